What follows belongs to an exercise in optimizing a design on an open flow for small area, a short achievable clock period and few clock cycles; a production flow would make more cautious choices.
Function was checked by simulation only, so behaviour that the tests miss may differ from the original.
The runs stand in the order in which they began. Some may have run side by side, so a run need not build on the results above it, and the first need not be the original design.
Not every run is shown, and edits may drop behaviour that the tests do not exercise.
Power and IR drop assume default switching activity.

==> flow/design.v <==
module register #(parameter WORD_LEN=32)(
    clk, 
    rst, 
    ld, 
    in, 
    out
    );
    input clk, rst, ld;
    input [WORD_LEN - 1: 0] in;
    output reg [WORD_LEN - 1: 0] out;
    always @(posedge clk or posedge rst) begin
        if (rst)
            out <= 0;
        else if (ld)
            out <= in;
    end
endmodule
module incrementer #(parameter WORD_LEN=32)(
    in, 
    out
    );
    input [WORD_LEN - 1:0] in;
    output [WORD_LEN - 1:0] out;
    assign out = in + 4;
endmodule
module mux2to1 #(parameter WORD_LEN=32) (
    a, 
    b, 
    sel_a, 
    sel_b, 
    out
    );
    input [WORD_LEN - 1:0] a, b;
    input sel_a, sel_b;
    output reg [WORD_LEN - 1:0] out;
    always @(a or b or sel_a or sel_b)
    begin
        out = 0;
        if (sel_a)
            out = a;
        else if (sel_b)
            out = b; 
    end
endmodule
module mux_3_to_1 
    #(parameter WIDTH=32)
(
    in1,
    in2,
    in3,
    sel,
    out
);
    input [WIDTH - 1 : 0] in1;
    input [WIDTH - 1 : 0] in2;
    input [WIDTH - 1 : 0] in3;
    input [1:0] sel;
    output reg [WIDTH - 1 : 0] out;
    always @(*) begin
        out = {WIDTH{1'b0}};
        if (sel == 2'b00)
            out = in1;
        else if (sel == 2'b01)
            out = in2;
        else if (sel == 2'b10)
            out = in3;
    end
endmodule
module IF_Stage(
    clk, 
    rst, 
    freeze, 
    branch_taken,
    branch_addr,
    instruction,
    PC,
    imem_addr,
    imem_rdata
);
    input clk, rst, freeze, branch_taken;
    input [32 - 1:0] branch_addr;
    output [32 - 1:0] instruction;
    output [32 - 1 : 0] PC;
    output [32 - 1 : 0] imem_addr;
    input [32 - 1 : 0] imem_rdata;
    wire [32 - 1 : 0] read_data;
    wire[32 - 1 : 0] pc_in, pc_reg_out, pc_inc_out;
    register #(.WORD_LEN(32)) pc_reg(
        .clk(clk), 
        .rst(rst),
        .ld(~freeze), 
        .in(pc_in), 
        .out(pc_reg_out)
    );
    incrementer #(.WORD_LEN(32)) pc_inc(
        .in(pc_reg_out), 
        .out(pc_inc_out)
    );
    mux2to1 #(.WORD_LEN(32)) pc_mux(
        .a(pc_inc_out), 
        .b(branch_addr), 
        .sel_a(~branch_taken), 
        .sel_b(branch_taken), 
        .out(pc_in)
    );
    assign imem_addr = pc_reg_out;
    assign read_data = imem_rdata;
    assign instruction = read_data;
    assign PC = pc_inc_out;
endmodule
module IF_Stage_Reg (
	input clk, rst, freeze, flush,
	input[32 - 1:0] PC_in, instruction_in,
	output reg[32 - 1:0] PC, instruction
);
	always @(posedge clk, posedge rst) begin
		if (rst)
		begin
			PC <= 32'b0;
			instruction <= 32'b0;
		end
		else begin
			if (freeze) begin
			  	PC <= PC;
				instruction <= instruction;
			end
			else if (flush)
			begin
			  	PC <= 32'b0;
				instruction <= 32'b0;
			end
			else
			begin
			  	PC <= PC_in;
				instruction <= instruction_in;
			end
		end
	end
endmodule
module ControlUnit(
		mode, opcode, s,
		exe_cmd, mem_read, mem_write,
		wb_enable, branch_taken, status_write_enable
		);
	input[2 - 1 : 0] mode;
	input[4 - 1 : 0] opcode;
	input s;
	output reg[4 - 1 : 0] exe_cmd;
	output reg mem_read, mem_write, wb_enable,
			branch_taken, status_write_enable;
	always @(mode, opcode, s) begin
		exe_cmd = 0; mem_read = 0;
		mem_write = 0; wb_enable = 0;
		branch_taken = 0;
		status_write_enable = 0;
		case (mode)
			2'b00 : begin
				case (opcode) 
					4'b1101 : begin
						wb_enable = 1'b1;
						status_write_enable = s;
						exe_cmd = 4'b1101;
					end
					4'b1111 : begin
						wb_enable = 1'b1;
						status_write_enable = s;
						exe_cmd = 4'b1111;
					end
					4'b0100 : begin
						wb_enable = 1'b1;
						status_write_enable = s;
						exe_cmd = 4'b0100;
					end
					4'b0101 : begin
						wb_enable = 1'b1;
						status_write_enable = s;
						exe_cmd = 4'b0101;
					end
					4'b0010 : begin
						wb_enable = 1'b1;
						status_write_enable = s;
						exe_cmd = 4'b0010;
					end		
					4'b0110 : begin
						wb_enable = 1'b1;
						status_write_enable = s;
						exe_cmd = 4'b0110;
					end
					4'b0000 : begin
						wb_enable = 1'b1;
						status_write_enable = s;
						exe_cmd = 4'b0000;
					end
					4'b1100 : begin
						wb_enable = 1'b1;
						status_write_enable = s;
						exe_cmd = 4'b1100;
					end
					4'b0001 : begin
						wb_enable = 1'b1;
						status_write_enable = s;
						exe_cmd = 4'b0001;
					end
					4'b1010 : begin
						wb_enable = 1'b0;
						status_write_enable = 1'b1;
						exe_cmd = 4'b1010;
					end
					4'b1000: begin
						wb_enable = 1'b0;
						status_write_enable = 1'b1;
						exe_cmd = 4'b1000;
					end
				endcase
			end
			2'b01 : begin
				case (s) 
					1'b1: begin
						wb_enable = 1'b1;
						status_write_enable = 1'b1;
						exe_cmd = 4'b0100;
						mem_read = 1'b1;
					end
					1'b0: begin
						wb_enable = 1'b0;
						status_write_enable = 1'b0;
						exe_cmd = 4'b0100;
						mem_write = 1'b1;
					end
				endcase
			end
			2'b10 : begin
				branch_taken = 1'b1;
			end
		endcase
	end
endmodule
module Condition_Check (
    cond,
    stat_reg,
    cond_state
);
    input [4 - 1:0] cond;
    input [4 - 1:0] stat_reg;
    output cond_state;
    wire z, c, n, v;
    assign {z, c, n, v} = stat_reg;
    reg cond_state_reg;
    always @(cond, z, c, n, v) begin
        cond_state_reg = 1'b0;
        case(cond)
            4'b0000 : begin
                cond_state_reg = z;
            end
            4'b0001 : begin
                cond_state_reg = ~z;
            end
            4'b0010 : begin
                cond_state_reg = c;
            end
            4'b0011 : begin
                cond_state_reg = ~c;
            end
            4'b0100 : begin
                cond_state_reg = n;
            end
            4'b0101 : begin
                cond_state_reg = ~n;
            end
            4'b0110 : begin
                cond_state_reg = v;
            end
            4'b0111 : begin
                cond_state_reg = ~v;
            end
            4'b1000 : begin
                cond_state_reg = c & ~z;
            end
            4'b1001 : begin
                cond_state_reg = ~c | z;
            end
            4'b1010 : begin
                cond_state_reg = (n & v) | (~n & ~v);
            end
            4'b1011 : begin
                cond_state_reg = (n & ~v) | (~n & v);
            end
            4'b1100 : begin
                cond_state_reg = ~z & ((n & v) | (~n & ~v));
            end
            4'b1101 : begin
                cond_state_reg = z | (n & ~v) | (~n & ~v);
            end
            4'b1110 : begin
                cond_state_reg = 1'b1;
            end
        endcase
    end
    assign cond_state = cond_state_reg;
endmodule
module RegisterFile (
	clk, 
    rst, 
    src1, 
    src2, 
    dest_wb, 
	result_wb,  
    wb_enable,
	reg1, 
    reg2
);
    input clk, rst;
    input [4 - 1 : 0] src1, src2, dest_wb;
	input[32 - 1:0] result_wb;
    input wb_enable;
	output [32 - 1:0] reg1, reg2;
    reg[32 - 1:0] data[0:16 - 1];
    always @(negedge clk, posedge rst) begin
		if (rst) begin
            data[0] <= 32'd0;
            data[1] <= 32'd1;
            data[2] <= 32'd2;
            data[3] <= 32'd3;
            data[4] <= 32'd4;
            data[5] <= 32'd5;
            data[6] <= 32'd6;
            data[7] <= 32'd7;
            data[8] <= 32'd8;
            data[9] <= 32'd9;
            data[10] <= 32'd10;
            data[11] <= 32'd11;
            data[12] <= 32'd12;
            data[13] <= 32'd13;
            data[14] <= 32'd14;
            data[15] <= 32'd15;
        end
        else if (wb_enable) data[dest_wb] <= result_wb;
	end
    assign reg1 = data[src1];
    assign reg2 = data[src2];
endmodule 
module ID_Stage(
	clk,
	rst,
	PC_in,
	instruction_in,
	hazard,
	status_register_in,	
	wb_dest,
	wb_value,
	wb_enable_WB,
	PC,
	mem_read_out, 
	mem_write_out, 
	wb_enable_out,
	execute_command_out,
	branch_taken_out, 
	status_write_enable_out,
	reg_file_out1, 
	reg_file_out2,
	two_src,
	src1_out, 
	src2_out,
	immediate_out,
	signed_immediate,
	shift_operand,
	dest_reg_out  
);
	input clk;
	input rst;
	input[32 - 1: 0] PC_in;
	input[32 - 1:0] instruction_in;
	input hazard;
	input [3:0] status_register_in;
	input [4 - 1 : 0] wb_dest;
	input [32 - 1 : 0] wb_value;
	input wb_enable_WB;
	output[32 - 1: 0] PC;
	output mem_read_out, mem_write_out, wb_enable_out;
	output [4 - 1:0] execute_command_out;
	output branch_taken_out, status_write_enable_out;
	output [32 - 1:0] reg_file_out1, reg_file_out2;
	output two_src;
	output [4 - 1 : 0] src1_out, src2_out;
	output immediate_out;
	output [23:0] signed_immediate;
	output [12 - 1:0] shift_operand;
	output [4 - 1:0] dest_reg_out;  
	assign PC = PC_in;
	assign src1_out = instruction_in[19:16];
	wire two_src_mem_write_en;
	wire control_unit_mux_enable;
	wire mem_write;
	assign two_src_mem_write_en = mem_write;
	assign two_src = (~instruction_in[25]) | (two_src_mem_write_en);
	wire mem_read, wb_enable, branch_taken, status_write_enable;
	wire [4 - 1:0] execute_command;
	ControlUnit control_unit(
		.mode(instruction_in[27:26]),
		.opcode(instruction_in[24:21]), 
		.s(instruction_in[20]),
		.exe_cmd(execute_command), 
		.mem_read(mem_read), 
		.mem_write(mem_write),
		.wb_enable(wb_enable), 
		.branch_taken(branch_taken),
		.status_write_enable(status_write_enable)
	);
	wire cond_state;
	assign control_unit_mux_enable = ~cond_state | hazard;
	assign mem_read_out = control_unit_mux_enable == 1'b0 ? mem_read : 1'b0;
	assign mem_write_out = control_unit_mux_enable == 1'b0 ? mem_write : 1'b0;
	assign wb_enable_out = control_unit_mux_enable == 1'b0 ? wb_enable : 1'b0;
	assign branch_taken_out = control_unit_mux_enable == 1'b0 ? branch_taken : 1'b0;
	assign status_write_enable_out = control_unit_mux_enable == 1'b0 ? status_write_enable : 1'b0;
	assign execute_command_out = control_unit_mux_enable == 1'b0 ? execute_command : 4'b0;
	wire[4 - 1:0] reg_file_src1, reg_file_src2;
	assign reg_file_src1 = instruction_in[19:16];
	assign reg_file_src2 = mem_write ? instruction_in[15:12] : instruction_in[3:0];
	assign src2_out = reg_file_src2; 
	RegisterFile register_file(
		.clk(clk), 
		.rst(rst),
    	.src1(reg_file_src1), 
		.src2(reg_file_src2),
		.dest_wb(wb_dest),
		.result_wb(wb_value),
    	.wb_enable(wb_enable_WB),
		.reg1(reg_file_out1), .reg2(reg_file_out2)
	);
	Condition_Check condition_check(
		.cond(instruction_in[31:28]),
		.stat_reg(status_register_in),
		.cond_state(cond_state)
    );
	assign shift_operand = instruction_in[11:0];
	assign signed_immediate = instruction_in[23:0];
	assign dest_reg_out = instruction_in[15:12];
	assign immediate_out = instruction_in[25];
endmodule
module ID_Stage_Reg(
	clk, 
	rst, 
	flush, 
	pc_in, 
	mem_read_in, 
	mem_write_in, 
	wb_enable_in,
	branch_taken_in, 
	status_write_enable_in, 
	execute_command_in, 
	val_rn_in, 
	val_rm_in,
	immediate_in, 
	signed_immediate_in, 
	shift_operand_in, 
	dest_reg_in,
	status_register_in, 
	pc_out, 
	mem_read_out, 
	mem_write_out, 
	wb_enable_out,
	branch_taken_out, 
	status_write_enable_out, 
	execute_command_out, 
	val_rn_out,
	val_rm_out,
	immediate_out, 
	signed_immediate_out, 
	shift_operand_out, 
	dest_reg_out,
	status_register_out,
	src1_in,
	src2_in,
	src1_out,
	src2_out,
	freeze
);
	input clk, rst, flush;
	input[32 - 1: 0] pc_in;
	input mem_read_in, mem_write_in, wb_enable_in;
	input branch_taken_in, status_write_enable_in;
	input [4 - 1:0] execute_command_in;
	input [32 - 1:0] val_rn_in, val_rm_in;
	input immediate_in;
	input [23:0] signed_immediate_in;
	input [12 - 1:0] shift_operand_in;
	input [4 - 1:0] dest_reg_in;
	input [3:0] status_register_in;
	input freeze;
	output reg[32 - 1: 0] pc_out;
	output reg mem_read_out, mem_write_out, wb_enable_out;
	output reg branch_taken_out, status_write_enable_out;
	output reg [4 - 1:0] execute_command_out;
	output reg [32 - 1:0] val_rn_out, val_rm_out;
	output reg immediate_out;
	output reg [23:0] signed_immediate_out;
	output reg [12 - 1:0] shift_operand_out;
	output reg [4 - 1:0] dest_reg_out;
	output reg [3:0] status_register_out;	
	input [4 - 1 : 0] src1_in, src2_in;
	output reg [4 - 1 : 0] src1_out, src2_out;
	always @(posedge clk, posedge rst) 
        if (rst) begin
			pc_out <= 32'b0;
			{mem_read_out, mem_write_out, wb_enable_out} <= {3'b0};
			{branch_taken_out, status_write_enable_out} <= {2'b0};
			execute_command_out <= 4'b0;
			{val_rn_out, val_rm_out} <= {32'b0, 32'b0};
			immediate_out <= 1'b0;
			signed_immediate_out <= 24'b0;
			shift_operand_out <= 12'b0;
			dest_reg_out <= 4'b0;
			status_register_out <= 4'b0;
		end
        else
		begin
			if (freeze)
			begin
			end
			else
			if (flush)
			begin
				pc_out <= 32'b0;
				{mem_read_out, mem_write_out, wb_enable_out} <= {3'b0};
				{branch_taken_out, status_write_enable_out} <= {2'b0};
				execute_command_out <= 4'b0;
				{val_rn_out, val_rm_out} <= {32'b0, 32'b0};
				immediate_out <= 1'b0;
				signed_immediate_out <= 24'b0;
				shift_operand_out <= 12'b0;
				dest_reg_out <= 4'b0;
				status_register_out <= 4'b0;
				src1_out <= 4'b0;
				src2_out <= 4'b0;
			end
			else
			begin
			  	pc_out <= pc_in;
				{mem_read_out, mem_write_out, wb_enable_out} <= {mem_read_in, mem_write_in, wb_enable_in};
				{branch_taken_out, status_write_enable_out} <= {branch_taken_in, status_write_enable_in};
				execute_command_out <= execute_command_in;
				{val_rn_out, val_rm_out} <= {val_rn_in, val_rm_in};
				immediate_out <= immediate_in;
				signed_immediate_out <= signed_immediate_in;
				shift_operand_out <= shift_operand_in;
				dest_reg_out <= dest_reg_in;
				status_register_out <= status_register_in;
            	src1_out <= src1_in;
				src2_out <= src2_in;
			end
		end
endmodule
module HazardDetector (
    input [4 - 1:0] src1, src2,
    input [4 - 1:0] exe_wb_dest,
    input [4 - 1:0]mem_wb_dest,
    input two_src, 
    input exe_wb_enable,
    input mem_wb_enable,
    input hazard_ignore,
    input EXE_mem_read_en,
    output reg hazard
);  
    always @(*)
    begin
        hazard = 1'b0;
        if (~hazard_ignore) begin
            if ((src1 == exe_wb_dest) && (exe_wb_enable == 1'b1))
                hazard = 1'b1;
            else
            if ((src1 == mem_wb_dest) && (mem_wb_enable == 1'b1))
                hazard = 1'b1;
            else
            if ((src2 == exe_wb_dest) && (exe_wb_enable == 1'b1) && (two_src == 1'b1))
                hazard = 1'b1;            
            else
            if ((src2 == mem_wb_dest) && (mem_wb_enable == 1'b1) && (two_src == 1'b1))
                hazard = 1'b1;    
            else
                hazard = 1'b0;
        end
        if (hazard_ignore) begin
            if ((src1 == exe_wb_dest) && EXE_mem_read_en)
                hazard = 1'b1;
            else
            if ((src2 == exe_wb_dest) && (two_src == 1'b1) && EXE_mem_read_en)
                hazard = 1'b1;
            else
                hazard = 1'b0;
        end
    end
endmodule
module val2gen(
		input [32 - 1:0] val_rm,
        input [11:0] shift_operand,
        input immediate, is_mem_command,
        output reg [32 - 1:0] val2_out
		);
    reg [2 * (32) - 1 : 0] tmp;
    integer i;
    always @(val_rm, shift_operand, immediate, is_mem_command) begin
        val2_out = 32'b0;
        tmp = 0;
        if (is_mem_command == 1'b0) begin
            if (immediate == 1'b1) begin
                val2_out = {24'b0 ,shift_operand[7 : 0]};
                tmp = {val2_out, val2_out} >> (({{2'b0},shift_operand[11 : 8]}) << 1);
                val2_out = tmp[32 - 1 : 0];
            end 
            else 
            if(immediate == 1'b0 && shift_operand[4] == 0) begin
                case(shift_operand[6:5])
                    2'b00 : begin
                        val2_out = val_rm << shift_operand[11 : 7];
                    end
                    2'b01 : begin
                        val2_out = val_rm >> shift_operand[11 : 7];
                    end
                    2'b10 : begin
                        val2_out = val_rm >>> shift_operand[11 : 7];
                    end
                    2'b11 : begin
                        tmp = {val_rm, val_rm} >> (shift_operand[11 : 7]);
                        val2_out = tmp[32 - 1 : 0];
                    end
                endcase
            end
        end 
        else  
        begin
            val2_out = { {20{shift_operand[11]}} , shift_operand[11 : 0]}; 
        end
    end
endmodule 
module ALU (
    alu_in1, 
    alu_in2,
    alu_command,
    status_register,
    alu_out,
    alu_status_register_out
    );
    input [32 - 1:0] alu_in1, alu_in2;
    input [4 - 1:0] alu_command;
    input [3:0] status_register;
    output reg [32 - 1:0] alu_out;
    output [3:0] alu_status_register_out;
    wire cin;
    assign cin = status_register[1];
    wire z, n; 
    assign z = (alu_out == 32'b0) ? 1'b1 : 1'b0;
    assign n = (alu_out[32 - 1]); 
    reg v, cout; 
    assign alu_status_register_out = {z, cout, n, v};
    always @(*) begin
        cout = 1'b0;
        v = 1'b0;
        case (alu_command)
            4'b1101:
                alu_out = alu_in2;
            4'b1111:
                alu_out = ~alu_in2; 
            4'b0100:
                begin
                    {cout, alu_out} = alu_in1 + alu_in2;
                    v = ((alu_in1[32 - 1] == alu_in2[32 - 1])
                            & (alu_out[32 - 1] != alu_in1[32 - 1]));
                end
            4'b0101:
                begin
                    {cout, alu_out} = alu_in1 + alu_in2 + cin;
                    v = ((alu_in1[32 - 1] == alu_in2[32 - 1]) 
                        & (alu_out[32 - 1] != alu_in1[32 - 1]));
                end
            4'b0010:
                begin
                    {cout, alu_out} = alu_in1 - alu_in2;
                    v = ((alu_in1[32 - 1] == ~alu_in2[32 - 1])
                        & (alu_out[32 - 1] != alu_in1[32 - 1]));
                end
            4'b0110:
                begin
                    {cout, alu_out} = alu_in1 - alu_in2 - 1 + cin;
                    v = ((alu_in1[32 - 1] == alu_in2[32 - 1])
                        & (alu_out[32 - 1] != alu_in1[32 - 1]));
                end
            4'b0000:
                alu_out	 = 	alu_in1 & alu_in2;
            4'b1100:
                alu_out	 = 	alu_in1 | alu_in2;
            4'b0001:
                alu_out	 = 	alu_in1 ^ alu_in2;
            4'b1010:
                begin
                    {cout, alu_out} = {alu_in1[31], {alu_in1}} - {alu_in2[31], {alu_in2}};
                        v = ((alu_in1[32 - 1] == ~alu_in2[32 - 1])
                            & (alu_out[32 - 1] != alu_in1[32 - 1]));
                end
            4'b1000:
                alu_out	 = 	alu_in1 & alu_in2;
            4'b0100:
                alu_out	 = 	alu_in1 + alu_in2;
            4'b0100:
                alu_out	 = 	alu_in1 + alu_in2;
            default:
                alu_out = 32'b0;
        endcase
    end    
endmodule
module EXE_Stage(
	clk, 
	rst,
	pc_in, 
	wb_enable_in, 
	mem_read_in, 
	mem_write_in, 
	status_register_write_enable, 
	branch_taken_in, 
	execute_command_in,
	immediate_in, 
	signed_immediate_24_in, 
	shift_operand_in, 
	val_rn_in, 
	val_rm_in, 
	status_register_in,
	pc_out,
	status_bits, 
	alu_res,
	branch_address,
	alu_res_in_MEM,
	wb_value_WB,
	alu_mux_src_1_sel,
	alu_mux_src_2_sel,
	val_rm_mux_out
);
	input clk, rst;
	input [32 - 1: 0] pc_in;
	input wb_enable_in, mem_read_in, mem_write_in, status_register_write_enable, branch_taken_in;
	input [4 - 1 : 0] execute_command_in;
	input immediate_in;
	input [23:0] signed_immediate_24_in;
	input [12 - 1 : 0] shift_operand_in;
	input [32 - 1: 0] val_rn_in, val_rm_in;
	input [3:0] status_register_in; 
	input [32 - 1 : 0] alu_res_in_MEM;
	input [32 - 1 : 0] wb_value_WB;
	input [1:0] alu_mux_src_1_sel;
	input [1:0] alu_mux_src_2_sel;
	output [32 - 1: 0] pc_out;
	output [3:0] status_bits;
	output [32 - 1 : 0] alu_res;
	output [32 - 1 : 0] branch_address;
	output [32 - 1 : 0] val_rm_mux_out;
	assign pc_out = pc_in;
	wire [32 - 1 : 0] alu_out;
	wire [32 - 1 : 0] val2out;
	wire [32 - 1 : 0] alu_mux_rn_out;
	wire [32 - 1 : 0] alu_mux_rm_out;
	ALU alu(
    	.alu_in1(alu_mux_rn_out), 
		.alu_in2(val2out),
    	.alu_command(execute_command_in),
    	.status_register(status_register_in),
    	.alu_out(alu_out),
    	.alu_status_register_out(status_bits)
    );
	assign alu_res = alu_out;
	wire is_mem_command;
	assign is_mem_command = mem_read_in | mem_write_in;
	mux_3_to_1 #(32) alu_mux_src_1(
		.in1(val_rn_in),
		.in2(alu_res_in_MEM),
		.in3(wb_value_WB),
		.sel(alu_mux_src_1_sel),
		.out(alu_mux_rn_out)
	);
	mux_3_to_1 #(32) alu_mux_src_2(
		.in1(val_rm_in),
		.in2(alu_res_in_MEM),
		.in3(wb_value_WB),
		.sel(alu_mux_src_2_sel),
		.out(alu_mux_rm_out)
	);
	assign val_rm_mux_out = alu_mux_rm_out;
	val2gen v2g(
		.val_rm(alu_mux_rm_out),
        .shift_operand(shift_operand_in),
        .immediate(immediate_in), 
		.is_mem_command(is_mem_command),
        .val2_out(val2out)
		);
	wire [32 - 1 : 0] adder_out;
	wire [32 - 1 : 0] sign_immediate_extended = { {8{signed_immediate_24_in[23]}}, signed_immediate_24_in}; 
	assign adder_out = pc_in + (sign_immediate_extended << 2);	
	assign branch_address = adder_out;
endmodule 
module EXE_Stage_Reg(
	clk,
	rst,
	pc_in,
	wb_enable_in,
	mem_read_in,
	mem_write_in,
	alu_res_in,
	val_rm_in,
	dest_in,
	pc_out,
	wb_enable_out,
	mem_read_out,
	mem_write_out,
	alu_res_out,
	val_rm_out,
	dest_out,
	freeze
);
	input clk, rst;
	input [32 - 1 : 0] pc_in;
	input wb_enable_in, mem_read_in, mem_write_in;
	input [32 - 1 : 0] alu_res_in, val_rm_in;
	input [4 - 1 : 0] dest_in;
	input freeze;
	output reg[32 - 1 : 0] pc_out;
	output reg wb_enable_out, mem_read_out, mem_write_out;
	output reg [32 - 1 : 0] alu_res_out, val_rm_out;
	output reg [4 - 1 : 0] dest_out;
	always @(posedge clk, posedge rst) 
        if (rst)
		begin
            pc_out <= 32'b0;
			{wb_enable_out, mem_read_out, mem_write_out} <= {3'b0};
			{alu_res_out, val_rm_out} <= {32'b0, 32'b0};
			dest_out <= 4'b0;
		end
        else
		begin
			if (freeze)
			begin
			end
			else
			begin
				pc_out <= pc_in;
				{wb_enable_out, mem_read_out, mem_write_out} <= {wb_enable_in, mem_read_in, mem_write_in};
				{alu_res_out, val_rm_out} <= {alu_res_in, val_rm_in};
				dest_out <= dest_in;
			end
		end
endmodule
module StatusRegister(
    clk,
    rst,
    ld,
    in,
    out
);
    input clk;
    input rst;
    input ld;
    input [3:0] in;
    output reg [3:0] out;
    always@(negedge clk, posedge rst) 
	begin
		if (rst) 
            out <= 0;
		else 
        if (ld) 
            out <= in;
	end
endmodule
module cache(
    clk,
    rst,
    address,
    write_data,
    cache_read_en,
    cache_write_en,
    invalidate,
    read_data,
    hit
);
    input clk, rst;
    input [16 : 0] address;
    input [63 : 0] write_data;
    input cache_read_en, cache_write_en, invalidate;
    output [32 - 1 : 0] read_data;
    output hit;
    wire [12 - 1 : 0] tag;
    wire col;
    wire [$clog2(16) - 1 : 0] row;
    assign {tag, row, col} = address;
    reg [32 - 1 : 0] data_0_0 [0 : 16 - 1];
    reg [32 - 1 : 0] data_0_1 [0 : 16 - 1];
    reg [32 - 1 : 0] data_1_0 [0 : 16 - 1];
    reg [32 - 1 : 0] data_1_1 [0 : 16 - 1];
    reg [12 - 1 : 0] tag_0 [0 : 16 - 1];
    reg [12 - 1 : 0] tag_1 [0 : 16 - 1];
    reg [16 - 1 : 0] valid_0;
    reg [16 - 1 : 0] valid_1;
    reg [16 - 1 : 0] lru;
    wire set_0_hit, set_1_hit;
    assign set_0_hit = (tag_0[row] == tag) & valid_0[row];
    assign set_1_hit = (tag_1[row] == tag) & valid_1[row];
    wire [32 - 1 : 0] data_0_out = col ? data_0_1[row] : data_0_0[row];
    wire [32 - 1 : 0] data_1_out = col ? data_1_1[row] : data_1_0[row];
    mux2to1 #(.WORD_LEN(32)) read_data_mux(
        .a(data_0_out),
        .b(data_1_out),
        .sel_a(set_0_hit),
        .sel_b(set_1_hit),
        .out(read_data)
    );
    assign hit = set_0_hit | set_1_hit;
    always @(posedge clk, posedge rst) begin
        if (rst) begin
            valid_0 <= {16{1'b0}};
            valid_1 <= {16{1'b0}};
            lru <= {16{1'b0}};
        end
        else begin
            if (cache_read_en & hit)
                lru[row] <= set_0_hit ? 1'b0: 1'b1;
            if (invalidate & hit) begin
                if (set_0_hit) begin
                    valid_0[row] <= 1'b0;
                    lru[row] <= 1'b1;
                end
                else if (set_1_hit) begin
                    valid_1[row] <= 1'b0;
                    lru[row] <= 1'b0;
                end
            end
            if (cache_write_en) begin
                if (~lru[row])
                    valid_1[row] <= 1'b1;
                else
                    valid_0[row] <= 1'b1;
            end
        end
    end
    always @(posedge clk) begin
        if (cache_write_en) begin
            if (~lru[row]) begin
                data_1_1[row] <= write_data[63 : 32];
                data_1_0[row] <= write_data[31 : 0];
                tag_1[row] <= tag;
            end
            else begin
                data_0_1[row] <= write_data[63 : 32];
                data_0_0[row] <= write_data[31 : 0];
                tag_0[row] <= tag;
            end
        end
    end
endmodule
module cache_controller(
    clk, 
    rst, 
    addr, 
    write_data,
    mem_read_enable, 
    mem_write_enable,
    sram_ready,
    read_data,
    sram_read_data,
    sram_addr,
    sram_write_data,
    sram_write_en,
    sram_read_en,
    ready
);
    input clk, rst;
    input [32 - 1 : 0] addr;
    input [32 - 1 : 0] write_data;
    input mem_read_enable, mem_write_enable;
    input [2 * 32 - 1 : 0] sram_read_data;
    input sram_ready;
    output reg [32 - 1 : 0] sram_addr;
    output reg [32 - 1 : 0] sram_write_data;
    output reg [32 - 1 : 0] read_data;
    output ready;
    output sram_write_en, sram_read_en;
    wire [16 : 0] cache_addr;
    assign cache_addr = addr[17 : 2];
    wire [32 - 1 : 0] cache_read_data;
    wire cache_write_en, cache_read_en, cache_invalidate;
    wire cache_hit;
    cache cache(
        .clk(clk),
        .rst(rst),
        .address(cache_addr),
        .write_data(sram_read_data),
        .cache_read_en(cache_read_en),
        .cache_write_en(cache_write_en),
        .invalidate(cache_invalidate),
        .read_data(cache_read_data),
        .hit(cache_hit)
    );
    reg [2 : 0] ps, ns;
    parameter   IDLE = 3'b000, 
                MISS = 3'b001, 
                WRITE = 3'b010;
    assign sram_write_en = (ps == WRITE);
    assign sram_read_en = (ps == MISS);
    assign ready = (ns == IDLE);
    assign cache_read_en = (ps == IDLE);
    assign cache_write_en = (ps == MISS && sram_ready);
    assign cache_invalidate = (ps == IDLE && ns == WRITE);
    always @(posedge clk, posedge rst) begin
        if (rst)
            ps <= IDLE;
        else
            ps <= ns;
    end
    always @(*)
    begin
        case (ps)
            IDLE: begin
            if (mem_read_enable && ~cache_hit)
                ns = MISS;
            else if (mem_write_enable)
                ns = WRITE;
            else
                ns = IDLE; 
            end
            MISS: begin
                if (sram_ready)
                    ns = IDLE;
                else
                    ns = MISS;
            end
            WRITE: begin
                if (sram_ready)
                    ns = IDLE;
                else
                    ns = WRITE;
            end
            default: ns = IDLE;
        endcase
    end
    always @(*) begin
        read_data = 32'b0;
        if (ps == IDLE && cache_hit)
            read_data = cache_read_data;
        else 
        if (ps == MISS && sram_ready) begin
            read_data = addr[2] ? sram_read_data[63:32] : sram_read_data[31:0];
        end
    end
    always @(*)
    begin
        sram_write_data = 32'b0;
        if (ps == WRITE)
            sram_write_data = write_data;
    end
    always @(*)
    begin
        sram_addr = 32'b0;
        if (ps == MISS || ps == WRITE)
            sram_addr = addr;
    end
endmodule
module MEM_Stage(
	clk,
	rst,
	pc_in,
	mem_write_in,
	mem_read_in,
	alu_res_in,
	val_rm_in,
	data_mem_out,
	pc_out,
	alu_res_out_MEM,
	freeze_MEM,
	dmem_addr,
	dmem_wdata,
	dmem_we,
	dmem_re,
	dmem_rdata,
	dmem_ready
);
	input clk;
	input rst;
	input [32 - 1 : 0] pc_in;
	input mem_write_in;
	input mem_read_in;
	input [32 - 1 : 0] alu_res_in;
	input [32 - 1 : 0] val_rm_in;
	output [32 - 1 : 0] data_mem_out;
	output [32 - 1 : 0] pc_out;
	output freeze_MEM;
	output [32 - 1 : 0] dmem_addr;
	output [32 - 1 : 0] dmem_wdata;
	output dmem_we, dmem_re;
	input [2 * 32 - 1 : 0] dmem_rdata;
	input dmem_ready;
	assign pc_out = pc_in;
	output [32 - 1 : 0] alu_res_out_MEM;
	assign alu_res_out_MEM = alu_res_in;
	wire [32 - 1 : 0] sram_addr;
    wire [32 - 1 : 0] sram_write_data;
    wire sram_write_en;
    wire sram_read_en;
    wire [2 * 32 - 1 : 0] sram_read_data; 
    wire sram_ready;
    assign dmem_addr = sram_addr;
    assign dmem_wdata = sram_write_data;
    assign dmem_we = sram_write_en;
    assign dmem_re = sram_read_en;
    assign sram_read_data = dmem_rdata;
    assign sram_ready = dmem_ready;
	wire cache_ready;
    cache_controller cache_ctrl(
        .clk(clk),
        .rst(rst),
        .addr(alu_res_in), 
        .write_data(val_rm_in),
        .mem_read_enable(mem_read_in), 
        .mem_write_enable(mem_write_in),
        .read_data(data_mem_out),
        .ready(cache_ready),
        .sram_addr(sram_addr),
        .sram_write_data(sram_write_data),
        .sram_write_en(sram_write_en),
        .sram_read_en(sram_read_en),
        .sram_read_data(sram_read_data), 
        .sram_ready(sram_ready)
    );
	assign freeze_MEM = ~cache_ready;
endmodule 
module MEM_Stage_Reg(
	clk,
	rst,
	pc_in,
	wb_enable_in,
	mem_read_in,
	alu_res_in,
	data_mem_in,
	dest_reg_in,
	wb_enable_out,
	mem_read_out,
	alu_res_out,
	data_mem_out,
	dest_reg_out,
	pc_out,
	freeze
);
	input clk;
	input rst;
	input [32 - 1 : 0] pc_in;
	input wb_enable_in;
	input mem_read_in;
	input [32 - 1 : 0] alu_res_in;
	input [32 - 1 : 0] data_mem_in;
	input [4 - 1 : 0] dest_reg_in;
	input freeze;
	output reg wb_enable_out;
	output reg mem_read_out;
	output reg [32 - 1 : 0] alu_res_out;
	output reg [32 - 1 : 0] data_mem_out;
	output reg [4 - 1 : 0] dest_reg_out;
	output reg [32 - 1 : 0] pc_out;
	always @(posedge clk, posedge rst) 
        if (rst)
		begin
			wb_enable_out <= 1'b0;
			mem_read_out <= 1'b0;
			alu_res_out <= 32'b0;
			data_mem_out <= 32'b0;
			dest_reg_out <= 4'b0;
			pc_out <= 32'b0;
		end
        else
		begin
			if (freeze)
			begin
			end
			else
			begin
				wb_enable_out <= wb_enable_in;
				mem_read_out <= mem_read_in;
				alu_res_out <= alu_res_in;
				data_mem_out <= data_mem_in;
				dest_reg_out <= dest_reg_in;
				pc_out <= pc_in;
			end
		end
endmodule
module WB_Stage(
	clk,
	rst,
	pc_in,
	mem_read,
	alu_res_in,
	data_mem_in,
	wb_value,
	pc_out
);
	input clk;
	input rst;
	input [32 - 1 : 0] pc_in;
	input mem_read;
	input [32 - 1 : 0] alu_res_in;
	input [32 - 1 : 0] data_mem_in;
	output [32 - 1 : 0] wb_value;
	output [32 - 1 : 0] pc_out;
	assign pc_out = pc_in;
	mux2to1  #(.WORD_LEN(32)) wb_stage_mux(
		.a(data_mem_in), .sel_a(mem_read),
		.b(alu_res_in), .sel_b(~mem_read),
		.out(wb_value)
	);
endmodule 
module Forwarding 
(
    en_forwarding,
	WB_wb_en, 
    MEM_wb_en,
    MEM_dst, 
    WB_dst, 
    src1_in, 
    src2_in,
    sel_src1, 
    sel_src2,
    ignore_hazard
);
    input en_forwarding;
	input WB_wb_en, MEM_wb_en;
    input [4 - 1:0] MEM_dst, WB_dst, src1_in, src2_in;
    output reg [1:0] sel_src1, sel_src2;
    output reg ignore_hazard;
	always@(*) begin
		sel_src1 = 2'b0;
		sel_src2 = 2'b0;
        ignore_hazard = 1'b0;
        if (en_forwarding && WB_wb_en) begin
            if (WB_dst == src1_in) begin
                sel_src1 = 2'b10;  
                ignore_hazard = 1'b1;
            end
            if (WB_dst == src2_in) begin
                sel_src2 = 2'b10;  
                ignore_hazard = 1'b1;
            end
        end
        if (en_forwarding && MEM_wb_en) begin
            if (MEM_dst == src1_in) begin
                sel_src1 = 2'b01;
                ignore_hazard = 1'b1;
            end
            if (MEM_dst == src2_in) begin
                sel_src2 = 2'b01;
                ignore_hazard = 1'b1;
            end
        end
	end
endmodule
module ARM(
	input clk,
	input rst,
	output [32 - 1 : 0] imem_addr,
	input [32 - 1 : 0] imem_rdata,
	output [32 - 1 : 0] dmem_addr,
	output [32 - 1 : 0] dmem_wdata,
	output dmem_we,
	output dmem_re,
	input [2 * 32 - 1 : 0] dmem_rdata,
	input dmem_ready,
	output wb_en,
	output [4 - 1 : 0] wb_dest,
	output [32 - 1 : 0] wb_value
);
	wire frwrd_mode;
	assign frwrd_mode = 1'b1;
	wire freeze, branch_taken, flush;
	wire[32 - 1:0] 	PC_IF, PC_IF_Reg,
								PC_ID, PC_ID_Reg,
								PC_EXE, PC_EXE_Reg,
								PC_MEM, PC_MEM_Reg,
								PC_WB;
	wire [3:0] actual_status_register_out; 
	wire[32 - 1:0] 	Instruction_IF, Instruction_IF_Reg;
	wire hazard;
	assign freeze = hazard;
	wire branch_taken_ID_Reg;
	assign flush = branch_taken_ID_Reg;
	wire branch_taken_EXE;
	assign branch_taken_EXE = branch_taken_ID_Reg;
	wire [32 - 1 : 0] branch_address_EXE;
	wire freeze_MEM;  
	IF_Stage IF_Stage(
		.clk(clk), 
		.rst(rst),
		.freeze(freeze | freeze_MEM), 
		.branch_taken(branch_taken_EXE),
		.branch_addr(branch_address_EXE),
		.PC(PC_IF),
		.instruction(Instruction_IF),
		.imem_addr(imem_addr),
		.imem_rdata(imem_rdata)
	);
	IF_Stage_Reg IF_Stage_Reg(
		.clk(clk), 
		.rst(rst),
		.freeze(freeze | freeze_MEM), 
		.flush(flush),
		.PC_in(PC_IF), 
		.instruction_in(Instruction_IF),
        .PC(PC_IF_Reg), 
		.instruction(Instruction_IF_Reg)
	);
	wire mem_read_ID, mem_read_ID_Reg;
	wire mem_write_ID, mem_write_ID_Reg;
	wire wb_enable_ID, wb_enable_ID_Reg;
	wire [4 - 1:0] execute_command_ID, execute_command_ID_Reg;
	wire branch_taken_ID; 
	wire status_write_enable_ID, status_write_enable_ID_Reg;
	wire [32 - 1:0] reg_file_1_ID, reg_file_1_ID_Reg;
	wire [32 - 1:0] reg_file_2_ID, reg_file_2_ID_Reg;
	wire immediate_ID, immediate_ID_Reg;
	wire [23:0] signed_immediate_ID, signed_immediate_ID_Reg;
	wire [12 - 1:0] shift_operand_ID, shift_operand_ID_Reg;
	wire [4 - 1:0] dest_reg_ID, dest_reg_ID_Reg;
	wire [3:0] status_register_ID_Reg, status_register_ID;
	wire two_src_ID;
	wire [4 - 1 : 0] src1_ID, src2_ID;
	wire [4 - 1 : 0] dest_reg_EXE_Reg;
	wire wb_enable_MEM_Reg;
	wire [32 - 1 : 0] wb_value_WB;
	wire [4 - 1 : 0] dest_reg_MEM_Reg;
	ID_Stage ID_Stage(
		.clk(clk), 
		.rst(rst), 
		.PC_in(PC_IF_Reg), 
		.hazard(hazard),
		.instruction_in(Instruction_IF_Reg), 
		.PC(PC_ID), 
		.status_register_in(actual_status_register_out),
		.wb_dest(dest_reg_MEM_Reg),
		.wb_value(wb_value_WB),
		.wb_enable_WB(wb_enable_MEM_Reg),
		.mem_read_out(mem_read_ID), 
		.mem_write_out(mem_write_ID), 
		.wb_enable_out(wb_enable_ID),
		.execute_command_out(execute_command_ID),
		.branch_taken_out(branch_taken_ID), 
		.status_write_enable_out(status_write_enable_ID),
		.reg_file_out1(reg_file_1_ID), 
		.reg_file_out2(reg_file_2_ID), 
		.two_src(two_src_ID),
		.src1_out(src1_ID),
		.src2_out(src2_ID),
		.immediate_out(immediate_ID),
		.signed_immediate(signed_immediate_ID), 
		.shift_operand(shift_operand_ID),
		.dest_reg_out(dest_reg_ID)
	);
	wire wb_enable_EXE_Reg;
	wire ignore_hazard_FWD;
	HazardDetector HazardDetector(
		.src1(src1_ID), 
		.src2(src2_ID),
		.exe_wb_dest(dest_reg_ID_Reg), 
		.mem_wb_dest(dest_reg_EXE_Reg),  
		.two_src(two_src_ID), 
		.exe_wb_enable(wb_enable_ID_Reg),  
		.mem_wb_enable(wb_enable_EXE_Reg),  
		.EXE_mem_read_en(mem_read_ID_Reg),
		.hazard(hazard),
		.hazard_ignore(frwrd_mode)
	);
	assign status_register_ID = actual_status_register_out;
	wire [4 - 1 : 0] src1_ID_Reg, src2_ID_Reg;
	ID_Stage_Reg ID_Stage_Reg(
		.clk(clk), 
		.rst(rst), 
		.flush(flush), 
		.pc_in(PC_ID), 
		.mem_read_in(mem_read_ID),
		.mem_write_in(mem_write_ID), 
		.wb_enable_in(wb_enable_ID),
		.branch_taken_in(branch_taken_ID), 
		.status_write_enable_in(status_write_enable_ID), 
		.execute_command_in(execute_command_ID), 
		.val_rn_in(reg_file_1_ID), 
		.val_rm_in(reg_file_2_ID),
		.immediate_in(immediate_ID), 
		.signed_immediate_in(signed_immediate_ID),
		.shift_operand_in(shift_operand_ID), 
		.dest_reg_in(dest_reg_ID),
		.status_register_in(status_register_ID), 
		.pc_out(PC_ID_Reg), 
		.mem_read_out(mem_read_ID_Reg),
		.mem_write_out(mem_write_ID_Reg), 
		.wb_enable_out(wb_enable_ID_Reg),
		.branch_taken_out(branch_taken_ID_Reg), 
		.status_write_enable_out(status_write_enable_ID_Reg), 
		.execute_command_out(execute_command_ID_Reg), 
		.val_rn_out(reg_file_1_ID_Reg), 
		.val_rm_out(reg_file_2_ID_Reg),
		.immediate_out(immediate_ID_Reg), 
		.signed_immediate_out(signed_immediate_ID_Reg),
		.shift_operand_out(shift_operand_ID_Reg), 
		.dest_reg_out(dest_reg_ID_Reg),
		.status_register_out(status_register_ID_Reg),
		.freeze(freeze_MEM),
		.src1_in(src1_ID),
		.src2_in(src2_ID),
		.src1_out(src1_ID_Reg),
		.src2_out(src2_ID_Reg)
	);
	wire [32 - 1 : 0] alu_res_EXE;
	wire [3:0] alu_status_bits;
	wire [32 - 1 : 0] val_rm_mux_out_EXE;
	wire [32 - 1 : 0] alu_res_out_MEM;
	wire [1 : 0] sel_src1_FWD, sel_src2_FWD;
	EXE_Stage EXE_Stage(
		.clk(clk), 
		.rst(rst),
		.pc_in(PC_ID_Reg), 
		.wb_enable_in(wb_enable_ID_Reg), 
		.mem_read_in(mem_read_ID_Reg), 
		.mem_write_in(mem_write_ID_Reg), 
		.status_register_write_enable(status_write_enable_ID_Reg), 
		.branch_taken_in(branch_taken_ID_Reg), 
		.execute_command_in(execute_command_ID_Reg),
		.immediate_in(immediate_ID_Reg), 
		.signed_immediate_24_in(signed_immediate_ID_Reg), 
		.shift_operand_in(shift_operand_ID_Reg), 
		.val_rn_in(reg_file_1_ID_Reg), 
		.val_rm_in(reg_file_2_ID_Reg), 
		.status_register_in(status_register_ID_Reg),
		.pc_out(PC_EXE),
		.status_bits(alu_status_bits), 
		.alu_res(alu_res_EXE),
		.branch_address(branch_address_EXE),
		.alu_res_in_MEM(alu_res_out_MEM),  
		.wb_value_WB(wb_value_WB),
		.alu_mux_src_1_sel(sel_src1_FWD),  
		.alu_mux_src_2_sel(sel_src2_FWD),  
		.val_rm_mux_out(val_rm_mux_out_EXE)
	);
	wire mem_read_EXE_Reg;
	wire mem_write_EXE_Reg;
	wire [32 - 1 : 0] alu_res_EXE_Reg;
	wire [32 - 1 : 0] val_rm_EXE_Reg;
	EXE_Stage_Reg EXE_Stage_Reg(
		.clk(clk),
		.rst(rst),
		.pc_in(PC_EXE),
		.wb_enable_in(wb_enable_ID_Reg),
		.mem_read_in(mem_read_ID_Reg),
		.mem_write_in(mem_write_ID_Reg),
		.alu_res_in(alu_res_EXE),
		.val_rm_in(val_rm_mux_out_EXE),
		.dest_in(dest_reg_ID_Reg),
		.freeze(freeze_MEM),
		.pc_out(PC_EXE_Reg),
		.wb_enable_out(wb_enable_EXE_Reg),
		.mem_read_out(mem_read_EXE_Reg),
		.mem_write_out(mem_write_EXE_Reg),
		.alu_res_out(alu_res_EXE_Reg),
		.val_rm_out(val_rm_EXE_Reg),
		.dest_out(dest_reg_EXE_Reg)
	);
	StatusRegister StatusRegister(
		.clk(clk),
		.rst(rst),
		.ld(status_write_enable_ID_Reg),
		.in(alu_status_bits),
		.out(actual_status_register_out)
	);
	wire [32 - 1 : 0] data_mem_MEM;
	MEM_Stage MEM_Stage(
		.clk(clk),
		.rst(rst),
		.pc_in(PC_EXE_Reg),
		.mem_write_in(mem_write_EXE_Reg),
		.mem_read_in(mem_read_EXE_Reg),
		.alu_res_in(alu_res_EXE_Reg),
		.val_rm_in(val_rm_EXE_Reg),
		.data_mem_out(data_mem_MEM),
		.pc_out(PC_MEM),
		.alu_res_out_MEM(alu_res_out_MEM),
		.freeze_MEM(freeze_MEM),
		.dmem_addr(dmem_addr),
		.dmem_wdata(dmem_wdata),
		.dmem_we(dmem_we),
		.dmem_re(dmem_re),
		.dmem_rdata(dmem_rdata),
		.dmem_ready(dmem_ready)
	);
	wire mem_read_MEM_Reg;
	wire [32 - 1 : 0] alu_res_MEM_Reg;
	wire [32 - 1 : 0] data_mem_MEM_Reg;
	MEM_Stage_Reg MEM_Stage_Reg(
		.clk(clk),
		.rst(rst),
		.pc_in(PC_MEM),
		.wb_enable_in(wb_enable_EXE_Reg),
		.mem_read_in(mem_read_EXE_Reg),
		.alu_res_in(alu_res_EXE_Reg),
		.data_mem_in(data_mem_MEM),
		.dest_reg_in(dest_reg_EXE_Reg),
		.freeze(freeze_MEM),
		.wb_enable_out(wb_enable_MEM_Reg),
		.mem_read_out(mem_read_MEM_Reg),
		.alu_res_out(alu_res_MEM_Reg),
		.data_mem_out(data_mem_MEM_Reg),
		.dest_reg_out(dest_reg_MEM_Reg),
		.pc_out(PC_MEM_Reg)
	);
	WB_Stage WB_Stage(
		.clk(clk),
		.rst(rst),
		.pc_in(PC_MEM_Reg),
		.mem_read(mem_read_MEM_Reg),
		.alu_res_in(alu_res_MEM_Reg),
		.data_mem_in(data_mem_MEM_Reg),
		.wb_value(wb_value_WB),
		.pc_out(PC_WB)
	);
	Forwarding Forwarding ( 
		.en_forwarding(frwrd_mode),
		.WB_wb_en(wb_enable_MEM_Reg), 
		.MEM_wb_en(wb_enable_EXE_Reg),
		.MEM_dst(dest_reg_EXE_Reg), 
		.WB_dst(dest_reg_MEM_Reg), 
		.src1_in(src1_ID_Reg), 
		.src2_in(src2_ID_Reg),
		.sel_src1(sel_src1_FWD), 
		.sel_src2(sel_src2_FWD),
		.ignore_hazard(ignore_hazard_FWD)
	);
	assign wb_en = wb_enable_MEM_Reg;
	assign wb_dest = dest_reg_MEM_Reg;
	assign wb_value = wb_value_WB;
endmodule 
==> flow/run.sh <==
#!/bin/bash
# synth_recipe.tcl (not shown) runs the flow's synth.tcl, then flattens the netlist and writes it again
# the make line also repeats each setting of config.mk as NAME=value (left out here)
make -C /OpenROAD-flow-scripts/flow DESIGN_CONFIG=/design/flow/config.mk WORK_HOME=/design/flow/orfs CLKGATE_MAP_FILE= SYNTH_SCRIPT=/design/flow/synth_recipe.tcl finish
==> flow/config.mk <==
export PLATFORM = sky130hd
export DESIGN_NAME = ARM
export DESIGN_NICKNAME = ARM
export VERILOG_FILES = /design/flow/design.v
export SDC_FILE = /design/flow/constraint.sdc
export NUM_CORES = 4
export LEC_CHECK = 0
export CAP_MARGIN = 20
export CORE_MARGIN = 2
export CORE_UTILIZATION = 40
export SETUP_SLACK_MARGIN = 0.5
export SLEW_MARGIN = 20
==> flow/constraint.sdc <==
create_clock -name core_clock -period 18.0 [get_ports {clk}]
set_input_delay 3.6000 -clock core_clock [delete_from_list [all_inputs] [get_ports {clk}]]
set_output_delay 3.6000 -clock core_clock [all_outputs]
set_load 0.01 [all_outputs]
==> results of run 1 <==
## where the power goes
group,leakage (nW),internal [mW],switching [mW]
sequential,33.9,9.26,0.924
combinational,23.3,6.50,10.7
clock,5.71,4.15,3.07
total,62.9,19.9,14.7
## cell families (layout without fill, tap and decap cells)
logic type / after synthesis / in the layout / synth area share, %
other cells: 0 / 20 / 0
compound gates: 2638 / 2638 / 11.3
buf+inv: 980 / 1954 / 2.47
flops: 3342 / 3342 / 62.5
fa+ha+maj: 159 / 159 / 1.31
xor+xnor: 188 / 188 / 1.07
mux: 1021 / 1021 / 13.4
simple gates: 2691 / 2693 / 7.95
## cells in the mapped netlist (41+ instances only)
master	n	area share, %
a211oi_1	41	0.20
a21oi_1	745	2.4
a221oi_1	101	0.58
a22o_1	91	0.52
a22oi_1	355	1.7
a31oi_1	58	0.24
and2_1	92	0.38
buf_1	102	0.25
buf_2	41	0.13
clkbuf_1	650	1.6
dfrtn_1	484	7.9
dfrtp_1	418	6.8
edfxtp_1	2408	47
ha_1	156	1.3
inv_1	175	0.43
mux2_2	51	0.37
mux2i_1	149	0.97
mux4_2	821	12
nand2_1	933	2.3
nand2b_1	82	0.33
nand3_1	194	0.63
nand3b_1	62	0.30
nand4_1	101	0.41
nor2_1	860	2.1
nor3_1	138	0.45
nor4_1	54	0.22
o211ai_1	48	0.24
o21a_1	45	0.22
o21ai_0	558	1.8
o22ai_1	60	0.25
o311ai_0	59	0.34
o31ai_1	87	0.43
o41ai_1	68	0.39
xnor2_1	134	0.77
xor2_1	54	0.31
## area by class of cell
cell class | instances | area, um^2
inverter | 178 | 672
tap | 5038 | 6300
timing repair buffer | 1099 | 9320
antenna | 20 | 50.0
sequential | 3342 | 95800
fill | 33300 | 203000
clock buffer | 464 | 9770
multi-input combinational | 6699 | 55200
clock inverter | 213 | 1640
## state kept, by name, summed over array words and instances (netlist names), 176 cells and up
name and cells:
MEM_Stage.cache_ctrl.cache.data_1_0 512, ID_Stage.register_file.data 512, MEM_Stage.cache_ctrl.cache.tag_1 176, MEM_Stage.cache_ctrl.cache.data_0_1 512
MEM_Stage.cache_ctrl.cache.tag_0 176, MEM_Stage.cache_ctrl.cache.data_1_1 512, MEM_Stage.cache_ctrl.cache.data_0_0 512
## path summary, 6_finish.rpt
check,from,to,slack (ns),cells past startpoint
worst min-delay path,ID_Stage.register_file.data[0][30],ID_Stage.register_file.data[0][30],0.45,2
max in group asynchronous,rst,ID_Stage.register_file.data[13][11],4.40,3
worst max register to register,ID_Stage_Reg.signed_immediate_out[7],StatusRegister.out[3],0.63,29
min in group asynchronous,rst,ID_Stage_Reg.signed_immediate_out[1],3.27,2
worst min register to register,ID_Stage.register_file.data[0][30],ID_Stage.register_file.data[0][30],0.45,2
worst max-delay path,ID_Stage_Reg.signed_immediate_out[7],StatusRegister.out[3],0.63,29
## placed cells by master, fill, tap and decap left out, drive strengths merged, types with 225 or more instances in the layout
master,n
clkdlybuf4s50,225
clkbuf,468
mux4,821
a22oi,355
nor2,861
a21oi,746
dfrtn,484
nand2,933
dfrtp,418
buf,870
edfxtp,2408
o21ai,562
## worst max-delay path, delay by kind of cell, from the launching register on
| family | cells | cell delay (ns) |
|---|---|---|
| AND/OR/NAND/NOR | 8 | 2.51 |
| XOR/XNOR | 1 | 0.17 |
| AO/OA/AOI/OAI | 12 | 3.04 |
| adder cells (fa/ha/maj) | 1 | 0.48 |
| flip-flops | 1 | 0.64 |
| buffers and inverters | 7 | 1.42 |
## stage by stage
step	hold WS [ns]	power, mW	setup TNS (ns)
3_5_place_dp	0.455	26.7	-0.128
6_report	0.454	34.6	0
4_1_cts	0.456	34.0	0
3_3_place_gp	0.445	26.6	-0.309
2_1_floorplan	0.432	19.1	-3546.01
5_1_grt	0.477	35.9	0
## per-layer routing
metal	part of all wire (%)	GRT usage, %	vias up
li1	-	-	44400
met1	39	39.6	55300
met2	45	44.9	6349
met3	9.6	5.64	1532
met4	7.0	16.9	32
met5	0.035	0	-
## what timing repair did
item                       CTS  global route
setup buffers                5            25
gates resized for setup     28           165
cloned                       2             5
setup endpoints to repair    4             4
pin swaps                    5            37
==> summary.txt, run 1 <==
Run status
  • Outcome: timing/DRC/antenna clean

Worst setup path
  • Most used cell, CP: buf_4
  • Crit path DAT: 9.25 ns
  • Startpoint Class: register
  • Critical path endpoint category: register
  • Worst path max stage delay: 0.64 ns
  • WP data required: 9.88 ns
  • Kind of critical path: register to register
  • CP max-delay cell: dfrtp_2
  • Critical Path Fanout Max: 21

Detailed routing
  • Wire per inst: 34.2 um
  • DRC: 0
  • Vias post-DR: 108,000
  • Routed WL: 584,000 um
  • Vias per cell: 6.31
  • First-pass iteration count of the detailed router: 7
  • Initial DRC count: 14,700
  • DRT antenna net count: 0

Placed design
  • Number of port buffers: 233
  • DP Worst Slack: -0.128 ns
  • Cell Area, Placed: 166,000 um^2
  • Routability cong.: 1.05
  • Post-DP HPWL: 361,000 um
  • Dpl cells: 16,300

Clocking
  • Worst skew pair latency: 0.92 ns
  • Hold_buf cts: 0
  • Cts bufs inserted: 354
  • Clk pin slew, worst setup/hold paths: 0.05 ns
  • Max Root-Sink Buffers: 4
  • Sink Count: 3,342
  • CTS H-tree depth: 5
  • Root Driver: clkbuf_16
  • CTS tree: yes

Floorplan
  • Die Height: 623 um
  • Die ar.: 388,000 um^2
  • Top Ports: 234
  • Core region area: 382,000 um^2
  • Die X: 623 um
  • FP Rows: 227
  • Starting Density: 40.1%

Finish
  • Fin area: 179,000 um^2
  • Post-route insts no fill: 17,100
  • Share of post-route cells with drive strength above 1: 21.9%
  • Layout area overhead: 16.7%
  • Post-layout utilization of the core: 46.8%
  • NumNets Final: 12,000

Global routing
  • Initial antenna violation count: 47
  • Tot GR Track Use: 29.5%
  • GRT Residual Overflow: 0
  • Vias in the first global route: 105,000
  • Largest net degree at the start of global routing: 174
  • First-pass GRT wire length: 816,000 um

Timing
  • Setup WS post-layout: 0.635 ns
  • Rel. slew slack: 19.8%
  • Clock Skews: 0.0661 ns
  • Worst-margin pin slew: 1.19 ns
  • RSZ-0062 raised after global routing: false
  • Setup violators final: 0
  • Slew Limit Fails: 0
  • Final hold violation count: 0

Pwr
  • VDD IR-drop max: 194 uV
  • Leakage: 62.9 nW
  • Power Density: 194 nW/um^2

Synthesis
  • Sequential cell area fraction in the yosys report: 62.5%
  • Post-synth EDFFs: 2,408
  • Ys Warns: 18
  • Post-synth ARST share: 27.9%
  • Post-synth top flop: edfxtp_1
  • Mapped Cells: 11,000
  • Mapped Area: 153,000 um^2
  • Synth unique cells: 108
  • Flops & latches, synth: 3,342
  • Syn Area/Cell: 13.9 um^2

Job
  • Max-Cap Viols: 0

Min path
  • HP Class: register to register
Testbench counts, summed over its fixed seeds: cycles 153,172.
==> inputs of run 2 (changes only) <==
==> flow/design.v (replaced) <==
module ARM(
	input clk,
	input rst,
	output [31:0] imem_addr,
	input  [31:0] imem_rdata,
	output [31:0] dmem_addr,
	output [31:0] dmem_wdata,
	output dmem_we,
	output dmem_re,
	input  [63:0] dmem_rdata,
	input  dmem_ready,
	output reg wb_en,
	output reg [3:0] wb_dest,
	output reg [31:0] wb_value
);
	reg [31:0] pc;
	reg [31:0] ir;
	reg ir_v;
	wire stall;
	wire br_taken;
	wire [31:0] br_target = pc + {{6{ir[23]}}, ir[23:0], 2'b00};
	assign imem_addr = pc;
	always @(posedge clk or posedge rst)
		if (rst) begin
			pc <= 32'd0;
			ir_v <= 1'b0;
		end else if (!stall) begin
			pc <= br_taken ? br_target : pc + 32'd4;
			ir_v <= ~br_taken;
		end
	always @(posedge clk)
		if (!stall) ir <= imem_rdata;
	wire [3:0] cond = ir[31:28];
	wire [1:0] mode = ir[27:26];
	wire       imm  = ir[25];
	wire [3:0] opc  = ir[24:21];
	wire       s    = ir[20];
	wire [3:0] rn   = ir[19:16];
	wire [3:0] rd   = ir[15:12];
	wire is_dp  = (mode == 2'b00);
	wire is_mem = (mode == 2'b01);
	wire is_br  = (mode == 2'b10);
	wire is_ldr = is_mem & s;
	wire is_str = is_mem & ~s;
	wire op_and = (opc == 4'b0000);
	wire op_eor = (opc == 4'b0001);
	wire op_sub = (opc == 4'b0010);
	wire op_add = (opc == 4'b0100);
	wire op_adc = (opc == 4'b0101);
	wire op_sbc = (opc == 4'b0110);
	wire op_tst = (opc == 4'b1000);
	wire op_cmp = (opc == 4'b1010);
	wire op_orr = (opc == 4'b1100);
	wire op_mov = (opc == 4'b1101);
	wire op_mvn = (opc == 4'b1111);
	wire op_valid = op_and | op_eor | op_sub | op_add | op_adc | op_sbc |
	                op_tst | op_cmp | op_orr | op_mov | op_mvn;
	reg [3:0] flags;
	wire fz = flags[3], fc = flags[2], fn = flags[1], fv = flags[0];
	reg cpass;
	always @(*) begin
		case (cond)
			4'h0: cpass = fz;
			4'h1: cpass = ~fz;
			4'h2: cpass = fc;
			4'h3: cpass = ~fc;
			4'h4: cpass = fn;
			4'h5: cpass = ~fn;
			4'h6: cpass = fv;
			4'h7: cpass = ~fv;
			4'h8: cpass = fc & ~fz;
			4'h9: cpass = ~fc | fz;
			4'hA: cpass = ~(fn ^ fv);
			4'hB: cpass = fn ^ fv;
			4'hC: cpass = ~fz & ~(fn ^ fv);
			4'hD: cpass = fz | ~fv;
			4'hE: cpass = 1'b1;
			default: cpass = 1'b0;
		endcase
	end
	wire ok = ir_v & cpass;
	reg [31:0] rf [0:15];
	reg [15:0] rw;
	wire [3:0] ra2 = is_mem ? rd : ir[3:0];
	wire [31:0] a   = rw[rn]  ? rf[rn]  : {28'd0, rn};
	wire [31:0] rmv = rw[ra2] ? rf[ra2] : {28'd0, ra2};
	wire        rf_we;
	wire [31:0] rf_wd;
	always @(posedge clk)
		if (rf_we) rf[rd] <= rf_wd;
	always @(posedge clk or posedge rst)
		if (rst) rw <= 16'd0;
		else if (rf_we) rw[rd] <= 1'b1;
	wire [4:0] sh_n = imm ? {ir[11:8], 1'b0} : ir[11:7];
	wire sh_lsl = ~imm & (ir[6:5] == 2'b00);
	wire sh_lsr = ~imm & (ir[6] ^ ir[5]);
	wire [4:0] rot_n = sh_lsl ? (5'd0 - sh_n) : sh_n;
	wire [31:0] rot_in = imm ? {24'd0, ir[7:0]} : rmv;
	wire [31:0] r0 = rot_n[0] ? {rot_in[0], rot_in[31:1]} : rot_in;
	wire [31:0] r1 = rot_n[1] ? {r0[1:0], r0[31:2]} : r0;
	wire [31:0] r2 = rot_n[2] ? {r1[3:0], r1[31:4]} : r1;
	wire [31:0] r3 = rot_n[3] ? {r2[7:0], r2[31:8]} : r2;
	wire [31:0] r4 = rot_n[4] ? {r3[15:0], r3[31:16]} : r3;
	wire [31:0] sh_mask = sh_lsl ? (32'hFFFFFFFF << sh_n) :
	                      sh_lsr ? (32'hFFFFFFFF >> sh_n) : 32'hFFFFFFFF;
	wire [31:0] b = is_mem ? {{20{ir[11]}}, ir[11:0]} :
	                (~imm & ir[4]) ? 32'd0 : (r4 & sh_mask);
	wire arith = is_mem | (is_dp & (op_add | op_adc | op_sub | op_sbc | op_cmp));
	wire inv   = is_dp & (op_sub | op_sbc | op_cmp);
	wire cin   = is_dp & ((op_adc | op_sbc) ? fn : (op_sub | op_cmp));
	wire [31:0] bx = inv ? ~b : b;
	wire [32:0] sum = {1'b0, a} + {1'b0, bx} + {32'd0, cin};
	wire a32 = is_dp & op_cmp & a[31];
	wire b32 = inv & ~(op_cmp & b[31]);
	wire cout_ar = a32 ^ b32 ^ sum[32];
	wire v_ar = ((a[31] ~^ bx[31]) ^ (is_dp & op_sbc)) & (sum[31] ^ a[31]);
	reg [31:0] logic_res;
	always @(*) begin
		case (opc[3:2])
			2'b00:   logic_res = op_eor ? (a ^ b) : (a & b);    
			2'b10:   logic_res = a & b;                         
			default: logic_res = opc[1] ? ~b : (opc[0] ? b : (a | b));  
		endcase
	end
	wire [31:0] res = arith ? sum[31:0] : logic_res;
	wire [3:0] new_flags = {(res == 32'd0), arith & cout_ar, res[31], arith & v_ar};
	reg busy, m_we, ld_wait;
	reg [31:0] m_addr, m_wdata;
	wire bus_free = ~busy | dmem_ready;
	wire do_ldr = ok & is_ldr;
	wire do_str = ok & is_str;
	wire ld_done = ld_wait & dmem_ready;
	wire issue = ((do_str | (do_ldr & ~ld_wait)) & bus_free);
	assign stall = (do_str & ~bus_free) | (do_ldr & ~ld_done);
	always @(posedge clk or posedge rst)
		if (rst) begin
			busy <= 1'b0;
			ld_wait <= 1'b0;
		end else begin
			if (issue) busy <= 1'b1;
			else if (dmem_ready) busy <= 1'b0;
			if (do_ldr & ~ld_wait & bus_free) ld_wait <= 1'b1;
			else if (dmem_ready) ld_wait <= 1'b0;
		end
	always @(posedge clk)
		if (issue) begin
			m_we <= is_str;
			m_addr <= sum[31:0];
			m_wdata <= rmv;
		end
	assign dmem_addr = m_addr;
	assign dmem_wdata = m_wdata;
	assign dmem_we = busy & m_we;
	assign dmem_re = busy & ~m_we;
	wire [31:0] ld_word = m_addr[2] ? dmem_rdata[63:32] : dmem_rdata[31:0];
	wire dp_we = ok & is_dp & op_valid & ~op_cmp & ~op_tst;
	assign rf_we = dp_we | (do_ldr & ld_done);
	assign rf_wd = is_mem ? ld_word : res;
	wire flags_we = ~stall & ok & ((is_dp & op_valid & (s | op_cmp | op_tst)) | is_ldr);
	always @(posedge clk or posedge rst)
		if (rst) flags <= 4'd0;
		else if (flags_we) flags <= new_flags;
	assign br_taken = ok & is_br;
	always @(posedge clk or posedge rst)
		if (rst) wb_en <= 1'b0;
		else wb_en <= rf_we;
	always @(posedge clk) begin
		wb_dest <= rd;
		wb_value <= rf_wd;
	end
endmodule
==> summary.txt, run 2 <==
Worst setup path
  • Crit path DAT: 12.59 ns
  • Worst path max stage delay: 0.87 ns
  • Kind of critical path: register to register
  • Critical path endpoint category: register
  • CP max-delay cell: buf_4
  • WP data required: 18.38 ns
  • Critical Path Fanout Max: 76
  • Startpoint Class: register

Clocking
  • Max Root-Sink Buffers: 3
  • Clk pin slew, worst setup/hold paths: 0.06 ns
  • Cts bufs inserted: 79
  • Cts repair resizes: 0
  • Hold_buf cts: 0
  • CTS H-tree depth: 3
  • CTS tree: yes
  • Worst skew pair latency: 0.69 ns
  • Post-CTS setup buffer count: 0
  • Sink Count: 703
  • Root Driver: clkbuf_16

Pwr
  • Power Density: 125 nW/um^2
  • Leakage: 17.7 nW
  • VDD IR-drop max: 67.8 uV
  • Post-layout power: 6.04 mW

Synthesis
  • Post-synth top cells: edfxtp_1, nand2_1, nor2_1, a21oi_1, mux2i_1
  • Post-synth ARST share: 7.68%
  • Sequential cell area fraction in the yosys report: 49.0%
  • Mapped Cells: 3,719
  • Most common cell in the netlist: edfxtp_1
  • Ys Warns: 1
  • Post-synth EDFFs: 609
  • Area leader, netlist: edfxtp_1
  • Synth unique cells: 113
  • Mapped Area: 41,700 um^2
  • Syn Area/Cell: 11.2 um^2
  • Post-synth top flop: edfxtp_1
  • Synth area leaders: edfxtp_1, mux4_2, nand2_1, mux2i_1, ha_1
  • Flops & latches, synth: 703
  • Top cell type's share of synthesized area: 43.8%

Floorplan
  • Die X: 327 um
  • Die Height: 327 um
  • FP Rows: 118
  • Top Ports: 234
  • Starting Density: 40.3%
  • Core region area: 103,000 um^2
  • Die ar.: 107,000 um^2

Global routing
  • Tot GR Track Use: 28.5%
  • First-pass GRT wire length: 223,000 um
  • Initial antenna violation count: 9
  • Largest net degree at the start of global routing: 77
  • GRT Residual Overflow: 0
  • Vias in the first global route: 31,300

Timing
  • Tcrit/Tclk final: 67.9%
  • Min Tclk post-route: 12.21 ns
  • Fmax: 0.0819 GHz
  • Rel. slew slack: 15.1%
  • Setup WS post-layout: 5.79 ns
  • Clock Skews: 0.0439 ns
  • RSZ-0062 raised after global routing: false
  • Setup TNS: 0 ns
  • Setup violators final: 0
  • Worst-margin pin slew: 1.26 ns
  • Final hold violation count: 0
  • Slew Limit Fails: 0

Detailed routing
  • DRT antenna net count: 0
  • Vias per cell: 6.30
  • Initial DRC count: 4,616
  • Routed WL: 156,000 um
  • Wire per inst: 29.3 um
  • Vias post-DR: 33,500
  • DRC: 0
  • First-pass iteration count of the detailed router: 6

Finish
  • Commonest non-fill, non-tap cell in the layout: edfxtp_1
  • Diode count: 0
  • Post-route insts no fill: 5,320
  • Max reg flops: 512
  • Largest Register: rf
  • NumNets Final: 4,112
  • Share of post-route cells with drive strength above 1: 12.7%
  • Commonest non-fill, non-tap cells in the layout: edfxtp_1, nand2_1, clkdlybuf4s50_1, nor2_1, a21oi_1
  • Layout area overhead: 15.4%

Run status
  • Outcome: timing/DRC/antenna clean

Job
  • Max-Cap Viols: 0

Placed design
  • Dpl cells: 5,175
  • Post-DP HPWL: 103,000 um
  • DP Worst Slack: 6.22 ns
  • Number of port buffers: 231
  • Routability cong.: 1.02

Min path
  • HP Class: register to register
## run 2: cells by family (layout without fill, tap and decap cells)
family / count (synthesis) / count (layout) / share of synthesized area (%)
simple gates: 1202 / 1202 / 13.2
compound gates: 855 / 855 / 14.3
flops: 703 / 703 / 49.0
mux: 365 / 365 / 13.4
buf+inv: 361 / 581 / 3.95
fa+ha+maj: 137 / 137 / 4.16
xor+xnor: 95 / 95 / 1.99
other cells: 1 / 2 / 0.00899
## run 2: final timing paths
check,cells after the start,to,start,slack (ns)
worst max-delay path,32,rf[11][30],ir[0],5.79
worst min-delay path,1,pc[31],pc[31],0.47
worst max register to register,32,rf[11][30],ir[0],5.79
worst min register to register,1,pc[31],pc[31],0.47
max in group asynchronous,3,ld_wait,rst,13.99
min in group asynchronous,3,rw[6],rst,3.47
## run 2: final cells by class
type | instances | area [um^2]
well taps | 1380 | 1730
flip-flops and latches | 703 | 20500
fillers | 9420 | 55300
clock buffers | 103 | 2140
multi-input cells | 2656 | 19900
inverters | 105 | 394
repair buffers | 331 | 3060
clock inverters | 42 | 551
## run 2: where the power goes
group	total (mW)	switching, mW	internal [mW]
Sequential	2.14	0.107	2.03
Combinational	2.21	1.42	0.787
Clock	1.69	0.699	0.989
## run 2: critical path, delay by kind of cell, from the launching register on
kind	cells	cell delay (ns)
AOI/OAI and AO/OA	20	6.14
buffers and inverters	4	2.64
adders and majority gates	2	0.95
muxes	2	0.80
DFF	1	0.57
xor gates and xnor gates	2	0.33
and+or+nand+nor	2	0.30
## run 2: routing by layer
layer / global-route usage, % / share of wire, % / wire length [um]
met1: 40.2 / 41 / 64500
met4: 12.6 / 4.7 / 7280
met3: 5.10 / 9.8 / 15200
met5: 0 / 0.016 / 25
met2: 43.1 / 44 / 69100
## run 2: per-stage QoR
step | utilization (%) | area, um^2 | hold WS, ns
floorplan | - | 41700 | 0.346
global placement | 43.9 | 45500 | 0.459
detailed placement | 43.9 | 45500 | 0.464
CTS | 46.5 | 48200 | 0.471
global route | 46.5 | 48200 | 0.496
finish | 46.5 | 48200 | 0.468
Testbench counts for the RTL of run 2, summed over its fixed seeds: cycles 143,618.
==> inputs of run 3 (changes only) <==
--- a/flow/design.v
+++ b/flow/design.v
@@ -17,8 +17,16 @@
 	reg [31:0] ir;
 	reg ir_v;
+	reg [4:0] rot_n;
+	reg sh_lsl, sh_lsr;
 	wire stall;
-	wire br_taken;
-	wire [31:0] br_target = pc + {{6{ir[23]}}, ir[23:0], 2'b00};
+	wire mispredict;
+	wire [31:0] pc_inc = pc + 32'd4;
+	wire pred_if = (imem_rdata[27:26] == 2'b10) & (imem_rdata[31:28] != 4'hF);
+	wire [31:0] pred_target = pc_inc + {{6{imem_rdata[23]}}, imem_rdata[23:0], 2'b00};
+	wire [31:0] recover = pc - {{6{ir[23]}}, ir[23:0], 2'b00};
 	assign imem_addr = pc;
+	wire [4:0] sh_n_if = imem_rdata[25] ? {imem_rdata[11:8], 1'b0} : imem_rdata[11:7];
+	wire lsl_if = ~imem_rdata[25] & (imem_rdata[6:5] == 2'b00);
+	wire lsr_if = ~imem_rdata[25] & (imem_rdata[6] ^ imem_rdata[5]);
 	always @(posedge clk or posedge rst)
 		if (rst) begin
@@ -26,9 +34,14 @@
 			ir_v <= 1'b0;
 		end else if (!stall) begin
-			pc <= br_taken ? br_target : pc + 32'd4;
-			ir_v <= ~br_taken;
+			pc <= mispredict ? recover : (pred_if ? pred_target : pc_inc);
+			ir_v <= ~mispredict;
 		end
 	always @(posedge clk)
-		if (!stall) ir <= imem_rdata;
+		if (!stall) begin
+			ir <= imem_rdata;
+			rot_n <= lsl_if ? (5'd0 - sh_n_if) : sh_n_if;
+			sh_lsl <= lsl_if;
+			sh_lsr <= lsr_if;
+		end
 	wire [3:0] cond = ir[31:28];
 	wire [1:0] mode = ir[27:26];
@@ -82,7 +95,4 @@
 	reg [31:0] rf [0:15];
 	reg [15:0] rw;
-	wire [3:0] ra2 = is_mem ? rd : ir[3:0];
-	wire [31:0] a   = rw[rn]  ? rf[rn]  : {28'd0, rn};
-	wire [31:0] rmv = rw[ra2] ? rf[ra2] : {28'd0, ra2};
 	wire        rf_we;
 	wire [31:0] rf_wd;
@@ -92,8 +102,15 @@
 		if (rst) rw <= 16'd0;
 		else if (rf_we) rw[rd] <= 1'b1;
-	wire [4:0] sh_n = imm ? {ir[11:8], 1'b0} : ir[11:7];
-	wire sh_lsl = ~imm & (ir[6:5] == 2'b00);
-	wire sh_lsr = ~imm & (ir[6] ^ ir[5]);
-	wire [4:0] rot_n = sh_lsl ? (5'd0 - sh_n) : sh_n;
+	wire [3:0] fi_rn  = imem_rdata[19:16];
+	wire [3:0] fi_ra2 = (imem_rdata[27:26] == 2'b01) ? imem_rdata[15:12] : imem_rdata[3:0];
+	wire [31:0] fi_a = (rf_we & (rd == fi_rn))  ? rf_wd : rw[fi_rn]  ? rf[fi_rn]  : {28'd0, fi_rn};
+	wire [31:0] fi_m = (rf_we & (rd == fi_ra2)) ? rf_wd : rw[fi_ra2] ? rf[fi_ra2] : {28'd0, fi_ra2};
+	reg [31:0] a, rmv;
+	always @(posedge clk)
+		if (!stall) begin
+			a <= fi_a;
+			rmv <= fi_m;
+		end
+	wire [4:0] sh_n = ir[11:7];
 	wire [31:0] rot_in = imm ? {24'd0, ir[7:0]} : rmv;
 	wire [31:0] r0 = rot_n[0] ? {rot_in[0], rot_in[31:1]} : rot_in;
@@ -125,33 +142,27 @@
 	wire [31:0] res = arith ? sum[31:0] : logic_res;
 	wire [3:0] new_flags = {(res == 32'd0), arith & cout_ar, res[31], arith & v_ar};
-	reg busy, m_we, ld_wait;
+	reg busy, m_we;
 	reg [31:0] m_addr, m_wdata;
-	wire bus_free = ~busy | dmem_ready;
+	wire [31:0] addr_c = a + {{20{ir[11]}}, ir[11:0]};
 	wire do_ldr = ok & is_ldr;
 	wire do_str = ok & is_str;
-	wire ld_done = ld_wait & dmem_ready;
-	wire issue = ((do_str | (do_ldr & ~ld_wait)) & bus_free);
-	assign stall = (do_str & ~bus_free) | (do_ldr & ~ld_done);
+	wire ld_done = dmem_ready & ~(busy & m_we);
+	assign stall = (do_str & busy) | (do_ldr & ~ld_done);
 	always @(posedge clk or posedge rst)
-		if (rst) begin
-			busy <= 1'b0;
-			ld_wait <= 1'b0;
-		end else begin
-			if (issue) busy <= 1'b1;
-			else if (dmem_ready) busy <= 1'b0;
-			if (do_ldr & ~ld_wait & bus_free) ld_wait <= 1'b1;
-			else if (dmem_ready) ld_wait <= 1'b0;
-		end
+		if (rst) busy <= 1'b0;
+		else if (busy) begin
+			if (dmem_ready) busy <= 1'b0;
+		end else if ((do_ldr | do_str) & ~dmem_ready) busy <= 1'b1;
 	always @(posedge clk)
-		if (issue) begin
+		if (~busy) begin
 			m_we <= is_str;
-			m_addr <= sum[31:0];
+			m_addr <= addr_c;
 			m_wdata <= rmv;
 		end
-	assign dmem_addr = m_addr;
-	assign dmem_wdata = m_wdata;
-	assign dmem_we = busy & m_we;
-	assign dmem_re = busy & ~m_we;
-	wire [31:0] ld_word = m_addr[2] ? dmem_rdata[63:32] : dmem_rdata[31:0];
+	assign dmem_addr = busy ? m_addr : addr_c;
+	assign dmem_wdata = busy ? m_wdata : rmv;
+	assign dmem_we = busy ? m_we : do_str;
+	assign dmem_re = busy ? ~m_we : do_ldr;
+	wire [31:0] ld_word = dmem_addr[2] ? dmem_rdata[63:32] : dmem_rdata[31:0];
 	wire dp_we = ok & is_dp & op_valid & ~op_cmp & ~op_tst;
 	assign rf_we = dp_we | (do_ldr & ld_done);
@@ -161,5 +172,5 @@
 		if (rst) flags <= 4'd0;
 		else if (flags_we) flags <= new_flags;
-	assign br_taken = ok & is_br;
+	assign mispredict = ir_v & is_br & (cond != 4'hF) & ~cpass;
 	always @(posedge clk or posedge rst)
 		if (rst) wb_en <= 1'b0;
==> summary.txt, run 3 <==
Finish
  • Filler Cell Count: 10,300
  • Commonest non-fill, non-tap cell in the layout: edfxtp_1
  • Layout area overhead: 15.1%
  • Largest Register: rf
  • Max reg flops: 512
  • Post-route insts no fill: 5,525
  • Share of post-route cells with drive strength above 1: 17.6%
  • NumNets Final: 4,220
  • Commonest non-fill, non-tap cells in the layout: edfxtp_1, mux4_2, nand2_1, clkdlybuf4s50_1, o21ai_0
  • Fin area: 53,600 um^2

Detailed routing
  • Metal1 wirelength: 63,000 um
  • Initial DRC count: 4,471
  • Routed WL: 159,000 um
  • DR WL met2: 71,700 um
  • Wire per inst: 28.8 um
  • Top Layer Used: met5
  • Vias post-DR: 34,400
  • DRC: 0
  • Met3 routed WL: 16,400 um
  • DRT antenna net count: 0
  • First-pass iteration count of the detailed router: 6
  • Vias per cell: 6.22

Worst setup path
  • Startpoint Class: register
  • RR Endpoint: flags[3]
  • Crit path DAT: 5.35 ns
  • R2R depth: 24
  • FF-to-FF setup slack: 9.71 ns
  • Critical Path Fanout Max: 10
  • Critical path endpoint category: primary output
  • WP data required: 14.40 ns
  • Reg2reg start: rot_n[0]
  • Kind of critical path: register to primary output

Synthesis
  • Area share of xor/xnor cells in the synthesized design: 3.18%
  • Syn Area/Cell: 12.4 um^2
  • Synth Area in Simple Gates: 8.39%
  • Post-Synth Adder-Cell Area: 5.37%
  • Mapped Area: 46,600 um^2
  • Post-synthesis mux area share: 21.2%
  • Post-synth top flop: edfxtp_1
  • Post-synth EDFFs: 616
  • Post-synth top cells: edfxtp_1, mux4_2, nand2_1, o21ai_0, nor2_1
  • Synth unique cells: 86
  • Most common cell in the netlist: edfxtp_1
  • Complex-gate fraction of the synthesized area: 11.7%
  • Ys Warns: 1
  • Top cell type's share of synthesized area: 39.7%
  • Flops & latches, synth: 769
  • Post-synth ARST share: 6.89%
  • Area leader, netlist: edfxtp_1
  • Sequential cell area fraction in the yosys report: 46.8%
  • Mapped Cells: 3,760
  • Largest family of logic cells by synthesized area: multiplexers
  • Synth area leaders: edfxtp_1, mux4_2, ha_1, dfxtp_1, dfrtp_1

Timing
  • Fmax: 0.112 GHz
  • Slew Limit Fails: 0
  • Setup violators final: 0
  • Setup TNS: 0 ns
  • Worst-margin pin slew: 1.20 ns
  • Clock Skews: 0.0354 ns
  • Final hold violation count: 0
  • Rel. slew slack: 19.2%
  • RSZ-0062 raised after global routing: false
  • Min Tclk post-route: 8.95 ns
  • Tcrit/Tclk final: 49.7%

Pwr
  • Power Density: 126 nW/um^2
  • Leakage: 19.4 nW
  • Post-layout power: 6.75 mW
  • VDD IR-drop max: 76.5 uV

Floorplan
  • Top Ports: 234
  • Starting Density: 40.2%
  • Die Height: 345 um
  • Die ar.: 119,000 um^2
  • Die X: 345 um
  • FP Rows: 125
  • Core region area: 116,000 um^2

Clocking
  • Max Root-Sink Buffers: 3
  • Sink Count: 769
  • Root Driver: clkbuf_16
  • Cts repair resizes: 0
  • Hold_buf cts: 0
  • Clk pin slew, worst setup/hold paths: 0.06 ns
  • CTS tree: yes
  • Cts bufs inserted: 86
  • CTS H-tree depth: 3
  • Worst skew pair latency: 0.69 ns
  • Post-CTS setup buffer count: 0

Global routing
  • First-pass GRT wire length: 231,000 um
  • Vias in the first global route: 33,200
  • GRT Residual Overflow: 0
  • Tot GR Track Use: 26.2%
  • Largest net degree at the start of global routing: 135
  • Initial antenna violation count: 15

Min path
  • Hold depth: 1
  • End of the worst hold path: m_wdata[18]
  • Hold Crit Start: m_wdata[18]
  • HP Class: register to register

Placed design
  • Cell Area, Placed: 50,700 um^2
  • Post-DP HPWL: 106,000 um
  • Routability cong.: 0.975
  • Number of port buffers: 231
  • Dpl cells: 5,359

Run status
  • Outcome: timing/DRC/antenna clean

Job
  • Max-Cap Viols: 0
## run 3: where the power goes
group	internal (mW)	switching [mW]	total, mW
sequential	2.22	0.289	2.51
clock	1.03	0.767	1.79
combinational	1.04	1.41	2.44
total	4.29	2.46	6.75
## run 3: final cells by class
class	instances	area [um^2]	share of cell area, %
Sequential cell	769	21800	40.7
Multi-Input combinational cell	2585	23400	43.7
Tap cell	1524	1910	3.55
Clock inverter	51	569	1.06
Antenna cell	3	7.51	0.0140
Inverter	176	666	1.24
Clock buffer	111	2320	4.32
Timing Repair Buffer	306	2910	5.42
## run 3: logic make-up (layout without fill, tap and decap cells)
logic type	count (synthesis)	after routing
other	1	5
AND/OR/NAND/NOR	847	847
AO/OA/AOI/OAI	842	842
buffers and inverters	407	644
adder cells (fa/ha/maj)	197	197
flip-flops	769	769
multiplexers	528	528
XOR/XNOR	169	169
## run 3: worst max-delay path, stage by stage, from the launching register on
cell,delay (ns)
edfxtp_1,0.57
ha_1,0.36
a21oi_1,0.29
o22ai_1,0.21
a41oi_1,0.42
a21oi_1,0.17
o31a_1,0.31
o21ai_0,0.24
o21ai_0,0.20
o311ai_0,0.35
a21oi_1,0.17
a31oi_1,0.34
nor2_1,0.10
a311oi_1,0.35
clkdlybuf4s50_1,0.61
## run 3: how the worst max path moves through the flow
stage          slack (ns)            end       start  cells after the start
2_1_floorplan       10.33           a[0]  dmem_ready                      5
3_3_place_gp         9.74  dmem_addr[31]       ir[1]                     14
3_5_place_dp         9.69  dmem_addr[31]       ir[1]                     14
4_1_cts              8.95  dmem_addr[31]       ir[1]                     14
5_1_grt              8.70  dmem_addr[31]       ir[1]                     14
6_report             9.05  dmem_addr[31]       ir[1]                     14
## run 3: metrics by stage
stage,hold slack (ns),setup WS [ns],util [%]
floorplan,0.389,10.33,-
global placement,0.455,9.74,43.8
detailed placement,0.459,9.69,43.8
CTS,0.473,8.95,46.3
global route,0.485,8.70,46.3
finish,0.468,9.05,46.3
## run 3: per-layer routing
layer	track usage (%)	up-vias
met5	0	-
met4	12.1	8
met3	6.09	350
met2	40.4	1923
met1	35.0	17100
li1	-	15000
Testbench counts for the RTL of run 3, summed over its fixed seeds: cycles 125,312.
==> inputs of run 4 (changes only) <==
--- a/flow/design.v
+++ b/flow/design.v
@@ -104,6 +104,20 @@
 	wire [3:0] fi_rn  = imem_rdata[19:16];
 	wire [3:0] fi_ra2 = (imem_rdata[27:26] == 2'b01) ? imem_rdata[15:12] : imem_rdata[3:0];
-	wire [31:0] fi_a = (rf_we & (rd == fi_rn))  ? rf_wd : rw[fi_rn]  ? rf[fi_rn]  : {28'd0, fi_rn};
-	wire [31:0] fi_m = (rf_we & (rd == fi_ra2)) ? rf_wd : rw[fi_ra2] ? rf[fi_ra2] : {28'd0, fi_ra2};
+	wire [15:0] oh_a = 16'd1 << fi_rn;
+	wire [15:0] oh_m = 16'd1 << fi_ra2;
+	reg [31:0] rd_a, rd_m;
+	integer i;
+	always @(*) begin
+		rd_a = 32'd0;
+		rd_m = 32'd0;
+		for (i = 0; i < 16; i = i + 1) begin
+			rd_a = rd_a | ({32{oh_a[i]}} & rf[i]);
+			rd_m = rd_m | ({32{oh_m[i]}} & rf[i]);
+		end
+	end
+	wire wr_a = |(oh_a & rw);
+	wire wr_m = |(oh_m & rw);
+	wire [31:0] fi_a = (rf_we & (rd == fi_rn))  ? rf_wd : wr_a ? rd_a : {28'd0, fi_rn};
+	wire [31:0] fi_m = (rf_we & (rd == fi_ra2)) ? rf_wd : wr_m ? rd_m : {28'd0, fi_ra2};
 	reg [31:0] a, rmv;
 	always @(posedge clk)
==> flow/flow/run.sh (new file) <==
#!/bin/bash
set -euo pipefail
bash standard.sh finish SETUP_SLACK_MARGIN=12 > standard_flow.log 2>&1
==> flow/standard.sh (new file) <==
#!/bin/bash
# synth_recipe.tcl (not shown) runs the flow's synth.tcl, then flattens the netlist and writes it again
# the make line also repeats each setting of config.mk as NAME=value (left out here)
make -C /OpenROAD-flow-scripts/flow DESIGN_CONFIG=/design/flow/config.mk WORK_HOME=/design/flow/orfs CLKGATE_MAP_FILE= SYNTH_SCRIPT=/design/flow/synth_recipe.tcl "${@:-finish}"
removed: flow/run.sh
==> summary.txt, run 4 <==
Worst setup path
  • CP max-delay cell: edfxtp_1
  • WP data required: 14.40 ns
  • Critical path endpoint category: primary output
  • Critical Path Fanout Max: 3
  • Worst path max stage delay: 0.56 ns
  • FF-to-FF setup slack: 11.94 ns
  • Startpoint Class: register
  • Most used cell, CP: o21ai_2
  • Crit path DAT: 3.95 ns
  • Critical path's top delay family: compound AO/OA/AOI/OAI gates
  • Crit path buf inv count: 1
  • Kind of critical path: register to primary output
  • Cell chain of the critical path: ha_4 -> a211oi_4 -> o21ai_2 -> a32o_2 -> a2111oi_4 -> o21ai_2 -> a31oi_2 -> a21oi_2 -> a311oi_2 -> o21ba_2 -> nor2_2 -> a211oi_2 -> buf_2

Clocking
  • Clk pin slew, worst setup/hold paths: 0.06 ns
  • CTS H-tree depth: 3
  • Root Driver: clkbuf_16
  • Sink Count: 769
  • CTS tree: yes
  • Hold_buf cts: 0
  • Worst skew pair latency: 0.71 ns
  • Max Root-Sink Buffers: 3
  • Cts bufs inserted: 84

Pwr
  • Leakage: 21.3 nW
  • Power Density: 121 nW/um^2
  • Post-layout power: 6.93 mW
  • VDD IR-drop max: 82.2 uV

Finish
  • Commonest non-fill, non-tap cells in the layout: edfxtp_1, nand2_1, a21oi_1, buf_4, nor2_1
  • Largest Register: rf
  • Post-layout utilization of the core: 50.2%
  • Commonest non-fill, non-tap cell in the layout: edfxtp_1
  • Layout area overhead: 24.4%
  • NumNets Final: 5,136
  • Max reg flops: 512
  • Share of post-route cells with drive strength above 1: 20.2%

Timing
  • Clock Skews: 0.0580 ns
  • Worst-margin pin slew: 1.16 ns
  • Slew Limit Fails: 0
  • Final hold violation count: 0
  • Fmax: 0.132 GHz
  • Rel. slew slack: 22.3%
  • Setup WS post-layout: 10.45 ns
  • Final hold slack: 0.446 ns
  • Tcrit/Tclk final: 42.0%
  • Min Tclk post-route: 7.55 ns
  • Setup TNS: 0 ns
  • RSZ-0062 raised after global routing: true
  • Setup violators final: 0

Synthesis
  • Post-synth top cells: edfxtp_1, nand2_1, a21oi_1, nor2_1, clkbuf_1
  • Syn Area/Cell: 10.4 um^2
  • Mapped Cells: 4,450
  • Synth area leaders: edfxtp_1, ha_1, dfxtp_1, nand2_1, a21oi_1
  • Flops & latches, synth: 769
  • Mapped Area: 46,100 um^2
  • Most common cell in the netlist: edfxtp_1
  • Post-synth ARST share: 6.89%
  • Sequential cell area fraction in the yosys report: 47.4%
  • Post-synth EDFFs: 616
  • Post-synth top flop: edfxtp_1
  • Ys Warns: 1
  • Top cell type's share of synthesized area: 40.1%
  • Area leader, netlist: edfxtp_1
  • Synth unique cells: 103

Placed design
  • Routability cong.: 1.02
  • DP Worst Slack: 9.33 ns
  • Number of port buffers: 231
  • Post-DP HPWL: 128,000 um

Global routing
  • Vias in the first global route: 39,700
  • Largest net degree at the start of global routing: 75
  • Initial antenna violation count: 15
  • GRT Residual Overflow: 0
  • Tot GR Track Use: 33.9%
  • First-pass GRT wire length: 289,000 um

Floorplan
  • Die ar.: 118,000 um^2
  • FP Rows: 124
  • Core region area: 114,000 um^2
  • Top Ports: 234
  • Die Height: 343 um
  • Die X: 343 um
  • Starting Density: 40.3%

Detailed routing
  • First-pass iteration count of the detailed router: 9
  • Initial DRC count: 6,949
  • Routed WL: 207,000 um
  • Vias per cell: 6.67
  • DRT antenna net count: 0
  • Wire per inst: 32.3 um
  • DRC: 0
  • Vias post-DR: 42,800

Min path
  • HP Class: register to register

Job
  • Max-Cap Viols: 0

Run status
  • Outcome: timing/DRC/antenna clean
-- run 4: final timing paths --
kind / start / to / depth (start not counted)
worst max-delay path: a[1] / dmem_addr[31] / 13
worst min-delay path: m_addr[19] / m_addr[19] / 2
worst max register to register: rmv[28] / rf[5][31] / 22
worst min register to register: m_addr[19] / m_addr[19] / 2
max in group asynchronous: rst / busy / 3
min in group asynchronous: rst / rw[2] / 3
-- run 4: timing repair --
item / in CTS / in global routing
endpoints found under the setup margin: 766 / 512
buffers inserted: 138 / 78
cloned: 10 / 6
gates resized for setup: 460 / 182
pin swaps: 94 / 78
-- run 4: where the power goes --
part           switching, mW  internal (mW)  leakage (nW)
combinational           1.59           1.16          12.6
clock                  0.770           1.01          1.38
sequential             0.231           2.17          7.29
total                   2.59           4.34          21.3
-- run 4: layout make-up --
type                            count  area (um^2)
Antenna cell                        3         7.51
Clock buffer                      112         2340
Clock inverter                     43          505
Fill cell                       10200        57000
Inverter                          159          643
Multi-Input combinational cell   3249        24600
Sequential cell                   769        21800
Tap cell                         1512         1890
Timing Repair Buffer              572         5550
Timing Repair inverter              5         35.0
-- run 4: per-layer routing --
layer  vias to the layer above  part of all wire (%)  GRT usage (%)
met5                         -                 0.025              0
met4                         8                   6.5           18.0
met3                       783                    13           9.20
met2                      3363                    43           51.4
met1                     20700                    37           44.1
li1                      18000                     -              -
-- run 4: kinds of logic (layout without fill, tap and decap cells) --
family          count (synthesis)  in the layout  synth area share, %
other cells                     1              5              0.00814
xor+xnor                      172            172                 3.27
simple gates                 1178           1178                 11.8
buf+inv                       435            891                 3.83
fa+ha+maj                     197            197                 5.43
mux                           200            202                 5.73
flops                         769            769                 47.4
compound gates               1498           1498                 22.6
-- run 4: worst min-delay path, delay by kind of cell (launching register included) --
kind	cells	cell delay (ns)
compound gates	1	0.05
flops	1	0.31
simple gates	1	0.06
-- run 4: metrics by stage --
| stage | cell area, um^2 | instances |
|---|---|---|
| after floorplan | 46500 | 4451 |
| after global placement | 50800 | 6034 |
| after detailed placement | 50800 | 6034 |
| after CTS | 55900 | 6337 |
| after global routing | 57400 | 6422 |
| final | 57400 | 6424 |
Testbench counts for the RTL of run 4, summed over its fixed seeds: cycles 125,312.
==> inputs of run 5 (changes only) <==
--- a/flow/design.v
+++ b/flow/design.v
@@ -161,11 +161,18 @@
 	wire do_ldr = ok & is_ldr;
 	wire do_str = ok & is_str;
+	reg lb_v;
+	reg [7:0]  lb_tag;
+	reg [63:0] lb_d;
+	wire hit = lb_v & (lb_tag == addr_c[10:3]);
+	wire [31:0] hit_word = addr_c[2] ? lb_d[63:32] : lb_d[31:0];
+	wire ld_bus = do_ldr & ~hit;
 	wire ld_done = dmem_ready & ~(busy & m_we);
-	assign stall = (do_str & busy) | (do_ldr & ~ld_done);
+	wire ld_fill = ld_bus & ld_done;
+	assign stall = (do_str & busy) | (ld_bus & ~ld_done);
 	always @(posedge clk or posedge rst)
 		if (rst) busy <= 1'b0;
 		else if (busy) begin
 			if (dmem_ready) busy <= 1'b0;
-		end else if ((do_ldr | do_str) & ~dmem_ready) busy <= 1'b1;
+		end else if ((ld_bus | do_str) & ~dmem_ready) busy <= 1'b1;
 	always @(posedge clk)
 		if (~busy) begin
@@ -174,11 +181,20 @@
 			m_wdata <= rmv;
 		end
+	always @(posedge clk or posedge rst)
+		if (rst) lb_v <= 1'b0;
+		else if (do_str & ~busy & hit) lb_v <= 1'b0;
+		else if (ld_fill) lb_v <= 1'b1;
+	always @(posedge clk)
+		if (ld_fill) begin
+			lb_tag <= addr_c[10:3];
+			lb_d <= dmem_rdata;
+		end
 	assign dmem_addr = busy ? m_addr : addr_c;
 	assign dmem_wdata = busy ? m_wdata : rmv;
 	assign dmem_we = busy ? m_we : do_str;
-	assign dmem_re = busy ? ~m_we : do_ldr;
-	wire [31:0] ld_word = dmem_addr[2] ? dmem_rdata[63:32] : dmem_rdata[31:0];
+	assign dmem_re = busy ? ~m_we : ld_bus;
+	wire [31:0] ld_word = hit ? hit_word : (dmem_addr[2] ? dmem_rdata[63:32] : dmem_rdata[31:0]);
 	wire dp_we = ok & is_dp & op_valid & ~op_cmp & ~op_tst;
-	assign rf_we = dp_we | (do_ldr & ld_done);
+	assign rf_we = dp_we | (do_ldr & (hit | ld_done));
 	assign rf_wd = is_mem ? ld_word : res;
 	wire flags_we = ~stall & ok & ((is_dp & op_valid & (s | op_cmp | op_tst)) | is_ldr);
==> summary.txt, run 5 <==
Floorplan
  • Starting Density: 40.3%
  • Die ar.: 122,000 um^2
  • Die X: 349 um
  • FP Rows: 126
  • Top Ports: 234
  • Core region area: 118,000 um^2
  • Die Height: 349 um

Detailed routing
  • DRC: 0
  • Initial DRC count: 6,644
  • Vias per cell: 6.65
  • Wire per inst: 32.0 um
  • Routed WL: 202,000 um
  • First-pass iteration count of the detailed router: 7
  • Vias post-DR: 41,900
  • DRT antenna net count: 0

Worst setup path
  • Worst path max stage delay: 0.55 ns
  • WP data required: 14.40 ns
  • Crit path DAT: 4.23 ns
  • Startpoint Class: register
  • Most used cell, CP: o211ai_1
  • Critical path endpoint category: primary output
  • Critical Path Fanout Max: 4
  • CP max-delay cell: edfxtp_1
  • Kind of critical path: register to primary output
  • Cell chain of the critical path: buf_6 -> inv_8 -> fa_2 -> nor2b_2 -> o31a_1 -> o211ai_1 -> a21oi_2 -> o311a_1 -> o21ai_2 -> o211ai_1 -> a31oi_1 -> a21oi_2 -> nand2_1 -> o211ai_1 -> mux2i_1 -> nand3_1 -> buf_2

Clocking
  • CTS H-tree depth: 3
  • Sink Count: 842
  • Root Driver: clkbuf_16
  • Max Root-Sink Buffers: 3
  • Hold_buf cts: 0
  • Cts bufs inserted: 89
  • Clk pin slew, worst setup/hold paths: 0.06 ns
  • CTS tree: yes
  • Worst skew pair latency: 0.71 ns

Finish
  • Layout area overhead: 25.3%
  • Commonest non-fill, non-tap cells in the layout: edfxtp_1, nand2_1, buf_4, a22oi_1, a21oi_1
  • Regs by FF count: rf: 512 flops, lb_d: 64 flops
  • NumNets Final: 4,989
  • Largest Register: rf
  • Commonest non-fill, non-tap cell in the layout: edfxtp_1
  • Max reg flops: 512
  • Post-layout utilization of the core: 50.5%
  • Share of post-route cells with drive strength above 1: 21.6%
  • Post-route insts no fill: 6,308

Placed design
  • Routability cong.: 1.01
  • Dpl cells: 5,889
  • Number of port buffers: 231
  • Post-DP HPWL: 119,000 um

Timing
  • Fmax: 0.128 GHz
  • Min Tclk post-route: 7.83 ns
  • Final hold violation count: 0
  • Slew Limit Fails: 0
  • Setup violators final: 0
  • RSZ-0062 raised after global routing: true
  • Worst-margin pin slew: 1.23 ns
  • Setup TNS: 0 ns
  • Tcrit/Tclk final: 43.5%
  • Clock Skews: 0.0573 ns
  • Rel. slew slack: 17.2%

Global routing
  • Largest net degree at the start of global routing: 72
  • Vias in the first global route: 39,200
  • GRT Residual Overflow: 0
  • Tot GR Track Use: 31.2%
  • Initial antenna violation count: 7
  • First-pass GRT wire length: 277,000 um

Min path
  • HP Class: register to register

Pwr
  • Int Pwr: 4.93 mW
  • Clock share of power: 25.3%
  • Sw frac: 36.5%
  • Leakage: 21.7 nW
  • Reg power frac: 34.6%
  • Sw Pwr: 2.83 mW
  • VDD IR-drop max: 75.2 uV
  • Power Density: 130 nW/um^2
  • Logic pwr share: 40.1%

Synthesis
  • Mapped Cells: 4,276
  • Post-synth EDFFs: 688
  • Syn Area/Cell: 11.1 um^2
  • Mapped Area: 47,600 um^2
  • Post-synth top cells: edfxtp_1, nand2_1, a21oi_1, nor2_1, a22oi_1
  • Synth unique cells: 97
  • Flops & latches, synth: 842
  • Most common cell in the netlist: edfxtp_1
  • Synth area leaders: edfxtp_1, ha_1, dfxtp_1, a22oi_1, a221oi_1
  • Post-synth top flop: edfxtp_1
  • Post-synth ARST share: 6.41%
  • Area leader, netlist: edfxtp_1
  • Sequential cell area fraction in the yosys report: 50.4%
  • Top cell type's share of synthesized area: 43.4%
  • Ys Warns: 1

Run status
  • Outcome: timing/DRC/antenna clean

Job
  • Max-Cap Viols: 0
==> run 5: changes by cell type after synthesis, moves of 44 or more <==
cell      before  now
a21oi_1      344  275
a22oi_1      167  240
edfxtp_1     616  688
o21ai_0      214  165
a22o_1       110  154
nand2_1      509  302
==> run 5: what timing repair did <==
action,CTS,global route
hold endpoints to repair,0,0
pin swaps,78,117
setup endpoints to repair,1007,556
gates resized for setup,450,228
buffers inserted,135,88
cloned,12,14
==> run 5: metrics by stage <==
stage / total power [mW] / area, um^2 / hold slack [ns] / worst slack [ns]
detailed placement: 5.27 / 52300 / 0.434 / 9.95
finish: 7.76 / 59700 / 0.445 / 10.17
global route: 8.05 / 59700 / 0.468 / 9.95
floorplan: 4.24 / 48000 / 0.346 / 11.33
CTS: 7.49 / 57900 / 0.449 / 10.20
global placement: 5.25 / 52300 / 0.432 / 9.96
==> run 5: metal layers <==
metal  part of all wire [%]  track usage [%]  up-vias
met1                     37             39.7    20300
met3                     13             9.06      778
met4                    6.2             16.6        8
met2                     44             47.8     3295
li1                       -                -    17600
met5                  0.034            0.240        -
==> run 5: cells by family (layout without fill, tap and decap cells) <==
kind of cell               Yosys count  after routing  synth area share [%]
adders and majority gates          197            197                  5.25
DFF                                842            842                  50.4
AOI/OAI and AO/OA                 1448           1448                  21.6
muxes                              213            213                  6.11
and+or+nand+nor                    960            960                  9.43
buffers and inverters              422            913                  3.54
other                                1              6               0.00787
xor gates and xnor gates           193            193                  3.64
==> run 5: path summary, 6_finish.rpt <==
check                      startpoint            end  slack, ns  cells past startpoint
hold / removal             m_addr[29]     m_addr[29]       0.44                      2
min in group asynchronous         rst          rw[6]       3.48                      3
setup / recovery                 a[1]  dmem_addr[30]      10.17                     17
setup reg to reg              rmv[23]        rmv[30]      11.77                     24
max in group asynchronous         rst           busy      13.80                      3
hold reg to reg            m_addr[29]     m_addr[29]       0.44                      2
==> run 5: power groups by stage <==
stage	registers, mW	clock network (mW)	logic [mW]
detailed placement	2.72	0	2.55
global placement	2.72	0	2.53
CTS	2.67	1.98	2.84
global route	2.69	2.05	3.31
floorplan	2.60	0	1.64
finish	2.68	1.97	3.11
==> run 5: worst max-delay path: cells and delay by family (launching register included) <==
family	cells	cell delay (ns)
flip-flops	1	0.55
buffers and inverters	3	0.35
multiplexers	1	0.21
adder cells (fa/ha/maj)	1	0.41
AND/OR/NAND/NOR	3	0.33
AO/OA/AOI/OAI	9	1.67
==> run 5: layout make-up <==
| cell class | count | area (um^2) |
|---|---|---|
| clock buffers | 114 | 2410 |
| flip-flops and latches | 842 | 24000 |
| clock inverters | 52 | 726 |
| well taps | 1536 | 1920 |
| repair buffers | 576 | 5780 |
| repair inverters | 9 | 70.1 |
| multi-input cells | 3013 | 24000 |
| diodes | 4 | 10.0 |
| inverters | 162 | 678 |
| fillers | 10400 | 58400 |
Testbench counts for the RTL of run 5, summed over its fixed seeds: cycles 114,659.
==> inputs of run 6 (changes only) <==
--- a/flow/design.v
+++ b/flow/design.v
@@ -167,14 +167,22 @@
 	wire [31:0] hit_word = addr_c[2] ? lb_d[63:32] : lb_d[31:0];
 	wire ld_bus = do_ldr & ~hit;
-	wire ld_done = dmem_ready & ~(busy & m_we);
-	wire ld_fill = ld_bus & ld_done;
-	assign stall = (do_str & busy) | (ld_bus & ~ld_done);
-	always @(posedge clk or posedge rst)
-		if (rst) busy <= 1'b0;
-		else if (busy) begin
-			if (dmem_ready) busy <= 1'b0;
-		end else if ((ld_bus | do_str) & ~dmem_ready) busy <= 1'b1;
-	always @(posedge clk)
-		if (~busy) begin
+	reg ld_wait;
+	wire bus_free = ~busy | dmem_ready;
+	wire ld_done = ld_wait & dmem_ready;
+	wire ld_fill = ld_done;
+	wire issue = (do_str | (ld_bus & ~ld_wait)) & bus_free;
+	assign stall = (do_str & ~bus_free) | (ld_bus & ~ld_done);
+	always @(posedge clk or posedge rst)
+		if (rst) begin
+			busy <= 1'b0;
+			ld_wait <= 1'b0;
+		end else begin
+			if (issue) busy <= 1'b1;
+			else if (dmem_ready) busy <= 1'b0;
+			if (ld_bus & ~ld_wait & bus_free) ld_wait <= 1'b1;
+			else if (dmem_ready) ld_wait <= 1'b0;
+		end
+	always @(posedge clk)
+		if (issue) begin
 			m_we <= is_str;
 			m_addr <= addr_c;
@@ -183,5 +191,5 @@
 	always @(posedge clk or posedge rst)
 		if (rst) lb_v <= 1'b0;
-		else if (do_str & ~busy & hit) lb_v <= 1'b0;
+		else if (do_str & bus_free & hit) lb_v <= 1'b0;
 		else if (ld_fill) lb_v <= 1'b1;
 	always @(posedge clk)
@@ -190,9 +198,9 @@
 			lb_d <= dmem_rdata;
 		end
-	assign dmem_addr = busy ? m_addr : addr_c;
-	assign dmem_wdata = busy ? m_wdata : rmv;
-	assign dmem_we = busy ? m_we : do_str;
-	assign dmem_re = busy ? ~m_we : ld_bus;
-	wire [31:0] ld_word = hit ? hit_word : (dmem_addr[2] ? dmem_rdata[63:32] : dmem_rdata[31:0]);
+	assign dmem_addr = m_addr;
+	assign dmem_wdata = m_wdata;
+	assign dmem_we = busy & m_we;
+	assign dmem_re = busy & ~m_we;
+	wire [31:0] ld_word = hit ? hit_word : (m_addr[2] ? dmem_rdata[63:32] : dmem_rdata[31:0]);
 	wire dp_we = ok & is_dp & op_valid & ~op_cmp & ~op_tst;
 	assign rf_we = dp_we | (do_ldr & (hit | ld_done));
==> summary.txt, run 6 <==
Detailed routing
  • First-pass iteration count of the detailed router: 10
  • Initial DRC count: 6,983
  • Vias post-DR: 43,900
  • DRT antenna net count: 0
  • Routed WL: 210,000 um
  • Wire per inst: 31.8 um
  • Vias per cell: 6.65
  • DRC: 0

Timing
  • Setup violators final: 0
  • Setup WS post-layout: 11.70 ns
  • Setup TNS: 0 ns
  • Slew Limit Fails: 0
  • RSZ-0062 raised after global routing: true
  • Tcrit/Tclk final: 35.0%
  • Final hold slack: 0.494 ns
  • Final hold violation count: 0
  • Worst-margin pin slew: 1.05 ns
  • Clock Skews: 0.0648 ns
  • Fmax: 0.159 GHz
  • Min Tclk post-route: 6.30 ns
  • Rel. slew slack: 30.1%

Synthesis
  • Post-synth EDFFs: 752
  • Sequential cell area fraction in the yosys report: 50.5%
  • Syn Area/Cell: 10.8 um^2
  • Mapped Cells: 4,523
  • Synth area leaders: edfxtp_1, ha_1, a21oi_1, nand2_1, a22oi_1
  • Top cell type's share of synthesized area: 46.2%
  • Mapped Area: 48,900 um^2
  • Synth unique cells: 100
  • Post-synth top flop: edfxtp_1
  • Most common cell in the netlist: edfxtp_1
  • Area leader, netlist: edfxtp_1
  • Flops & latches, synth: 843
  • Post-synth top cells: edfxtp_1, nand2_1, a21oi_1, clkbuf_1, o21ai_0
  • Post-synth ARST share: 6.52%
  • Ys Warns: 1

Placed design
  • Post-DP HPWL: 125,000 um
  • Routability cong.: 1.02
  • Cell Area, Placed: 53,300 um^2
  • DP Worst Slack: 8.85 ns
  • Number of port buffers: 231

Worst setup path
  • RR Endpoint: flags[3]
  • Cell chain of the critical path: buf_12 -> ha_4 -> fa_2 -> a211oi_2 -> o211ai_1 -> nand2_2 -> o311a_4 -> o31ai_4 -> nand4_1 -> a31oi_4 -> o41a_1 -> a221o_1 -> a21bo_2 -> xnor2_2 -> a32oi_1
  • CP max-delay cell: o41a_1
  • Kind of critical path: primary input to register
  • Critical path's top delay family: compound AO/OA/AOI/OAI gates
  • Worst path max stage delay: 0.48 ns
  • Critical Path Fanout Max: 3
  • Worst setup startpoint: imem_rdata[0]
  • Crit path DAT: 6.83 ns
  • Reg2reg start: rmv[8]
  • FF-to-FF setup slack: 11.75 ns
  • Worst path depth: 15
  • WP data required: 18.53 ns
  • Critical path endpoint category: register
  • Startpoint Class: primary input
  • Setup crit end: pc[30]
  • R2R depth: 20
  • Crit path buf inv count: 1

Finish
  • Regs by FF count: rf: 512 flops, lb_d: 64 flops
  • Share of post-route cells with drive strength above 1: 17.4%
  • Layout area overhead: 23.2%
  • NumNets Final: 5,184
  • Max reg flops: 512
  • Commonest non-fill, non-tap cells in the layout: edfxtp_1, nand2_1, a21oi_1, buf_4, clkdlybuf4s50_1
  • Fin area: 60,300 um^2
  • Commonest non-fill, non-tap cell in the layout: edfxtp_1
  • Largest Register: rf

Clocking
  • Worst skew pair latency: 0.73 ns
  • Root Driver: clkbuf_16
  • Sink Count: 843
  • CTS H-tree depth: 3
  • Cts bufs inserted: 92
  • Hold_buf cts: 0
  • Clk pin slew, worst setup/hold paths: 0.06 ns
  • CTS tree: yes
  • Max Root-Sink Buffers: 3

Floorplan
  • Top Ports: 234
  • Die ar.: 125,000 um^2
  • Core region area: 122,000 um^2
  • Die Height: 354 um
  • Die X: 354 um
  • Starting Density: 40.2%
  • FP Rows: 128

Global routing
  • Tot GR Track Use: 32.1%
  • GRT Residual Overflow: 0
  • Largest net degree at the start of global routing: 82
  • Vias in the first global route: 41,200
  • Initial antenna violation count: 17
  • First-pass GRT wire length: 294,000 um

Job
  • Max-Cap Viols: 0

Pwr
  • Clock share of power: 25.8%
  • Sw frac: 37.4%
  • Reg power frac: 34.7%
  • Logic pwr share: 39.5%
  • Leakage: 22.0 nW
  • Int Pwr: 4.86 mW
  • VDD IR-drop max: 79.4 uV
  • Power Density: 129 nW/um^2
  • Sw Pwr: 2.90 mW

Run status
  • Outcome: timing/DRC/antenna clean

Min path
  • HP Class: register to register
  • Hold Crit Start: ld_wait
-- run 6: area by class of cell --
| cell class | instances | area, um^2 |
|---|---|---|
| fillers | 10700 | 61300 |
| flip-flops and latches | 843 | 24700 |
| multi-input cells | 3223 | 24100 |
| repair buffers | 548 | 5540 |
| clock buffers | 107 | 2400 |
| well taps | 1625 | 2030 |
| clock inverters | 63 | 792 |
| inverters | 177 | 689 |
| diodes | 13 | 32.5 |
| repair inverters | 3 | 20.0 |
-- run 6: repair_timing --
action	4_1_cts	5_1_grt
cloned	21	5
setup endpoints to repair	718	416
gates resized for setup	309	154
setup buffers	127	60
pin swaps	65	37
-- run 6: cells by family after synthesis --
family                     after synthesis  share of synthesized area (%)
AOI/OAI and AO/OA                     1541                           21.7
other                                    1                        0.00767
muxes                                  189                           4.98
adders and majority gates              197                           5.12
and+or+nand+nor                       1107                           10.7
xor gates and xnor gates               184                           3.35
buffers and inverters                  461                           3.72
DFF                                    843                           50.5
-- run 6: worst min-delay path by stage --
| stage | to | cells after the start |
|---|---|---|
| after floorplan | wb_dest[2] | 0 |
| after global placement | ld_wait | 1 |
| after detailed placement | ld_wait | 1 |
| after CTS | ld_wait | 1 |
| after global routing | rw[11] | 1 |
| final | ld_wait | 1 |
-- run 6: routing by layer --
layer | global-route usage [%] | up-vias | part of all wire [%]
li1 | - | 18300 | -
met1 | 40.7 | 21100 | 36
met2 | 47.9 | 3477 | 43
met3 | 9.83 | 962 | 13
met4 | 20.1 | 14 | 7.5
met5 | 0.566 | - | 0.098
-- run 6: power groups by stage --
stage               logic, mW  clock network (mW)  registers, mW
finish                   3.07                2.00           2.70
floorplan                1.63                   0           2.65
CTS                      2.84                2.02           2.69
detailed placement       2.51                   0           2.76
global placement         2.49                   0           2.76
global route             3.26                2.10           2.70
-- run 6: stage by stage --
| stage | cells | util [%] | power [mW] |
|---|---|---|---|
| after global placement | 6206 | 43.8 | 5.25 |
| after detailed placement | 6206 | 43.8 | 5.27 |
| after global routing | 6592 | 49.5 | 8.06 |
| after CTS | 6524 | 48.7 | 7.54 |
| final | 6602 | 49.6 | 7.76 |
| after floorplan | 4524 | - | 4.28 |
Testbench counts for the RTL of run 6, summed over its fixed seeds: cycles 121,395.
==> inputs of run 7 (changes only) <==
--- a/flow/design.v
+++ b/flow/design.v
@@ -155,5 +155,9 @@
 	end
 	wire [31:0] res = arith ? sum[31:0] : logic_res;
-	wire [3:0] new_flags = {(res == 32'd0), arith & cout_ar, res[31], arith & v_ar};
+	wire [31:0] zp = a ^ bx;
+	wire [31:0] zt = {a[30:0] | bx[30:0], cin};
+	wire z_sum = &(zp ~^ zt);
+	wire z_logic = (logic_res == 32'd0);
+	wire [3:0] new_flags = {arith ? z_sum : z_logic, arith & cout_ar, res[31], arith & v_ar};
 	reg busy, m_we;
 	reg [31:0] m_addr, m_wdata;
@@ -161,9 +165,20 @@
 	wire do_ldr = ok & is_ldr;
 	wire do_str = ok & is_str;
-	reg lb_v;
-	reg [7:0]  lb_tag;
-	reg [63:0] lb_d;
-	wire hit = lb_v & (lb_tag == addr_c[10:3]);
-	wire [31:0] hit_word = addr_c[2] ? lb_d[63:32] : lb_d[31:0];
+	localparam LB = 2;
+	reg [LB-1:0] lb_v;
+	reg [8:0]  lb_tag [0:LB-1];
+	reg [31:0] lb_d   [0:LB-1];
+	reg lb_ptr;
+	reg [LB-1:0] lb_hit;
+	reg [31:0] hit_word;
+	integer j;
+	always @(*) begin
+		hit_word = 32'd0;
+		for (j = 0; j < LB; j = j + 1) begin
+			lb_hit[j] = lb_v[j] & (lb_tag[j] == addr_c[10:2]);
+			hit_word = hit_word | ({32{lb_hit[j]}} & lb_d[j]);
+		end
+	end
+	wire hit = |lb_hit;
 	wire ld_bus = do_ldr & ~hit;
 	reg ld_wait;
@@ -190,11 +205,19 @@
 		end
 	always @(posedge clk or posedge rst)
-		if (rst) lb_v <= 1'b0;
-		else if (do_str & bus_free & hit) lb_v <= 1'b0;
-		else if (ld_fill) lb_v <= 1'b1;
-	always @(posedge clk)
-		if (ld_fill) begin
-			lb_tag <= addr_c[10:3];
-			lb_d <= dmem_rdata;
+		if (rst) begin
+			lb_v <= {LB{1'b0}};
+			lb_ptr <= 1'b0;
+		end else if (do_str & bus_free) begin
+			lb_v <= lb_v & ~lb_hit;
+		end else if (ld_fill) begin
+			lb_v[lb_ptr] <= 1'b1;
+			lb_ptr <= ~lb_ptr;
+		end
+	always @(posedge clk)
+		for (j = 0; j < LB; j = j + 1) begin
+			if (ld_fill & (lb_ptr == j)) begin
+				lb_tag[j] <= addr_c[10:2];
+				lb_d[j] <= m_addr[2] ? dmem_rdata[63:32] : dmem_rdata[31:0];
+			end
 		end
 	assign dmem_addr = m_addr;
==> summary.txt, run 7 <==
Synthesis
  • Area leader, netlist: edfxtp_1
  • Mapped Area: 49,800 um^2
  • Most common cell in the netlist: edfxtp_1
  • Post-synth top cells: edfxtp_1, nand2_1, a21oi_1, nor2_1, clkbuf_1
  • Synth unique cells: 103
  • Post-synth top flop: edfxtp_1
  • Top cell type's share of synthesized area: 45.9%
  • Flops & latches, synth: 855
  • Sequential cell area fraction in the yosys report: 50.2%
  • Synth area leaders: edfxtp_1, ha_1, a21oi_1, a22oi_1, dfrtp_1
  • Post-synth ARST share: 6.67%
  • Ys Warns: 3
  • Post-synth EDFFs: 762
  • Syn Area/Cell: 11.0 um^2
  • Mapped Cells: 4,542

Timing
  • Final hold slack: 0.470 ns
  • Tcrit/Tclk final: 33.4%
  • Fmax: 0.167 GHz
  • Clock Skews: 0.0424 ns
  • Worst-margin pin slew: 1.23 ns
  • Slew Limit Fails: 0
  • Setup TNS: 0 ns
  • Rel. slew slack: 18.0%
  • Final hold violation count: 0
  • RSZ-0062 raised after global routing: true
  • Min Tclk post-route: 6.00 ns
  • Setup violators final: 0

Worst setup path
  • R2R depth: 20
  • Critical path endpoint category: register
  • Crit path buf inv count: 1
  • CP max-delay cell: buf_2
  • Kind of critical path: primary input to register
  • Critical path's top delay family: compound AO/OA/AOI/OAI gates
  • Startpoint Class: primary input
  • WP data required: 18.60 ns
  • Cell chain of the critical path: buf_2 -> ha_1 -> o21ai_0 -> nor2_2 -> o221ai_2 -> o21ai_2 -> o31ai_4 -> o211a_1 -> a21oi_2 -> a41oi_2 -> mux2i_1 -> o41a_1 -> o22a_1
  • Worst path depth: 13
  • Critical Path Fanout Max: 6
  • Worst path max stage delay: 0.40 ns
  • Crit path DAT: 6.60 ns

Finish
  • Filler Cell Count: 11,100
  • Largest Register: rf
  • Layout area overhead: 20.6%
  • NumNets Final: 5,179
  • Fin area: 60,100 um^2
  • Max reg flops: 512
  • Commonest non-fill, non-tap cells in the layout: edfxtp_1, nand2_1, a21oi_1, nor2_1, a22oi_1
  • Post-layout utilization of the core: 48.6%
  • Regs by FF count: rf: 512 flops, lb_d: 64 flops
  • Share of post-route cells with drive strength above 1: 15.5%
  • Commonest non-fill, non-tap cell in the layout: edfxtp_1

Floorplan
  • Starting Density: 40.3%
  • Core region area: 124,000 um^2
  • Top Ports: 234
  • Die X: 357 um
  • FP Rows: 129
  • Die ar.: 127,000 um^2
  • Die Height: 357 um

Clocking
  • CTS H-tree depth: 3
  • Sink Count: 855
  • Cts bufs inserted: 93
  • Hold_buf cts: 0
  • CTS tree: yes
  • Max Root-Sink Buffers: 3
  • Clk pin slew, worst setup/hold paths: 0.06 ns
  • Worst skew pair latency: 0.74 ns
  • Root Driver: clkbuf_16

Min path
  • Hold depth: 1
  • HP Class: register to register

Pwr
  • Power Density: 133 nW/um^2
  • VDD IR-drop max: 94.5 uV
  • Post-layout power: 8.01 mW
  • Leakage: 21.9 nW

Placed design
  • Routability cong.: 0.982
  • Cell Area, Placed: 54,200 um^2
  • Number of port buffers: 231
  • Post-DP HPWL: 129,000 um

Detailed routing
  • Routed WL: 211,000 um
  • Met3 routed WL: 26,800 um
  • Vias post-DR: 43,200
  • Vias per cell: 6.57
  • DRT antenna net count: 0
  • First-pass iteration count of the detailed router: 9
  • DRC: 0
  • Initial DRC count: 7,006
  • Wire per inst: 32.1 um
  • DR WL met2: 90,600 um
  • Top Layer Used: met5
  • Metal1 wirelength: 78,500 um

Global routing
  • Largest net degree at the start of global routing: 161
  • GRT Residual Overflow: 0
  • Vias in the first global route: 40,400
  • Tot GR Track Use: 32.1%
  • Initial antenna violation count: 15
  • First-pass GRT wire length: 296,000 um

Run status
  • Outcome: timing/DRC/antenna clean

Job
  • Max-Cap Viols: 0
==> run 7: cell types whose count changed in the layout (fill, tap and decap cells not counted), sizes merged, moves of 26 or more <==
| cell | previous run | this run |
|---|---|---|
| inv | 173 | 199 |
| buf | 304 | 244 |
| o211ai | 68 | 32 |
| o21ai | 222 | 194 |
| ha | 192 | 224 |
| nor2 | 212 | 252 |
| nand2 | 427 | 369 |
| and2 | 62 | 25 |
==> run 7: timing repair <==
item | in CTS | in global routing
setup buffers | 103 | 34
gates cloned | 20 | 0
endpoints found under the setup margin | 1021 | 396
resized for setup | 207 | 99
pin swaps | 26 | 29
==> run 7: layout make-up <==
class | count | area (um^2) | share of cell area, %
tap | 1637 | 2050 | 3.41
antenna | 4 | 10.0 | 0.0167
sequential | 855 | 25000 | 41.7
multi-input combinational | 3207 | 24000 | 39.9
inverter | 205 | 820 | 1.36
clock buffer | 112 | 2460 | 4.09
clock inverter | 61 | 662 | 1.10
timing repair buffer | 487 | 5050 | 8.41
timing repair inverter | 2 | 12.5 | 0.0208
==> run 7: kinds of logic after synthesis <==
family,Yosys count,share of synthesized area [%]
other cells,1,0.00753
fa+ha+maj,229,5.83
mux,184,4.83
buf+inv,486,3.92
compound gates,1503,21.0
flops,855,50.2
simple gates,1062,10.0
xor+xnor,222,4.21
==> run 7: metrics by stage <==
stage / std cells / worst slack, ns
global placement: 6236 / 9.36
CTS: 6532 / 11.94
global route: 6567 / 11.88
floorplan: 4543 / 11.80
detailed placement: 6236 / 9.32
finish: 6570 / 12.00
==> run 7: path summary, 6_finish.rpt <==
kind / startpoint / endpoint / slack, ns
setup / recovery: imem_rdata[3] / pc[28] / 12.00
hold / removal: pc[31] / pc[31] / 0.47
setup reg to reg: rmv[11] / rmv[31] / 12.03
hold reg to reg: pc[31] / pc[31] / 0.47
max in group asynchronous: rst / flags[2] / 13.85
min in group asynchronous: rst / wb_en / 3.42
==> run 7: power breakdown <==
part | leakage, nW | internal, mW | total, mW | switching (mW)
clock network | 1.52 | 1.13 | 1.96 | 0.839
logic | 12.3 | 1.30 | 3.25 | 1.95
registers | 8.13 | 2.53 | 2.80 | 0.270
total | 21.9 | 4.95 | 8.01 | 3.06
==> run 7: worst reg2reg max path, stage by stage (launching register included) <==
cell,delay (ns)
edfxtp_1,0.60
mux2i_1,0.26
mux4_2,0.55
o22a_1,0.29
a21oi_1,0.48
a211oi_2,0.22
xor2_1,0.38
inv_1,0.08
ha_1,0.44
o21ai_0,0.20
o21ai_1,0.27
a31oi_4,0.16
o21ai_4,0.23
a21oi_4,0.10
buf_4,0.16
o31ai_4,0.33
o211ai_1,0.15
o221ai_1,0.14
a21oi_2,0.10
buf_4,0.26
mux2_2,0.33
==> run 7: routing by layer <==
| metal | global-route usage, % | up-vias |
|---|---|---|
| li1 | - | 18200 |
| met4 | 19.1 | 14 |
| met3 | 10.0 | 820 |
| met2 | 48.0 | 3214 |
| met5 | 0 | - |
| met1 | 41.0 | 20900 |
Testbench counts for the RTL of run 7, summed over its fixed seeds: cycles 112,813.
==> inputs of run 8 (changes only) <==
==> flow/flow/run.sh (replaced) <==
#!/bin/bash
set -euo pipefail
bash standard.sh finish SETUP_SLACK_MARGIN=12 CORE_UTILIZATION=55 PLACE_DENSITY=0.7 > standard_flow.log 2>&1
==> summary.txt, run 8 <==
Timing
  • RSZ-0062 raised after global routing: true
  • Setup violators final: 0
  • Fmax: 0.167 GHz
  • Tcrit/Tclk final: 33.3%
  • Slew Limit Fails: 0
  • Clock Skews: 0.0480 ns
  • Worst-margin pin slew: 1.11 ns
  • Final hold slack: 0.478 ns
  • Rel. slew slack: 25.9%
  • Setup TNS: 0 ns
  • Min Tclk post-route: 5.99 ns
  • Final hold violation count: 0

Clocking
  • Worst skew pair latency: 0.72 ns
  • Sink Count: 855
  • Hold_buf cts: 0
  • Clk pin slew, worst setup/hold paths: 0.07 ns
  • Root Driver: clkbuf_16
  • CTS H-tree depth: 3
  • Cts bufs inserted: 89
  • Max Root-Sink Buffers: 3
  • CTS tree: yes

Run status
  • Outcome: timing/DRC/antenna clean

Global routing
  • First-pass GRT wire length: 279,000 um
  • Vias in the first global route: 40,500
  • Largest net degree at the start of global routing: 82
  • GRT Residual Overflow: 0
  • Tot GR Track Use: 41.0%
  • Initial antenna violation count: 10

Synthesis
  • Post-synth EDFFs: 762
  • Flops & latches, synth: 855
  • Mapped Area: 49,800 um^2
  • Top cell type's share of synthesized area: 45.9%
  • Synth unique cells: 103
  • Most common cell in the netlist: edfxtp_1
  • Syn Area/Cell: 11.0 um^2
  • Post-synth top cells: edfxtp_1, nand2_1, a21oi_1, nor2_1, clkbuf_1
  • Mapped Cells: 4,542
  • Sequential cell area fraction in the yosys report: 50.2%
  • Synth area leaders: edfxtp_1, ha_1, a21oi_1, a22oi_1, dfrtp_1
  • Post-synth ARST share: 6.67%
  • Ys Warns: 3
  • Area leader, netlist: edfxtp_1
  • Post-synth top flop: edfxtp_1

Placed design
  • Dpl cells: 5,772
  • Routability cong.: 1.01
  • Number of port buffers: 231
  • Post-DP HPWL: 122,000 um

Worst setup path
  • Critical path endpoint category: register
  • Worst path max stage delay: 0.81 ns
  • Crit path buf inv count: 2
  • Critical path's top delay family: compound AO/OA/AOI/OAI gates
  • Cell chain of the critical path: mux4_2 -> nand2_1 -> mux4_2 -> a211o_1 -> a21boi_4 -> xor2_2 -> inv_1 -> ha_1 -> a211oi_2 -> o21a_1 -> o21ai_1 -> a31oi_2 -> o21ai_4 -> a21oi_4 -> o21ai_1 -> a311o_1 -> a21oi_2 -> a31oi_2 -> buf_6 -> mux2_1
  • Critical Path Fanout Max: 19
  • Crit path DAT: 6.43 ns
  • WP data required: 18.44 ns
  • CP max-delay cell: edfxtp_1
  • Startpoint Class: register
  • Kind of critical path: register to register

Finish
  • Regs by FF count: rf: 512 flops, lb_d: 64 flops
  • Share of post-route cells with drive strength above 1: 14.6%
  • Post-layout utilization of the core: 65.6%
  • Commonest non-fill, non-tap cell in the layout: edfxtp_1
  • Commonest non-fill, non-tap cells in the layout: edfxtp_1, nand2_1, a21oi_1, nor2_1, ha_1
  • Layout area overhead: 18.3%
  • Largest Register: rf
  • NumNets Final: 5,142
  • Post-route insts no fill: 6,074
  • Max reg flops: 512

Job
  • Max-Cap Viols: 0

Detailed routing
  • DRT antenna net count: 0
  • Wire per inst: 32.5 um
  • First-pass iteration count of the detailed router: 7
  • DRC: 0
  • Vias per cell: 7.15
  • Initial DRC count: 7,735
  • Vias post-DR: 43,500
  • Routed WL: 198,000 um

Floorplan
  • Die ar.: 93,000 um^2
  • Top Ports: 234
  • Die X: 305 um
  • FP Rows: 110
  • Die Height: 305 um
  • Starting Density: 55.4%
  • Core region area: 89,900 um^2

Pwr
  • Power Density: 135 nW/um^2
  • Leakage: 21.7 nW
  • Post-layout power: 7.94 mW
  • VDD IR-drop max: 149 uV

Min path
  • HP Class: register to register
run 8: final cells by class:
| type | instances | area [um^2] |
|---|---|---|
| inverters | 205 | 810 |
| repair inverters | 1 | 5.00 |
| diodes | 8 | 20.0 |
| clock inverters | 49 | 709 |
| repair buffers | 455 | 4530 |
| clock buffers | 118 | 2430 |
| fillers | 6857 | 30900 |
| flip-flops and latches | 855 | 25000 |
| multi-input cells | 3207 | 23900 |
| well taps | 1176 | 1470 |
run 8: cell families after synthesis:
logic type,share of synthesized area (%)
adder cells (fa/ha/maj),5.83
multiplexers,4.83
buffers and inverters,3.92
XOR/XNOR,4.21
other,0.00753
flip-flops,50.2
AND/OR/NAND/NOR,10.0
AO/OA/AOI/OAI,21.0
run 8: worst register-to-register path, cell delays in order, from the launching register on:
cell and delay, ns:
edfxtp_1 0.81, mux4_2 0.42, nand2_1 0.15, mux4_2 0.49
a211o_1 0.38, a21boi_4 0.18, xor2_2 0.20, inv_1 0.09
ha_1 0.34, a211oi_2 0.30, o21a_1 0.21, o21ai_1 0.10
a31oi_2 0.29, o21ai_4 0.12, a21oi_4 0.25, o21ai_1 0.14
a311o_1 0.39, a21oi_2 0.25, a31oi_2 0.08, buf_6 0.22
mux2_1 0.33
run 8: metal layers:
metal / up-vias / global-route usage [%] / routed length, um
met3: 911 / 12.9 / 28100
li1: 18100 / - / -
met1: 20800 / 52.9 / 70700
met5: - / 0 / 41
met4: 6 / 24.9 / 14000
met2: 3635 / 60.4 / 84700
run 8: final timing paths:
check                      slack [ns]  depth (start not counted)  startpoint  endpoint
max in group asynchronous       13.88                          3         rst   lb_v[0]
min in group asynchronous        3.45                          3         rst     wb_en
setup reg to reg                12.01                         20     rmv[26]   rmv[29]
hold reg to reg                  0.48                          1      pc[31]    pc[31]
setup / recovery                12.01                         20     rmv[26]   rmv[29]
hold / removal                   0.48                          1      pc[31]    pc[31]
run 8: report_power, final:
part	switching, mW	internal (mW)	leakage [nW]	total [mW]
Sequential	0.294	2.53	8.13	2.82
Combinational	1.88	1.26	12.1	3.14
Clock	0.840	1.14	1.50	1.98
Total	3.02	4.92	21.7	7.94
run 8: what timing repair did:
action | CTS | global route
setup buffers | 52 | 63
hold endpoints to repair | 0 | 0
pin swaps | 20 | 24
resized for setup | 164 | 125
setup endpoints to repair | 979 | 919
cloned | 8 | 4
run 8: metrics by stage:
| step | worst slack [ns] | instance area (um^2) |
|---|---|---|
| after global placement | 9.88 | 53600 |
| after CTS | 11.90 | 57900 |
| after floorplan | 11.80 | 49900 |
| final | 12.01 | 58900 |
| after detailed placement | 9.84 | 53600 |
| after global routing | 11.92 | 58900 |
==> inputs of run 9 (changes only) <==
==> flow/flow/run.sh (replaced) <==
#!/bin/bash
set -euo pipefail
bash standard.sh finish SETUP_SLACK_MARGIN=12 CORE_UTILIZATION=55 PLACE_DENSITY=0.7 \
  "BUFFER_PORTS_ARGS=-buffer_cell sky130_fd_sc_hd__buf_1" CTS_CLUSTER_SIZE=30 \
  > standard_flow.log 2>&1
==> summary.txt, run 9 <==
Synthesis
  • Syn Area/Cell: 11.0 um^2
  • Area leader, netlist: edfxtp_1
  • Top cell type's share of synthesized area: 45.9%
  • Mapped Cells: 4,542
  • Ys Warns: 3
  • Post-synth top flop: edfxtp_1
  • Synth unique cells: 103
  • Most common cell in the netlist: edfxtp_1
  • Mapped Area: 49,800 um^2
  • Flops & latches, synth: 855
  • Post-synth top cells: edfxtp_1, nand2_1, a21oi_1, nor2_1, clkbuf_1
  • Post-synth EDFFs: 762
  • Sequential cell area fraction in the yosys report: 50.2%
  • Post-synth ARST share: 6.67%
  • Synth area leaders: edfxtp_1, ha_1, a21oi_1, a22oi_1, dfrtp_1

Timing
  • Fmax: 0.163 GHz
  • RSZ-0062 raised after global routing: true
  • Clock Skews: 0.0534 ns
  • Setup violators final: 0
  • Rel. slew slack: 23.9%
  • Final hold violation count: 0
  • Min Tclk post-route: 6.12 ns
  • Setup WS post-layout: 11.88 ns
  • Setup TNS: 0 ns
  • Worst-margin pin slew: 1.14 ns
  • Slew Limit Fails: 0
  • Tcrit/Tclk final: 34.0%

Placed design
  • Cell Area, Placed: 52,100 um^2
  • Post-DP HPWL: 122,000 um
  • Routability cong.: 1.01
  • DP Worst Slack: 10.07 ns
  • Number of port buffers: 231

Detailed routing
  • First-pass iteration count of the detailed router: 10
  • DRT antenna net count: 0
  • Vias post-DR: 43,500
  • DR WL met2: 83,700 um
  • Met3 routed WL: 29,000 um
  • Initial DRC count: 7,800
  • Metal1 wirelength: 70,000 um
  • Routed WL: 199,000 um
  • DRC: 0
  • Wire per inst: 32.8 um
  • Top Layer Used: met5
  • Vias per cell: 7.18

Pwr
  • VDD IR-drop max: 99.5 uV
  • Post-layout power: 7.79 mW
  • Leakage: 21.0 nW
  • Power Density: 136 nW/um^2

Run status
  • Outcome: timing/DRC/antenna clean

Floorplan
  • Die Height: 305 um
  • FP Rows: 110
  • Starting Density: 55.4%
  • Top Ports: 234
  • Die X: 305 um
  • Core region area: 89,900 um^2
  • Die ar.: 93,000 um^2

Global routing
  • Largest net degree at the start of global routing: 65
  • Vias in the first global route: 40,500
  • First-pass GRT wire length: 277,000 um
  • Initial antenna violation count: 8
  • Tot GR Track Use: 40.5%
  • GRT Residual Overflow: 0

Worst setup path
  • Startpoint Class: primary input
  • Critical path endpoint category: register
  • WP data required: 18.50 ns
  • Critical Path Fanout Max: 33
  • Crit path DAT: 6.62 ns
  • Kind of critical path: primary input to register

Finish
  • Share of post-route cells with drive strength above 1: 14.4%
  • Largest Register: rf
  • Layout area overhead: 15.1%
  • Commonest non-fill, non-tap cell in the layout: edfxtp_1
  • Commonest non-fill, non-tap cells in the layout: edfxtp_1, nand2_1, a21oi_1, nor2_1, buf_1
  • Max reg flops: 512
  • Regs by FF count: rf: 512 flops, lb_d: 64 flops
  • Filler Cell Count: 7,082
  • NumNets Final: 5,133
  • Fin area: 57,400 um^2

Clocking
  • Max Root-Sink Buffers: 3
  • Root Driver: clkbuf_16
  • CTS H-tree depth: 3
  • Clk pin slew, worst setup/hold paths: 0.06 ns
  • Cts bufs inserted: 91
  • Worst skew pair latency: 0.72 ns
  • Sink Count: 855
  • CTS tree: yes
  • Hold_buf cts: 0

Min path
  • HP Class: register to register

Job
  • Max-Cap Viols: 0
## run 9: cell counts after synthesis
Identical to the previous run, type by type.
## run 9: repair_timing
item                       in CTS  in global routing
setup endpoints to repair     949                365
setup buffers                  35                 66
pin swaps                      12                 29
gates resized for setup       119                106
gates cloned                    3                 13
## run 9: cell families after synthesis
group	Yosys count	share of synthesized area, %
mux	184	4.83
simple gates	1062	10.0
compound gates	1503	21.0
fa+ha+maj	229	5.83
xor+xnor	222	4.21
flops	855	50.2
other cells	1	0.00753
buf+inv	486	3.92
## run 9: layout make-up
class	count	area, um^2	share of cell area, %
repair inverters	2	12.5	0.0218
clock inverters	62	697	1.21
diodes	9	22.5	0.0393
inverters	205	811	1.41
repair buffers	446	3080	5.37
multi-input cells	3204	23800	41.5
clock buffers	109	2430	4.24
flip-flops and latches	855	25000	43.6
well taps	1176	1470	2.56
## run 9: final timing paths
| kind | startpoint | end | slack (ns) | depth (start not counted) |
|---|---|---|---|---|
| max reg2reg | rmv[8] | rmv[29] | 12.02 | 19 |
| max | imem_rdata[19] | a[4] | 11.88 | 12 |
| min in group asynchronous | rst | rw[4] | 3.14 | 3 |
| max in group asynchronous | rst | lb_ptr | 14.18 | 3 |
| min | pc[31] | pc[31] | 0.48 | 1 |
| min reg2reg | pc[31] | pc[31] | 0.48 | 1 |
## run 9: critical path, stage by stage
cell and delay [ns]:
buf_2 0.29, nand2_1 0.29, nor3_2 0.25, buf_6 0.48, a22o_1 0.21, a221oi_1 0.05
nand3_1 0.16, nor2_4 0.05, buf_6 0.23, a31oi_1 0.62, nor2_1 0.12, a21oi_1 0.21
## run 9: per-stage QoR
stage	hold WS, ns	cells	utilization, %
after floorplan	0.346	4543	-
after global placement	0.467	5771	58.0
after detailed placement	0.474	5771	58.0
after CTS	0.487	5980	62.4
after global routing	0.508	6059	63.8
final	0.481	6068	63.8
## run 9: metal layers
metal / global-route usage [%] / vias up
met2: 59.6 / 3733
met3: 11.9 / 1050
met5: 0.879 / -
met1: 52.4 / 20700
met4: 25.8 / 10
li1: - / 18100
## run 9: power breakdown
part | internal, mW | total, mW | switching [mW]
Sequential | 2.53 | 2.82 | 0.292
Clock | 1.10 | 1.95 | 0.849
Combinational | 1.13 | 3.02 | 1.89
==> inputs of run 10 (changes only) <==
==> flow/flow/run.sh (replaced) <==
#!/bin/bash
set -euo pipefail
bash standard.sh finish SETUP_SLACK_MARGIN=12 CORE_UTILIZATION=55 PLACE_DENSITY=0.7 \
  "BUFFER_PORTS_ARGS=-buffer_cell sky130_fd_sc_hd__buf_1" SLEW_MARGIN=10 CAP_MARGIN=10 \
  > standard_flow.log 2>&1
==> summary.txt, run 10 <==
Run status
  • Outcome: timing/DRC/antenna clean

Synthesis
  • Top cell type's share of synthesized area: 45.9%
  • Ys Warns: 3
  • Area leader, netlist: edfxtp_1
  • Post-synth top cells: edfxtp_1, nand2_1, a21oi_1, nor2_1, clkbuf_1
  • Synth unique cells: 103
  • Flops & latches, synth: 855
  • Mapped Cells: 4,542
  • Mapped Area: 49,800 um^2
  • Post-synth ARST share: 6.67%
  • Synth area leaders: edfxtp_1, ha_1, a21oi_1, a22oi_1, dfrtp_1
  • Post-synth top flop: edfxtp_1
  • Sequential cell area fraction in the yosys report: 50.2%
  • Most common cell in the netlist: edfxtp_1
  • Syn Area/Cell: 11.0 um^2
  • Post-synth EDFFs: 762

Finish
  • NumNets Final: 5,133
  • Commonest non-fill, non-tap cells in the layout: edfxtp_1, nand2_1, a21oi_1, nor2_1, buf_1
  • Register area: 25,000 um^2
  • Filler Cell Count: 7,082
  • Regs by FF count: rf: 512 flops, lb_d: 64 flops
  • Fin area: 57,400 um^2
  • Commonest non-fill, non-tap cell in the layout: edfxtp_1
  • Multi-input gate area: 23,800 um^2
  • Layout area overhead: 15.1%
  • Max reg flops: 512
  • Largest Register: rf
  • Share of post-route cells with drive strength above 1: 14.4%

Timing
  • Final hold violation count: 0
  • Setup TNS: 0 ns
  • Slew Limit Fails: 0
  • Setup violators final: 0
  • Fmax: 0.163 GHz
  • Rel. slew slack: 23.9%
  • Min Tclk post-route: 6.12 ns
  • Worst-margin pin slew: 1.14 ns
  • RSZ-0062 raised after global routing: true
  • Tcrit/Tclk final: 34.0%
  • Clock Skews: 0.0534 ns

Job
  • Max-Cap Viols: 0

Detailed routing
  • DRC: 0
  • Wire per inst: 32.8 um
  • Routed WL: 199,000 um
  • Vias post-DR: 43,500
  • Vias per cell: 7.18
  • Initial DRC count: 7,800
  • DRT antenna net count: 0
  • First-pass iteration count of the detailed router: 10

Worst setup path
  • WP data required: 18.50 ns
  • Crit path DAT: 6.62 ns
  • Critical path endpoint category: register
  • Startpoint Class: primary input
  • Critical Path Fanout Max: 33
  • CP max-delay cell: a31oi_1
  • Kind of critical path: primary input to register
  • Cell chain of the critical path: buf_2 -> nand2_1 -> nor3_2 -> buf_6 -> a22o_1 -> a221oi_1 -> nand3_1 -> nor2_4 -> buf_6 -> a31oi_1 -> nor2_1 -> a21oi_1
  • Most used cell, CP: buf_6
  • FF-to-FF setup slack: 12.02 ns
  • Crit path buf inv count: 3
  • Critical path's top delay family: compound AO/OA/AOI/OAI gates
  • Worst path max stage delay: 0.62 ns

Placed design
  • Cell Area, Placed: 52,100 um^2
  • Post-DP HPWL: 122,000 um
  • Routability cong.: 1.01
  • Number of port buffers: 231

Global routing
  • GRT Residual Overflow: 0
  • Vias in the first global route: 40,500
  • Tot GR Track Use: 40.5%
  • Initial antenna violation count: 8
  • First-pass GRT wire length: 277,000 um
  • Largest net degree at the start of global routing: 65

Pwr
  • Leakage: 21.0 nW
  • VDD IR-drop max: 99.5 uV
  • Power Density: 136 nW/um^2

Clocking
  • Max Root-Sink Buffers: 3
  • Sink Count: 855
  • Worst skew pair latency: 0.72 ns
  • CTS H-tree depth: 3
  • Clk pin slew, worst setup/hold paths: 0.06 ns
  • CTS tree: yes
  • Cts bufs inserted: 91
  • Root Driver: clkbuf_16

Floorplan
  • Die X: 305 um
  • Die ar.: 93,000 um^2
  • FP Rows: 110
  • Core region area: 89,900 um^2
  • Top Ports: 234
  • Die Height: 305 um
  • Starting Density: 55.4%

Min path
  • HP Class: register to register
## run 10: cell counts in the layout (fill, tap and decap cells not counted)
Identical to the previous run, type by type.
## run 10: cell families (layout without fill, tap and decap cells)
family | Yosys count | after routing | share of synthesized area, %
buf+inv | 486 | 824 | 3.92
mux | 184 | 184 | 4.83
xor+xnor | 222 | 222 | 4.21
fa+ha+maj | 229 | 229 | 5.83
simple gates | 1062 | 1064 | 10.0
other cells | 1 | 11 | 0.00753
compound gates | 1503 | 1503 | 21.0
flops | 855 | 855 | 50.2
## run 10: per-layer routing
| metal | vias to the layer above | global-route usage, % | share of wire, % |
|---|---|---|---|
| met5 | - | 0.879 | 0.083 |
| met4 | 10 | 25.8 | 8.2 |
| met3 | 1050 | 11.9 | 15 |
| met2 | 3733 | 59.6 | 42 |
| met1 | 20700 | 52.4 | 35 |
| li1 | 18100 | - | - |
## run 10: final cells by class
cell class,instances,share of cell area [%]
antenna,9,0.0393
clock buffer,109,4.24
clock inverter,62,1.21
inverter,205,1.41
multi-input combinational,3204,41.5
sequential,855,43.6
tap,1176,2.56
timing repair buffer,446,5.37
timing repair inverter,2,0.0218
## run 10: timing repair
action,in CTS,in global routing
endpoints found under the hold margin,0,0
pin swaps,12,29
gates cloned,3,13
endpoints found under the setup margin,949,365
resized for setup,119,106
hold buffers,0,0
setup buffers,35,66
## run 10: path summary, 6_finish.rpt
check	from	end	cells past startpoint
worst min register to register	pc[31]	pc[31]	1
worst min-delay path	pc[31]	pc[31]	1
worst max-delay path	imem_rdata[19]	a[4]	12
min in group asynchronous	rst	rw[4]	3
max in group asynchronous	rst	lb_ptr	3
worst max register to register	rmv[8]	rmv[29]	19
## run 10: power by group
group / leakage, nW / switching (mW) / internal, mW / total (mW)
combinational: 11.3 / 1.89 / 1.13 / 3.02
clock: 1.51 / 0.849 / 1.10 / 1.95
sequential: 8.13 / 0.292 / 2.53 / 2.82
## run 10: metrics by stage
| step | hold WS [ns] | std cells | power, mW | setup slack, ns | util [%] |
|---|---|---|---|---|---|
| final | 0.481 | 6068 | 7.79 | 11.88 | 63.8 |
| after CTS | 0.487 | 5980 | 7.56 | 12.00 | 62.4 |
| after global placement | 0.467 | 5771 | 5.50 | 10.16 | 58.0 |
| after global routing | 0.508 | 6059 | 8.07 | 11.89 | 63.8 |
| after detailed placement | 0.474 | 5771 | 5.53 | 10.07 | 58.0 |
| after floorplan | 0.346 | 4543 | 4.57 | 11.80 | - |
==> inputs of run 11 (changes only) <==
==> flow/flow/run.sh (replaced) <==
#!/bin/bash
set -euo pipefail
bash standard.sh finish SETUP_SLACK_MARGIN=12 CORE_UTILIZATION=65 PLACE_DENSITY=0.78 \
  "BUFFER_PORTS_ARGS=-buffer_cell sky130_fd_sc_hd__buf_1" \
  > standard_flow.log 2>&1
==> summary.txt, run 11 <==
Floorplan
  • Die Height: 281 um
  • Die X: 281 um
  • Starting Density: 65.6%
  • Die ar.: 78,900 um^2
  • FP Rows: 101
  • Core region area: 75,900 um^2
  • Top Ports: 234

Clocking
  • Sink Count: 855
  • Worst skew pair latency: 0.69 ns
  • CTS H-tree depth: 3
  • Clk pin slew, worst setup/hold paths: 0.06 ns
  • Max Root-Sink Buffers: 3
  • CTS tree: yes
  • Cts bufs inserted: 87
  • Root Driver: clkbuf_16

Global routing
  • Tot GR Track Use: 46.8%
  • Largest net degree at the start of global routing: 161
  • Vias in the first global route: 41,200
  • First-pass GRT wire length: 269,000 um
  • GRT Residual Overflow: 0
  • Initial antenna violation count: 11

Min path
  • HP Class: register to register

Worst setup path
  • Reg2reg start: rot_n[0]
  • Cell chain of the critical path: clkbuf_2 -> nand2b_1 -> nor2_4 -> buf_4 -> a22oi_1 -> nand3_1 -> nor2_2 -> buf_6 -> a31oi_1 -> nor2_1 -> a21oi_1
  • Setup crit end: a[12]
  • Crit path DAT: 6.60 ns
  • Startpoint Class: primary input
  • RR Endpoint: a[31]
  • R2R depth: 23
  • Crit path buf inv count: 3
  • Kind of critical path: primary input to register
  • FF-to-FF setup slack: 12.02 ns
  • Critical path's top delay family: buffers and inverters
  • Critical path endpoint category: register
  • WP data required: 18.51 ns
  • CP max-delay cell: a31oi_1
  • Worst path depth: 11
  • Worst path max stage delay: 0.63 ns
  • Critical Path Fanout Max: 33
  • Worst setup startpoint: imem_rdata[17]

Timing
  • Fmax: 0.164 GHz
  • Final hold violation count: 0
  • Setup TNS: 0 ns
  • Tcrit/Tclk final: 33.9%
  • RSZ-0062 raised after global routing: true
  • Setup WS post-layout: 11.90 ns
  • Worst-margin pin slew: 1.37 ns
  • Clock Skews: 0.0368 ns
  • Min Tclk post-route: 6.10 ns
  • Setup violators final: 0
  • Slew Limit Fails: 0
  • Rel. slew slack: 8.57%

Synthesis
  • Post-Synth Adder-Cell Area: 5.83%
  • Area share of xor/xnor cells in the synthesized design: 4.21%
  • Sequential cell area fraction in the yosys report: 50.2%
  • Flops & latches, synth: 855
  • Area leader, netlist: edfxtp_1
  • Mapped Area: 49,800 um^2
  • Post-synth EDFFs: 762
  • Complex-gate fraction of the synthesized area: 21.0%
  • Synth Area in Simple Gates: 10.0%
  • Top cell type's share of synthesized area: 45.9%
  • Post-synth top cells: edfxtp_1, nand2_1, a21oi_1, nor2_1, clkbuf_1
  • Post-synthesis mux area share: 4.83%
  • Largest family of logic cells by synthesized area: compound AO/OA/AOI/OAI gates
  • Synth unique cells: 103
  • Ys Warns: 3
  • Post-synth top flop: edfxtp_1
  • Syn Area/Cell: 11.0 um^2
  • Synth area leaders: edfxtp_1, ha_1, a21oi_1, a22oi_1, dfrtp_1
  • Most common cell in the netlist: edfxtp_1
  • Mapped Cells: 4,542
  • Post-synth ARST share: 6.67%

Job
  • Max-Cap Viols: 0

Finish
  • Register area: 25,000 um^2
  • Largest Register: rf
  • Multi-input gate area: 23,700 um^2
  • Regs by FF count: rf: 512 flops, lb_d: 64 flops
  • Max reg flops: 512
  • Filler Cell Count: 5,109
  • Commonest non-fill, non-tap cells in the layout: edfxtp_1, nand2_1, a21oi_1, nor2_1, buf_1
  • NumNets Final: 5,109
  • Layout area overhead: 14.0%
  • Commonest non-fill, non-tap cell in the layout: edfxtp_1
  • Share of post-route cells with drive strength above 1: 13.8%

Pwr
  • VDD IR-drop max: 126 uV
  • Leakage: 20.8 nW
  • Power Density: 136 nW/um^2

Run status
  • Outcome: timing/DRC/antenna clean

Detailed routing
  • Wire per inst: 32.1 um
  • Initial DRC count: 8,642
  • DRC: 0
  • First-pass iteration count of the detailed router: 9
  • DRT antenna net count: 0
  • Routed WL: 190,000 um
  • Vias per cell: 7.45
  • Vias post-DR: 43,900

Placed design
  • Routability cong.: 1.04
  • Post-DP HPWL: 117,000 um
  • Number of port buffers: 231
  • DP Worst Slack: 10.15 ns
-- run 11: metal layers --
layer  vias up  routed length (um)  track usage (%)
met2      4052               80000             68.9
met1     20600               63300             58.1
met4        14               16800             31.8
met5         -                 192            0.750
met3      1223               29200             16.4
li1      18100                   -                -
-- run 11: timing repair --
action,4_1_cts,5_1_grt
hold buffers,0,0
pin swaps,16,27
setup endpoints to repair,918,857
gates cloned,4,5
buffers inserted,48,45
gates resized for setup,115,96
endpoints found under the hold margin,0,0
-- run 11: cell families after synthesis --
group,Yosys count
AOI/OAI and AO/OA,1503
xor gates and xnor gates,222
adders and majority gates,229
buffers and inverters,486
DFF,855
muxes,184
other,1
and+or+nand+nor,1062
-- run 11: where the power goes --
group | internal (mW) | switching, mW | total, mW
sequential | 2.53 | 0.295 | 2.82
combinational | 1.11 | 1.85 | 2.96
clock | 1.14 | 0.824 | 1.97
total | 4.78 | 2.97 | 7.75
-- run 11: worst register-to-register path, stage by stage (launching register included) --
cell and delay, ns:
edfxtp_1 0.40, buf_4 0.15, buf_12 0.16, mux4_2 0.57, and2_1 0.21, mux4_2 0.50
nor3b_1 0.18, a211oi_2 0.21, buf_4 0.16, xor2_1 0.19, inv_1 0.07, ha_2 0.38
o21ai_0 0.12, o21a_1 0.23, o21ai_1 0.18, a31oi_2 0.16, o21ai_2 0.30, a21oi_4 0.13
o31ai_4 0.33, buf_4 0.17, o221ai_2 0.15, a21oi_1 0.29, buf_4 0.32, a21o_1 0.24
-- run 11: worst min path at each step --
stage | end | depth (start not counted) | slack [ns] | startpoint
floorplan | wb_dest[3] | 0 | 0.35 | ir[15]
detailed placement | pc[31] | 1 | 0.47 | pc[31]
global placement | pc[31] | 1 | 0.46 | pc[31]
CTS | pc[31] | 1 | 0.48 | pc[31]
global route | pc[31] | 1 | 0.51 | pc[31]
finish | pc[31] | 1 | 0.47 | pc[31]
-- run 11: layout make-up --
type	count	share of cell area, %
clock buffers	111	4.08
clock inverters	51	1.42
multi-input cells	3204	41.8
well taps	1030	2.27
repair buffers	426	4.86
inverters	205	1.43
flip-flops and latches	855	44.1
repair inverters	2	0.0220
diodes	14	0.0617
-- run 11: metrics by stage --
| stage | power [mW] | instance area, um^2 | utilization, % | hold slack [ns] | cells |
|---|---|---|---|---|---|
| 2_1_floorplan | 4.57 | 49900 | - | 0.346 | 4543 |
| 3_3_place_gp | 5.43 | 51900 | 68.4 | 0.461 | 5620 |
| 3_5_place_dp | 5.48 | 51900 | 68.4 | 0.467 | 5620 |
| 4_1_cts | 7.50 | 55900 | 73.7 | 0.480 | 5834 |
| 5_1_grt | 8.00 | 56800 | 74.8 | 0.508 | 5884 |
| 6_report | 7.75 | 56800 | 74.8 | 0.468 | 5898 |
==> inputs of run 12 (changes only) <==
==> flow/flow/run.sh (replaced) <==
#!/bin/bash
set -euo pipefail
bash standard.sh finish SETUP_SLACK_MARGIN=12 CORE_UTILIZATION=70 PLACE_DENSITY=0.82 \
  "BUFFER_PORTS_ARGS=-buffer_cell sky130_fd_sc_hd__buf_1" \
  > standard_flow.log 2>&1
==> summary.txt, run 12 <==
Synthesis
  • Post-synth top cells: edfxtp_1, nand2_1, a21oi_1, nor2_1, clkbuf_1
  • Mapped Area: 49,800 um^2
  • Sequential cell area fraction in the yosys report: 50.2%
  • Synth unique cells: 103
  • Top cell type's share of synthesized area: 45.9%
  • Most common cell in the netlist: edfxtp_1
  • Synth area leaders: edfxtp_1, ha_1, a21oi_1, a22oi_1, dfrtp_1
  • Post-synth ARST share: 6.67%
  • Post-synth top flop: edfxtp_1
  • Mapped Cells: 4,542
  • Syn Area/Cell: 11.0 um^2
  • Flops & latches, synth: 855
  • Post-synth EDFFs: 762
  • Ys Warns: 3
  • Area leader, netlist: edfxtp_1

Detailed routing
  • Routed WL: 194,000 um
  • Vias per cell: 7.83
  • Initial DRC count: 9,653
  • DRT antenna net count: 0
  • DRC: 0
  • First-pass iteration count of the detailed router: 11
  • Wire per inst: 33.4 um
  • Vias post-DR: 45,400

Timing
  • Slew Limit Fails: 0
  • Setup violators final: 0
  • RSZ-0062 raised after global routing: true
  • Final hold slack: 0.493 ns
  • Rel. slew slack: 17.4%
  • Fmax: 0.159 GHz
  • Tcrit/Tclk final: 34.9%
  • Min Tclk post-route: 6.29 ns
  • Clock Skews: 0.0467 ns
  • Setup TNS: 0 ns
  • Final hold violation count: 0
  • Worst-margin pin slew: 1.24 ns
  • Setup WS post-layout: 11.71 ns

Floorplan
  • Die Height: 271 um
  • Starting Density: 70.9%
  • FP Rows: 97
  • Die ar.: 73,300 um^2
  • Die X: 271 um
  • Top Ports: 234
  • Core region area: 70,300 um^2

Run status
  • Outcome: timing/DRC/antenna clean

Worst setup path
  • Critical path's top delay family: compound AO/OA/AOI/OAI gates
  • Crit path DAT: 6.60 ns
  • WP data required: 18.31 ns
  • Crit path buf inv count: 3
  • Cell chain of the critical path: ha_1 -> inv_1 -> fa_1 -> nand2b_1 -> a21o_1 -> a32oi_2 -> a21oi_1 -> xnor3_1 -> nor2b_1 -> a22oi_2 -> buf_4 -> a211oi_4 -> o21a_4 -> and3_4 -> buf_4
  • Critical path endpoint category: register
  • Critical Path Fanout Max: 31
  • Startpoint Class: register
  • Most used cell, CP: buf_4
  • Worst path max stage delay: 0.83 ns
  • CP max-delay cell: a211oi_4
  • Kind of critical path: register to register

Global routing
  • Tot GR Track Use: 50.7%
  • Initial antenna violation count: 14
  • Vias in the first global route: 42,000
  • GRT Residual Overflow: 0
  • Largest net degree at the start of global routing: 91
  • First-pass GRT wire length: 274,000 um

Finish
  • Max reg flops: 512
  • Commonest non-fill, non-tap cell in the layout: edfxtp_1
  • Layout area overhead: 13.6%
  • NumNets Final: 5,113
  • Largest Register: rf
  • Commonest non-fill, non-tap cells in the layout: edfxtp_1, nand2_1, a21oi_1, nor2_1, buf_1
  • Regs by FF count: rf: 512 flops, lb_d: 64 flops
  • Fin area: 56,600 um^2
  • Share of post-route cells with drive strength above 1: 14.1%

Pwr
  • Leakage: 20.7 nW
  • Sw Pwr: 3.01 mW
  • Clock share of power: 23.7%
  • VDD IR-drop max: 150 uV
  • Power Density: 136 nW/um^2
  • Int Pwr: 4.68 mW
  • Logic pwr share: 39.7%
  • Reg power frac: 36.7%
  • Sw frac: 39.1%

Clocking
  • Worst skew pair latency: 0.68 ns
  • Clk pin slew, worst setup/hold paths: 0.06 ns
  • Sink Count: 855
  • Root Driver: clkbuf_16
  • Hold_buf cts: 0
  • Max Root-Sink Buffers: 3
  • CTS tree: yes
  • Cts bufs inserted: 85
  • CTS H-tree depth: 3

Placed design
  • Number of port buffers: 231
  • Post-DP HPWL: 119,000 um
  • Cell Area, Placed: 51,800 um^2
  • Routability cong.: 1.05
  • DP Worst Slack: 10.32 ns

Job
  • Max-Cap Viols: 0

Min path
  • HP Class: register to register
==> run 12: cell counts after synthesis <==
Identical to the previous run, type by type.
==> run 12: timing repair <==
item / 4_1_cts / 5_1_grt
cloned: 3 / 8
gates resized for setup: 107 / 136
pin swaps: 11 / 34
buffers inserted: 50 / 46
endpoints found under the setup margin: 943 / 887
hold endpoints to repair: 0 / 0
==> run 12: area by class of cell <==
type,instances,area (um^2)
Timing Repair Buffer,431,2800
Clock inverter,43,484
Sequential cell,855,25000
Multi-Input combinational cell,3205,23900
Fill cell,4092,13700
Timing Repair inverter,2,12.5
Inverter,205,805
Tap cell,940,1180
Antenna cell,6,15.0
Clock buffer,115,2360
==> run 12: worst paths after layout <==
kind,startpoint,to,slack [ns],depth (start not counted)
max reg2reg,ir[0],rf[5][28],11.71,15
min in group asynchronous,rst,pc[19],3.18,3
min reg2reg,pc[31],pc[31],0.49,1
max in group asynchronous,rst,lb_ptr,14.10,3
min,pc[31],pc[31],0.49,1
max,ir[0],rf[5][28],11.71,15
==> run 12: power groups by stage <==
stage | logic, mW | clock network (mW) | registers, mW
after floorplan | 1.84 | 0 | 2.73
after global placement | 2.58 | 0 | 2.84
after detailed placement | 2.63 | 0 | 2.85
after CTS | 2.77 | 1.80 | 2.79
after global routing | 3.22 | 1.88 | 2.81
final | 3.05 | 1.82 | 2.82
==> run 12: per-layer routing <==
layer	up-vias	wire length, um	GRT usage [%]	share of wire (%)
met1	21100	60900	62.2	31
met5	-	230	0.395	0.12
met3	1538	33400	19.8	17
met4	22	19600	37.5	10
met2	4798	79800	72.5	41
li1	18000	-	-	-
==> run 12: cell families after synthesis <==
logic type	count (synthesis)	share of synthesized area, %
AND/OR/NAND/NOR	1062	10.0
XOR/XNOR	222	4.21
flip-flops	855	50.2
multiplexers	184	4.83
AO/OA/AOI/OAI	1503	21.0
buffers and inverters	486	3.92
other	1	0.00753
adder cells (fa/ha/maj)	229	5.83
==> run 12: stage by stage <==
stage	instances	utilization [%]	power [mW]
CTS	5742	79.1	7.36
detailed placement	5531	73.7	5.48
global placement	5531	73.7	5.43
floorplan	4543	-	4.57
finish	5802	80.6	7.69
global route	5798	80.6	7.91
==> inputs of run 13 (changes only) <==
==> flow/flow/run.sh (replaced) <==
#!/bin/bash
set -euo pipefail
bash standard.sh finish SETUP_SLACK_MARGIN=11.75 CORE_UTILIZATION=65 PLACE_DENSITY=0.78 \
  "BUFFER_PORTS_ARGS=-buffer_cell sky130_fd_sc_hd__buf_1" \
  > standard_flow.log 2>&1
==> summary.txt, run 13 <==
Run status
  • Outcome: timing/DRC/antenna clean

Clocking
  • CTS H-tree depth: 3
  • Cts bufs inserted: 86
  • Sink Count: 855
  • Max Root-Sink Buffers: 3
  • Worst skew pair latency: 0.71 ns
  • CTS tree: yes
  • Clk pin slew, worst setup/hold paths: 0.07 ns
  • Root Driver: clkbuf_16

Worst setup path
  • Reg2reg start: rmv[13]
  • RR Endpoint: rmv[29]
  • Critical path endpoint category: register
  • WP data required: 18.42 ns
  • Startpoint Class: primary input
  • Crit path DAT: 6.65 ns
  • FF-to-FF setup slack: 11.78 ns
  • Critical Path Fanout Max: 26
  • Kind of critical path: primary input to register
  • R2R depth: 20
  • Worst setup startpoint: imem_rdata[27]

Placed design
  • Dpl cells: 5,620
  • Post-DP HPWL: 118,000 um
  • Routability cong.: 1.05
  • DP Worst Slack: 10.19 ns
  • Number of port buffers: 231

Finish
  • Share of post-route cells with drive strength above 1: 11.9%
  • Filler Cell Count: 5,266
  • Commonest non-fill, non-tap cell in the layout: edfxtp_1
  • Layout area overhead: 12.0%
  • Regs by FF count: rf: 512 flops, lb_d: 64 flops
  • Post-route insts no fill: 5,825
  • Commonest non-fill, non-tap cells in the layout: edfxtp_1, nand2_1, a21oi_1, nor2_1, buf_1
  • Max reg flops: 512
  • NumNets Final: 5,047
  • Largest Register: rf

Synthesis
  • Post-synth ARST share: 6.67%
  • Most common cell in the netlist: edfxtp_1
  • Synth unique cells: 103
  • Synth area leaders: edfxtp_1, ha_1, a21oi_1, a22oi_1, dfrtp_1
  • Flops & latches, synth: 855
  • Area leader, netlist: edfxtp_1
  • Top cell type's share of synthesized area: 45.9%
  • Post-synth top flop: edfxtp_1
  • Ys Warns: 3
  • Post-synth EDFFs: 762
  • Syn Area/Cell: 11.0 um^2
  • Post-synth top cells: edfxtp_1, nand2_1, a21oi_1, nor2_1, clkbuf_1
  • Mapped Cells: 4,542
  • Mapped Area: 49,800 um^2
  • Sequential cell area fraction in the yosys report: 50.2%

Floorplan
  • Top Ports: 234
  • Die ar.: 78,900 um^2
  • Core region area: 75,900 um^2
  • Die X: 281 um
  • Die Height: 281 um
  • Starting Density: 65.6%
  • FP Rows: 101

Detailed routing
  • Wire per inst: 31.9 um
  • DRC: 0
  • Vias per cell: 7.39
  • Vias post-DR: 43,100
  • Routed WL: 186,000 um
  • First-pass iteration count of the detailed router: 10
  • Initial DRC count: 8,075
  • DRT antenna net count: 0

Pwr
  • Sw Pwr: 2.92 mW
  • Power Density: 136 nW/um^2
  • Clock share of power: 25.2%
  • VDD IR-drop max: 104 uV
  • Int Pwr: 4.67 mW
  • Reg power frac: 37.3%
  • Logic pwr share: 37.5%
  • Leakage: 20.3 nW
  • Sw frac: 38.4%

Timing
  • RSZ-0062 raised after global routing: true
  • Final hold violation count: 0
  • Worst-margin pin slew: 1.06 ns
  • Fmax: 0.161 GHz
  • Tcrit/Tclk final: 34.6%
  • Setup WS post-layout: 11.78 ns
  • Min Tclk post-route: 6.22 ns
  • Clock Skews: 0.0747 ns
  • Setup TNS: 0 ns
  • Rel. slew slack: 29.0%
  • Slew Limit Fails: 0
  • Setup violators final: 0

Global routing
  • Met3 Use GR: 16.5%
  • Initial antenna violation count: 8
  • First-pass GRT wire length: 266,000 um
  • Largest net degree at the start of global routing: 65
  • Met1 GRT Util: 57.6%
  • GR Util met2: 67.9%
  • Vias in the first global route: 40,100
  • Layer with the highest usage: met2
  • Tot GR Track Use: 46.2%
  • GRT Residual Overflow: 0

Min path
  • Hold Crit Start: pc[31]
  • HP Class: register to register
  • Hold depth: 1
  • End of the worst hold path: pc[31]

Job
  • Max-Cap Viols: 0
## run 13: cell counts after synthesis
Identical to the previous run, type by type.
## run 13: cell type report
class / count / area, um^2 / share of cell area (%)
Clock buffer: 118 / 2420 / 4.34
Timing Repair Buffer: 366 / 2040 / 3.66
Sequential cell: 855 / 25000 / 44.9
Clock inverter: 43 / 639 / 1.15
Timing Repair inverter: 1 / 5.00 / 0.00897
Antenna cell: 3 / 7.51 / 0.0135
Multi-Input combinational cell: 3204 / 23600 / 42.2
Tap cell: 1030 / 1290 / 2.31
Inverter: 205 / 801 / 1.44
## run 13: routing by layer
metal / routed length [um] / vias up
li1: - / 17900
met1: 62200 / 20100
met2: 78400 / 3870
met3: 28800 / 1150
met4: 16500 / 8
met5: 60 / -
## run 13: power by group through the flow
stage | Clock, mW | Sequential (mW) | Combinational (mW)
after floorplan | 0 | 2.73 | 1.84
after global placement | 0 | 2.85 | 2.59
after detailed placement | 0 | 2.85 | 2.63
after CTS | 1.91 | 2.81 | 2.70
after global routing | 1.99 | 2.83 | 3.04
final | 1.91 | 2.83 | 2.85
## run 13: how the worst max path moves through the flow
stage	to	slack [ns]
4_1_cts	rmv[25]	11.74
2_1_floorplan	pc[28]	11.78
3_3_place_gp	rmv[3]	10.28
3_5_place_dp	rmv[1]	10.19
5_1_grt	rmv[29]	11.63
6_report	rmv[3]	11.78
## run 13: cells by family after synthesis
kind of cell	Yosys count	share of synthesized area, %
AO/OA/AOI/OAI	1503	21.0
AND/OR/NAND/NOR	1062	10.0
flip-flops	855	50.2
buffers and inverters	486	3.92
adder cells (fa/ha/maj)	229	5.83
XOR/XNOR	222	4.21
multiplexers	184	4.83
other	1	0.00753
## run 13: timing repair
item,4_1_cts,5_1_grt
setup buffers,18,20
hold buffers,0,0
gates resized for setup,62,72
pin swaps,5,9
hold endpoints to repair,0,0
setup endpoints to repair,405,361
cloned,2,1
## run 13: worst max-delay path: stages
cell and delay (ns):
buf_1 0.19, nand2b_4 0.30, mux2i_4 0.38, nand2b_2 0.43
nor2_2 0.06, clkbuf_8 0.28, a22oi_1 0.26, nand2_1 0.07
a2111oi_0 0.64, o2111ai_1 0.20, o21ai_0 0.11, mux2i_1 0.09
## run 13: stage by stage
stage               utilization, %  hold WS (ns)  total power [mW]  area (um^2)
finish                        73.5         0.481              7.59        55800
global route                  73.4         0.499              7.85        55800
CTS                           72.9         0.479              7.42        55300
detailed placement            68.3         0.466              5.48        51900
global placement              68.3         0.461              5.44        51900
floorplan                        -         0.346              4.57        49900
==> inputs of run 14 (changes only) <==
==> flow/flow/run.sh (replaced) <==
#!/bin/bash
set -euo pipefail
bash standard.sh finish SETUP_SLACK_MARGIN=12 CORE_UTILIZATION=60 PLACE_DENSITY=0.74 \
  "BUFFER_PORTS_ARGS=-buffer_cell sky130_fd_sc_hd__buf_1" \
  > standard_flow.log 2>&1
==> summary.txt, run 14 <==
Timing
  • Slew Limit Fails: 0
  • Final hold violation count: 0
  • Fmax: 0.165 GHz
  • Setup violators final: 0
  • RSZ-0062 raised after global routing: true
  • Setup TNS: 0 ns
  • Worst-margin pin slew: 1.11 ns
  • Rel. slew slack: 25.9%
  • Min Tclk post-route: 6.07 ns
  • Clock Skews: 0.0526 ns
  • Tcrit/Tclk final: 33.7%
  • Final hold slack: 0.476 ns
  • Setup WS post-layout: 11.93 ns

Finish
  • Regs by FF count: rf: 512 flops, lb_d: 64 flops
  • NumNets Final: 5,108
  • Commonest non-fill, non-tap cells in the layout: edfxtp_1, nand2_1, a21oi_1, nor2_1, ha_1
  • Max reg flops: 512
  • Layout area overhead: 13.6%
  • Fin area: 56,600 um^2
  • Largest Register: rf
  • Post-layout utilization of the core: 68.9%
  • Share of post-route cells with drive strength above 1: 13.5%
  • Post-route insts no fill: 5,931
  • Commonest non-fill, non-tap cell in the layout: edfxtp_1

Global routing
  • Initial antenna violation count: 7
  • Tot GR Track Use: 44.5%
  • GRT Residual Overflow: 0
  • Largest net degree at the start of global routing: 66
  • Vias in the first global route: 40,800
  • First-pass GRT wire length: 277,000 um

Pwr
  • VDD IR-drop max: 118 uV
  • Sw Pwr: 2.97 mW
  • Post-layout power: 7.68 mW
  • Leakage: 20.7 nW
  • Sw frac: 38.7%
  • Clock share of power: 24.8%
  • Logic pwr share: 38.5%
  • Reg power frac: 36.7%
  • Int Pwr: 4.71 mW
  • Power Density: 136 nW/um^2

Synthesis
  • Top cell type's share of synthesized area: 45.9%
  • Sequential cell area fraction in the yosys report: 50.2%
  • Mapped Area: 49,800 um^2
  • Syn Area/Cell: 11.0 um^2
  • Post-synth top cells: edfxtp_1, nand2_1, a21oi_1, nor2_1, clkbuf_1
  • Synth area leaders: edfxtp_1, ha_1, a21oi_1, a22oi_1, dfrtp_1
  • Mapped Cells: 4,542
  • Most common cell in the netlist: edfxtp_1
  • Post-synth EDFFs: 762
  • Flops & latches, synth: 855
  • Synth unique cells: 103
  • Ys Warns: 3
  • Post-synth ARST share: 6.67%
  • Area leader, netlist: edfxtp_1
  • Post-synth top flop: edfxtp_1

Placed design
  • Post-DP HPWL: 122,000 um
  • Number of port buffers: 231
  • Routability cong.: 1.02
  • Cell Area, Placed: 52,000 um^2
  • DP Worst Slack: 10.16 ns
  • Dpl cells: 5,662

Clocking
  • Clk pin slew, worst setup/hold paths: 0.06 ns
  • CTS tree: yes
  • CTS H-tree depth: 3
  • Cts bufs inserted: 87
  • Worst skew pair latency: 0.71 ns
  • Hold_buf cts: 0
  • Max Root-Sink Buffers: 3
  • Root Driver: clkbuf_16
  • Sink Count: 855

Floorplan
  • FP Rows: 105
  • Die Height: 292 um
  • Starting Density: 60.7%
  • Die ar.: 85,400 um^2
  • Core region area: 82,100 um^2
  • Die X: 292 um
  • Top Ports: 234

Min path
  • HP Class: register to register

Detailed routing
  • Wire per inst: 32.8 um
  • Routed WL: 195,000 um
  • First-pass iteration count of the detailed router: 10
  • Vias per cell: 7.33
  • Vias post-DR: 43,500
  • DRT antenna net count: 0
  • Initial DRC count: 7,719
  • DRC: 0

Worst setup path
  • Critical path endpoint category: register
  • Critical Path Fanout Max: 32
  • WP data required: 18.54 ns
  • Crit path DAT: 6.61 ns
  • Startpoint Class: primary input
  • Kind of critical path: primary input to register

Run status
  • Outcome: timing/DRC/antenna clean

Job
  • Max-Cap Viols: 0
[run 14: timing repair]
item,CTS,global route
setup endpoints to repair,948,821
hold endpoints to repair,0,0
buffers inserted,55,35
resized for setup,108,84
gates cloned,5,4
pin swaps,13,22
[run 14: power by group through the flow]
stage	sequential [mW]	clock [mW]	combinational (mW)
after CTS	2.80	1.91	2.79
after global placement	2.86	0	2.61
after floorplan	2.73	0	1.84
after global routing	2.81	1.98	3.16
final	2.82	1.91	2.96
after detailed placement	2.86	0	2.65
[run 14: routing by layer]
metal	global-route usage, %	share of wire (%)	up-vias
met5	0.340	0.014	-
met4	29.3	8.7	4
met3	14.9	15	1100
met2	64.9	42	3816
met1	56.6	35	20500
li1	-	-	18000
[run 14: kinds of logic after synthesis]
| group | after synthesis | share of synthesized area, % |
|---|---|---|
| xor+xnor | 222 | 4.21 |
| buf+inv | 486 | 3.92 |
| mux | 184 | 4.83 |
| compound gates | 1503 | 21.0 |
| other cells | 1 | 0.00753 |
| fa+ha+maj | 229 | 5.83 |
| flops | 855 | 50.2 |
| simple gates | 1062 | 10.0 |
[run 14: worst max-delay path, stage by stage]
cell and delay [ns]:
buf_2 0.27, nand2_1 0.30, nor3_2 0.28, buf_4 0.48
a22o_1 0.22, a221oi_1 0.05, nand3_1 0.15, nor2_2 0.06
clkbuf_8 0.31, a31oi_1 0.57, nor2_1 0.13, a21oi_1 0.16
[run 14: path summary, 6_finish.rpt]
path                           startpoint          to  slack (ns)  depth (start not counted)
setup / recovery           imem_rdata[19]        a[5]       11.93                         12
hold / removal                     pc[31]      pc[31]        0.48                          1
setup reg to reg                   rmv[4]  rf[11][22]       11.97                         22
hold reg to reg                    pc[31]      pc[31]        0.48                          1
max in group asynchronous             rst        busy       14.17                          3
min in group asynchronous             rst      rw[12]        3.17                          3
[run 14: cell type report]
| type | instances | area (um^2) |
|---|---|---|
| antenna | 6 | 15.0 |
| tap | 1070 | 1340 |
| fill | 6138 | 25500 |
| multi-input combinational | 3206 | 23800 |
| sequential | 855 | 25000 |
| clock buffer | 114 | 2340 |
| timing repair inverter | 1 | 5.00 |
| inverter | 205 | 798 |
| clock inverter | 50 | 661 |
| timing repair buffer | 424 | 2640 |
==> inputs of run 15 (changes only) <==
==> flow/flow/run.sh (replaced) <==
#!/bin/bash
set -euo pipefail
bash standard.sh finish SETUP_SLACK_MARGIN=12.25 CORE_UTILIZATION=65 PLACE_DENSITY=0.78 \
  "BUFFER_PORTS_ARGS=-buffer_cell sky130_fd_sc_hd__buf_1" \
  > standard_flow.log 2>&1
==> summary.txt, run 15 <==
Detailed routing
  • Vias post-DR: 45,900
  • Metal1 wirelength: 65,800 um
  • Routed WL: 204,000 um
  • Initial DRC count: 9,521
  • DRC: 0
  • Top Layer Used: met5
  • First-pass iteration count of the detailed router: 12
  • Wire per inst: 33.9 um
  • Vias per cell: 7.64
  • DRT antenna net count: 0
  • Met3 routed WL: 33,000 um
  • DR WL met2: 85,800 um

Timing
  • Final hold violation count: 0
  • Min Tclk post-route: 6.01 ns
  • Setup violators final: 0
  • Worst-margin pin slew: 1.23 ns
  • Slew Limit Fails: 0
  • Setup WS post-layout: 11.99 ns
  • Clock Skews: 0.0544 ns
  • Rel. slew slack: 17.7%
  • Fmax: 0.166 GHz
  • RSZ-0062 raised after global routing: true
  • Setup TNS: 0 ns
  • Tcrit/Tclk final: 33.4%

Finish
  • Max reg flops: 512
  • NumNets Final: 5,228
  • Commonest non-fill, non-tap cell in the layout: edfxtp_1
  • Post-layout utilization of the core: 77.7%
  • Fin area: 59,000 um^2
  • Layout area overhead: 18.4%
  • Commonest non-fill, non-tap cells in the layout: edfxtp_1, nand2_1, a21oi_1, nor2_1, buf_4
  • Regs by FF count: rf: 512 flops, lb_d: 64 flops
  • Filler Cell Count: 4,825
  • Register area: 25,000 um^2
  • Multi-input gate area: 24,600 um^2
  • Share of post-route cells with drive strength above 1: 17.9%
  • Largest Register: rf

Pwr
  • Sw frac: 38.8%
  • Int Pwr: 4.92 mW
  • Clock share of power: 24.8%
  • Leakage: 21.7 nW
  • Logic pwr share: 40.1%
  • Post-layout power: 8.04 mW
  • Power Density: 136 nW/um^2
  • Sw Pwr: 3.12 mW
  • VDD IR-drop max: 98.3 uV
  • Reg power frac: 35.1%

Global routing
  • Vias in the first global route: 41,800
  • First-pass GRT wire length: 281,000 um
  • Initial antenna violation count: 16
  • GRT Residual Overflow: 0
  • Largest net degree at the start of global routing: 79
  • Tot GR Track Use: 49.3%

Synthesis
  • Synth unique cells: 103
  • Flops & latches, synth: 855
  • Ys Warns: 3
  • Syn Area/Cell: 11.0 um^2
  • Post-synth EDFFs: 762
  • Mapped Area: 49,800 um^2
  • Most common cell in the netlist: edfxtp_1
  • Post-synth ARST share: 6.67%
  • Area leader, netlist: edfxtp_1
  • Top cell type's share of synthesized area: 45.9%
  • Post-synth top cells: edfxtp_1, nand2_1, a21oi_1, nor2_1, clkbuf_1
  • Mapped Cells: 4,542
  • Post-synth top flop: edfxtp_1
  • Sequential cell area fraction in the yosys report: 50.2%
  • Synth area leaders: edfxtp_1, ha_1, a21oi_1, a22oi_1, dfrtp_1

Clocking
  • CTS H-tree depth: 3
  • Clk pin slew, worst setup/hold paths: 0.06 ns
  • Root Driver: clkbuf_16
  • Max Root-Sink Buffers: 3
  • CTS tree: yes
  • Cts bufs inserted: 87
  • Sink Count: 855
  • Hold_buf cts: 0
  • Worst skew pair latency: 0.71 ns

Min path
  • HP Class: register to register

Placed design
  • Routability cong.: 1.03
  • Cell Area, Placed: 52,000 um^2
  • Number of port buffers: 231
  • DP Worst Slack: 10.16 ns
  • Post-DP HPWL: 121,000 um

Floorplan
  • Die X: 281 um
  • FP Rows: 101
  • Starting Density: 65.6%
  • Die Height: 281 um
  • Core region area: 75,900 um^2
  • Die ar.: 78,900 um^2
  • Top Ports: 234

Worst setup path
  • Critical path endpoint category: register
  • WP data required: 18.49 ns
  • Critical Path Fanout Max: 9
  • Kind of critical path: primary input to register
  • Crit path DAT: 6.50 ns
  • Startpoint Class: primary input

Run status
  • Outcome: timing/DRC/antenna clean

Job
  • Max-Cap Viols: 0
-- run 15: changes by cell type in the layout (fill, tap and decap cells not counted), sizes merged, moves of 3 or more --
| cell | before | now |
|---|---|---|
| buf | 413 | 519 |
| bufbuf | 0 | 8 |
| clkbuf | 125 | 136 |
| clkinv | 29 | 22 |
| diode | 6 | 9 |
| inv | 202 | 197 |
| nor2 | 251 | 254 |
-- run 15: cell type report --
| type | count | share of cell area, % |
|---|---|---|
| antenna | 9 | 0.0382 |
| clock buffer | 124 | 4.17 |
| clock inverter | 40 | 1.18 |
| inverter | 205 | 1.38 |
| multi-input combinational | 3209 | 41.7 |
| sequential | 855 | 42.4 |
| tap | 1030 | 2.18 |
| timing repair buffer | 539 | 6.92 |
| timing repair inverter | 3 | 0.0339 |
-- run 15: timing repair --
item,in CTS,in global routing
gates cloned,17,6
gates resized for setup,168,237
setup endpoints to repair,1115,775
buffers inserted,101,101
pin swaps,33,41
-- run 15: per-layer routing --
metal	GRT usage, %	vias to the layer above
met2	72.1	4688
met3	18.3	1489
met4	35.6	14
met5	0	-
li1	-	18300
met1	60.1	21400
-- run 15: critical path: stages --
cell and delay, ns:
buf_6 0.10, nand2b_4 0.24, mux2i_4 0.27, buf_12 0.16
buf_4 0.14, or3_4 0.49, a21oi_1 0.29, a21oi_2 0.05
nand4_1 0.15, buf_6 0.14, buf_4 0.18, or2_4 0.34
nand3_1 0.14, o21ai_0 0.17
-- run 15: cell families after synthesis --
| logic type | count (synthesis) | share of synthesized area, % |
|---|---|---|
| buffers and inverters | 486 | 3.92 |
| xor gates and xnor gates | 222 | 4.21 |
| AOI/OAI and AO/OA | 1503 | 21.0 |
| other | 1 | 0.00753 |
| muxes | 184 | 4.83 |
| and+or+nand+nor | 1062 | 10.0 |
| adders and majority gates | 229 | 5.83 |
| DFF | 855 | 50.2 |
-- run 15: worst paths after layout --
check                                    start         to  slack [ns]  cells after the start
worst min register to register          pc[31]     pc[31]        0.48                      1
min in group asynchronous                  rst      rw[4]        3.15                      3
worst max register to register            a[1]  rf[4][24]       12.22                     14
worst min-delay path                    pc[31]     pc[31]        0.48                      1
max in group asynchronous                  rst    ld_wait       14.14                      3
worst max-delay path            imem_rdata[27]    rmv[10]       11.99                     14
-- run 15: power groups by stage --
stage	Combinational [mW]	Clock [mW]	Sequential, mW
floorplan	1.86	0	2.73
global placement	2.60	0	2.86
detailed placement	2.64	0	2.86
CTS	2.85	1.97	2.80
global route	3.39	2.05	2.82
finish	3.23	1.99	2.82
-- run 15: per-stage QoR --
stage	hold WS, ns	instances
global route	0.512	6005
finish	0.484	6014
floorplan	0.346	4543
CTS	0.480	5898
detailed placement	0.466	5616
global placement	0.463	5616

==> port drivers added, routing unchanged <==
Ports are ideal in the flow. The routed layouts listed here were re-timed in OpenROAD. Step 1 sets driving cells, clkbuf_16 on the clock port and buf_2 on the other inputs (assumed; they add their load-dependent delay and slew). Step 2 times the ports against the registers' clock, not the clock port: input delays grow and output delays shrink by t, the midpoint of the rising clock arrivals with the driver on. Three values: ideal, step 1, step 2; two values: the first two.
run	t, ns	setup slack, ns	worst setup path after step 2	worst slew at a driven data input, ns
run 2	0.741	5.785 / 5.785 / 5.785	register to register	0.06
run 3	0.750	9.047 / 8.966 / 9.706	register to register	0.07
run 4	0.749	10.446 / 10.373 / 11.109	input to register	0.11
run 5	0.758	10.167 / 10.095 / 10.852	register to output	0.10
run 6	0.764	11.700 / 11.701 / 10.938	input to register	0.12
run 7	0.795	11.996 / 12.033 / 11.247	input to register	0.08
run 8	0.769	12.013 / 12.013 / 11.301	input to register	0.05
run 9	0.758	11.878 / 11.920 / 11.161	input to register	0.06
run 10	0.758	11.878 / 11.920 / 11.161	input to register	0.06
run 11	0.744	11.904 / 11.951 / 11.207	input to register	0.06
run 12	0.732	11.711 / 11.711 / 11.014	input to register	0.08
run 13	0.749	11.777 / 11.785 / 11.076	input to register	0.06
run 14	0.756	11.935 / 11.966 / 11.223	input to register	0.05
run 15	0.758	11.991 / 12.020 / 11.261	input to register	0.06
After both steps every run listed still meets setup and hold. The setup slack of run 6, which loses most, moves by +0.001 ns with the drivers and by -0.762 ns with both steps.
